This design comes from an exercise in tuning for small area on the open sky130 flow, not from production work. At most, simulation tests tie the RTL to the original design; equivalence was not proved. The runs stand in the order in which they began. Some may have run side by side, so a run need not build on the results above it, and the first need not be the original design. Some runs may be left out. An edit can pass the tests and still lose a function that they never use. The RTL of runs 1 to 4, 9 and 11 was laid out without a check of its function. Power and IR drop assume default switching activity.

<file path="flow/run.sh">
#!/bin/bash
# synth_recipe.tcl (not shown) runs the flow's synth.tcl, then flattens the netlist and writes it again
# the make line also repeats each setting of config.mk as NAME=value (left out here)
make -C /OpenROAD-flow-scripts/flow DESIGN_CONFIG=/design/flow/config.mk WORK_HOME=/design/flow/orfs CLKGATE_MAP_FILE= SYNTH_SCRIPT=/design/flow/synth_recipe.tcl finish
</file>
<file path="flow/config.mk">
export PLATFORM = sky130hd
export DESIGN_NAME = comm
export DESIGN_NICKNAME = comm
export VERILOG_FILES = /design/flow/design.v
export SDC_FILE = /design/flow/constraint.sdc
export NUM_CORES = 4
export LEC_CHECK = 0
export CAP_MARGIN = 20
export CORE_MARGIN = 2
export CORE_UTILIZATION = 40
export SLEW_MARGIN = 20
</file>
<file path="flow/constraint.sdc">
create_clock -name core_clock -period 10.0 [get_ports {clk}]
set_input_delay 2.0000 -clock core_clock [delete_from_list [all_inputs] [get_ports {clk}]]
set_output_delay 2.0000 -clock core_clock [all_outputs]
set_load 0.01 [all_outputs]
</file>
<file path="flow/design.v">
module FIFO #(parameter DATA_W = 8, ADDR_W = 5, BUFF_L = 32, OUT_ADDR_W = 3) (
    input  wire              clk           ,  
    input  wire              rst_n         ,  
    input  wire [DATA_W-1:0] fifo_in       ,
    input  wire              fifo_in_valid ,
    input  wire              rd_en         ,
    output reg               fifo_out      ,
    output reg               fifo_out_valid
);
    reg [DATA_W - 1 : 0] mem_array  [0: 2**ADDR_W - 1];
    reg [ADDR_W - 1 : 0] rd_ptr, wr_ptr;
    reg [ADDR_W - 1 : 0] rd_ptr_nxt, wr_ptr_nxt;
    reg                  full_ff, empty_ff;
    reg                  full_ff_nxt, empty_ff_nxt;
    reg [    DATA_W - 1 : 0] out_buff    ;
    reg [OUT_ADDR_W - 1 : 0] out_cnt, out_cnt_nxt;
    reg [             1 : 0] out_state_ff, out_state_ff_nxt;
    reg                      fetch       ;
    always @(posedge clk or negedge rst_n) begin : proc_reg_update
        if (~rst_n)    begin
            rd_ptr       <= {(ADDR_W){1'b 0}};
            wr_ptr       <= {(ADDR_W){1'b 0}};
            full_ff      <= 1'b 0;
            empty_ff     <= 1'b 1;
            out_cnt      <= {(OUT_ADDR_W){1'b 0}};
            out_state_ff <= 2'b 00;
        end else begin
            rd_ptr       <= rd_ptr_nxt;
            wr_ptr       <= wr_ptr_nxt;
            empty_ff     <= empty_ff_nxt;
            full_ff      <= full_ff_nxt;
            out_cnt      <= out_cnt_nxt;
            out_state_ff <= out_state_ff_nxt;
        end
    end
    always @(*) begin
        fetch <= (rd_en && out_state_ff == 2'b 00) || out_state_ff == 2'b 10;
    end
    always @(*) begin
        if (fetch == 1'b 1 && fifo_in_valid == 1'b 0) begin
            wr_ptr_nxt   <= wr_ptr;
            if (~empty_ff) begin
                rd_ptr_nxt   <= (rd_ptr < BUFF_L - 1)? rd_ptr + 4'h 1: {(ADDR_W){1'b 0}};
                if ((rd_ptr + 1 == wr_ptr) || ((rd_ptr == BUFF_L- 1) && (wr_ptr == 0)))
                    empty_ff_nxt <= 1'b 1;
                else
                    empty_ff_nxt <= 1'b 0;
                full_ff_nxt  <= 1'b 0;
            end else begin
                rd_ptr_nxt   <= rd_ptr;
                empty_ff_nxt <= empty_ff;
                full_ff_nxt  <= full_ff;
            end
        end else if (fetch == 1'b 0 && fifo_in_valid == 1'b 1) begin
            rd_ptr_nxt   <= rd_ptr;
            if (~full_ff) begin
                wr_ptr_nxt   <= (wr_ptr < BUFF_L - 1)? wr_ptr + 4'h 1: {(ADDR_W){1'b 0}};
                if ((wr_ptr + 1 == rd_ptr) || ((wr_ptr == BUFF_L- 1) && (rd_ptr == 0)))
                    full_ff_nxt  <= 1'b 1;
                else
                    full_ff_nxt  <= 1'b 0;
                empty_ff_nxt <= 1'b 0;
            end else begin
                wr_ptr_nxt   <= wr_ptr;
                empty_ff_nxt <= empty_ff;
                full_ff_nxt  <= full_ff;
            end
        end else if (fetch == 1'b 1 && fifo_in_valid == 1'b 1 && ~empty_ff) begin
            rd_ptr_nxt   <= (rd_ptr < BUFF_L - 1)? rd_ptr + 4'h 1: {(ADDR_W){1'b 0}};
            wr_ptr_nxt   <= (wr_ptr < BUFF_L - 1)? wr_ptr + 4'h 1: {(ADDR_W){1'b 0}};
            full_ff_nxt  <= full_ff;
            empty_ff_nxt <= empty_ff;
        end else begin
            rd_ptr_nxt   <= rd_ptr;
            wr_ptr_nxt   <= wr_ptr;
            full_ff_nxt  <= full_ff;
            empty_ff_nxt <= empty_ff;
        end
    end
    always @(posedge clk) begin : proc_mem
        if (fetch && ~fifo_in_valid) begin
             mem_array[wr_ptr] <= mem_array[wr_ptr];
            if (out_state_ff[0] == 1'b 0 && ~empty_ff) begin
                out_buff          <= mem_array[rd_ptr];
            end else
                out_buff          <= {(DATA_W){1'b 0}};
        end else if (~fetch && fifo_in_valid) begin
            out_buff <= out_buff;
            if (~full_ff)
                mem_array[wr_ptr] <= fifo_in;
            else
                mem_array[wr_ptr] <= mem_array[wr_ptr];
        end else if (fetch && fifo_in_valid) begin
            if (out_state_ff[0] == 1'b 0) begin
                if (empty_ff) begin
                    out_buff          <= fifo_in;
                    mem_array[wr_ptr] <= mem_array[wr_ptr];
                end else begin
                    out_buff          <= mem_array[rd_ptr];
                    mem_array[wr_ptr] <= fifo_in;
                end
            end else if (~full_ff) begin
                out_buff          <= out_buff;
                mem_array[wr_ptr] <= fifo_in;
            end else begin
                out_buff          <= out_buff;
                mem_array[wr_ptr] <= mem_array[wr_ptr];
            end
        end else begin
            out_buff          <= out_buff;
            mem_array[wr_ptr] <= mem_array[wr_ptr];
        end
    end
    always @(*) begin
        case (out_state_ff)
            2'b 00 : begin
                out_cnt_nxt <= {(OUT_ADDR_W){1'b 0}};
                if ((rd_en && ~empty_ff) || (rd_en && fifo_in_valid))
                    out_state_ff_nxt <= 2'b 01;
                else
                    out_state_ff_nxt <= 2'b 00;
            end
            2'b 01 : begin
                out_cnt_nxt <= out_cnt + 3'h 1;
                if (out_cnt == {{(OUT_ADDR_W - 1){1'b 1}}, 1'b 0}) begin
                    out_state_ff_nxt <= 2'b 10;
                end else begin
                    out_state_ff_nxt <= 2'b 01;
                end
            end
            2'b 10 : begin
                out_cnt_nxt <= {(OUT_ADDR_W){1'b 0}};
                if (empty_ff == 1'b 1)
                    out_state_ff_nxt <= 2'b 00;
                else
                    out_state_ff_nxt <= 2'b 01;
            end
            default : begin 
                out_cnt_nxt <= {(OUT_ADDR_W){1'b 0}};
                out_state_ff_nxt <= 2'b 00;
            end
        endcase
    end
    always @(negedge clk or negedge rst_n) begin
        if (~rst_n) begin
            fifo_out_valid <= 1'b 0;
            fifo_out       <= 1'b 0;
        end else begin
            fifo_out_valid <= (out_state_ff != 2'b00);
            fifo_out       <= (out_state_ff == 2'b 00)? 1'b 0 : out_buff[out_cnt];
        end
    end
endmodule
module CRC (
    input  wire clk           ,  
    input  wire rst_n         ,  
    input  wire data_in       ,
    input  wire data_in_valid ,
    output reg  data_out      ,
    output reg  data_out_valid
);
    reg  [ 3 : 0] out_ptr, out_ptr_nxt;
    reg  [ 1 : 0] state_ff, state_ff_nxt;
    reg  [15 : 0] ff      ;
    wire [15 : 0] next_ff ;
    assign {next_ff[14:11], next_ff[9:4], next_ff[2:0]} = {ff[15:12], ff[10:5], ff[3:1]};
    assign next_ff[3]  = ff[4] ^ next_ff[15];
    assign next_ff[10] = ff[11] ^ next_ff[15];
    assign next_ff[15] = ff[0] ^ data_in;
    always @(posedge clk or negedge rst_n) begin : proc_ff
        if(~rst_n) begin
            ff <= {16{1'b 1}};
        end else if (data_in_valid == 1'b 0 && state_ff == 2'b 00) begin
            ff <= {16{1'b 1}};
        end else if (data_in_valid == 1'b 1) begin
            ff <= next_ff;
        end else 
            ff <= ff;
    end
    always @(posedge clk or negedge rst_n) begin : proc_state_update
        if(~rst_n) begin
            out_ptr  <= {4{1'b 0}};
            state_ff <= 2'b 00;
        end else begin
            out_ptr  <= out_ptr_nxt;
            state_ff <= state_ff_nxt;
        end
    end
    always @(*)    begin
        case (state_ff)
            2'b 00 : begin
                out_ptr_nxt  <= {4{1'b 0}};
                if (data_in_valid == 1'b 1)
                    state_ff_nxt <= 2'b 01;
                else
                    state_ff_nxt <= 2'b 00;
            end
            2'b 01 : begin
                out_ptr_nxt  <= {4{1'b 0}};
                if (data_in_valid == 1'b 0)
                    state_ff_nxt <= 2'b 10;
                else
                    state_ff_nxt <= 2'b 01;
            end
            2'b 10 : begin
                if (out_ptr == {4{1'b 1}}) begin
                    state_ff_nxt <= 2'b 00;
                    out_ptr_nxt  <= {4{1'b 0}};
                end else begin
                    state_ff_nxt <= 2'b 10;
                    out_ptr_nxt  <= out_ptr + 4'h 1;
                end
            end
            default : begin
                state_ff_nxt <= 2'b 00;
                out_ptr_nxt  <= {4{1'b 0}};
            end
        endcase
    end
    always @(negedge clk or negedge rst_n) begin : proc_out
        if (~rst_n) begin
            data_out       <= 1'b 0;
            data_out_valid <= 1'b 0;
        end else begin
            data_out       <= (state_ff == 2'b 10)? ~ff[out_ptr] : 1'b 0;
            data_out_valid <= state_ff == 2'b 10;
        end
    end
endmodule
module WHITENING (
    input  wire       clk           ,  
    input  wire       rst_n         ,  
    input  wire       fifo_in       ,
    input  wire       fifo_in_valid ,
    input  wire       CRC_in        ,
    input  wire       CRC_in_valid  ,
    output reg  [7 : 0] data_out      ,
    output reg        data_out_valid
);
    reg [1 : 0] in_state_ff, in_state_ff_nxt;
    reg [2 : 0] in_bit_cnt, in_bit_cnt_nxt;
    reg [8 : 0] pin_ff     ;
    reg [7 : 0] pin_reg, pin_reg_nxt;
    reg [7 : 0] in_buff    ;
    wire [8 : 0] pin_ff_nxt;
    wire         data_in   ;
    assign pin_ff_nxt = {(pin_ff[0] ^ pin_ff[5]), pin_ff[8 : 1]};
    assign data_in = (fifo_in_valid)? fifo_in :
        (CRC_in_valid)? CRC_in : 1'b 0;
    always @(posedge clk or negedge rst_n) begin : proc_whitening
        if (~rst_n) begin
            pin_ff <= {9{1'b 1}};
        end else if (fifo_in_valid || CRC_in_valid) begin
            pin_ff <= pin_ff_nxt;
        end else if (in_state_ff == 2'b 00) begin
            pin_ff <= {9{1'b 1}};
        end else
            pin_ff <= pin_ff;
    end
    always @(posedge clk or negedge rst_n) begin : proc_update_states
        if(~rst_n) begin
            in_state_ff <= 2'b 00;
            in_bit_cnt  <= {3{1'b 0}};
            pin_reg     <= {3{1'b 0}};
        end else begin
            in_state_ff <= in_state_ff_nxt;
            in_bit_cnt  <= in_bit_cnt_nxt;
            pin_reg     <= pin_reg_nxt;
        end
    end
    always @(*) begin : proc_input_state_control
        case (in_state_ff)
            2'b 00 : begin
                if (fifo_in_valid == 1'b 1) begin
                    in_state_ff_nxt <= 2'b 01;
                    in_bit_cnt_nxt  <= 3'b001;
                end else begin
                    in_state_ff_nxt <= 2'b 00;
                    in_bit_cnt_nxt  <= {3{1'b 0}};
                end
            end
            2'b 01 : begin
                if (fifo_in_valid == 1'b 0) begin
                    in_bit_cnt_nxt  <= {3{1'b 0}};
                    in_state_ff_nxt <= 2'b 10;
                end else begin
                    in_state_ff_nxt <= 2'b 01;
                    in_bit_cnt_nxt  <= in_bit_cnt + 3'h 1;
                end
            end
            2'b 10 : begin
                if (CRC_in_valid == 1'b 1) begin
                    in_state_ff_nxt <= 2'b 11;
                    in_bit_cnt_nxt  <= 3'b 001;
                end else begin
                    in_state_ff_nxt <= 2'b 10;
                    in_bit_cnt_nxt  <= {3{1'b 0}};
                end
            end
            2'b 11 : begin
                in_bit_cnt_nxt  <= in_bit_cnt + 3'h 1;
                if (CRC_in_valid == 1'b 0)
                    in_state_ff_nxt <= 2'b 00;
                else
                    in_state_ff_nxt <= 2'b 11;
            end
            default : begin
                in_state_ff_nxt <= 2'b 00;
                in_bit_cnt_nxt  <= {3{1'b 0}};
            end
        endcase
    end
    always @(*) begin : proc_pincode_control
        if ((CRC_in_valid || fifo_in_valid) && in_bit_cnt == {3{1'b 0}})
            pin_reg_nxt <= pin_ff[7 : 0];
        else
            pin_reg_nxt <= pin_reg;
    end
    always @(posedge clk or negedge rst_n) begin : proc_input_update
        if(~rst_n) begin
            in_buff <= {8{1'b 0}};
        end else if (fifo_in_valid || CRC_in_valid) begin
            in_buff <= {data_in, in_buff[7 : 1]};
        end else if (in_state_ff == 2'b 00) begin
            in_buff <= {8{1'b 0}};
        end else 
            in_buff <= in_buff;
    end
    always @(negedge clk or negedge rst_n) begin : proc_output_update
        if(~rst_n) begin
            data_out       <= {8{1'b 0}};
            data_out_valid <= 1'b 0;
        end else begin
            data_out       <= pin_reg ^ in_buff;
            data_out_valid <= ((in_state_ff == 2'b 01 || in_state_ff == 2'b 11) && (in_bit_cnt == {3{1'b 0}}))? 1'b 1 : 1'b 0;
        end
    end
endmodule
module FRAMING (
    input  wire       clk           ,  
    input  wire       rst_n         ,  
    input  wire       frame_en      ,
    input  wire [7:0] data_in       ,
    input  wire       data_in_valid ,
    output reg        data_out      ,
    output reg        data_out_valid,
    output reg        frame_ready
);
    parameter [63:0] Preamble = 64'h AA_AA_AA_AA_AA_AA_AA_AA;
    parameter [15:0] SFD = 16'h F3_98;
    parameter DATA_W = 8, ADDR_W = 4, BUFF_L = 10, OUT_ADDR_W = 3;
    reg [1:0] state_ff, state_ff_nxt;
    reg [5:0] bit_ptr, bit_ptr_nxt;
    wire      fifo_rd_en, fifo_out, fifo_out_valid;
    reg [DATA_W - 1 : 0] mem_array  [0: 2**ADDR_W - 1];
    reg [ADDR_W - 1 : 0] rd_ptr, wr_ptr;
    reg [ADDR_W - 1 : 0] rd_ptr_nxt, wr_ptr_nxt;
    reg                  full_ff, empty_ff;
    reg                  full_ff_nxt, empty_ff_nxt;
    reg [    DATA_W - 1 : 0] out_buff    ;
    reg [OUT_ADDR_W - 1 : 0] out_cnt, out_cnt_nxt;
    reg [             1 : 0] out_state_ff, out_state_ff_nxt;
    wire                     fetch       ;
    always @(posedge clk or negedge rst_n) begin : proc_reg_update
        if (~rst_n)    begin
            rd_ptr       <= {(ADDR_W){1'b 0}};
            wr_ptr       <= {(ADDR_W){1'b 0}};
            full_ff      <= 1'b 0;
            empty_ff     <= 1'b 1;
            out_cnt      <= {(OUT_ADDR_W){1'b 0}};
            out_state_ff <= 2'b 00;
            state_ff     <= 2'b 00;
            bit_ptr      <= {6{1'b 0}};
        end else begin
            rd_ptr       <= rd_ptr_nxt;
            wr_ptr       <= wr_ptr_nxt;
            empty_ff     <= empty_ff_nxt;
            full_ff      <= full_ff_nxt;
            out_cnt      <= out_cnt_nxt;
            out_state_ff <= out_state_ff_nxt;
            state_ff     <= state_ff_nxt;
            bit_ptr      <= bit_ptr_nxt;
        end
    end
    assign fetch      = (fifo_rd_en && out_state_ff == 2'b 00) || out_state_ff == 2'b 10;
    assign fifo_rd_en = (state_ff == 2'b 10) && (bit_ptr == 6'h 0F);
    always @(*) begin
        if (fetch == 1'b 1 && data_in_valid == 1'b 0) begin
            wr_ptr_nxt   <= wr_ptr;
            if (~empty_ff) begin
                rd_ptr_nxt   <= (rd_ptr < BUFF_L - 1)? rd_ptr + 4'h 1: {(ADDR_W){1'b 0}};
                if ((rd_ptr + 1 == wr_ptr) || ((rd_ptr == BUFF_L- 1) && (wr_ptr == 0)))
                    empty_ff_nxt <= 1'b 1;
                else
                    empty_ff_nxt <= 1'b 0;
                full_ff_nxt  <= 1'b 0;
            end else begin
                rd_ptr_nxt   <= rd_ptr;
                empty_ff_nxt <= empty_ff;
                full_ff_nxt  <= full_ff;
            end
        end else if (fetch == 1'b 0 && data_in_valid == 1'b 1) begin
            rd_ptr_nxt   <= rd_ptr;
            if (~full_ff) begin
                wr_ptr_nxt   <= (wr_ptr < BUFF_L - 1)? wr_ptr + 4'h 1: {(ADDR_W){1'b 0}};
                if ((wr_ptr + 1 == rd_ptr) || ((wr_ptr == BUFF_L- 1) && (rd_ptr == 0)))
                    full_ff_nxt  <= 1'b 1;
                else
                    full_ff_nxt  <= 1'b 0;
                empty_ff_nxt <= 1'b 0;
            end else begin
                wr_ptr_nxt   <= wr_ptr;
                empty_ff_nxt <= empty_ff;
                full_ff_nxt  <= full_ff;
            end
        end else if (fetch == 1'b 1 && data_in_valid == 1'b 1 && ~empty_ff) begin
            rd_ptr_nxt   <= (rd_ptr < BUFF_L - 1)? rd_ptr + 4'h 1: {(ADDR_W){1'b 0}};
            wr_ptr_nxt   <= (wr_ptr < BUFF_L - 1)? wr_ptr + 4'h 1: {(ADDR_W){1'b 0}};
            full_ff_nxt  <= full_ff;
            empty_ff_nxt <= empty_ff;
        end else begin
            rd_ptr_nxt   <= rd_ptr;
            wr_ptr_nxt   <= wr_ptr;
            full_ff_nxt  <= full_ff;
            empty_ff_nxt <= empty_ff;
        end
    end
    always @(posedge clk) begin : proc_mem
        if (fetch && ~data_in_valid) begin
            mem_array[wr_ptr] <= mem_array[wr_ptr];
            if (out_state_ff[0] == 1'b 0 && ~empty_ff)
                out_buff          <= mem_array[rd_ptr];
            else
                out_buff          <= out_buff;
        end else if (~fetch && data_in_valid) begin
            out_buff          <= out_buff;
            if (~full_ff)
                mem_array[wr_ptr] <= data_in;
            else 
                mem_array[wr_ptr] <= mem_array[wr_ptr];
        end else if (fetch && data_in_valid) begin
            if (out_state_ff[0] == 1'b 0) begin
                if (empty_ff) begin
                    out_buff          <= data_in;
                    mem_array[wr_ptr] <= mem_array[wr_ptr];
                end else begin
                    out_buff          <= mem_array[rd_ptr];
                    mem_array[wr_ptr] <= data_in;
                end
            end else if (~full_ff) begin
                out_buff          <= out_buff;
                mem_array[wr_ptr] <= data_in;
            end
        end else begin
            out_buff          <= out_buff;
            mem_array[wr_ptr] <= mem_array[wr_ptr];
        end
    end
    always @(*) begin
        case (out_state_ff)
            2'b 00 : begin
                out_cnt_nxt <= {(OUT_ADDR_W){1'b 0}};
                if ((fifo_rd_en && ~empty_ff) || (fifo_rd_en && data_in_valid))
                    out_state_ff_nxt <= 2'b 01;
                else
                    out_state_ff_nxt <= 2'b 00;
            end
            2'b 01 : begin
                out_cnt_nxt <= out_cnt + 3'h 1;
                if (out_cnt == {{(OUT_ADDR_W - 1){1'b 1}}, 1'b 0})
                    out_state_ff_nxt <= 2'b 10;
                else
                    out_state_ff_nxt <= 2'b 01;
            end
            2'b 10 : begin
                out_cnt_nxt <= {(OUT_ADDR_W){1'b 0}};
                if (empty_ff == 1'b 1)
                    out_state_ff_nxt <= 2'b 00;
                else
                    out_state_ff_nxt <= 2'b 01;
            end
            default : begin
                out_cnt_nxt <= {(OUT_ADDR_W){1'b 0}};
                out_state_ff_nxt <= 2'b 00;
            end
        endcase
    end
    always @(*) begin : proc_state_control
        case (state_ff)
            2'b 00 : begin
                bit_ptr_nxt  <= {6{1'b 0}};
                if(frame_en == 1'b 1) begin
                    state_ff_nxt <= 2'b 01;
                end else begin
                    state_ff_nxt <= 2'b 00;
                end
            end
            2'b 01 : begin
                if(bit_ptr == 6'h 3F) begin
                    state_ff_nxt <= 2'b 10;
                    bit_ptr_nxt  <= {6{1'b 0}};
                end else begin
                    state_ff_nxt <= 2'b 01;
                    bit_ptr_nxt  <= bit_ptr + 6'h 1;
                end
            end
            2'b 10 : begin
                if(bit_ptr == 6'h 0F) begin
                    state_ff_nxt <= 2'b 11;
                    bit_ptr_nxt  <= {6{1'b 0}};
                end else begin
                    state_ff_nxt <= 2'b 10;
                    bit_ptr_nxt  <= bit_ptr + 6'h 1;
                end
            end
            2'b 11 : begin
                bit_ptr_nxt  <= {6{1'b 0}};
                if(data_out_valid == 1'b 1) begin
                    state_ff_nxt <= 2'b 11;
                end else begin
                    state_ff_nxt <= 2'b 00;
                end
            end
            default : begin
                state_ff_nxt <= 2'b 00;
                bit_ptr_nxt  <= {6{1'b 0}};
            end
        endcase
    end
    always @(negedge clk or negedge rst_n) begin : proc_output_control
        if (~rst_n) begin
            data_out_valid <= 1'b 0;
            data_out       <= 1'b 0;
        end else begin
            case (state_ff)
                2'b 00 : begin
                    data_out_valid <= 1'b 0;
                    data_out       <= 1'b 0;
                end
                2'b 01 : begin
                    data_out_valid <= 1'b 1;
                    data_out       <= Preamble[bit_ptr];
                end
                2'b 10 : begin
                    data_out_valid <= 1'b 1;
                    data_out       <= SFD[bit_ptr];
                end
                2'b 11 : begin
                    data_out_valid <= (out_state_ff != 2'b00);
                    data_out       <= (out_state_ff == 2'b 00)? 1'b 0 : out_buff[out_cnt];
                end
                default : begin
                    data_out_valid <= data_out_valid;
                    data_out       <= data_out;
                end
            endcase
        end
    end
    always @(*) begin : proc_output_connect
        frame_ready <= state_ff == 2'b 00;
    end
endmodule
module framing_encoding (
	input  wire       clk                       ,  
	input  wire       reset_n                   ,  
	input  wire [7:0] phr_psdu_in               ,
	input  wire       phr_psdu_in_valid         ,
	output wire       framing_encoding_out      ,
	output wire       framing_encoding_out_valid
);
	wire       fifo_rd_en, fifo_out, fifo_out_valid, crc_out, crc_out_valid, whitening_out_valid;
	wire [7:0] whitening_out;
	FIFO #(
		.ADDR_W(4 ),
		.BUFF_L(16)
	) fifo (
		.clk           (clk              ),
		.rst_n         (reset_n          ),
		.fifo_in       (phr_psdu_in      ),
		.fifo_in_valid (phr_psdu_in_valid),
		.rd_en         (fifo_rd_en       ),
		.fifo_out      (fifo_out         ),
		.fifo_out_valid(fifo_out_valid   )
	);
	CRC crc (
		.clk           (clk           ),
		.rst_n         (reset_n       ),
		.data_in       (fifo_out      ),
		.data_in_valid (fifo_out_valid),
		.data_out      (crc_out       ),
		.data_out_valid(crc_out_valid )
	);
	WHITENING whitening (
		.clk           (clk                ),
		.rst_n         (reset_n            ),
		.fifo_in       (fifo_out           ),
		.fifo_in_valid (fifo_out_valid     ),
		.CRC_in        (crc_out            ),
		.CRC_in_valid  (crc_out_valid      ),
		.data_out      (whitening_out      ),
		.data_out_valid(whitening_out_valid)
	);
	FRAMING framing (
		.clk           (clk                       ),
		.rst_n         (reset_n                   ),
		.frame_en      (phr_psdu_in_valid         ),
		.data_in       (whitening_out             ),
		.data_in_valid (whitening_out_valid       ),
		.data_out      (framing_encoding_out      ),
		.data_out_valid(framing_encoding_out_valid),
		.frame_ready   (fifo_rd_en                )
	);
endmodule
module DEMODULATION(
  input      wire      clk,
  input      wire      rst,
  input      wire      data_in,
  input      wire      fsc_end,
  output     reg       data_out,
  output     reg       data_out_valid
  );
    reg            state, state_nxt;
    reg [79:0]     buffer, buffer_nxt;
    wire           match;
    parameter SHR = 80'hF3_98_AA_AA_AA_AA_AA_AA_AA_AA;
    assign match = (buffer == SHR);
    always @(posedge clk or negedge rst) begin
        if (~rst) begin
            buffer  <= {80{1'b1}};
        end else begin
            buffer  <= buffer_nxt;
        end
    end
    always @(negedge clk or negedge rst) begin
        if (~rst) begin
            state  <= 0;
        end else begin
            state  <= state_nxt;
        end
    end
    always @(*) begin : proc_buffer_control
        if (state == 2'b 00 || fsc_end) begin
            buffer_nxt <= {data_in, buffer[79 : 1]};
        end else begin
            buffer_nxt <= {80{1'b1}};
        end
    end
    always @(*) begin : proc_state_control
        case (state)
            0 : state_nxt <= (match)? 1'b 1 : state;
            1 : state_nxt <= (fsc_end)? 1'b 0 : state;
        endcase
    end
    always @(*) begin : proc_out_control
        data_out <= (state)? data_in : 1'b 0;
        data_out_valid <= state;
    end
endmodule
module DEWHITENING (
    input  wire           clk           ,  
    input  wire           rst_n         ,  
    input  wire           data_in       ,
    input  wire           data_in_valid ,
    output reg  [7 : 0]   data_out      ,
    output reg  [1 : 0]   data_out_valid,
    output reg            fsc_end
);
    reg [2 : 0] in_bit_cnt, in_bit_cnt_nxt;
    reg [8 : 0] pin_ff     ;
    reg [7 : 0] pin_reg, pin_reg_nxt;
    reg [7 : 0] in_buff    ;
    reg [7 : 0] cnt, cnt_nxt;
    reg [1 : 0] phr_cnt, phr_cnt_nxt;
    reg [1 : 0] state, state_nxt;
    wire [8 : 0] pin_ff_nxt;
    wire [7 : 0] whitening_out;
    assign pin_ff_nxt = {(pin_ff[0] ^ pin_ff[5]), pin_ff[8 : 1]};
    assign whitening_out = pin_reg ^ in_buff;
    always @(posedge clk or negedge rst_n) begin : proc_update_states
        if(~rst_n) begin
            in_bit_cnt  <= {3{1'b 0}};
            pin_reg     <= {8{1'b 0}};
            cnt         <= {8{1'b 0}};
            phr_cnt     <= 2'b 00;
            state       <= 2'b 00;
        end else begin
            in_bit_cnt  <= in_bit_cnt_nxt;
            pin_reg     <= pin_reg_nxt;
            cnt         <= cnt_nxt;
            phr_cnt     <= phr_cnt_nxt;
            state       <= state_nxt;
        end
    end
    always @(posedge clk or negedge rst_n) begin : proc_update_pin
        if (~rst_n)
            pin_ff <= {9{1'b 1}};
        else if (~data_in_valid || fsc_end)
            pin_ff <= {9{1'b 1}};
        else
            pin_ff <= pin_ff_nxt;
    end
    always @(*) begin : proc_input_state_control
        if (data_in_valid == 1'b 1) begin
            in_bit_cnt_nxt  <= in_bit_cnt + 3'h 1;
        end else begin
            in_bit_cnt_nxt  <= {3{1'b 0}};
        end
    end
    always @(*) begin : proc_pincode_control
        if (data_in_valid && in_bit_cnt == {3{1'b 0}})
            pin_reg_nxt <= pin_ff[7 : 0];
        else
            pin_reg_nxt <= pin_reg;
    end
    always @(posedge clk or negedge rst_n) begin : proc_input_update
        if(~rst_n) begin
            in_buff <= {8{1'b 0}};
        end else if (data_in_valid && ~fsc_end) begin
            in_buff <= {data_in, in_buff[7 : 1]};
        end else
            in_buff <= in_buff;
    end
    always @(*) begin : proc_state
        if (in_bit_cnt == 3'h 0)
            case (state)
                2'b 00 : state_nxt <= (data_in_valid && ~fsc_end) ? 2'b 01 : state;
                2'b 01 : state_nxt <= phr_cnt == 2'h 1 ? 2'b 10 : state;
                2'b 10 : state_nxt <= cnt == 8'h 01 ? 2'b 11 : state;
                2'b 11 : state_nxt <= cnt == 8'h 01 ? 2'b 00 : state;
            endcase
        else 
            state_nxt <= state;
    end
    always @(*) begin : proc_cnt
        if (in_bit_cnt == 3'h 0 && data_in_valid && state != 2'h 0) begin
            if (state == 2'h 1) begin
                cnt_nxt <= (cnt == 8'h 00) ? whitening_out : cnt - 8'h 01;
                phr_cnt_nxt <= (phr_cnt == 2'h 0) ? 2'h 3 : phr_cnt - 2'h 1;
            end else begin
                cnt_nxt <= (cnt == 8'h 01 && state != 2'h 3) ? 8'h 2 : cnt - 8'h 01;
                phr_cnt_nxt <= 2'h 0;
            end
        end else begin
            cnt_nxt <= cnt;
            phr_cnt_nxt <= phr_cnt;
        end
    end
    always @(negedge clk or negedge rst_n) begin : proc_output
        if (~rst_n) begin
            data_out       <= 8'h 00;
            data_out_valid <= 2'h 0;
            fsc_end        <= 1'b 0;
        end else if (in_bit_cnt == 3'h 0 && data_in_valid && ~fsc_end) begin
            data_out       <= whitening_out;
            data_out_valid <= state;
            fsc_end <=  (state == 2'h 3 && cnt == 8'h 01) ? 1'b 1 : 1'b 0;
        end else begin
            data_out       <= 8'h 00;
            data_out_valid <= 2'h 0;
            fsc_end        <= 1'b 0;
        end
   end
endmodule
module framing_decoding (
	input  wire       clk                       ,  
	input  wire       reset_n                   ,  
	input  wire       data_in,
	output wire [7:0] data_out,
	output wire [1:0]      data_out_valid
);
    wire fsc_end;
    wire dem_out, dem_out_valid;
    DEMODULATION u0Demodulation(
        .clk    (clk),
        .rst    (reset_n),
        .data_in    (data_in),
        .fsc_end    (fsc_end),
        .data_out   (dem_out),
        .data_out_valid    (dem_out_valid)
    );
    DEWHITENING u0Dewhitening(
        .clk        (clk),
        .rst_n      (reset_n),
        .data_in    (dem_out),
        .data_in_valid (dem_out_valid),
        .data_out   (data_out),
        .data_out_valid (data_out_valid),
        .fsc_end    (fsc_end)
    );
endmodule
module comm (
     input  wire          clk,
     input  wire          reset_n,
     input  wire [7:0]    phr_psdu_in,
     input  wire          phr_psdu_in_valid,
     output wire          tx_out,
     output wire          tx_out_valid,
     input  wire          rx_in,
     output wire [7:0]    out,
     output wire [1:0]    out_valid
);
framing_encoding u0framing_encoding(
    .framing_encoding_out        (tx_out),
    .framing_encoding_out_valid  (tx_out_valid),
    .phr_psdu_in                 (phr_psdu_in),
    .phr_psdu_in_valid           (phr_psdu_in_valid),
    .clk                         (clk),
    .reset_n                     (reset_n)
);
framing_decoding u0framing_decoding(
    .data_out        (out),
    .data_out_valid  (out_valid),
    .data_in         (rx_in),
    .clk             (clk),
    .reset_n         (reset_n)
);
endmodule
</file>
==> results.txt, run 1 <==
- CTS resizes: 0
- I/O Pins: 24
- Post-Synthesis Cells: 1,600
- # diodes: 0
- Post-synthesis cell type count: 70
- Leak pwr: 9.31 nW
- Placed cell area: 23,800 sq um
- Worst Path Buf+Inv: 1
- Slew Viols, Final: 0
- Worst endpoint required time: 8.00 ns
- DIE WIDTH: 243 um
- Top fanout value on the critical path: 3
- Post-CTS Setup Bufs: 0
- Syn_area_per_cell: 14.2 sq um
- Worst-Margin Slew: 1.09 ns
- RSZ-0062 raised after global routing: false
- Ys async rst share: 46.6%
- CP max stage delay: 0.54 ns
- Fin nets: 1,674
- Die Y-Extent: 243 um
- Routed Wire Length: 47,600 um
- Initial antenna violation count: 0
- Register bit total from synthesis: 509
- First-pass GRT wire length: 76,000 um
- Placer Congestion: 0.809
- Fillers: 5,010
- Area grow syn2layout: 12.1%
- DIE AREA: 58,900 sq um
- Share of the synthesized area in the top cell type: 35.8%
- Vias per cell: 5.40
- Final Hold Vio Count: 0
- CP delay by family, top: buffers and inverters
- Hold Startpoint: u0framing_encoding.crc.ff[8]$_DFFE_PN1P_
- Post-route core utilization: 45.3%
- # port buffers: 23
- Result of the run: timing/DRC/antenna clean
- Setup-failing EPs final: 0
- Worst path cell trace: clkdlybuf4s50_1
- Pwr/cell area: 259 nW/um^2
- Clock Tree Buf Depth: 3
- Drt pass-1 iters: 6
- DR WL/cell: 19.7 um
- CTS sink cnt: 509
- 1st-iter DRT viols: 947
- Most common library cells after synthesis: 272 x edfxtp_1, 148 x nor2_1, 116 x dfstp_2
- Total grt overflow: 0
- EDFF count, synth: 272
- WP data arrival: 6.53 ns
- Vias in the first global route: 13,422
- CP endpoint kind: primary output
- CTS buffer count: 53
- CP Class: flop to primary output
- Drc violations: 0
- Final TNS setup: 0 ns
- Max-cap violations: 0
- Via count: 13,046
- Starting Density: 40.4%
- Design Area, Final: 25,600 sq um
- Hold Path Class: flop to flop
- Reg clk slew, reported paths: 0.06 ns
- Rel. slew slack: 26.8%
- Peak supply drop: 0.144 mV
- Core Rows: 87
- H-Tree Depth: 2
- Cts hold-fix bufs: 0
- Synth Net Count: 1,661
- GRT Util Overall: 16.3%
- Most common flop cell mapped by yosys: edfxtp_1
- Sequential area share after synthesis: 62.5%
- Hold WS: 0.463 ns
- Antenna viol nets, final: 0
- Clock latency on the worst-skew pair: 0.60 ns
- Root Buffer: clkbuf_16
- Layout cell share with drive strength beyond 1: 21.0%
- Final Skew: 0.0356 ns
- Critical-path top delay cell: clkdlybuf4s50_1
- Hpwl dp: 30,500 um
- Core ar.: 56,400 sq um
- Startpoint class of the critical path: flop
- Number of synthesis warnings: 6
- Synth top area cells: edfxtp_1 36%, dfstp_2 13%, dfrtp_1 10%
- Most numerous cell in the Yosys netlist: edfxtp_1
- Critical Path Start: u0framing_encoding.framing.data_out_valid$_DFF_NN0_
- Area leader, netlist: edfxtp_1
- Area of the mapped netlist: 22,800 sq um
- Top flop regs: u0framing_encoding.fifo.mem_array: 128 flops, u0framing_encoding.framing.mem_array: 128 flops, u0framing_decoding.u0Demodulation.buffer: 80 flops
- R2r startpoint: u0framing_encoding.whitening.data_out_valid$_DFF_NN0_
- Largest net degree at the start of global routing: 102
- CTS tree: done
[per-stage QoR]
stage	setup WS [ns]	total power [W]	instances
detailed placement	2.05	0.00468	2313
floorplan	2.36	0.00416	1600
CTS	1.43	0.00668	2413
global placement	2.05	0.00463	2313
finish	1.47	0.00661	2414
global route	1.43	0.00695	2414
[cells in the final DEF (no fill, tap or decap), types with 27 or more instances in the layout]
| master | Yosys | layout |
|---|---|---|
| a211oi_1 | 46 | 45 |
| a21oi_1 | 41 | 41 |
| clkbuf_16 | 0 | 53 |
| dfrtn_1 | 27 | 27 |
| dfrtp_1 | 94 | 90 |
| dfstp_2 | 116 | 116 |
| edfxtp_1 | 272 | 272 |
| ha_1 | 49 | 49 |
| inv_1 | 55 | 55 |
| mux2_2 | 37 | 37 |
| mux2i_1 | 30 | 30 |
| mux4_2 | 74 | 74 |
| nand2_1 | 75 | 75 |
| nand2b_1 | 106 | 105 |
| nor2_1 | 148 | 146 |
| nor2b_1 | 27 | 27 |
| o21ai_0 | 33 | 33 |
| xnor2_1 | 31 | 31 |
[area by class of cell]
type	instances	area (sq um)	share of cell area, %
Inverter	57	214	0.837
Tap cell	756	946	3.70
Timing Repair Buffer	39	355	1.39
Multi-Input combinational cell	953	8030	31.4
Clock inverter	34	365	1.43
Clock buffer	66	1400	5.46
Sequential cell	509	14200	55.8
[routing by layer]
metal  routed length (um)  vias to the layer above  part of all wire, %  GRT usage [%]
met3                 1980                       92                  4.1           2.51
met2                23200                      308                   49           27.1
met4                 1680                        0                  3.5           6.53
met5                    0                        -                    0              0
li1                     -                     6001                    -              -
met1                20700                     6645                   44           21.5
[power by group]
group | switching [W] | internal [W]
sequential | 0.000277 | 0.00274
combinational | 0.000944 | 0.000675
clock | 0.000825 | 0.00115
total | 0.00205 | 0.00457
[path summary, 6_finish.rpt]
kind,endpoint,cells after the start,slack [ns]
setup / recovery,tx_out_valid,1,1.47
hold / removal,u0framing_encoding.crc.ff[7]$_DFFE_PN1P_,2,0.46
setup reg to reg,u0framing_encoding.framing.mem_array[1][0]$_DFFE_PP_,6,2.18
hold reg to reg,u0framing_encoding.crc.ff[7]$_DFFE_PN1P_,2,0.46
max in group asynchronous,u0framing_encoding.crc.data_out$_DFF_NN0_,1,3.06
min in group asynchronous,u0framing_encoding.framing.out_cnt[2]$_DFF_PN0_,1,1.43
[cells by family (layout without fill, tap and decap cells)]
group | Yosys count | count (layout) | share of synthesized area [%]
muxes | 165 | 165 | 13.2
xor gates and xnor gates | 45 | 45 | 1.73
adders and majority gates | 49 | 49 | 2.69
and+or+nand+nor | 465 | 465 | 10.6
AOI/OAI and AO/OA | 229 | 229 | 6.82
DFF | 509 | 509 | 62.5
buffers and inverters | 138 | 196 | 2.54
==> inputs of run 2 (changes only) <==
==> flow/design.v (replaced) <==
module comm (
     input  wire          clk,
     input  wire          reset_n,
     input  wire [7:0]    phr_psdu_in,
     input  wire          phr_psdu_in_valid,
     output wire          tx_out,
     output wire          tx_out_valid,
     input  wire          rx_in,
     output wire [7:0]    out,
     output wire [1:0]    out_valid
);
    reg        active;
    reg [7:0]  t;
    reg [4:0]  nreg;    
    reg [1:0]  g;       
    reg [8:0]  pn;
    reg [15:0] crc;
    reg [20:0] ring [0:7];
    wire       dphase = active && (t[7:3] >= 5'd10) && (t[7:3] < nreg);
    wire       sphase = active && (t[7:3] >= 5'd10);
    wire [2:0] bi = t[2:0];
    reg        dbit;
    always @(*) begin
        case (g)
            2'd0:    dbit = ring[bi][(17 + bi) % 21];
            2'd1:    dbit = ring[bi][3 + bi];
            default: dbit = ring[bi][10 + bi];
        endcase
    end
    localparam [15:0] SFD = 16'hF398;
    wire       hbit = (t[7:6] == 2'b00) ? t[0] : SFD[t[3:0]];
    wire       sbit = (dphase ? dbit : ~crc[0]) ^ pn[0];
    assign tx_out_valid = active;
    assign tx_out       = active && (sphase ? sbit : hbit);
    integer k;
    always @(posedge clk) begin
        for (k = 0; k < 8; k = k + 1)
            ring[k] <= {ring[k][19:0], phr_psdu_in_valid ? phr_psdu_in[k] : ring[k][20]};
    end
    always @(posedge clk or negedge reset_n) begin
        if (~reset_n) begin
            active <= 1'b0;
            t      <= 8'd0;
            nreg   <= 5'd10;
            g      <= 2'd0;
        end else begin
            if (!active) begin
                active <= phr_psdu_in_valid;
                t      <= 8'd0;
                nreg   <= phr_psdu_in_valid ? 5'd11 : 5'd10;
                g      <= 2'd0;
            end else begin
                t <= t + 8'd1;
                if (phr_psdu_in_valid)
                    nreg <= nreg + 5'd1;
                if (sphase && t[2:0] == 3'd7)
                    g <= (g == 2'd2) ? 2'd0 : g + 2'd1;
                if (t[7:3] == nreg + 5'd1 && t[2:0] == 3'd7)
                    active <= 1'b0;
            end
        end
    end
    wire crc_fb = dphase ? (crc[0] ^ dbit) : 1'b0;
    always @(posedge clk) begin
        if (sphase) begin
            pn  <= {pn[0] ^ pn[5], pn[8:1]};
            crc <= {crc_fb, crc[15:12], crc[11] ^ crc_fb, crc[10:5], crc[4] ^ crc_fb, crc[3:1]};
        end else begin
            pn  <= 9'h1FF;
            crc <= 16'hFFFF;
        end
    end
    reg  [6:0] kmp;
    reg        dsr;         
    reg        fer;         
    reg  [2:0] ibc;
    reg  [1:0] st;
    reg  [7:0] cnt;
    reg  [1:0] pc;
    reg  [8:0] pf;
    reg  [7:0] ib;          
    function [6:0] kmp_next(input [6:0] s, input b);
        begin
            if (s < 7'd64)
                kmp_next = (b == s[0]) ? s + 7'd1 : (s[0] ? 7'd1 : 7'd0);
            else case (s)
                7'd64: kmp_next = b ? 7'd0  : 7'd65;
                7'd65: kmp_next = b ? 7'd64 : 7'd66;
                7'd66: kmp_next = b ? 7'd2  : 7'd67;
                7'd67: kmp_next = b ? 7'd68 : 7'd1;
                7'd68: kmp_next = b ? 7'd69 : 7'd3;
                7'd69: kmp_next = b ? 7'd0  : 7'd70;
                7'd70: kmp_next = b ? 7'd2  : 7'd71;
                7'd71: kmp_next = b ? 7'd72 : 7'd1;
                7'd72: kmp_next = b ? 7'd73 : 7'd3;
                7'd73: kmp_next = b ? 7'd74 : 7'd1;
                7'd74: kmp_next = b ? 7'd0  : 7'd75;
                7'd75: kmp_next = b ? 7'd2  : 7'd76;
                7'd76: kmp_next = b ? 7'd77 : 7'd1;
                7'd77: kmp_next = b ? 7'd78 : 7'd3;
                7'd78: kmp_next = b ? 7'd79 : 7'd1;
                7'd79: kmp_next = b ? 7'd80 : 7'd1;
                default: kmp_next = b ? 7'd0 : 7'd1;
            endcase
        end
    endfunction
    wire match = (kmp == 7'd80);
    wire ds    = dsr ? ~fer : match;
    wire fire  = (ibc == 3'd0) && dsr && !fer;
    wire fe    = fire && (st == 2'd3) && (cnt == 8'd1);
    assign out       = fire ? ib : 8'd0;
    assign out_valid = fire ? st : 2'd0;
    always @(posedge clk or negedge reset_n) begin
        if (~reset_n) begin
            kmp <= 7'd0;
            dsr <= 1'b0;
            fer <= 1'b0;
            ibc <= 3'd0;
            st  <= 2'd0;
            cnt <= 8'd0;
            pc  <= 2'd0;
        end else begin
            kmp <= (!ds || fe) ? kmp_next(kmp, rx_in) : 7'd0;
            dsr <= ds;
            fer <= fe;
            ibc <= ds ? ibc + 3'd1 : 3'd0;
            if (ibc == 3'd0) begin
                case (st)
                    2'd0: st <= (ds && !fe) ? 2'd1 : 2'd0;
                    2'd1: st <= (pc == 2'd1) ? 2'd2 : 2'd1;
                    2'd2: st <= (cnt == 8'd1) ? 2'd3 : 2'd2;
                    2'd3: st <= (cnt == 8'd1) ? 2'd0 : 2'd3;
                endcase
                if (ds && st != 2'd0) begin
                    if (st == 2'd1) begin
                        cnt <= (cnt == 8'd0) ? ib : cnt - 8'd1;
                        pc  <= (pc == 2'd0) ? 2'd3 : pc - 2'd1;
                    end else begin
                        cnt <= (cnt == 8'd1 && st != 2'd3) ? 8'd2 : cnt - 8'd1;
                        pc  <= 2'd0;
                    end
                end
            end
        end
    end
    always @(posedge clk) begin
        pf <= (!ds || fe) ? 9'h1FF : {pf[0] ^ pf[5], pf[8:1]};
        if (ds && !fe)
            ib <= {rx_in ^ pf[0], ib[7:1]};
    end
endmodule
==> results.txt, run 2 <==
- Result of the run: timing/DRC/antenna clean (unchanged)
- 1st-iter DRT viols: 555 (was 947)
- Layout cell share with drive strength beyond 1: 8.90% (was 21.0%)
- Largest register FFs: 168
- Synth Net Count: 851 (was 1,661)
- DR WL/cell: 17.0 um (was 19.7 um)
- Starting Density: 40.9% (was 40.4%)
- Hold Path Class: flop to flop (unchanged)
- Sequential area share after synthesis: 58.9% (was 62.5%)
- Worst Hold End: ring[1][16]$_DFF_P_ (was u0framing_encoding.crc.ff[7]$_DFFE_PN1P_)
- Post-Synthesis Cells: 817 (was 1,600)
- Die Y-Extent: 154 um (was 243 um)
- H-Tree Depth: 1 (was 2)
- Hold Startpoint: ring[1][15]$_DFF_P_ (was u0framing_encoding.crc.ff[8]$_DFFE_PN1P_)
- Fin crit share: 68.9%
- Final Critical Period: 6.89 ns
- Placed cell area: 9370 sq um (was 23,800 sq um)
- Setup-failing EPs final: 0 (unchanged)
- Total grt overflow: 0 (unchanged)
- Fillers: 1,984 (was 5,010)
- First-pass GRT wire length: 31,900 um (was 76,000 um)
- Reg2reg setup slack: 6.01 ns (was 2.18 ns)
- Reg clk slew, reported paths: 0.06 ns (about the same)
- Most common library cells after synthesis: 202 x dfxtp_1, 44 x a21oi_1, 43 x nand2_1 (was 272 x edfxtp_1, 148 x nor2_1, 116 x dfstp_2)
- Largest net degree at the start of global routing: 41 (was 102)
- Most numerous cell in the Yosys netlist: dfxtp_1 (was edfxtp_1)
- Final Hold Vio Count: 0 (unchanged)
- Reg2Reg Depth: 12 (was 6)
- Via count: 6,094 (was 13,046)
- Hpwl dp: 12,500 um (was 30,500 um)
- Simple-gate area share of the yosys netlist: 12.8% (was 10.6%)
- Area grow syn2layout: 14.2% (was 12.1%)
- RSZ-0062 raised after global routing: false (unchanged)
- Post-CTS Setup Bufs: 0 (unchanged)
- Register bit total from synthesis: 250 (was 509)
- Final Skew: 0.0306 ns (was 0.0356 ns)
- Hold WS: 0.324 ns (was 0.463 ns)
- CP Class: flop to primary output (unchanged)
- Drc violations: 0 (unchanged)
- Leak pwr: 3.97 nW (was 9.31 nW)
- Peak supply drop: 0.184 mV (was 0.144 mV)
- Placer Congestion: 0.864 (was 0.809)
- Syn_area_per_cell: 11.0 sq um (was 14.2 sq um)
- Adder-cell area share of the yosys netlist: 3.06% (was 2.69%)
- Largest family of logic cells by synthesized area: compound AO/OA/AOI/OAI gates (was multiplexers)
- Final WS setup: 3.11 ns (was 1.47 ns)
- Worst endpoint required time: 8.00 ns (about the same)
- Post-synthesis cell type count: 75 (was 70)
- Most common flop cell mapped by yosys: dfxtp_1 (was edfxtp_1)
- Storage cell area: 5290 sq um (was 14,200 sq um)
- Antenna viol nets, final: 0 (unchanged)
- Area of the multi-input gates: 3370 sq um (was 8030 sq um)
- Pre-CTS setup slack: 3.71 ns (was 2.05 ns)
- # port buffers: 23 (unchanged)
- R2r startpoint: t[0]$_DFF_PN0_ (was u0framing_encoding.whitening.data_out_valid$_DFF_NN0_)
- Routed Wire Length: 19,100 um (was 47,600 um)
- Cts hold-fix bufs: 0 (unchanged)
- Design Area, Final: 10,300 sq um (was 25,600 sq um)
- Vias per cell: 5.43 (was 5.40)
- # diodes: 0 (unchanged)
- Clock Tree Buf Depth: 3 (unchanged)
- Final TNS setup: 0 ns (unchanged)
- Slew Viols, Final: 0 (unchanged)
- Worst-Margin Slew: 0.981 ns (was 1.09 ns)
- CTS buffer count: 26 (was 53)
- Worst R2R End: crc[10]$_SDFF_PN1_ (was u0framing_encoding.framing.mem_array[1][0]$_DFFE_PP_)
- WP data arrival: 4.89 ns (was 6.53 ns)
- Area of the mapped netlist: 8980 sq um (was 22,800 sq um)
- CTS sink cnt: 250 (was 509)
- Area leader, netlist: dfxtp_1 (was edfxtp_1)
- Ys async rst share: 16.0% (was 46.6%)
- Top flop regs: ring: 168 flops, crc: 16 flops (was u0framing_encoding.fifo.mem_array: 128 flops, u0framing_encoding.framing.mem_array: 128 flops, u0framing_decoding.u0Demodulation.buffer: 80 flops)
- Commonest non-fill, non-tap cells in the layout: 202 x dfxtp_1, 44 x a21oi_1, 43 x nand2_1 (was 272 x edfxtp_1, 146 x nor2_1, 116 x dfstp_2)
- Pwr/cell area: 314 nW/um^2 (was 259 nW/um^2)
- Core Rows: 54 (was 87)
- EDFF count, synth: 8 (was 272)
- Number of synthesis warnings: 2 (was 6)
- Vias in the first global route: 6,086 (was 13,422)
- Root Buffer: clkbuf_16 (unchanged)
- Initial antenna violation count: 0 (unchanged)
- Rel. slew slack: 34.4% (was 26.8%)
- Clock latency on the worst-skew pair: 0.54 ns (was 0.60 ns)
- Synth Area in XOR/XNOR: 1.95% (was 1.73%)
- Drt pass-1 iters: 7 (was 6)
- CTS resizes: 0 (unchanged)
- Startpoint class of the critical path: flop (unchanged)
- DIE AREA: 23,700 sq um (was 58,900 sq um)
- CTS tree: done (unchanged)
- Share of the synthesized area in the top cell type: 45.0% (was 35.8%)
- Max-cap violations: 0 (unchanged)
- I/O Pins: 24 (unchanged)
- Fin nets: 859 (was 1,674)
- Core ar.: 22,000 sq um (was 56,400 sq um)
- WHS Path Cells: 0 (was 2)
- Most common cell after layout, fill and taps aside: dfxtp_1 (was edfxtp_1)
- Biggest register: ring
- Multiplexer share of the synthesized area: 2.47% (was 13.2%)
- Top fanout value on the critical path: 26 (was 3)
- Synth Area in Compound Gates: 17.3% (was 6.82%)
- FMAX: 0.145 GHz
- CP endpoint kind: primary output (unchanged)
- Synth top area cells: dfxtp_1 45%, dfrtp_1 11%, ha_1 3.1% (was edfxtp_1 36%, dfstp_2 13%, dfrtp_1 10%)
- GRT Util Overall: 16.4% (was 16.3%)
- DIE WIDTH: 154 um (was 243 um)
==> run 2: changes by cell type after synthesis, moves of 38 or more <==
cell | previous run | this run
a211oi_1 | 46 | 8
edfxtp_1 | 272 | 8
mux4_2 | 74 | 1
dfxtp_1 | 0 | 202
dfstp_2 | 116 | 2
nand2b_1 | 106 | 31
nor2_1 | 148 | 34
dfrtp_1 | 94 | 38
==> run 2: area by class of cell <==
type / count / area share (%)
Sequential cell: 250 / 51.6
Multi-Input combinational cell: 494 / 32.8
Clock buffer: 37 / 7.04
Tap cell: 280 / 3.42
Timing Repair Buffer: 30 / 2.71
Clock inverter: 9 / 1.59
Inverter: 23 / 0.842
==> run 2: logic make-up (layout without fill, tap and decap cells) <==
logic type | count (synthesis) | in the layout
XOR/XNOR | 20 | 20
adder cells (fa/ha/maj) | 22 | 22
flip-flops | 250 | 250
AND/OR/NAND/NOR | 216 | 216
AO/OA/AOI/OAI | 217 | 217
multiplexers | 19 | 19
buffers and inverters | 73 | 99
==> run 2: critical path, stage by stage, from the launching register on <==
cell             delay, ns
dfrtp_1               0.72
inv_1                 0.21
ha_1                  0.47
buf_4                 0.33
a2111oi_4             0.21
buf_4                 0.30
or2b_1                0.25
o31a_1                0.12
a2111oi_0             0.46
o31a_2                0.25
a31oi_2               0.11
xnor2_1               0.15
a21oi_1               0.18
clkdlybuf4s50_1       0.56
==> run 2: power by group <==
part	internal [W]	leakage (nW)	switching, W
Sequential	0.00112	2.26	0.000148
Combinational	0.000401	1.27	0.000559
Clock	0.000606	0.432	0.000385
Total	0.00213	3.97	0.00109
==> run 2: how the worst max path moves through the flow <==
stage                  end            from  cells after the start  slack, ns
finish              tx_out  t[0]$_DFF_PN0_                     13       3.11
global route        tx_out  t[0]$_DFF_PN0_                     13       2.80
CTS                 tx_out  t[0]$_DFF_PN0_                     13       3.09
detailed placement  tx_out  t[0]$_DFF_PN0_                     13       3.71
global placement    tx_out  t[0]$_DFF_PN0_                     13       3.70
floorplan           tx_out  t[0]$_DFF_PN0_                     14       4.84
==> run 2: routing by layer <==
metal  track usage, %  share of wire [%]  vias up
li1                 -                  -     2978
met1             22.3                 46     2920
met2             27.0                 47      157
met3             2.99                5.0       39
met4             4.85                2.4        0
met5                0                  0        -
==> run 2: through the flow <==
step | std cells | utilization [%] | power (W)
after global routing | 1123 | 46.7 | 0.00342
after floorplan | 817 | - | 0.00202
after CTS | 1123 | 46.7 | 0.00325
final | 1123 | 46.7 | 0.00322
after detailed placement | 1077 | 42.7 | 0.00224
after global placement | 1077 | 42.7 | 0.00223
==> inputs of run 3 (changes only) <==
--- a/flow/config.mk
+++ b/flow/config.mk
@@ -8,4 +8,6 @@
 export CAP_MARGIN = 20
 export CORE_MARGIN = 2
 export CORE_UTILIZATION = 40
+export CTS_BUF_LIST = sky130_fd_sc_hd__clkbuf_8
+export CTS_CLUSTER_SIZE = 30
 export SLEW_MARGIN = 20
==> results.txt, run 3 <==
- Result of the run: timing/DRC/antenna clean (unchanged)
- WP data arrival: 4.90 ns (was 4.89 ns)
- Peak supply drop: 0.167 mV (was 0.184 mV)
- Most common cell after layout, fill and taps aside: dfxtp_1 (unchanged)
- Fin crit share: 69.0% (was 68.9%)
- Via count: 6,157 (was 6,094)
- Synth Net Count: 851 (unchanged)
- Vias per cell: 5.35 (was 5.43)
- 1st-iter DRT viols: 444 (was 555)
- CP endpoint kind: primary output (unchanged)
- Grt met1 use: 22.1% (was 22.3%)
- Pre-CTS setup slack: 3.71 ns (unchanged)
- Starting Density: 40.9% (unchanged)
- CTS buffer count: 41 (was 26)
- I/O Pins: 24 (unchanged)
- Routed Wire Length: 19,000 um (was 19,100 um)
- CP max stage delay: 0.72 ns (about the same)
- Startpoint class of the critical path: flop (unchanged)
- Syn_area_per_cell: 11.0 sq um (unchanged)
- First-pass GRT wire length: 32,000 um (was 31,900 um)
- Worst path cell trace: inv_1 > ha_1 > buf_4 > a2111oi_4 > buf_4 > or2b_1 > o31a_1 > a2111oi_0 > o31a_2 > a31oi_2 > xnor2_1 > a21oi_1 > clkdlybuf4s50_1 (unchanged)
- Clock Tree Buf Depth: 3 (unchanged)
- Drt pass-1 iters: 5 (was 7)
- Area leader, netlist: dfxtp_1 (unchanged)
- CP most frequent cell: buf_4 (unchanged)
- Post-CTS Setup Bufs: 0 (unchanged)
- Final WS setup: 3.10 ns (was 3.11 ns)
- Critical-path top delay cell: dfrtp_1 (unchanged)
- Post-synthesis cell type count: 75 (unchanged)
- Layout cell share with drive strength beyond 1: 11.6% (was 8.90%)
- Setup-failing EPs final: 0 (unchanged)
- Pwr/cell area: 306 nW/um^2 (was 314 nW/um^2)
- Root Buffer: clkbuf_8 (was clkbuf_16)
- Cts hold-fix bufs: 0 (unchanged)
- DIE WIDTH: 154 um (unchanged)
- Area of the mapped netlist: 8980 sq um (unchanged)
- Largest net degree at the start of global routing: 41 (unchanged)
- Total grt overflow: 0 (unchanged)
- Core Rows: 54 (unchanged)
- Final Hold Vio Count: 0 (unchanged)
- Most numerous cell in the Yosys netlist: dfxtp_1 (unchanged)
- Worst-Margin Slew: 1.00 ns (was 0.981 ns)
- Most common flop cell mapped by yosys: dfxtp_1 (unchanged)
- Max-cap violations: 0 (unchanged)
- FMAX: 0.145 GHz (about the same)
- # diodes: 0 (unchanged)
- Core ar.: 22,000 sq um (unchanged)
- Reg2reg setup slack: 5.98 ns (was 6.01 ns)
- CTS sink cnt: 250 (unchanged)
- Register bit total from synthesis: 250 (unchanged)
- Synth top area cells: dfxtp_1 45%, dfrtp_1 11%, ha_1 3.1% (unchanged)
- Rel. slew slack: 33.1% (was 34.4%)
- Clock latency on the worst-skew pair: 0.55 ns (was 0.54 ns)
- Met2 Resource Use GR: 26.7% (was 27.0%)
- Most Crowded Layer GR: met2 (unchanged)
- Ys async rst share: 16.0% (unchanged)
- Placer Congestion: 0.864 (unchanged)
- Post-Synthesis Cells: 817 (unchanged)
- Hpwl dp: 12,500 um (unchanged)
- Commonest non-fill, non-tap cells in the layout: 202 x dfxtp_1, 49 x clkbuf_8, 44 x a21oi_1 (was 202 x dfxtp_1, 44 x a21oi_1, 43 x nand2_1)
- Slew Viols, Final: 0 (unchanged)
- DIE AREA: 23,700 sq um (unchanged)
- Top flop regs: ring: 168 flops, crc: 16 flops (unchanged)
- Biggest register: ring (unchanged)
- Worst Path Buf+Inv: 4 (unchanged)
- Final TNS setup: 0 ns (unchanged)
- Final Skew: 0.0323 ns (was 0.0306 ns)
- Die Y-Extent: 154 um (unchanged)
- Drc violations: 0 (unchanged)
- CP delay by family, top: buffers and inverters (unchanged)
- GRT Util Overall: 16.6% (was 16.4%)
- Most common library cells after synthesis: 202 x dfxtp_1, 44 x a21oi_1, 43 x nand2_1 (unchanged)
- Final Critical Period: 6.90 ns (was 6.89 ns)
- H-Tree Depth: 2 (was 1)
- DR WL/cell: 16.5 um (was 17.0 um)
- Reg clk slew, reported paths: 0.06 ns (about the same)
- EDFF count, synth: 8 (unchanged)
- Sequential area share after synthesis: 58.9% (unchanged)
- Share of the synthesized area in the top cell type: 45.0% (unchanged)
- Met3 Usage GRT: 3.75% (was 2.99%)
- Worst endpoint required time: 8.00 ns (about the same)
- Largest register FFs: 168 (unchanged)
- Antenna viol nets, final: 0 (unchanged)
- CP Class: flop to primary output (unchanged)
- CTS resizes: 0 (unchanged)
- Number of synthesis warnings: 2 (unchanged)
- Leak pwr: 4.02 nW (was 3.97 nW)
- Vias in the first global route: 6,211 (was 6,086)
- Hold Path Class: flop to flop (unchanged)
- # port buffers: 23 (unchanged)
- Initial antenna violation count: 0 (unchanged)
- RSZ-0062 raised after global routing: false (unchanged)
- CTS tree: done (unchanged)
- Top fanout value on the critical path: 26 (unchanged)
- Fin nets: 874 (was 859)
- Area grow syn2layout: 13.8% (was 14.2%)
-- run 3: cell counts after synthesis --
Identical to the previous run, type by type.
-- run 3: path summary, 6_finish.rpt --
path | startpoint | endpoint | cells past startpoint
max reg2reg | t[0]$_DFF_PN0_ | crc[10]$_SDFF_PN1_ | 12
min | ring[2][15]$_DFF_P_ | ring[2][16]$_DFF_P_ | 0
min in group asynchronous | reset_n | cnt[1]$_DFFE_PN0P_ | 2
min reg2reg | ring[2][15]$_DFF_P_ | ring[2][16]$_DFF_P_ | 0
max in group asynchronous | reset_n | t[2]$_DFF_PN0_ | 2
max | t[0]$_DFF_PN0_ | tx_out | 13
-- run 3: metal layers --
layer,share of wire (%),vias up
li1,-,3032
met1,47,2949
met2,46,144
met3,5.3,32
met4,1.8,0
met5,0,-
-- run 3: layout make-up --
type | count | area [sq um]
Sequential cell | 250 | 5290
Multi-Input combinational cell | 494 | 3370
Timing Repair Buffer | 30 | 278
Fill cell | 1982 | 11700
Clock buffer | 49 | 674
Inverter | 23 | 86.3
Clock inverter | 24 | 178
Tap cell | 280 | 350
-- run 3: cells by family after synthesis --
kind of cell	synth area share, %
and+or+nand+nor	12.8
DFF	58.9
buffers and inverters	3.61
xor gates and xnor gates	1.95
AOI/OAI and AO/OA	17.3
adders and majority gates	3.06
muxes	2.47
-- run 3: stage by stage --
| stage | std cells | power, W | util (%) | hold WS [ns] | cell area [sq um] |
|---|---|---|---|---|---|
| detailed placement | 1077 | 0.00224 | 42.7 | 0.312 | 9370 |
| CTS | 1150 | 0.00316 | 46.6 | 0.324 | 10200 |
| finish | 1150 | 0.00313 | 46.6 | 0.325 | 10200 |
| global placement | 1077 | 0.00223 | 42.7 | 0.311 | 9370 |
| floorplan | 817 | 0.00202 | - | 0.310 | 8980 |
| global route | 1150 | 0.00335 | 46.6 | 0.319 | 10200 |
-- run 3: where the power goes --
| part | internal, W | switching [W] | leakage [nW] |
|---|---|---|---|
| logic | 0.000401 | 0.000556 | 1.27 |
| clock network | 0.000504 | 0.000400 | 0.484 |
| registers | 0.00112 | 0.000147 | 2.26 |
| total | 0.00203 | 0.00110 | 4.02 |
==> inputs of run 4 (changes only) <==
--- a/flow/design.v
+++ b/flow/design.v
@@ -19,14 +19,14 @@
     wire       dphase = active && (t[7:3] >= 5'd10) && (t[7:3] < nreg);
     wire       sphase = active && (t[7:3] >= 5'd10);
     wire [2:0] bi = t[2:0];
-    reg        dbit;
-    always @(*) begin
-        case (g)
-            2'd0:    dbit = ring[bi][(17 + bi) % 21];
-            2'd1:    dbit = ring[bi][3 + bi];
-            default: dbit = ring[bi][10 + bi];
-        endcase
-    end
+    wire [7:0] r0, r1, r2;
+    genvar gi;
+    generate for (gi = 0; gi < 8; gi = gi + 1) begin : rd
+        assign r0[gi] = ring[gi][(17 + gi) % 21];
+        assign r1[gi] = ring[gi][3 + gi];
+        assign r2[gi] = ring[gi][10 + gi];
+    end endgenerate
+    wire dbit = g[1] ? r2[bi] : g[0] ? r1[bi] : r0[bi];
     localparam [15:0] SFD = 16'hF398;
     wire       hbit = (t[7:6] == 2'b00) ? t[0] : SFD[t[3:0]];
     wire       sbit = (dphase ? dbit : ~crc[0]) ^ pn[0];
@@ -38,37 +38,31 @@
             ring[k] <= {ring[k][19:0], phr_psdu_in_valid ? phr_psdu_in[k] : ring[k][20]};
     end
     always @(posedge clk or negedge reset_n) begin
-        if (~reset_n) begin
+        if (~reset_n)
             active <= 1'b0;
-            t      <= 8'd0;
-            nreg   <= 5'd10;
-            g      <= 2'd0;
+        else if (!active)
+            active <= phr_psdu_in_valid;
+        else if (t[7:3] == nreg + 5'd1 && t[2:0] == 3'd7)
+            active <= 1'b0;
+    end
+    always @(posedge clk) begin
+        if (!active) begin
+            t    <= 8'd0;
+            nreg <= phr_psdu_in_valid ? 5'd11 : 5'd10;
         end else begin
-            if (!active) begin
-                active <= phr_psdu_in_valid;
-                t      <= 8'd0;
-                nreg   <= phr_psdu_in_valid ? 5'd11 : 5'd10;
-                g      <= 2'd0;
-            end else begin
-                t <= t + 8'd1;
-                if (phr_psdu_in_valid)
-                    nreg <= nreg + 5'd1;
-                if (sphase && t[2:0] == 3'd7)
-                    g <= (g == 2'd2) ? 2'd0 : g + 2'd1;
-                if (t[7:3] == nreg + 5'd1 && t[2:0] == 3'd7)
-                    active <= 1'b0;
-            end
+            t <= t + 8'd1;
+            if (phr_psdu_in_valid)
+                nreg <= nreg + 5'd1;
         end
+        if (!sphase)
+            g <= 2'd0;
+        else if (t[2:0] == 3'd7)
+            g <= (g == 2'd2) ? 2'd0 : g + 2'd1;
     end
     wire crc_fb = dphase ? (crc[0] ^ dbit) : 1'b0;
     always @(posedge clk) begin
-        if (sphase) begin
-            pn  <= {pn[0] ^ pn[5], pn[8:1]};
-            crc <= {crc_fb, crc[15:12], crc[11] ^ crc_fb, crc[10:5], crc[4] ^ crc_fb, crc[3:1]};
-        end else begin
-            pn  <= 9'h1FF;
-            crc <= 16'hFFFF;
-        end
+        pn  <= {sphase ? pn[0] ^ pn[5] : 1'b1, pn[8:1]};
+        crc <= {dphase ? crc_fb : !sphase, crc[15:12], crc[11] ^ crc_fb, crc[10:5], crc[4] ^ crc_fb, crc[3:1]};
     end
     reg  [6:0] kmp;
     reg        dsr;         
@@ -114,16 +108,12 @@
         if (~reset_n) begin
             kmp <= 7'd0;
             dsr <= 1'b0;
-            fer <= 1'b0;
-            ibc <= 3'd0;
             st  <= 2'd0;
             cnt <= 8'd0;
             pc  <= 2'd0;
         end else begin
             kmp <= (!ds || fe) ? kmp_next(kmp, rx_in) : 7'd0;
             dsr <= ds;
-            fer <= fe;
-            ibc <= ds ? ibc + 3'd1 : 3'd0;
             if (ibc == 3'd0) begin
                 case (st)
                     2'd0: st <= (ds && !fe) ? 2'd1 : 2'd0;
@@ -144,8 +134,9 @@
         end
     end
     always @(posedge clk) begin
-        pf <= (!ds || fe) ? 9'h1FF : {pf[0] ^ pf[5], pf[8:1]};
-        if (ds && !fe)
-            ib <= {rx_in ^ pf[0], ib[7:1]};
+        fer <= fe;
+        ibc <= ds ? ibc + 3'd1 : 3'd0;
+        pf  <= ds ? {pf[0] ^ pf[5], pf[8:1]} : 9'h1FF;
+        ib  <= {rx_in ^ pf[0], ib[7:1]};
     end
 endmodule
==> flow/flow/run.sh (new file) <==
#!/bin/bash
# Standard layout, with a leaner clock tree (no dummy loads, larger sink
# clusters) and the smallest buffer on the ports.
set -euo pipefail
export CTS_ARGS="-sink_clustering_enable -repair_clock_nets -dont_use_dummy_load -buf_list sky130_fd_sc_hd__clkbuf_16 -sink_clustering_size 20 -sink_clustering_max_diameter 150"
export BUFFER_PORTS_ARGS="-buffer_cell sky130_fd_sc_hd__buf_1"
bash standard.sh > standard.log 2>&1
==> flow/standard.sh (new file) <==
#!/bin/bash
# synth_recipe.tcl (not shown) runs the flow's synth.tcl, then flattens the netlist and writes it again
# the make line also repeats each setting of config.mk as NAME=value (left out here)
make -C /OpenROAD-flow-scripts/flow DESIGN_CONFIG=/design/flow/config.mk WORK_HOME=/design/flow/orfs CLKGATE_MAP_FILE= SYNTH_SCRIPT=/design/flow/synth_recipe.tcl "${@:-finish}"
--- a/flow/config.mk
+++ b/flow/config.mk
@@ -8,6 +8,4 @@
 export CAP_MARGIN = 20
 export CORE_MARGIN = 2
 export CORE_UTILIZATION = 40
-export CTS_BUF_LIST = sky130_fd_sc_hd__clkbuf_8
-export CTS_CLUSTER_SIZE = 30
 export SLEW_MARGIN = 20
removed: flow/run.sh
==> results.txt, run 4 <==
- Result of the run: timing/DRC/antenna clean (unchanged)
- Number of synthesis warnings: 2 (unchanged)
- WP data arrival: 3.02 ns (was 4.90 ns)
- Antenna viol nets, final: 0 (unchanged)
- Final WS setup: 4.98 ns (was 3.10 ns)
- H-Tree Depth: 1 (was 2)
- CTS tree: done (unchanged)
- Pwr/cell area: 274 nW/um^2 (was 306 nW/um^2)
- Rel. slew slack: 48.9% (was 33.1%)
- Most common library cells after synthesis: 224 x dfxtp_1, 30 x nor2_1, 24 x o21ai_0 (was 202 x dfxtp_1, 44 x a21oi_1, 43 x nand2_1)
- Vias per cell: 4.78 (was 5.35)
- Area grow syn2layout: 9.64% (was 13.8%)
- Commonest non-fill, non-tap cells in the layout: 224 x dfxtp_1, 30 x nor2_1, 24 x o21ai_0 (was 202 x dfxtp_1, 49 x clkbuf_8, 44 x a21oi_1)
- Share of the synthesized area in the top cell type: 61.6% (was 45.0%)
- EDFF count, synth: 5 (was 8)
- Clock Tree Buf Depth: 3 (unchanged)
- Vias in the first global route: 3,839 (was 6,211)
- Hold Path Class: flop to flop (unchanged)
- CP delay by family, top: multiplexers (was buffers and inverters)
- Drc violations: 0 (unchanged)
- Post-synthesis cell type count: 48 (was 75)
- Initial antenna violation count: 0 (unchanged)
- Worst-Margin Slew: 0.767 ns (was 1.00 ns)
- GRT Util Overall: 12.0% (was 16.6%)
- Fin nets: 624 (was 874)
- First-pass GRT wire length: 19,400 um (was 32,000 um)
- Most common flop cell mapped by yosys: dfxtp_1 (unchanged)
- Total grt overflow: 0 (unchanged)
- Area of the mapped netlist: 7280 sq um (was 8980 sq um)
- CTS resizes: 0 (unchanged)
- Core Rows: 49 (was 54)
- Fin crit share: 50.2% (was 69.0%)
- Synth top area cells: dfxtp_1 62%, dfrtp_1 7.2%, ha_1 3.3% (was dfxtp_1 45%, dfrtp_1 11%, ha_1 3.1%)
- Worst endpoint required time: 8.00 ns (about the same)
- Routed Wire Length: 11,500 um (was 19,000 um)
- Sequential area share after synthesis: 70.8% (was 58.9%)
- CP endpoint kind: primary output (unchanged)
- Starting Density: 40.7% (was 40.9%)
- Placer Congestion: 0.846 (was 0.864)
- Placed cell area: 7590 sq um (was 9370 sq um)
- Top flop regs: ring: 168 flops, crc: 16 flops (unchanged)
- # diodes: 0 (unchanged)
- CTS buffer count: 16 (was 41)
- DIE AREA: 19,300 sq um (was 23,700 sq um)
- Drt pass-1 iters: 4 (was 5)
- Final Critical Period: 5.02 ns (was 6.90 ns)
- Biggest register: ring (unchanged)
- CTS sink cnt: 250 (unchanged)
- Final TNS setup: 0 ns (unchanged)
- Peak supply drop: 0.146 mV (was 0.167 mV)
- Cts hold-fix bufs: 0 (unchanged)
- Leak pwr: 3.27 nW (was 4.02 nW)
- Max-cap violations: 0 (unchanged)
- Layout Cells excl Fill: 820 (was 1,150)
- Root Buffer: clkbuf_16 (was clkbuf_8)
- 1st-iter DRT viols: 260 (was 444)
- Hpwl dp: 7520 um (was 12,500 um)
- CP max stage delay: 0.61 ns (was 0.72 ns)
- Worst path cell trace: mux2_2 > mux4_2 > mux4_2 > xnor2_1 > a211oi_1 > buf_1 (was inv_1 > ha_1 > buf_4 > a2111oi_4 > buf_4 > or2b_1 > o31a_1 > a2111oi_0 > o31a_2 > a31oi_2 > xnor2_1 > a21oi_1 > clkdlybuf4s50_1)
- Setup-failing EPs final: 0 (unchanged)
- Final Hold Vio Count: 0 (unchanged)
- Syn_area_per_cell: 12.8 sq um (was 11.0 sq um)
- Via count: 3,921 (was 6,157)
- DR WL/cell: 14.0 um (was 16.5 um)
- Most common cell after layout, fill and taps aside: dfxtp_1 (unchanged)
- Register bit total from synthesis: 250 (unchanged)
- Reg clk slew, reported paths: 0.08 ns (was 0.06 ns)
- Worst Path Buf+Inv: 1 (was 4)
- # port buffers: 23 (unchanged)
- Fillers: 1,648 (was 1,982)
- Final Skew: 0.0251 ns (was 0.0323 ns)
- Top fanout value on the critical path: 11 (was 26)
- Critical-path top delay cell: dfxtp_1 (was dfrtp_1)
- Placed Cells: 804 (was 1,077)
- Synth Net Count: 601 (was 851)
- Largest net degree at the start of global routing: 22 (was 41)
- Post-CTS Setup Bufs: 0 (unchanged)
- Layout cell share with drive strength beyond 1: 7.11% (was 11.6%)
- CP Class: flop to primary output (unchanged)
- CP most frequent cell: mux4_2 (was buf_4)
- Ys async rst share: 8.40% (was 16.0%)
- Core ar.: 17,900 sq um (was 22,000 sq um)
- Area leader, netlist: dfxtp_1 (unchanged)
- I/O Pins: 24 (unchanged)
- Slew Viols, Final: 0 (unchanged)
- FMAX: 0.199 GHz (was 0.145 GHz)
- DIE WIDTH: 139 um (was 154 um)
- Post-Synthesis Cells: 570 (was 817)
- Design Area, Final: 7990 sq um (was 10,200 sq um)
- RSZ-0062 raised after global routing: false (unchanged)
- Clock latency on the worst-skew pair: 0.46 ns (was 0.55 ns)
- Most numerous cell in the Yosys netlist: dfxtp_1 (unchanged)
- Die Y-Extent: 139 um (was 154 um)
- Largest register FFs: 168 (unchanged)
- Startpoint class of the critical path: flop (unchanged)
- Pre-CTS setup slack: 5.40 ns (was 3.71 ns)
run 4: cell count changes after synthesis, sizes merged, moves of 20 or more:
cell,before,now
dfxtp,202,224
a22oi,26,3
nand2,43,19
a21oi,44,16
buf,21,1
run 4: final timing paths:
path | to | cells after the start | slack (ns) | startpoint
worst max-delay path | tx_out | 6 | 4.98 | g[0]$_SDFFE_PP0N_
worst min-delay path | ring[6][15]$_DFF_P_ | 0 | 0.30 | ring[6][14]$_DFF_P_
worst max register to register | cnt[6]$_DFFE_PN0P_ | 7 | 7.16 | kmp[0]$_DFFE_PN0P_
worst min register to register | ring[6][15]$_DFF_P_ | 0 | 0.30 | ring[6][14]$_DFF_P_
max in group asynchronous | cnt[2]$_DFFE_PN0P_ | 2 | 8.28 | reset_n
min in group asynchronous | dsr$_DFF_PN0_ | 2 | 1.48 | reset_n
run 4: per-stage QoR:
step | hold WS [ns] | util [%] | power [W]
6_report | 0.296 | 44.6 | 0.00219
5_1_grt | 0.311 | 44.6 | 0.00232
4_1_cts | 0.299 | 44.6 | 0.00221
3_5_place_dp | 0.312 | 42.4 | 0.00163
3_3_place_gp | 0.310 | 42.4 | 0.00161
2_1_floorplan | 0.310 | - | 0.00153
run 4: final cells by class:
| type | count | area [sq um] | share of cell area, % |
|---|---|---|---|
| tap | 229 | 287 | 3.59 |
| inverter | 21 | 78.8 | 0.987 |
| multi-input combinational | 280 | 1970 | 24.6 |
| timing repair buffer | 24 | 93.8 | 1.17 |
| sequential | 250 | 5160 | 64.6 |
| clock buffer | 16 | 400 | 5.01 |
run 4: where the power goes:
part	switching, W	total (W)	internal, W
combinational	0.000191	0.000361	0.000170
clock	0.000290	0.000575	0.000285
sequential	0.000105	0.00125	0.00114
total	0.000586	0.00219	0.00160
run 4: cell families (layout without fill, tap and decap cells):
group / after synthesis / count (layout) / share of synthesized area [%]
flops: 250 / 250 / 70.8
xor+xnor: 24 / 24 / 2.89
fa+ha+maj: 19 / 19 / 3.26
buf+inv: 40 / 61 / 2.16
compound gates: 74 / 74 / 6.30
mux: 26 / 26 / 4.72
simple gates: 137 / 137 / 9.83
run 4: layer usage:
metal  routed length (um)  track usage [%]
met1                 5780             17.9
met2                 5040             18.4
met3                  444             1.93
met4                  195             3.14
met5                    0                0
==> inputs of run 5 (changes only) <==
--- a/flow/design.v
+++ b/flow/design.v
@@ -66,42 +66,32 @@
     end
     reg  [6:0] kmp;
     reg        dsr;         
-    reg        fer;         
-    reg  [2:0] ibc;
+    reg  [2:0] ibc;         
     reg  [1:0] st;
     reg  [7:0] cnt;
-    reg  [1:0] pc;
+    reg  [1:0] pc;          
     reg  [8:0] pf;
     reg  [7:0] ib;          
-    function [6:0] kmp_next(input [6:0] s, input b);
-        begin
-            if (s < 7'd64)
-                kmp_next = (b == s[0]) ? s + 7'd1 : (s[0] ? 7'd1 : 7'd0);
-            else case (s)
-                7'd64: kmp_next = b ? 7'd0  : 7'd65;
-                7'd65: kmp_next = b ? 7'd64 : 7'd66;
-                7'd66: kmp_next = b ? 7'd2  : 7'd67;
-                7'd67: kmp_next = b ? 7'd68 : 7'd1;
-                7'd68: kmp_next = b ? 7'd69 : 7'd3;
-                7'd69: kmp_next = b ? 7'd0  : 7'd70;
-                7'd70: kmp_next = b ? 7'd2  : 7'd71;
-                7'd71: kmp_next = b ? 7'd72 : 7'd1;
-                7'd72: kmp_next = b ? 7'd73 : 7'd3;
-                7'd73: kmp_next = b ? 7'd74 : 7'd1;
-                7'd74: kmp_next = b ? 7'd0  : 7'd75;
-                7'd75: kmp_next = b ? 7'd2  : 7'd76;
-                7'd76: kmp_next = b ? 7'd77 : 7'd1;
-                7'd77: kmp_next = b ? 7'd78 : 7'd3;
-                7'd78: kmp_next = b ? 7'd79 : 7'd1;
-                7'd79: kmp_next = b ? 7'd80 : 7'd1;
-                default: kmp_next = b ? 7'd0 : 7'd1;
-            endcase
-        end
-    endfunction
+    localparam [15:0] SFD_BITS = 16'hF398;
+    reg [6:0] kmp_fb;
+    always @(*) begin
+        if (!kmp[6])
+            kmp_fb = {6'd0, kmp[0]};
+        else case (kmp[3:0])
+            4'd1:                    kmp_fb = 7'd64;
+            4'd2, 4'd6, 4'd11:       kmp_fb = 7'd2;
+            4'd4, 4'd8, 4'd13:       kmp_fb = 7'd3;
+            4'd0, 4'd5, 4'd10:       kmp_fb = 7'd0;
+            default:                 kmp_fb = 7'd1;
+        endcase
+    end
+    wire       kmp_exp = kmp[6] ? SFD_BITS[kmp[3:0]] : kmp[0];
+    wire [6:0] kmp_nx  = (rx_in == kmp_exp) ? kmp + 7'd1 : kmp_fb;
     wire match = (kmp == 7'd80);
-    wire ds    = dsr ? ~fer : match;
-    wire fire  = (ibc == 3'd0) && dsr && !fer;
-    wire fe    = fire && (st == 2'd3) && (cnt == 8'd1);
+    wire busy  = dsr && (st != 2'd0);           
+    wire ds    = dsr ? busy : match;
+    wire fire  = (ibc == 3'd0) && busy;
+    wire fe    = fire && (st == 2'd3) && pc[0];
     assign out       = fire ? ib : 8'd0;
     assign out_valid = fire ? st : 2'd0;
     always @(posedge clk or negedge reset_n) begin
@@ -112,29 +102,30 @@
             cnt <= 8'd0;
             pc  <= 2'd0;
         end else begin
-            kmp <= (!ds || fe) ? kmp_next(kmp, rx_in) : 7'd0;
+            kmp <= (!ds || fe) ? kmp_nx : 7'd0;
             dsr <= ds;
-            if (ibc == 3'd0) begin
+            if (!dsr && match)
+                st <= 2'd1;
+            if (fire) begin
                 case (st)
-                    2'd0: st <= (ds && !fe) ? 2'd1 : 2'd0;
-                    2'd1: st <= (pc == 2'd1) ? 2'd2 : 2'd1;
-                    2'd2: st <= (cnt == 8'd1) ? 2'd3 : 2'd2;
-                    2'd3: st <= (cnt == 8'd1) ? 2'd0 : 2'd3;
+                    2'd1: begin
+                        st  <= (pc == 2'd1) ? 2'd2 : 2'd1;
+                        cnt <= (cnt == 8'd0) ? ib : cnt - 8'd1;
+                        pc  <= pc - 2'd1;
+                    end
+                    2'd2: begin
+                        st  <= (cnt == 8'd1) ? 2'd3 : 2'd2;
+                        cnt <= cnt - 8'd1;
+                    end
+                    default: begin
+                        st  <= pc[0] ? 2'd0 : 2'd3;
+                        pc  <= {1'b0, ~pc[0]};
+                    end
                 endcase
-                if (ds && st != 2'd0) begin
-                    if (st == 2'd1) begin
-                        cnt <= (cnt == 8'd0) ? ib : cnt - 8'd1;
-                        pc  <= (pc == 2'd0) ? 2'd3 : pc - 2'd1;
-                    end else begin
-                        cnt <= (cnt == 8'd1 && st != 2'd3) ? 8'd2 : cnt - 8'd1;
-                        pc  <= 2'd0;
-                    end
-                end
             end
         end
     end
     always @(posedge clk) begin
-        fer <= fe;
         ibc <= ds ? ibc + 3'd1 : 3'd0;
         pf  <= ds ? {pf[0] ^ pf[5], pf[8:1]} : 9'h1FF;
         ib  <= {rx_in ^ pf[0], ib[7:1]};
==> results.txt, run 5 <==
- Post-Synthesis Cells: 513 (was 570)
- Register bit total from synthesis: 249 (was 250)
- Placer Congestion: 0.752 (was 0.846)
- Critical-path top delay cell: dfxtp_1 (unchanged)
- Core ar.: 17,200 sq um (was 17,900 sq um)
- Worst endpoint required time: 8.00 ns (about the same)
- Pwr/cell area: 253 nW/um^2 (was 274 nW/um^2)
- WP data arrival: 3.06 ns (was 3.02 ns)
- Largest register FFs: 168 (unchanged)
- Layout cell share with drive strength beyond 1: 9.01% (was 7.11%)
- CTS buffer count: 16 (unchanged)
- Final Hold Vio Count: 0 (unchanged)
- Setup-failing EPs final: 0 (unchanged)
- H-Tree Depth: 1 (unchanged)
- Leak pwr: 3.17 nW (was 3.27 nW)
- Sequential area share after synthesis: 73.7% (was 70.8%)
- Top flop regs: ring: 168 flops, crc: 16 flops (unchanged)
- Top layer in use: met4 (unchanged)
- DIE WIDTH: 136 um (was 139 um)
- Antenna viol nets, final: 0 (unchanged)
- Met2 WL: 4370 um (was 5040 um)
- Fillers: 1,580 (was 1,648)
- Slew Viols, Final: 0 (unchanged)
- Total grt overflow: 0 (unchanged)
- CP max stage delay: 0.60 ns (was 0.61 ns)
- Rel. slew slack: 49.9% (was 48.9%)
- Synth top area cells: dfxtp_1 64%, dfrtp_1 7.5%, ha_1 3.8% (was dfxtp_1 62%, dfrtp_1 7.2%, ha_1 3.3%)
- Pre-CTS setup slack: 5.36 ns (was 5.40 ns)
- M1 WL: 5140 um (was 5780 um)
- Most numerous cell in the Yosys netlist: dfxtp_1 (unchanged)
- Synth Area in XOR/XNOR: 3.52% (was 2.89%)
- # diodes: 0 (unchanged)
- Post-synthesis cell type count: 41 (was 48)
- FMAX: 0.198 GHz (was 0.199 GHz)
- 1st-iter DRT viols: 96 (was 260)
- RSZ-0062 raised after global routing: false (unchanged)
- Commonest non-fill, non-tap cells in the layout: 223 x dfxtp_1, 27 x nor2_1, 23 x buf_1 (was 224 x dfxtp_1, 30 x nor2_1, 24 x o21ai_0)
- CTS resizes: 0 (unchanged)
- Area of the mapped netlist: 6980 sq um (was 7280 sq um)
- Drc violations: 0 (unchanged)
- Startpoint class of the critical path: flop (unchanged)
- Fin nets: 579 (was 624)
- Number of synthesis warnings: 2 (unchanged)
- CP delay by family, top: multiplexers (unchanged)
- Initial antenna violation count: 0 (unchanged)
- Most common cell after layout, fill and taps aside: dfxtp_1 (unchanged)
- Max-cap violations: 0 (unchanged)
- EDFF count, synth: 5 (unchanged)
- Fin crit share: 50.6% (was 50.2%)
- Final TNS setup: 0 ns (unchanged)
- Clock latency on the worst-skew pair: 0.48 ns (was 0.46 ns)
- Ys async rst share: 8.43% (was 8.40%)
- CTS sink cnt: 249 (was 250)
- Most common flop cell mapped by yosys: dfxtp_1 (unchanged)
- I/O Pins: 24 (unchanged)
- Via count: 3,403 (was 3,921)
- Final Skew: 0.0439 ns (was 0.0251 ns)
- Largest net degree at the start of global routing: 22 (unchanged)
- CTS tree: done (unchanged)
- Simple-gate area share of the yosys netlist: 9.11% (was 9.82%)
- Starting Density: 40.6% (was 40.7%)
- Design Power: 0.00195 W (was 0.00219 W)
- Multiplexer share of the synthesized area: 4.64% (was 4.72%)
- Die Y-Extent: 136 um (was 139 um)
- Worst-Margin Slew: 0.752 ns (was 0.767 ns)
- GRT Util Overall: 11.3% (was 12.0%)
- CP endpoint kind: primary output (unchanged)
- Reg2reg setup slack: 7.37 ns (was 7.16 ns)
- Largest family of logic cells by synthesized area: simple AND/OR/NAND/NOR gates (unchanged)
- Area leader, netlist: dfxtp_1 (unchanged)
- Syn_area_per_cell: 13.6 sq um (was 12.8 sq um)
- Result of the run: timing/DRC/antenna clean (unchanged)
- Area of the multi-input gates: 1730 sq um (was 1970 sq um)
- Area grow syn2layout: 10.7% (was 9.64%)
- Adder-cell area share of the yosys netlist: 3.77% (was 3.26%)
- Final Critical Period: 5.06 ns (was 5.02 ns)
- First-pass GRT wire length: 16,700 um (was 19,400 um)
- Peak supply drop: 0.161 mV (was 0.146 mV)
- Top fanout value on the critical path: 11 (unchanged)
- Cts hold-fix bufs: 0 (unchanged)
- Post-CTS Setup Bufs: 0 (unchanged)
- CP Class: flop to primary output (unchanged)
- Drt pass-1 iters: 4 (unchanged)
- # port buffers: 23 (unchanged)
- Core Rows: 48 (was 49)
- Synth Area in Compound Gates: 3.62% (was 6.30%)
- Hold WS: 0.297 ns (was 0.296 ns)
- Synth Net Count: 546 (was 601)
- Routed Wire Length: 10,100 um (was 11,500 um)
- CP most frequent cell: mux4_2 (unchanged)
- Hold Path Class: flop to flop (unchanged)
- Biggest register: ring (unchanged)
- Hpwl dp: 6560 um (was 7520 um)
- Most common library cells after synthesis: 223 x dfxtp_1, 27 x nor2_1, 21 x dfrtp_1, 21 x ha_1, 19 x inv_1 (was 224 x dfxtp_1, 30 x nor2_1, 24 x o21ai_0)
- DIE AREA: 18,500 sq um (was 19,300 sq um)
- Met3 WL post-DR: 304 um (was 444 um)
- Reg clk slew, reported paths: 0.08 ns (about the same)
- Worst Path Buf+Inv: 1 (unchanged)
- Vias per cell: 4.43 (was 4.78)
- DR WL/cell: 13.1 um (was 14.0 um)
- Storage cell area: 5140 sq um (was 5160 sq um)
- Share of the synthesized area in the top cell type: 64.0% (was 61.6%)
- Clock Tree Buf Depth: 3 (unchanged)
- Vias in the first global route: 3,375 (was 3,839)
- Final WS setup: 4.94 ns (was 4.98 ns)
- Worst path cell trace: mux2_2 > mux4_2 > mux4_2 > xnor2_1 > a211oi_1 > buf_1 (unchanged)
- Root Buffer: clkbuf_16 (unchanged)
run 5: path summary, 6_finish.rpt:
path / startpoint / end / cells after the start
worst max register to register: g[0]$_SDFFE_PP0N_ / crc[15]$_DFF_P_ / 6
worst min register to register: ring[7][18]$_DFF_P_ / ring[7][19]$_DFF_P_ / 0
min in group asynchronous: reset_n / kmp[0]$_DFFE_PN0P_ / 2
worst max-delay path: g[0]$_SDFFE_PP0N_ / tx_out / 6
worst min-delay path: ring[7][18]$_DFF_P_ / ring[7][19]$_DFF_P_ / 0
max in group asynchronous: reset_n / cnt[4]$_DFFE_PN0P_ / 2
run 5: layout make-up:
cell class	count	share of cell area [%]
Clock buffer	16	5.19
Timing Repair Buffer	25	1.31
Multi-Input combinational cell	235	22.4
Inverter	19	0.924
Tap cell	225	3.65
Sequential cell	249	66.6
run 5: power by group:
part	internal [W]	switching [W]	total, W	leakage (nW)
registers	0.00112	0.0000726	0.00119	2.20
logic	0.000104	0.0000847	0.000188	0.773
clock network	0.000285	0.000293	0.000578	0.197
run 5: metal layers:
metal  vias to the layer above  global-route usage (%)
li1                       1748                       -
met1                      1602                    16.0
met2                        36                    17.5
met3                        17                    2.39
met4                         0                    3.70
met5                         -                       0
run 5: through the flow:
step                instance area, sq um  util [%]  instances
finish                              7720      44.9        769
global route                        7720      44.9        769
CTS                                 7710      44.9        769
detailed placement                  7310      42.6        753
global placement                    7310      42.6        753
floorplan                           6980         -        513
run 5: cells by family after synthesis:
| kind of cell | after synthesis |
|---|---|
| compound gates | 43 |
| xor+xnor | 28 |
| fa+ha+maj | 21 |
| buf+inv | 29 |
| flops | 249 |
| mux | 24 |
| simple gates | 119 |
==> inputs of run 6 (changes only) <==
==> flow/flow/run.sh (replaced) <==
#!/bin/bash
# Standard layout, with a leaner clock tree (no dummy loads, larger sink
# clusters) and the smallest buffer on the ports.
set -euo pipefail
export CTS_ARGS="-sink_clustering_enable -repair_clock_nets -dont_use_dummy_load -buf_list sky130_fd_sc_hd__clkbuf_16 -sink_clustering_buffer sky130_fd_sc_hd__clkbuf_8 -sink_clustering_size 16 -sink_clustering_max_diameter 80"
export BUFFER_PORTS_ARGS="-buffer_cell sky130_fd_sc_hd__buf_1"
bash standard.sh > standard.log 2>&1
==> results.txt, run 6 <==
- DIE AREA: 18,500 sq um (unchanged)
- Pwr/cell area: 243 nW/um^2 (was 253 nW/um^2)
- Drc violations: 0 (unchanged)
- Root Buffer: clkbuf_16 (unchanged)
- I/O Pins: 24 (unchanged)
- Register bit total from synthesis: 249 (unchanged)
- Most common cell after layout, fill and taps aside: dfxtp_1 (unchanged)
- Routed Wire Length: 9950 um (was 10,100 um)
- Syn_area_per_cell: 13.6 sq um (unchanged)
- CTS buffer count: 19 (was 16)
- 1st-iter DRT viols: 99 (was 96)
- Biggest register: ring (unchanged)
- Clock Tree Buf Depth: 3 (unchanged)
- Result of the run: timing/DRC/antenna clean (unchanged)
- Ys async rst share: 8.43% (unchanged)
- Fin crit share: 50.4% (was 50.6%)
- FMAX: 0.198 GHz (about the same)
- CTS tree: done (unchanged)
- Initial antenna violation count: 0 (unchanged)
- Reg clk slew, reported paths: 0.10 ns (was 0.08 ns)
- Final Skew: 0.0409 ns (was 0.0439 ns)
- EDFF count, synth: 5 (unchanged)
- Sequential area share after synthesis: 73.7% (unchanged)
- Final Hold Vio Count: 0 (unchanged)
- Layout cell share with drive strength beyond 1: 9.51% (was 9.01%)
- Share of the synthesized area in the top cell type: 64.0% (unchanged)
- Hold WS: 0.304 ns (was 0.297 ns)
- Most numerous cell in the Yosys netlist: dfxtp_1 (unchanged)
- Via count: 3,445 (was 3,403)
- Max-cap violations: 0 (unchanged)
- Rel. slew slack: 49.5% (was 49.9%)
- DIE WIDTH: 136 um (unchanged)
- H-Tree Depth: 1 (unchanged)
- Antenna viol nets, final: 0 (unchanged)
- CP endpoint kind: primary output (unchanged)
- Drt pass-1 iters: 4 (unchanged)
- Top fanout value on the critical path: 11 (unchanged)
- Reg2reg setup slack: 7.37 ns (about the same)
- Storage cell area: 5140 sq um (unchanged)
- Synth top area cells: dfxtp_1 64%, dfrtp_1 7.5%, ha_1 3.8% (unchanged)
- Final Critical Period: 5.04 ns (was 5.06 ns)
- Placer Congestion: 0.752 (unchanged)
- Most common library cells after synthesis: 223 x dfxtp_1, 27 x nor2_1, 21 x dfrtp_1, 21 x ha_1, 19 x inv_1 (unchanged)
- Vias in the first global route: 3,446 (was 3,375)
- Largest net degree at the start of global routing: 22 (unchanged)
- DR WL/cell: 12.9 um (was 13.1 um)
- # port buffers: 23 (unchanged)
- Starting Density: 40.6% (unchanged)
- CP Class: flop to primary output (unchanged)
- Cts hold-fix bufs: 0 (unchanged)
- Post-synthesis cell type count: 41 (unchanged)
- Peak supply drop: 0.127 mV (was 0.161 mV)
- Leak pwr: 3.12 nW (was 3.17 nW)
- Fin nets: 582 (was 579)
- Post-CTS Setup Bufs: 0 (unchanged)
- Post-Synthesis Cells: 513 (unchanged)
- Fillers: 1,587 (was 1,580)
- Clock latency on the worst-skew pair: 0.46 ns (was 0.48 ns)
- Number of synthesis warnings: 2 (unchanged)
- # diodes: 0 (unchanged)
- Die Y-Extent: 136 um (unchanged)
- Final TNS setup: 0 ns (unchanged)
- Hold Path Class: flop to flop (unchanged)
- Critical-path top delay cell: dfxtp_1 (unchanged)
- Slew Viols, Final: 0 (unchanged)
- Top flop regs: ring: 168 flops, crc: 16 flops (unchanged)
- RSZ-0062 raised after global routing: false (unchanged)
- Total grt overflow: 0 (unchanged)
- Setup-failing EPs final: 0 (unchanged)
- CP most frequent cell: mux4_2 (unchanged)
- Worst path cell trace: mux2_2 > mux4_2 > mux4_2 > xnor2_1 > a211oi_1 > buf_1 (unchanged)
- Worst endpoint required time: 8.00 ns (about the same)
- CTS resizes: 0 (unchanged)
- GRT Util Overall: 11.4% (was 11.3%)
- Area grow syn2layout: 9.15% (was 10.7%)
- CP max stage delay: 0.61 ns (was 0.60 ns)
- Area of the mapped netlist: 6980 sq um (unchanged)
- Hpwl dp: 6560 um (unchanged)
- Largest register FFs: 168 (unchanged)
- Worst-Margin Slew: 0.757 ns (was 0.752 ns)
- Synth Net Count: 546 (unchanged)
- Vias per cell: 4.46 (was 4.43)
- Commonest non-fill, non-tap cells in the layout: 223 x dfxtp_1, 27 x nor2_1, 23 x buf_1 (unchanged)
- First-pass GRT wire length: 16,800 um (was 16,700 um)
- CTS sink cnt: 249 (unchanged)
- Most common flop cell mapped by yosys: dfxtp_1 (unchanged)
- WP data arrival: 3.04 ns (was 3.06 ns)
- Area of the multi-input gates: 1730 sq um (unchanged)
- Area leader, netlist: dfxtp_1 (unchanged)
- Core Rows: 48 (unchanged)
- Core ar.: 17,200 sq um (unchanged)
- Startpoint class of the critical path: flop (unchanged)
run 6: changes by cell type in the layout (fill, tap and decap cells not counted):
cell / delta
clkbuf_8: +16
clkbuf_16: -13
run 6: through the flow:
stage	area [sq um]	util (%)	power, W	cells	worst slack [ns]
final	7610	44.3	0.00185	772	4.96
after floorplan	6980	-	0.00134	513	5.77
after global placement	7310	42.6	0.00140	753	5.39
after global routing	7610	44.3	0.00196	772	4.79
after detailed placement	7310	42.6	0.00140	753	5.36
after CTS	7610	44.3	0.00189	772	4.85
run 6: cell type report:
type                       instances  share of cell area [%]
sequential                       249                    67.5
multi-input combinational        235                    22.7
clock buffer                      19                    3.88
tap                              225                    3.70
timing repair buffer              25                    1.33
inverter                          19                   0.937
run 6: path summary, 6_finish.rpt:
check,start,to,depth (start not counted)
setup / recovery,g[0]$_SDFFE_PP0N_,tx_out,6
hold reg to reg,crc[13]$_DFF_P_,crc[12]$_DFF_P_,0
setup reg to reg,g[0]$_SDFFE_PP0N_,crc[15]$_DFF_P_,6
max in group asynchronous,reset_n,kmp[4]$_DFF_PN0_,2
hold / removal,crc[13]$_DFF_P_,crc[12]$_DFF_P_,0
min in group asynchronous,reset_n,pc[1]$_DFFE_PN0P_,2
run 6: cells by family after synthesis:
kind of cell / count (synthesis) / synth area share, %
DFF: 249 / 73.7
and+or+nand+nor: 119 / 9.11
AOI/OAI and AO/OA: 43 / 3.62
buffers and inverters: 29 / 1.67
xor gates and xnor gates: 28 / 3.52
muxes: 24 / 4.64
adders and majority gates: 21 / 3.77
run 6: report_power, final:
| part | internal, W | total, W | switching [W] | leakage (nW) |
|---|---|---|---|---|
| sequential | 0.00112 | 0.00119 | 0.0000721 | 2.20 |
| combinational | 0.000104 | 0.000188 | 0.0000845 | 0.773 |
| clock | 0.000199 | 0.000477 | 0.000279 | 0.152 |
| total | 0.00142 | 0.00185 | 0.000435 | 3.12 |
run 6: metal layers:
metal / track usage [%] / part of all wire [%]
met1: 15.9 / 50
met2: 17.6 / 44
met3: 2.31 / 3.7
met4: 4.17 / 2.1
met5: 0 / 0
run 6: critical path, delay by kind of cell (launching register included):
family | cells | cell delay (ns)
AOI/OAI and AO/OA | 1 | 0.27
xor gates and xnor gates | 1 | 0.15
buffers and inverters | 1 | 0.18
DFF | 1 | 0.61
muxes | 3 | 1.38
==> inputs of run 7 (changes only) <==
--- a/flow/config.mk
+++ b/flow/config.mk
@@ -7,5 +7,5 @@
 export LEC_CHECK = 0
 export CAP_MARGIN = 20
 export CORE_MARGIN = 2
-export CORE_UTILIZATION = 40
+export CORE_UTILIZATION = 65
 export SLEW_MARGIN = 20
==> results.txt, run 7 <==
- Result of the run: timing/DRC/antenna clean (unchanged)
- CTS tree: done (unchanged)
- Layout Cells excl Fill: 683 (was 772)
- Syn_area_per_cell: 13.6 sq um (unchanged)
- Pwr/cell area: 246 nW/um^2 (was 243 nW/um^2)
- Vias in the first global route: 3,419 (was 3,446)
- Most common flop cell mapped by yosys: dfxtp_1 (unchanged)
- EDFF count, synth: 5 (unchanged)
- Core Rows: 37 (was 48)
- Drc violations: 0 (unchanged)
- Routed Wire Length: 9730 um (was 9950 um)
- 1st-iter DRT viols: 191 (was 99)
- Final TNS setup: 0 ns (unchanged)
- Layout cell share with drive strength beyond 1: 9.51% (unchanged)
- Reg clk slew, reported paths: 0.09 ns (was 0.10 ns)
- Cts hold-fix bufs: 0 (unchanged)
- Placed cell area: 7200 sq um (was 7310 sq um)
- Register bit total from synthesis: 249 (unchanged)
- H-Tree Depth: 1 (unchanged)
- Clock Tree Buf Depth: 3 (unchanged)
- Ys async rst share: 8.43% (unchanged)
- GRT Util Overall: 18.0% (was 11.4%)
- Biggest register: ring (unchanged)
- Starting Density: 67.3% (was 40.6%)
- Sequential area share after synthesis: 73.7% (unchanged)
- CP Class: flop to primary output (unchanged)
- Design Area, Final: 7500 sq um (was 7610 sq um)
- Clock latency on the worst-skew pair: 0.45 ns (was 0.46 ns)
- Setup-failing EPs final: 0 (unchanged)
- DR WL/cell: 14.2 um (was 12.9 um)
- Commonest non-fill, non-tap cells in the layout: 223 x dfxtp_1, 27 x nor2_1, 23 x buf_1 (unchanged)
- Post-synthesis cell type count: 41 (unchanged)
- Fillers: 734 (was 1,587)
- Slew Viols, Final: 0 (unchanged)
- Final Critical Period: 4.99 ns (was 5.04 ns)
- Die Y-Extent: 108 um (was 136 um)
- Root Buffer: clkbuf_16 (unchanged)
- Vias per cell: 5.03 (was 4.46)
- Total grt overflow: 0 (unchanged)
- Post-CTS Setup Bufs: 0 (unchanged)
- Antenna viol nets, final: 0 (unchanged)
- Top fanout value on the critical path: 11 (unchanged)
- CTS resizes: 0 (unchanged)
- Worst endpoint required time: 8.00 ns (about the same)
- Area grow syn2layout: 7.55% (was 9.15%)
- Number of synthesis warnings: 2 (unchanged)
- Startpoint class of the critical path: flop (unchanged)
- Placed Cells: 664 (was 753)
- Fin nets: 582 (unchanged)
- Worst-Margin Slew: 0.719 ns (was 0.757 ns)
- Most common cell after layout, fill and taps aside: dfxtp_1 (unchanged)
- First-pass GRT wire length: 16,400 um (was 16,800 um)
- Peak supply drop: 0.177 mV (was 0.127 mV)
- Largest net degree at the start of global routing: 22 (unchanged)
- Max-cap violations: 0 (unchanged)
- Drt pass-1 iters: 4 (unchanged)
- WP data arrival: 2.99 ns (was 3.04 ns)
- Fin crit share: 49.9% (was 50.4%)
- Share of the synthesized area in the top cell type: 64.0% (unchanged)
- Post-Synthesis Cells: 513 (unchanged)
- Largest register FFs: 168 (unchanged)
- CTS buffer count: 19 (unchanged)
- Area leader, netlist: dfxtp_1 (unchanged)
- FMAX: 0.200 GHz (was 0.198 GHz)
- Hpwl dp: 6460 um (was 6560 um)
- Initial antenna violation count: 0 (unchanged)
- Placer Congestion: 0.811 (was 0.752)
- # port buffers: 23 (unchanged)
- Most common library cells after synthesis: 223 x dfxtp_1, 27 x nor2_1, 21 x dfrtp_1, 21 x ha_1, 19 x inv_1 (unchanged)
- Rel. slew slack: 52.1% (was 49.5%)
- RSZ-0062 raised after global routing: false (unchanged)
- DIE WIDTH: 108 um (was 136 um)
- Synth top area cells: dfxtp_1 64%, dfrtp_1 7.5%, ha_1 3.8% (unchanged)
- Via count: 3,435 (was 3,445)
- Leak pwr: 3.12 nW (unchanged)
- # diodes: 0 (unchanged)
- Top flop regs: ring: 168 flops, crc: 16 flops (unchanged)
- Final Hold Vio Count: 0 (unchanged)
- Design Power: 0.00185 W (about the same)
- Final Skew: 0.0273 ns (was 0.0409 ns)
- Core ar.: 10,400 sq um (was 17,200 sq um)
- Synth Net Count: 546 (unchanged)
- CTS sink cnt: 249 (unchanged)
- CP endpoint kind: primary output (unchanged)
- DIE AREA: 11,600 sq um (was 18,500 sq um)
- Most numerous cell in the Yosys netlist: dfxtp_1 (unchanged)
- Area of the mapped netlist: 6980 sq um (unchanged)
- Hold Path Class: flop to flop (unchanged)
- I/O Pins: 24 (unchanged)
## run 7: cell counts in the layout (fill, tap and decap cells not counted)
No cell type changed its count.
## run 7: cells by family after synthesis
group                      share of synthesized area [%]
DFF                                                 73.7
and+or+nand+nor                                     9.11
AOI/OAI and AO/OA                                   3.62
buffers and inverters                               1.67
xor gates and xnor gates                            3.52
muxes                                               4.64
adders and majority gates                           3.77
## run 7: area by class of cell
class | instances | area, sq um | share of cell area (%)
sequential | 249 | 5140 | 68.5
multi-input combinational | 235 | 1730 | 23.0
clock buffer | 19 | 295 | 3.94
tap | 136 | 170 | 2.27
timing repair buffer | 25 | 101 | 1.35
inverter | 19 | 71.3 | 0.950
## run 7: worst max-delay path, stage by stage (launching register included)
cell,delay [ns]
dfxtp_1,0.60
mux2_2,0.38
mux4_2,0.46
mux4_2,0.54
xnor2_1,0.15
a211oi_1,0.23
buf_1,0.19
## run 7: per-stage QoR
stage | setup WS [ns] | hold slack [ns] | util (%)
3_3_place_gp | 5.46 | 0.310 | 69.5
3_5_place_dp | 5.47 | 0.312 | 69.5
6_report | 5.01 | 0.296 | 72.4
5_1_grt | 4.87 | 0.293 | 72.4
2_1_floorplan | 5.77 | 0.310 | -
4_1_cts | 4.97 | 0.298 | 72.3
## run 7: path summary, 6_finish.rpt
kind,from,to,slack [ns],cells past startpoint
setup / recovery,g[0]$_SDFFE_PP0N_,tx_out,5.01,6
hold / removal,ring[6][15]$_DFF_P_,ring[6][16]$_DFF_P_,0.30,0
setup reg to reg,g[0]$_SDFFE_PP0N_,crc[15]$_DFF_P_,7.37,6
hold reg to reg,ring[6][15]$_DFF_P_,ring[6][16]$_DFF_P_,0.30,0
max in group asynchronous,reset_n,cnt[5]$_DFFE_PN0P_,8.27,2
min in group asynchronous,reset_n,kmp[4]$_DFF_PN0_,1.50,2
## run 7: per-layer routing
layer  routed length, um  vias up  part of all wire, %  GRT usage (%)
li1                    -     1746                    -              -
met2                4400       58                   45           28.5
met1                4740     1618                   49           25.7
met5                   0        -                    0              0
met4                 156        0                  1.6           4.58
met3                 427       13                  4.4           3.39
## run 7: where the power goes
part           total, W  switching, W  leakage (nW)  internal [W]
combinational  0.000188     0.0000842         0.773      0.000103
clock          0.000471      0.000273         0.152      0.000198
sequential      0.00119     0.0000741          2.20       0.00112
total           0.00185      0.000431          3.12       0.00142
==> inputs of run 8 (changes only) <==
==> flow/flow/run.sh (replaced) <==
#!/bin/bash
# Standard layout (standard.sh, standard synthesis unchanged) with:
# - a leaner clock tree: no dummy loads, clkbuf_8 sink clusters of up to 16
#   flip-flops, clkbuf_8 root;
# - the smallest buffer (buf_1) on every input and output port.
# The make output goes to standard.log; ORFS keeps each step's log in orfs/logs.
set -euo pipefail
export CTS_ARGS="-sink_clustering_enable -repair_clock_nets -dont_use_dummy_load -buf_list sky130_fd_sc_hd__clkbuf_16 -root_buf sky130_fd_sc_hd__clkbuf_8 -sink_clustering_buffer sky130_fd_sc_hd__clkbuf_8 -sink_clustering_size 16 -sink_clustering_max_diameter 80"
export BUFFER_PORTS_ARGS="-buffer_cell sky130_fd_sc_hd__buf_1"
bash standard.sh > standard.log 2>&1
==> results.txt, run 8 <==
- Share of the synthesized area in the top cell type: 64.0% (unchanged)
- Biggest register: ring (unchanged)
- Placer Congestion: 0.811 (unchanged)
- Register bit total from synthesis: 249 (unchanged)
- CTS sink cnt: 249 (unchanged)
- Drt pass-1 iters: 4 (unchanged)
- Peak supply drop: 0.176 mV (was 0.177 mV)
- Most common cell after layout, fill and taps aside: dfxtp_1 (unchanged)
- Via count: 3,439 (was 3,435)
- Synth top area cells: dfxtp_1 64%, dfrtp_1 7.5%, ha_1 3.8% (unchanged)
- H-Tree Depth: 1 (unchanged)
- Most common library cells after synthesis: 223 x dfxtp_1, 27 x nor2_1, 21 x dfrtp_1, 21 x ha_1, 19 x inv_1 (unchanged)
- Area of the mapped netlist: 6980 sq um (unchanged)
- Setup-failing EPs final: 0 (unchanged)
- Vias per cell: 5.04 (was 5.03)
- Routed Wire Length: 9720 um (was 9730 um)
- WP data arrival: 3.02 ns (was 2.99 ns)
- Worst endpoint required time: 8.00 ns (about the same)
- Max-cap violations: 0 (unchanged)
- Worst path cell trace: mux2_2 > mux4_2 > mux4_2 > xnor2_1 > a211oi_1 > buf_1 (unchanged)
- Hpwl dp: 6460 um (unchanged)
- CTS resizes: 0 (unchanged)
- CTS buffer count: 19 (unchanged)
- DR WL/cell: 14.2 um (about the same)
- First-pass GRT wire length: 16,300 um (was 16,400 um)
- GRT Util Overall: 17.8% (was 18.0%)
- Leak pwr: 3.11 nW (was 3.12 nW)
- Number of synthesis warnings: 2 (unchanged)
- Commonest non-fill, non-tap cells in the layout: 223 x dfxtp_1, 27 x nor2_1, 23 x buf_1 (unchanged)
- Area grow syn2layout: 7.07% (was 7.55%)
- Most common flop cell mapped by yosys: dfxtp_1 (unchanged)
- Drc violations: 0 (unchanged)
- Clock latency on the worst-skew pair: 0.49 ns (was 0.45 ns)
- Slew Viols, Final: 0 (unchanged)
- Area leader, netlist: dfxtp_1 (unchanged)
- Fillers: 738 (was 734)
- Hold Path Class: flop to flop (unchanged)
- Sequential area share after synthesis: 73.7% (unchanged)
- Startpoint class of the critical path: flop (unchanged)
- # port buffers: 23 (unchanged)
- Most numerous cell in the Yosys netlist: dfxtp_1 (unchanged)
- Post-Synthesis Cells: 513 (unchanged)
- DIE WIDTH: 108 um (unchanged)
- # diodes: 0 (unchanged)
- Top fanout value on the critical path: 11 (unchanged)
- Clock Tree Buf Depth: 3 (unchanged)
- Largest net degree at the start of global routing: 22 (unchanged)
- I/O Pins: 24 (unchanged)
- Pwr/cell area: 244 nW/um^2 (was 246 nW/um^2)
- Hold WS: 0.296 ns (about the same)
- Layout cell share with drive strength beyond 1: 9.51% (unchanged)
- Final Hold Vio Count: 0 (unchanged)
- CP Class: flop to primary output (unchanged)
- Result of the run: timing/DRC/antenna clean (unchanged)
- Post-synthesis cell type count: 41 (unchanged)
- EDFF count, synth: 5 (unchanged)
- Syn_area_per_cell: 13.6 sq um (unchanged)
- CTS tree: done (unchanged)
- Synth Net Count: 546 (unchanged)
- Post-CTS Setup Bufs: 0 (unchanged)
- Core ar.: 10,400 sq um (unchanged)
- CP endpoint kind: primary output (unchanged)
- Vias in the first global route: 3,412 (was 3,419)
- Final Critical Period: 5.02 ns (was 4.99 ns)
- Cts hold-fix bufs: 0 (unchanged)
- Fin crit share: 50.2% (was 49.9%)
- Final Skew: 0.0269 ns (was 0.0273 ns)
- Initial antenna violation count: 0 (unchanged)
- Root Buffer: clkbuf_8 (was clkbuf_16)
- Final TNS setup: 0 ns (unchanged)
- RSZ-0062 raised after global routing: false (unchanged)
- Starting Density: 67.3% (unchanged)
- Antenna viol nets, final: 0 (unchanged)
- FMAX: 0.199 GHz (was 0.200 GHz)
- Reg clk slew, reported paths: 0.10 ns (was 0.09 ns)
- Total grt overflow: 0 (unchanged)
- Top flop regs: ring: 168 flops, crc: 16 flops (unchanged)
- Core Rows: 37 (unchanged)
- Largest register FFs: 168 (unchanged)
- Fin nets: 582 (unchanged)
- CP max stage delay: 0.60 ns (about the same)
- DIE AREA: 11,600 sq um (unchanged)
- Ys async rst share: 8.43% (unchanged)
- Die Y-Extent: 108 um (unchanged)
- Worst-Margin Slew: 0.734 ns (was 0.719 ns)
- 1st-iter DRT viols: 171 (was 191)
- CP most frequent cell: mux4_2 (unchanged)
- Rel. slew slack: 51.0% (was 52.1%)
- Critical-path top delay cell: dfxtp_1 (unchanged)
==> run 8: cell count changes in the layout (fill, tap and decap cells not counted) <==
cell       delta
clkbuf_8      +3
clkbuf_16     -3
==> run 8: worst max-delay path, delay by kind of cell, from the launching register on <==
kind	cells	cell delay (ns)
muxes	3	1.38
DFF	1	0.60
AOI/OAI and AO/OA	1	0.23
buffers and inverters	1	0.19
xor gates and xnor gates	1	0.15
==> run 8: area by class of cell <==
class	count	area, sq um	share of cell area [%]
Sequential cell	249	5140	68.8
Inverter	19	71.3	0.955
Tap cell	136	170	2.28
Multi-Input combinational cell	235	1730	23.1
Timing Repair Buffer	25	101	1.36
Clock buffer	19	262	3.50
==> run 8: report_power, final <==
part | leakage (nW) | internal (W) | total, W | switching [W]
logic | 0.773 | 0.000103 | 0.000188 | 0.0000843
registers | 2.20 | 0.00112 | 0.00119 | 0.0000748
clock network | 0.137 | 0.000171 | 0.000440 | 0.000269
total | 3.11 | 0.00139 | 0.00182 | 0.000428
==> run 8: kinds of logic (layout without fill, tap and decap cells) <==
group / after synthesis / count (layout) / synth area share [%]
compound gates: 43 / 43 / 3.62
xor+xnor: 28 / 28 / 3.52
fa+ha+maj: 21 / 21 / 3.77
buf+inv: 29 / 63 / 1.67
flops: 249 / 249 / 73.7
mux: 24 / 24 / 4.64
simple gates: 119 / 119 / 9.11
==> run 8: final timing paths <==
path / depth (start not counted) / slack [ns] / startpoint / endpoint
min in group asynchronous: 2 / 1.47 / reset_n / kmp[4]$_DFF_PN0_
worst max-delay path: 6 / 4.98 / g[0]$_SDFFE_PP0N_ / tx_out
max in group asynchronous: 2 / 8.30 / reset_n / dsr$_DFF_PN0_
worst min register to register: 0 / 0.30 / ring[6][15]$_DFF_P_ / ring[6][16]$_DFF_P_
worst min-delay path: 0 / 0.30 / ring[6][15]$_DFF_P_ / ring[6][16]$_DFF_P_
worst max register to register: 6 / 7.37 / g[0]$_SDFFE_PP0N_ / crc[15]$_DFF_P_
==> run 8: per-stage QoR <==
step                      utilization (%)  area (sq um)  total power, W  instances  worst slack, ns
final                                72.0          7470         0.00182        683             4.98
after global placement               69.5          7200         0.00139        664             5.46
after CTS                            72.0          7460         0.00184        683             4.94
after floorplan                         -          6980         0.00134        513             5.77
after global routing                 72.0          7470         0.00191        683             4.84
after detailed placement             69.5          7200         0.00140        664             5.47
==> run 8: per-layer routing <==
metal	vias up	share of wire (%)	track usage, %
met4	0	1.9	4.49
met1	1621	49	25.6
met3	18	3.5	2.85
met5	-	0	0
met2	51	45	28.4
li1	1749	-	-
==> inputs of run 9 (changes only) <==
--- a/flow/design.v
+++ b/flow/design.v
@@ -67,9 +67,8 @@
     reg  [6:0] kmp;
     reg        dsr;         
     reg  [2:0] ibc;         
-    reg  [1:0] st;
+    reg  [2:0] st;
     reg  [7:0] cnt;
-    reg  [1:0] pc;          
     reg  [8:0] pf;
     reg  [7:0] ib;          
     localparam [15:0] SFD_BITS = 16'hF398;
@@ -88,41 +87,29 @@
     wire       kmp_exp = kmp[6] ? SFD_BITS[kmp[3:0]] : kmp[0];
     wire [6:0] kmp_nx  = (rx_in == kmp_exp) ? kmp + 7'd1 : kmp_fb;
     wire match = (kmp == 7'd80);
-    wire busy  = dsr && (st != 2'd0);           
+    wire busy  = dsr && (st != 3'd0);           
     wire ds    = dsr ? busy : match;
     wire fire  = (ibc == 3'd0) && busy;
-    wire fe    = fire && (st == 2'd3) && pc[0];
+    wire fe    = fire && (st == 3'd7);
+    wire hdr   = (st != 3'd0) && (st <= 3'd4);
+    wire pay   = (st == 3'd5);
     assign out       = fire ? ib : 8'd0;
-    assign out_valid = fire ? st : 2'd0;
+    assign out_valid = fire ? {st[2] && !hdr, !pay} : 2'd0;
     always @(posedge clk or negedge reset_n) begin
         if (~reset_n) begin
             kmp <= 7'd0;
             dsr <= 1'b0;
-            st  <= 2'd0;
+            st  <= 3'd0;
             cnt <= 8'd0;
-            pc  <= 2'd0;
         end else begin
             kmp <= (!ds || fe) ? kmp_nx : 7'd0;
             dsr <= ds;
-            if (!dsr && match)
-                st <= 2'd1;
-            if (fire) begin
-                case (st)
-                    2'd1: begin
-                        st  <= (pc == 2'd1) ? 2'd2 : 2'd1;
-                        cnt <= (cnt == 8'd0) ? ib : cnt - 8'd1;
-                        pc  <= pc - 2'd1;
-                    end
-                    2'd2: begin
-                        st  <= (cnt == 8'd1) ? 2'd3 : 2'd2;
-                        cnt <= cnt - 8'd1;
-                    end
-                    default: begin
-                        st  <= pc[0] ? 2'd0 : 2'd3;
-                        pc  <= {1'b0, ~pc[0]};
-                    end
-                endcase
-            end
+            if ((!dsr && match) || (fire && !(pay && cnt != 8'd1)))
+                st <= st + 3'd1;
+            if (fire && hdr)
+                cnt <= (cnt == 8'd0) ? ib : cnt - 8'd1;
+            else if (fire && pay)
+                cnt <= cnt - 8'd1;
         end
     end
     always @(posedge clk) begin
==> results.txt, run 9 <==
- Most numerous cell in the Yosys netlist: dfxtp_1 (unchanged)
- H-Tree Depth: 1 (unchanged)
- Fin crit share: 50.4% (was 50.2%)
- Synth top area cells: dfxtp_1 64%, dfrtp_1 7.2%, ha_1 4.1% (was dfxtp_1 64%, dfrtp_1 7.5%, ha_1 3.8%)
- Final WS setup: 4.96 ns (was 4.98 ns)
- FMAX: 0.199 GHz (about the same)
- Hold Path Class: flop to flop (unchanged)
- Peak supply drop: 0.178 mV (was 0.176 mV)
- CP delay by family, top: multiplexers (unchanged)
- Worst Hold End: ring[7][1]$_DFF_P_ (was ring[6][16]$_DFF_P_)
- Area of the mapped netlist: 6970 sq um (was 6980 sq um)
- Core Rows: 37 (unchanged)
- Reg2reg setup slack: 6.92 ns (was 7.37 ns)
- # port buffers: 23 (unchanged)
- Area grow syn2layout: 6.94% (was 7.07%)
- Layout cell share with drive strength beyond 1: 9.47% (was 9.51%)
- CP most frequent cell: mux4_2 (unchanged)
- Antenna viol nets, final: 0 (unchanged)
- R2r startpoint: st[0]$_DFFE_PN0P_ (was g[0]$_SDFFE_PP0N_)
- Most common library cells after synthesis: 223 x dfxtp_1, 24 x a21oi_1, 23 x ha_1 (was 223 x dfxtp_1, 27 x nor2_1, 21 x dfrtp_1, 21 x ha_1, 19 x inv_1)
- CTS sink cnt: 248 (was 249)
- CTS tree: done (unchanged)
- Clock Tree Buf Depth: 3 (unchanged)
- Startpoint class of the critical path: flop (unchanged)
- Largest net degree at the start of global routing: 21 (was 22)
- Placer Congestion: 0.788 (was 0.811)
- Vias in the first global route: 3,424 (was 3,412)
- Final Skew: 0.0354 ns (was 0.0269 ns)
- Root Buffer: clkbuf_8 (unchanged)
- Final Critical Period: 5.04 ns (was 5.02 ns)
- Worst endpoint required time: 8.00 ns (about the same)
- Share of the synthesized area in the top cell type: 64.0% (about the same)
- Largest register FFs: 168 (unchanged)
- Met2 WL: 4630 um (was 4390 um)
- CTS resizes: 0 (unchanged)
- Syn_area_per_cell: 13.5 sq um (was 13.6 sq um)
- Final Hold Vio Count: 0 (unchanged)
- Most common flop cell mapped by yosys: dfxtp_1 (unchanged)
- 1st-iter DRT viols: 127 (was 171)
- Routed Wire Length: 9960 um (was 9720 um)
- Worst path cell trace: mux2_2 > mux4_2 > mux4_2 > xnor2_1 > a211oi_1 > buf_1 (unchanged)
- Reg clk slew, reported paths: 0.09 ns (was 0.10 ns)
- Vias per cell: 5.06 (was 5.04)
- I/O Pins: 24 (unchanged)
- CP max stage delay: 0.58 ns (was 0.60 ns)
- DR WL/cell: 14.5 um (was 14.2 um)
- GRT Util Overall: 18.2% (was 17.8%)
- First-pass GRT wire length: 16,500 um (was 16,300 um)
- DIE WIDTH: 108 um (about the same)
- Area leader, netlist: dfxtp_1 (unchanged)
- Cts hold-fix bufs: 0 (unchanged)
- M1 WL: 4720 um (was 4810 um)
- Slew Viols, Final: 0 (unchanged)
- Drc violations: 0 (unchanged)
- CTS buffer count: 19 (unchanged)
- Hold Startpoint: ring[7][0]$_DFF_P_ (was ring[6][15]$_DFF_P_)
- Ys async rst share: 8.06% (was 8.43%)
- Top fanout value on the critical path: 11 (unchanged)
- Top layer in use: met4 (unchanged)
- Core ar.: 10,400 sq um (unchanged)
- Synth Net Count: 552 (was 546)
- Post-route core utilization: 71.9% (was 72.0%)
- Result of the run: timing/DRC/antenna clean (unchanged)
- Final TNS setup: 0 ns (unchanged)
- Post-CTS Setup Bufs: 0 (unchanged)
- Post-synthesis cell type count: 42 (was 41)
- Post-Synthesis Cells: 517 (was 513)
- Critical-path top delay cell: dfxtp_1 (unchanged)
- Starting Density: 67.3% (about the same)
- Total grt overflow: 0 (unchanged)
- Leak pwr: 3.10 nW (was 3.11 nW)
- Top flop regs: ring: 168 flops, crc: 16 flops (unchanged)
- Clock latency on the worst-skew pair: 0.50 ns (was 0.49 ns)
- EDFF count, synth: 5 (unchanged)
- # diodes: 0 (unchanged)
- Number of synthesis warnings: 2 (unchanged)
- CP Class: flop to primary output (unchanged)
- Setup-failing EPs final: 0 (unchanged)
- Die Y-Extent: 108 um (about the same)
- CP endpoint kind: primary output (unchanged)
- Sequential area share after synthesis: 73.3% (was 73.7%)
- WHS Path Cells: 0 (unchanged)
- Reg2Reg Depth: 8 (was 6)
- WP data arrival: 3.04 ns (was 3.02 ns)
- Via count: 3,464 (was 3,439)
- Pre-CTS setup slack: 5.48 ns (was 5.47 ns)
- Hpwl dp: 6660 um (was 6460 um)
- Commonest non-fill, non-tap cells in the layout: 223 x dfxtp_1, 24 x a21oi_1, 23 x ha_1 (was 223 x dfxtp_1, 27 x nor2_1, 23 x buf_1)
- Rel. slew slack: 38.5% (was 51.0%)
- Initial antenna violation count: 0 (unchanged)
- Worst Path Buf+Inv: 1 (unchanged)
- Fin nets: 586 (was 582)
- Register bit total from synthesis: 248 (was 249)
- Worst R2R End: cnt[5]$_DFFE_PN0P_ (was crc[15]$_DFF_P_)
- Met3 WL post-DR: 356 um (was 339 um)
- Pwr/cell area: 243 nW/um^2 (was 244 nW/um^2)
- Worst-Margin Slew: 0.915 ns (was 0.734 ns)
- Drt pass-1 iters: 4 (unchanged)
- RSZ-0062 raised after global routing: false (unchanged)
- Max-cap violations: 0 (unchanged)
- Most common cell after layout, fill and taps aside: dfxtp_1 (unchanged)
- Biggest register: ring (unchanged)
- DIE AREA: 11,600 sq um (about the same)
## run 9: changes by cell type in the layout (fill, tap and decap cells not counted), sizes merged, moves of 2 or more
cell	change
or4	-2
nor3	-4
nand2	+6
nand3	-3
and2	+2
a21oi	+10
ha	+2
nor2	-6
or3	+2
a31oi	-2
## run 9: area by class of cell
class | count | area, sq um
fillers | 694 | 2910
repair buffers | 24 | 95.1
multi-input cells | 238 | 1740
well taps | 136 | 170
flip-flops and latches | 248 | 5110
inverters | 20 | 75.1
clock buffers | 19 | 262
## run 9: worst max-delay path by stage
stage | to | depth (start not counted) | startpoint
finish | tx_out | 6 | g[0]$_SDFFE_PP0N_
floorplan | tx_out | 6 | g[0]$_SDFFE_PP0N_
CTS | tx_out | 6 | g[0]$_SDFFE_PP0N_
detailed placement | tx_out | 6 | g[0]$_SDFFE_PP0N_
global route | tx_out | 6 | g[0]$_SDFFE_PP0N_
global placement | tx_out | 6 | g[0]$_SDFFE_PP0N_
## run 9: through the flow
step	std cells	hold WS (ns)	area, sq um	total power (W)
after global placement	666	0.310	7200	0.00139
after global routing	685	0.327	7460	0.00190
after detailed placement	666	0.312	7200	0.00139
after CTS	685	0.318	7460	0.00183
after floorplan	517	0.310	6970	0.00134
final	685	0.312	7460	0.00182
## run 9: cells by family (layout without fill, tap and decap cells)
group           Yosys count  after routing  synth area share (%)
flops                   248            248                  73.3
fa+ha+maj                23             23                  4.13
buf+inv                  31             63                  1.78
simple gates            113            113                  8.59
xor+xnor                 28             28                  3.52
compound gates           51             51                  4.14
mux                      23             23                  4.50
## run 9: power by group
group | internal, W | switching (W) | leakage [nW]
logic | 0.000102 | 0.0000835 | 0.777
clock network | 0.000171 | 0.000273 | 0.137
registers | 0.00111 | 0.0000743 | 2.19
total | 0.00139 | 0.000430 | 3.10
## run 9: metal layers
| layer | vias to the layer above | GRT usage [%] |
|---|---|---|
| li1 | 1760 | - |
| met1 | 1622 | 24.2 |
| met2 | 60 | 30.5 |
| met3 | 22 | 3.63 |
| met4 | 0 | 5.31 |
| met5 | - | 0 |
==> inputs of run 10 (changes only) <==
--- a/flow/design.v
+++ b/flow/design.v
@@ -10,14 +10,15 @@
      output wire [1:0]    out_valid
 );
     reg        active;
-    reg [7:0]  t;
-    reg [4:0]  nreg;    
-    reg [1:0]  g;       
+    reg [6:0]  t;       
+    reg        sph;     
+    reg [4:0]  nb;      
+    wire [1:0] g = t[4:3];
     reg [8:0]  pn;
     reg [15:0] crc;
     reg [20:0] ring [0:7];
-    wire       dphase = active && (t[7:3] >= 5'd10) && (t[7:3] < nreg);
-    wire       sphase = active && (t[7:3] >= 5'd10);
+    wire       sphase = sph;
+    wire       dphase = sph && (nb > 5'd2);
     wire [2:0] bi = t[2:0];
     wire [7:0] r0, r1, r2;
     genvar gi;
@@ -28,7 +29,7 @@
     end endgenerate
     wire dbit = g[1] ? r2[bi] : g[0] ? r1[bi] : r0[bi];
     localparam [15:0] SFD = 16'hF398;
-    wire       hbit = (t[7:6] == 2'b00) ? t[0] : SFD[t[3:0]];
+    wire       hbit = t[6] ? SFD[t[3:0]] : t[0];
     wire       sbit = (dphase ? dbit : ~crc[0]) ^ pn[0];
     assign tx_out_valid = active;
     assign tx_out       = active && (sphase ? sbit : hbit);
@@ -42,22 +43,29 @@
             active <= 1'b0;
         else if (!active)
             active <= phr_psdu_in_valid;
-        else if (t[7:3] == nreg + 5'd1 && t[2:0] == 3'd7)
+        else if (sph && nb == 5'd1 && t[2:0] == 3'd7)
             active <= 1'b0;
     end
     always @(posedge clk) begin
         if (!active) begin
-            t    <= 8'd0;
-            nreg <= phr_psdu_in_valid ? 5'd11 : 5'd10;
+            t   <= 7'd0;
+            sph <= 1'b0;
+            nb  <= phr_psdu_in_valid ? 5'd3 : 5'd2;
         end else begin
-            t <= t + 8'd1;
+            if (!sph)
+                t <= (t == 7'd79) ? 7'd0 : t + 7'd1;
+            else begin
+                t[2:0] <= t[2:0] + 3'd1;
+                if (t[2:0] == 3'd7)
+                    t[4:3] <= (t[4:3] == 2'd2) ? 2'd0 : t[4:3] + 2'd1;
+            end
+            if (t == 7'd79)
+                sph <= 1'b1;
             if (phr_psdu_in_valid)
-                nreg <= nreg + 5'd1;
+                nb <= nb + 5'd1;
+            else if (sph && t[2:0] == 3'd7)
+                nb <= nb - 5'd1;
         end
-        if (!sphase)
-            g <= 2'd0;
-        else if (t[2:0] == 3'd7)
-            g <= (g == 2'd2) ? 2'd0 : g + 2'd1;
     end
     wire crc_fb = dphase ? (crc[0] ^ dbit) : 1'b0;
     always @(posedge clk) begin
@@ -100,21 +108,20 @@
             kmp <= 7'd0;
             dsr <= 1'b0;
             st  <= 3'd0;
-            cnt <= 8'd0;
         end else begin
             kmp <= (!ds || fe) ? kmp_nx : 7'd0;
             dsr <= ds;
             if ((!dsr && match) || (fire && !(pay && cnt != 8'd1)))
                 st <= st + 3'd1;
-            if (fire && hdr)
-                cnt <= (cnt == 8'd0) ? ib : cnt - 8'd1;
-            else if (fire && pay)
-                cnt <= cnt - 8'd1;
         end
     end
     always @(posedge clk) begin
+        if (fire && (hdr || pay))
+            cnt <= (st == 3'd1 || (hdr && cnt == 8'd0)) ? ib : cnt - 8'd1;
+    end
+    always @(posedge clk) begin
         ibc <= ds ? ibc + 3'd1 : 3'd0;
-        pf  <= ds ? {pf[0] ^ pf[5], pf[8:1]} : 9'h1FF;
+        pf  <= {ds ? pf[0] ^ pf[5] : 1'b1, pf[8:1]};
         ib  <= {rx_in ^ pf[0], ib[7:1]};
     end
 endmodule
==> results.txt, run 10 <==
- Total grt overflow: 0 (unchanged)
- Vias in the first global route: 3,344 (was 3,424)
- GRT Util Overall: 18.1% (was 18.2%)
- Final Hold Vio Count: 0 (unchanged)
- Worst path cell trace: mux2_2 > mux4_2 > o22ai_1 > nor3_1 > xor2_1 > o221a_2 > buf_1 (was mux2_2 > mux4_2 > mux4_2 > xnor2_1 > a211oi_1 > buf_1)
- Synth top area cells: dfxtp_1 65%, edfxtp_1 5.7%, dfrtp_1 4.4% (was dfxtp_1 64%, dfrtp_1 7.2%, ha_1 4.1%)
- Largest register FFs: 168 (unchanged)
- Die Y-Extent: 107 um (was 108 um)
- Placer Congestion: 0.871 (was 0.788)
- Worst Path Buf+Inv: 1 (unchanged)
- Storage cell area: 5110 sq um (unchanged)
- Post-CTS Setup Bufs: 0 (unchanged)
- Syn_area_per_cell: 13.9 sq um (was 13.5 sq um)
- Cts hold-fix bufs: 0 (unchanged)
- Most common cell after layout, fill and taps aside: dfxtp_1 (unchanged)
- I/O Pins: 24 (unchanged)
- Rel. slew slack: 29.2% (was 38.5%)
- Root Buffer: clkbuf_8 (unchanged)
- CP Class: flop to primary output (unchanged)
- Setup-failing EPs final: 0 (unchanged)
- WP data arrival: 2.91 ns (was 3.04 ns)
- Vias per cell: 5.06 (about the same)
- Critical-path top delay cell: dfxtp_1 (unchanged)
- Post-Synthesis Cells: 491 (was 517)
- Result of the run: timing/DRC/antenna clean (unchanged)
- Clock Tree Buf Depth: 3 (unchanged)
- CTS resizes: 0 (unchanged)
- Area grow syn2layout: 6.96% (was 6.94%)
- Final TNS setup: 0 ns (unchanged)
- Worst-Margin Slew: 1.06 ns (was 0.915 ns)
- Peak supply drop: 0.208 mV (was 0.178 mV)
- Layout cell share with drive strength beyond 1: 8.38% (was 9.47%)
- CTS buffer count: 19 (unchanged)
- Reg clk slew, reported paths: 0.09 ns (about the same)
- FMAX: 0.204 GHz (was 0.199 GHz)
- Core Rows: 37 (unchanged)
- CTS tree: done (unchanged)
- Routed Wire Length: 9730 um (was 9960 um)
- Area of the mapped netlist: 6850 sq um (was 6970 sq um)
- Most common library cells after synthesis: 221 x dfxtp_1, 29 x nor2_1, 21 x ha_1 (was 223 x dfxtp_1, 24 x a21oi_1, 23 x ha_1)
- Top fanout value on the critical path: 15 (was 11)
- Worst endpoint required time: 8.00 ns (about the same)
- Area of the multi-input gates: 1610 sq um (was 1740 sq um)
- Slew Viols, Final: 0 (unchanged)
- DIE AREA: 11,400 sq um (was 11,600 sq um)
- Antenna viol nets, final: 0 (unchanged)
- Biggest register: ring (unchanged)
- RSZ-0062 raised after global routing: false (unchanged)
- Number of synthesis warnings: 2 (unchanged)
- Top layer in use: met4 (unchanged)
- Final Skew: 0.0367 ns (was 0.0354 ns)
- Placed cell area: 7060 sq um (was 7200 sq um)
- Ys async rst share: 4.88% (was 8.06%)
- M1 WL: 4870 um (was 4720 um)
- CP delay by family, top: multiplexers (unchanged)
- Design Area, Final: 7320 sq um (was 7460 sq um)
- Top flop regs: ring: 168 flops, crc: 16 flops (unchanged)
- Register bit total from synthesis: 246 (was 248)
- Share of the synthesized area in the top cell type: 64.6% (was 64.0%)
- First-pass GRT wire length: 16,300 um (was 16,500 um)
- H-Tree Depth: 1 (unchanged)
- 1st-iter DRT viols: 179 (was 127)
- DR WL/cell: 14.7 um (was 14.5 um)
- Final Critical Period: 4.91 ns (was 5.04 ns)
- Drc violations: 0 (unchanged)
- CP max stage delay: 0.67 ns (was 0.58 ns)
- Hold Path Class: flop to flop (unchanged)
- Fin nets: 560 (was 586)
- Max-cap violations: 0 (unchanged)
- Fillers: 740 (was 694)
- Pwr/cell area: 255 nW/um^2 (was 243 nW/um^2)
- Starting Density: 66.6% (was 67.3%)
- Most common flop cell mapped by yosys: dfxtp_1 (unchanged)
- DIE WIDTH: 107 um (was 108 um)
- Sequential area share after synthesis: 74.7% (was 73.3%)
- Via count: 3,346 (was 3,464)
- Initial antenna violation count: 0 (unchanged)
- Hpwl dp: 6510 um (was 6660 um)
- Area leader, netlist: dfxtp_1 (unchanged)
- Commonest non-fill, non-tap cells in the layout: 221 x dfxtp_1, 29 x nor2_1, 23 x buf_1 (was 223 x dfxtp_1, 24 x a21oi_1, 23 x ha_1)
- EDFF count, synth: 13 (was 5)
- Drt pass-1 iters: 4 (unchanged)
- Largest net degree at the start of global routing: 18 (was 21)
- CP endpoint kind: primary output (unchanged)
- Met2 WL: 4350 um (was 4630 um)
- Clock latency on the worst-skew pair: 0.49 ns (was 0.50 ns)
- Met3 WL post-DR: 362 um (was 356 um)
- Post-synthesis cell type count: 47 (was 42)
- Leak pwr: 3.02 nW (was 3.10 nW)
- Synth Net Count: 524 (was 552)
- # diodes: 0 (unchanged)
- Core ar.: 10,300 sq um (was 10,400 sq um)
- Most numerous cell in the Yosys netlist: dfxtp_1 (unchanged)
- Fin crit share: 49.1% (was 50.4%)
- Startpoint class of the critical path: flop (unchanged)
- CTS sink cnt: 246 (was 248)
- # port buffers: 23 (unchanged)
[run 10: power breakdown]
part / internal, W / total, W / switching (W)
clock network: 0.000171 / 0.000437 / 0.000266
logic: 0.000117 / 0.000212 / 0.0000941
registers: 0.00113 / 0.00122 / 0.0000900
total: 0.00141 / 0.00186 / 0.000451
[run 10: path summary, 6_finish.rpt]
check                                   startpoint            endpoint  slack (ns)  cells past startpoint
worst max-delay path             t[3]$_SDFFE_PN0P_              tx_out        5.09                      7
worst min-delay path            ring[2][8]$_DFF_P_  ring[2][9]$_DFF_P_        0.28                      0
worst max register to register   st[0]$_DFFE_PN0P_    kmp[4]$_DFF_PN0_        7.42                      8
worst min register to register  ring[2][8]$_DFF_P_  ring[2][9]$_DFF_P_        0.28                      0
max in group asynchronous                  reset_n    active$_DFF_PN0_        8.03                      1
min in group asynchronous                  reset_n    kmp[2]$_DFF_PN0_        1.53                      1
[run 10: metrics by stage]
step	hold WS, ns	util, %	std cells	total power (W)	setup WS [ns]
4_1_cts	0.282	71.2	660	0.00188	5.05
2_1_floorplan	0.310	-	491	0.00139	6.12
3_5_place_dp	0.312	68.7	641	0.00145	5.60
6_report	0.282	71.2	661	0.00186	5.09
3_3_place_gp	0.310	68.7	641	0.00144	5.63
5_1_grt	0.281	71.2	661	0.00196	4.92
[run 10: kinds of logic after synthesis]
group,after synthesis,synth area share (%)
buffers and inverters,29,1.83
AOI/OAI and AO/OA,42,3.67
DFF,246,74.7
and+or+nand+nor,102,7.77
adders and majority gates,21,3.84
xor gates and xnor gates,25,3.20
muxes,26,4.97
[run 10: per-layer routing]
layer	GRT usage (%)	vias up
li1	-	1687
met1	26.0	1594
met2	29.1	53
met3	3.34	12
met4	4.17	0
met5	0	-
[run 10: final cells by class]
| cell class | count | area share (%) |
|---|---|---|
| clock buffers | 19 | 3.57 |
| well taps | 136 | 2.32 |
| flip-flops and latches | 246 | 69.9 |
| multi-input cells | 216 | 21.9 |
| repair buffers | 25 | 1.35 |
| inverters | 19 | 0.974 |
[run 10: worst reg2reg max path, stage by stage (launching register included)]
cell and delay, ns:
dfrtp_1 0.39, inv_1 0.08, ha_1 0.22, ha_1 0.19
nand2b_1 0.19, nor3_1 0.64, a21oi_1 0.31, or2_2 0.40
nor2_1 0.11
==> inputs of run 11 (changes only) <==
--- a/flow/design.v
+++ b/flow/design.v
@@ -73,7 +73,6 @@
         crc <= {dphase ? crc_fb : !sphase, crc[15:12], crc[11] ^ crc_fb, crc[10:5], crc[4] ^ crc_fb, crc[3:1]};
     end
     reg  [6:0] kmp;
-    reg        dsr;         
     reg  [2:0] ibc;         
     reg  [2:0] st;
     reg  [7:0] cnt;
@@ -95,8 +94,8 @@
     wire       kmp_exp = kmp[6] ? SFD_BITS[kmp[3:0]] : kmp[0];
     wire [6:0] kmp_nx  = (rx_in == kmp_exp) ? kmp + 7'd1 : kmp_fb;
     wire match = (kmp == 7'd80);
-    wire busy  = dsr && (st != 3'd0);           
-    wire ds    = dsr ? busy : match;
+    wire busy  = (st != 3'd0);
+    wire ds    = busy || match;
     wire fire  = (ibc == 3'd0) && busy;
     wire fe    = fire && (st == 3'd7);
     wire hdr   = (st != 3'd0) && (st <= 3'd4);
@@ -106,12 +105,10 @@
     always @(posedge clk or negedge reset_n) begin
         if (~reset_n) begin
             kmp <= 7'd0;
-            dsr <= 1'b0;
             st  <= 3'd0;
         end else begin
             kmp <= (!ds || fe) ? kmp_nx : 7'd0;
-            dsr <= ds;
-            if ((!dsr && match) || (fire && !(pay && cnt != 8'd1)))
+            if (match || (fire && !(pay && cnt != 8'd1)))
                 st <= st + 3'd1;
         end
     end
==> flow/flow/run.sh (replaced) <==
#!/bin/bash
# Standard layout (standard.sh, standard synthesis unchanged) with:
# - a leaner clock tree: no dummy loads, clkbuf_8 sink clusters of up to 16
#   flip-flops, clkbuf_4 root and tree levels;
# - the smallest buffer (buf_1) on every input and output port.
# The make output goes to standard.log; ORFS keeps each step's log in orfs/logs.
set -euo pipefail
export CTS_ARGS="-sink_clustering_enable -repair_clock_nets -dont_use_dummy_load -buf_list sky130_fd_sc_hd__clkbuf_4 -root_buf sky130_fd_sc_hd__clkbuf_4 -sink_clustering_buffer sky130_fd_sc_hd__clkbuf_8 -sink_clustering_size 16 -sink_clustering_max_diameter 80"
export BUFFER_PORTS_ARGS="-buffer_cell sky130_fd_sc_hd__buf_1"
bash standard.sh > standard.log 2>&1
==> results.txt, run 11 <==
- Initial antenna violation count: 0 (unchanged)
- CTS sink cnt: 245 (was 246)
- Final Skew: 0.0393 ns (was 0.0367 ns)
- Simple-gate area share of the yosys netlist: 7.74% (was 7.77%)
- CTS tree: done (unchanged)
- First-pass GRT wire length: 15,500 um (was 16,300 um)
- Pre-CTS setup slack: 5.61 ns (was 5.60 ns)
- Most numerous cell in the Yosys netlist: dfxtp_1 (unchanged)
- Reg clk slew, reported paths: 0.09 ns (about the same)
- Core ar.: 10,200 sq um (was 10,300 sq um)
- DR WL/cell: 14.2 um (was 14.7 um)
- Result of the run: timing/DRC/antenna clean (unchanged)
- # diodes: 0 (unchanged)
- Drt pass-1 iters: 4 (unchanged)
- H-Tree Depth: 1 (unchanged)
- Worst endpoint required time: 8.00 ns (about the same)
- Top fanout value on the critical path: 15 (unchanged)
- Root Buffer: clkbuf_4 (was clkbuf_8)
- Syn_area_per_cell: 14.0 sq um (was 13.9 sq um)
- Rel. slew slack: 52.3% (was 29.2%)
- Hold Path Class: flop to flop (unchanged)
- Die Y-Extent: 106 um (was 107 um)
- Most common flop cell mapped by yosys: dfxtp_1 (unchanged)
- Vias in the first global route: 3,250 (was 3,344)
- 1st-iter DRT viols: 146 (was 179)
- Startpoint class of the critical path: flop (unchanged)
- RSZ-0062 raised after global routing: false (unchanged)
- Adder-cell area share of the yosys netlist: 3.86% (was 3.84%)
- Area of the mapped netlist: 6810 sq um (was 6850 sq um)
- Leak pwr: 2.98 nW (was 3.02 nW)
- Peak supply drop: 0.210 mV (was 0.208 mV)
- DIE AREA: 11,300 sq um (was 11,400 sq um)
- FMAX: 0.201 GHz (was 0.204 GHz)
- Synth Area in Compound Gates: 3.53% (was 3.67%)
- Number of synthesis warnings: 2 (unchanged)
- Register bit total from synthesis: 245 (was 246)
- Setup-failing EPs final: 0 (unchanged)
- Vias per cell: 4.92 (was 5.06)
- Pwr/cell area: 296 nW/um^2 (was 255 nW/um^2)
- Final WS setup: 5.03 ns (was 5.09 ns)
- Clock Tree Buf Depth: 3 (unchanged)
- Synth Net Count: 521 (was 524)
- Layout cell share with drive strength beyond 1: 8.45% (was 8.38%)
- Largest family of logic cells by synthesized area: simple AND/OR/NAND/NOR gates (unchanged)
- Starting Density: 66.6% (about the same)
- Largest net degree at the start of global routing: 18 (unchanged)
- Post-synthesis cell type count: 44 (was 47)
- Total grt overflow: 0 (unchanged)
- Max-cap violations: 0 (unchanged)
- Cts hold-fix bufs: 0 (unchanged)
- CTS resizes: 0 (unchanged)
- WP data arrival: 2.97 ns (was 2.91 ns)
- Placed Cells: 637 (was 641)
- Drc violations: 0 (unchanged)
- Routed Wire Length: 9310 um (was 9730 um)
- Core Rows: 37 (unchanged)
- EDFF count, synth: 13 (unchanged)
- Worst-Margin Slew: 0.714 ns (was 1.06 ns)
- Area grow syn2layout: 6.62% (was 6.96%)
- Most common library cells after synthesis: 221 x dfxtp_1, 32 x nor2_1, 21 x ha_1 (was 221 x dfxtp_1, 29 x nor2_1, 21 x ha_1)
- Antenna viol nets, final: 0 (unchanged)
- DIE WIDTH: 106 um (was 107 um)
- Post-Synthesis Cells: 488 (was 491)
- Ys async rst share: 4.49% (was 4.88%)
- GRT Util Overall: 17.3% (was 18.1%)
- Final TNS setup: 0 ns (unchanged)
- Design Power: 0.00215 W (was 0.00186 W)
- Slew Viols, Final: 0 (unchanged)
- CP endpoint kind: primary output (unchanged)
- CP Class: flop to primary output (unchanged)
- Placer Congestion: 0.816 (was 0.871)
- Largest register FFs: 168 (unchanged)
- Layout Cells excl Fill: 657 (was 661)
- Via count: 3,232 (was 3,346)
- Multiplexer share of the synthesized area: 4.98% (was 4.97%)
- Top flop regs: ring: 168 flops, crc: 16 flops (unchanged)
- Fin nets: 556 (was 560)
- Fin crit share: 49.7% (was 49.1%)
- Area leader, netlist: dfxtp_1 (unchanged)
- Reg2reg setup slack: 7.55 ns (was 7.42 ns)
- Final Hold Vio Count: 0 (unchanged)
- Final Critical Period: 4.97 ns (was 4.91 ns)
- Synth Area in XOR/XNOR: 3.34% (was 3.20%)
- Synth top area cells: dfxtp_1 65%, edfxtp_1 5.7%, dfrtp_1 4.0% (was dfxtp_1 65%, edfxtp_1 5.7%, dfrtp_1 4.4%)
- Commonest non-fill, non-tap cells in the layout: 221 x dfxtp_1, 32 x nor2_1, 22 x buf_1 (was 221 x dfxtp_1, 29 x nor2_1, 23 x buf_1)
- Post-CTS Setup Bufs: 0 (unchanged)
- Most common cell after layout, fill and taps aside: dfxtp_1 (unchanged)
- CTS buffer count: 19 (unchanged)
- Biggest register: ring (unchanged)
- Hpwl dp: 6090 um (was 6510 um)
- Sequential area share after synthesis: 74.8% (was 74.7%)
- # port buffers: 23 (unchanged)
- Clock latency on the worst-skew pair: 0.57 ns (was 0.49 ns)
- Share of the synthesized area in the top cell type: 65.0% (was 64.6%)
- I/O Pins: 24 (unchanged)
==> run 11: changes by cell type in the layout (fill, tap and decap cells not counted), moves of 2 or more <==
cell and change:
and2_1 -3, clkbuf_4 +3, clkbuf_8 -3, nor2_1 +3
nor4_1 -2
==> run 11: logic make-up (layout without fill, tap and decap cells) <==
kind of cell             Yosys count  after routing
flip-flops                       245            245
buffers and inverters             28             61
adder cells (fa/ha/maj)           21             21
AND/OR/NAND/NOR                  101            101
XOR/XNOR                          26             26
multiplexers                      26             26
AO/OA/AOI/OAI                     41             41
==> run 11: path summary, 6_finish.rpt <==
kind | to | startpoint | cells after the start
max | tx_out | t[3]$_SDFFE_PN0P_ | 7
min | ring[3][5]$_DFF_P_ | ring[3][4]$_DFF_P_ | 0
max reg2reg | crc[15]$_DFF_P_ | t[3]$_SDFFE_PN0P_ | 6
min reg2reg | ring[3][5]$_DFF_P_ | ring[3][4]$_DFF_P_ | 0
max in group asynchronous | st[0]$_DFFE_PN0P_ | reset_n | 1
min in group asynchronous | kmp[1]$_DFF_PN0_ | reset_n | 1
==> run 11: metrics by stage <==
stage,cell area (sq um),util (%),hold WS (ns)
after global placement,7010,68.5,0.310
final,7260,71.0,0.280
after global routing,7260,71.0,0.291
after detailed placement,7010,68.5,0.312
after CTS,7250,70.9,0.283
after floorplan,6810,-,0.310
==> run 11: critical path: stages, from the launching register on <==
cell     delay (ns)
dfxtp_1        0.72
mux2_2         0.40
mux4_2         0.46
o22ai_1        0.18
nor3_1         0.13
xor2_1         0.16
o221a_2        0.25
buf_1          0.12
==> run 11: layer usage <==
metal | wire length (um) | share of wire (%) | GRT usage, %
met5 | 0 | 0 | 0
met3 | 302 | 3.2 | 3.07
met2 | 4200 | 45 | 27.6
met4 | 165 | 1.8 | 5.17
met1 | 4640 | 50 | 24.4
==> run 11: where the power goes <==
part,switching (W),total (W),internal [W]
Combinational,0.000206,0.000402,0.000196
Clock,0.000262,0.000419,0.000156
Sequential,0.000128,0.00133,0.00120
Total,0.000597,0.00215,0.00155
==> run 11: layout make-up <==
class	count	area (sq um)
Clock buffer	19	243
Fill cell	722	2970
Inverter	18	67.6
Multi-Input combinational cell	215	1600
Sequential cell	245	5090
Tap cell	136	170
Timing Repair Buffer	24	92.6
==> inputs of run 12 (changes only) <==
--- a/flow/design.v
+++ b/flow/design.v
@@ -18,7 +18,8 @@
     reg [15:0] crc;
     reg [20:0] ring [0:7];
     wire       sphase = sph;
-    wire       dphase = sph && (nb > 5'd2);
+    wire       crc_ph = (nb[4:2] == 3'b111) && (nb[1] != nb[0]);    
+    wire       dphase = sph && !crc_ph;
     wire [2:0] bi = t[2:0];
     wire [7:0] r0, r1, r2;
     genvar gi;
@@ -43,14 +44,14 @@
             active <= 1'b0;
         else if (!active)
             active <= phr_psdu_in_valid;
-        else if (sph && nb == 5'd1 && t[2:0] == 3'd7)
+        else if (sph && nb == 5'd29 && t[2:0] == 3'd7)
             active <= 1'b0;
     end
     always @(posedge clk) begin
         if (!active) begin
             t   <= 7'd0;
             sph <= 1'b0;
-            nb  <= phr_psdu_in_valid ? 5'd3 : 5'd2;
+            nb  <= 5'd31;
         end else begin
             if (!sph)
                 t <= (t == 7'd79) ? 7'd0 : t + 7'd1;
@@ -62,7 +63,7 @@
             if (t == 7'd79)
                 sph <= 1'b1;
             if (phr_psdu_in_valid)
-                nb <= nb + 5'd1;
+                nb <= t[4:0];            
             else if (sph && t[2:0] == 3'd7)
                 nb <= nb - 5'd1;
         end
@@ -113,7 +114,7 @@
         end
     end
     always @(posedge clk) begin
-        if (fire && (hdr || pay))
+        if (fire)
             cnt <= (st == 3'd1 || (hdr && cnt == 8'd0)) ? ib : cnt - 8'd1;
     end
     always @(posedge clk) begin
==> results.txt, run 12 <==
- Rel. slew slack: 49.3% (was 52.3%)
- Biggest register: ring (unchanged)
- FMAX: 0.191 GHz (was 0.201 GHz)
- CP endpoint kind: primary output (unchanged)
- Setup-failing EPs final: 0 (unchanged)
- Total grt overflow: 0 (unchanged)
- Reg2Reg Depth: 5 (was 6)
- # diodes: 0 (unchanged)
- Drt pass-1 iters: 5 (was 4)
- Core ar.: 10,200 sq um (unchanged)
- CTS resizes: 0 (unchanged)
- Fin crit share: 52.5% (was 49.7%)
- Via count: 3,293 (was 3,232)
- DIE WIDTH: 106 um (about the same)
- Most Crowded Layer GR: met2 (unchanged)
- Synth top area cells: dfxtp_1 67%, dfrtp_1 4.1%, edfxtp_1 3.5% (was dfxtp_1 65%, edfxtp_1 5.7%, dfrtp_1 4.0%)
- Met3 Usage GRT: 2.82% (was 3.07%)
- Register bit total from synthesis: 245 (unchanged)
- Clock power share: 19.2% (was 19.5%)
- CTS sink cnt: 245 (unchanged)
- Grt met1 use: 24.9% (was 24.4%)
- Critical Path Start: t[3]$_SDFFE_PN0P_ (unchanged)
- Reg2reg setup slack: 7.23 ns (was 7.55 ns)
- Top fanout value on the critical path: 19 (was 15)
- Most common library cells after synthesis: 226 x dfxtp_1, 30 x nor2_1, 22 x inv_1 (was 221 x dfxtp_1, 32 x nor2_1, 21 x ha_1)
- RSZ-0062 raised after global routing: false (unchanged)
- Final Skew: 0.0442 ns (was 0.0393 ns)
- Largest register FFs: 168 (unchanged)
- Leak pwr: 3.02 nW (was 2.98 nW)
- Reg clk slew, reported paths: 0.09 ns (about the same)
- Largest net degree at the start of global routing: 20 (was 18)
- Top flop regs: ring: 168 flops, crc: 16 flops (unchanged)
- Worst endpoint required time: 8.00 ns (about the same)
- Fin nets: 556 (unchanged)
- Vias per cell: 5.00 (was 4.92)
- CP most frequent cell: mux4_2
- # port buffers: 23 (unchanged)
- Sequential area share after synthesis: 74.5% (was 74.8%)
- First-pass GRT wire length: 15,700 um (was 15,500 um)
- 1st-iter DRT viols: 174 (was 146)
- Synth Net Count: 521 (unchanged)
- Most numerous cell in the Yosys netlist: dfxtp_1 (unchanged)
- Hpwl dp: 6220 um (was 6090 um)
- Vias in the first global route: 3,278 (was 3,250)
- Final Hold Vio Count: 0 (unchanged)
- Share of the synthesized area in the top cell type: 66.8% (was 65.0%)
- Hold Path Class: flop to flop (unchanged)
- Clock Tree Buf Depth: 3 (unchanged)
- Peak supply drop: 0.183 mV (was 0.210 mV)
- Pre-CTS setup slack: 5.36 ns (was 5.61 ns)
- Core Rows: 37 (unchanged)
- Initial antenna violation count: 0 (unchanged)
- Antenna viol nets, final: 0 (unchanged)
- Worst-Margin Slew: 0.751 ns (was 0.714 ns)
- Post-synthesis cell type count: 46 (was 44)
- Switching Share: 28.2% (was 27.8%)
- Startpoint class of the critical path: flop (unchanged)
- Met2 Resource Use GR: 28.0% (was 27.6%)
- EDFF count, synth: 8 (was 13)
- Slew Viols, Final: 0 (unchanged)
- Max-cap violations: 0 (unchanged)
- CTS buffer count: 19 (unchanged)
- Pint: 0.00157 W (was 0.00155 W)
- Routed Wire Length: 9410 um (was 9310 um)
- Area leader, netlist: dfxtp_1 (unchanged)
- Worst R2R End: crc[3]$_DFF_P_ (was crc[15]$_DFF_P_)
- Most common cell after layout, fill and taps aside: dfxtp_1 (unchanged)
- R2r startpoint: t[3]$_SDFFE_PN0P_ (unchanged)
- Clock latency on the worst-skew pair: 0.58 ns (was 0.57 ns)
- NetSw: 0.000619 W (was 0.000597 W)
- Starting Density: 66.2% (was 66.6%)
- Area grow syn2layout: 6.95% (was 6.62%)
- Commonest non-fill, non-tap cells in the layout: 226 x dfxtp_1, 30 x nor2_1, 23 x buf_1 (was 221 x dfxtp_1, 32 x nor2_1, 22 x buf_1)
- Drc violations: 0 (unchanged)
- Post-CTS Setup Bufs: 0 (unchanged)
- Placer Congestion: 0.825 (was 0.816)
- H-Tree Depth: 1 (unchanged)
- Cts hold-fix bufs: 0 (unchanged)
- Combinational share of power: 19.7% (was 18.7%)
- Most common flop cell mapped by yosys: dfxtp_1 (unchanged)
- Hold WS: 0.274 ns (was 0.280 ns)
- Sequential Power Share: 61.1% (was 61.8%)
- DIE AREA: 11,200 sq um (was 11,300 sq um)
- Die Y-Extent: 106 um (about the same)
- Final TNS setup: 0 ns (unchanged)
- CTS tree: done (unchanged)
- Final WS setup: 4.75 ns (was 5.03 ns)
- Result of the run: timing/DRC/antenna clean (unchanged)
- Pwr/cell area: 303 nW/um^2 (was 296 nW/um^2)
- Final Critical Period: 5.25 ns (was 4.97 ns)
- DR WL/cell: 14.3 um (was 14.2 um)
- CP max stage delay: 0.77 ns (was 0.72 ns)
- GRT Util Overall: 17.5% (was 17.3%)
- Ys async rst share: 4.49% (unchanged)
- Worst Setup EP: tx_out (unchanged)
- CP Class: flop to primary output (unchanged)
- Layout cell share with drive strength beyond 1: 7.84% (was 8.45%)
- WP data arrival: 3.25 ns (was 2.97 ns)
- Number of synthesis warnings: 2 (unchanged)
- Syn_area_per_cell: 13.8 sq um (was 14.0 sq um)
- Worst path cell trace: mux2_2 > mux4_2 > mux4_2 > xnor2_1 > a21oi_1 > buf_1 (was mux2_2 > mux4_2 > o22ai_1 > nor3_1 > xor2_1 > o221a_2 > buf_1)
- Critical-path top delay cell: dfxtp_1 (unchanged)
- Root Buffer: clkbuf_4 (unchanged)
- Post-Synthesis Cells: 490 (was 488)
- I/O Pins: 24 (unchanged)
- Area of the mapped netlist: 6770 sq um (was 6810 sq um)
- Post-route core utilization: 70.8% (was 71.0%)
[run 12: metrics by stage]
step           total power, W  cells  cell area [sq um]
6_report              0.00219    659               7240
4_1_cts               0.00221    657               7220
5_1_grt               0.00233    659               7240
3_5_place_dp          0.00179    638               6980
2_1_floorplan         0.00167    490               6770
3_3_place_gp          0.00177    638               6980
[run 12: layer usage]
metal  vias up  part of all wire, %  wire length (um)
li1       1684                    -                 -
met1      1550                   50              4680
met2        42                   46              4300
met3        17                  3.0               278
met4         0                  1.7               157
met5         -                    0                 0
[run 12: worst min-delay path by stage]
stage / startpoint / to / slack (ns) / depth (start not counted)
after global routing: ring[4][3]$_DFF_P_ / ring[4][4]$_DFF_P_ / 0.27 / 0
after detailed placement: pf[1]$_DFF_P_ / pf[0]$_DFF_P_ / 0.31 / 0
after floorplan: crc[1]$_DFF_P_ / crc[0]$_DFF_P_ / 0.31 / 0
after CTS: ring[5][7]$_DFF_P_ / ring[5][8]$_DFF_P_ / 0.28 / 0
after global placement: ring[0][8]$_DFF_P_ / ring[0][9]$_DFF_P_ / 0.31 / 0
final: ring[5][7]$_DFF_P_ / ring[5][8]$_DFF_P_ / 0.27 / 0
[run 12: critical path, delay by kind of cell (launching register included)]
kind	cells	cell delay, ns
AOI/OAI and AO/OA	1	0.15
xor gates and xnor gates	1	0.15
buffers and inverters	1	0.17
DFF	1	0.77
muxes	3	1.41
[run 12: cell type report]
cell class / count / area, sq um
Multi-Input combinational cell: 212 / 1600
Timing Repair Buffer: 25 / 106
Inverter: 22 / 82.6
Tap cell: 136 / 170
Sequential cell: 245 / 5040
Fill cell: 720 / 2990
Clock buffer: 19 / 243
[run 12: power by group through the flow]
stage                     Sequential, W  Combinational (W)  Clock [W]
after global routing            0.00137           0.000491   0.000468
after CTS                       0.00134           0.000436   0.000436
after global placement          0.00135           0.000416          0
final                           0.00134           0.000431   0.000421
after detailed placement        0.00136           0.000430          0
after floorplan                 0.00130           0.000370          0
[run 12: cells by family after synthesis]
logic type / share of synthesized area (%)
adders and majority gates: 3.51
and+or+nand+nor: 7.15
muxes: 5.60
DFF: 74.5
AOI/OAI and AO/OA: 4.23
xor gates and xnor gates: 3.11
buffers and inverters: 1.94
==> inputs of run 13 (changes only) <==
--- a/flow/design.v
+++ b/flow/design.v
@@ -114,7 +114,7 @@
         end
     end
     always @(posedge clk) begin
-        if (fire)
+        if (fire && (hdr || pay))
             cnt <= (st == 3'd1 || (hdr && cnt == 8'd0)) ? ib : cnt - 8'd1;
     end
     always @(posedge clk) begin
==> results.txt, run 13 <==
- CP Class: flop to primary output (unchanged)
- Vias per cell: 5.05 (was 5.00)
- Placer Congestion: 0.752 (was 0.825)
- Routed Wire Length: 9540 um (was 9410 um)
- Hpwl dp: 6200 um (was 6220 um)
- Placed Cells: 643 (was 638)
- Post-CTS Setup Bufs: 0 (unchanged)
- FMAX: 0.200 GHz (was 0.191 GHz)
- Multiplexer share of the synthesized area: 4.81% (was 5.60%)
- Rel. slew slack: 27.1% (was 49.3%)
- Synth Net Count: 527 (was 521)
- CTS resizes: 0 (unchanged)
- H-Tree Depth: 1 (unchanged)
- Sequential Power Share: 61.1% (about the same)
- Commonest non-fill, non-tap cells in the layout: 226 x dfxtp_1, 31 x nor2_1, 23 x buf_1 (was 226 x dfxtp_1, 30 x nor2_1, 23 x buf_1)
- Post-Synthesis Cells: 496 (was 490)
- Switching Share: 28.4% (was 28.2%)
- Worst-Margin Slew: 1.09 ns (was 0.751 ns)
- Most common library cells after synthesis: 226 x dfxtp_1, 31 x nor2_1, 20 x nand2_1 (was 226 x dfxtp_1, 30 x nor2_1, 22 x inv_1)
- I/O Pins: 24 (unchanged)
- WP data arrival: 3.01 ns (was 3.25 ns)
- Area of the mapped netlist: 6790 sq um (was 6770 sq um)
- Sequential area share after synthesis: 74.2% (was 74.5%)
- Ys async rst share: 4.49% (unchanged)
- 1st-iter DRT viols: 134 (was 174)
- Reg2Reg Depth: 6 (was 5)
- Combinational share of power: 19.3% (was 19.7%)
- Starting Density: 66.4% (was 66.2%)
- DR WL/cell: 14.4 um (was 14.3 um)
- Die Y-Extent: 106 um (about the same)
- Slew Viols, Final: 0 (unchanged)
- Area grow syn2layout: 6.43% (was 6.95%)
- Largest register FFs: 168 (unchanged)
- Most common cell after layout, fill and taps aside: dfxtp_1 (unchanged)
- DIE WIDTH: 106 um (about the same)
- Area leader, netlist: dfxtp_1 (unchanged)
- RSZ-0062 raised after global routing: false (unchanged)
- Core Rows: 37 (unchanged)
- Post-synthesis cell type count: 47 (was 46)
- # diodes: 0 (unchanged)
- Final Hold Vio Count: 0 (unchanged)
- Syn_area_per_cell: 13.7 sq um (was 13.8 sq um)
- DIE AREA: 11,300 sq um (was 11,200 sq um)
- Pint: 0.00155 W (was 0.00157 W)
- GRT Util Overall: 17.6% (was 17.5%)
- Worst path cell trace: mux2_2 > mux4_2 > o22ai_2 > nor2_2 > xnor2_1 > a21oi_1 > buf_1 (was mux2_2 > mux4_2 > mux4_2 > xnor2_1 > a21oi_1 > buf_1)
- Core ar.: 10,200 sq um (unchanged)
- Drc violations: 0 (unchanged)
- Startpoint class of the critical path: flop (unchanged)
- Setup-failing EPs final: 0 (unchanged)
- Critical-path top delay cell: dfxtp_1 (unchanged)
- Cts hold-fix bufs: 0 (unchanged)
- # port buffers: 23 (unchanged)
- Clock latency on the worst-skew pair: 0.58 ns (about the same)
- Number of synthesis warnings: 2 (unchanged)
- Final TNS setup: 0 ns (unchanged)
- Drt pass-1 iters: 4 (was 5)
- Via count: 3,344 (was 3,293)
- Antenna viol nets, final: 0 (unchanged)
- EDFF count, synth: 8 (unchanged)
- Fin nets: 559 (was 556)
- Final Critical Period: 5.01 ns (was 5.25 ns)
- Result of the run: timing/DRC/antenna clean (unchanged)
- Largest net degree at the start of global routing: 18 (was 20)
- Worst R2R End: cnt[0]$_DFFE_PP_ (was crc[3]$_DFF_P_)
- Layout Cells excl Fill: 662 (was 659)
- Initial antenna violation count: 0 (unchanged)
- Vias in the first global route: 3,237 (was 3,278)
- Reg clk slew, reported paths: 0.09 ns (about the same)
- Adder-cell area share of the yosys netlist: 3.50% (was 3.51%)
- Most numerous cell in the Yosys netlist: dfxtp_1 (unchanged)
- Final Skew: 0.0450 ns (was 0.0442 ns)
- CTS buffer count: 19 (unchanged)
- CTS sink cnt: 245 (unchanged)
- CTS tree: done (unchanged)
- Max-cap violations: 0 (unchanged)
- Hold Path Class: flop to flop (unchanged)
- Register bit total from synthesis: 245 (unchanged)
- Simple-gate area share of the yosys netlist: 7.63% (was 7.15%)
- CP endpoint kind: primary output (unchanged)
- Largest family of logic cells by synthesized area: simple AND/OR/NAND/NOR gates (unchanged)
- Layout cell share with drive strength beyond 1: 8.56% (was 7.84%)
- R2r startpoint: st[0]$_DFFE_PN0P_ (was t[3]$_SDFFE_PN0P_)
- Clock power share: 19.5% (was 19.2%)
- Top fanout value on the critical path: 15 (was 19)
- Root Buffer: clkbuf_4 (unchanged)
- Clock Tree Buf Depth: 3 (unchanged)
- Reg2reg setup slack: 7.46 ns (was 7.23 ns)
- Worst endpoint required time: 8.00 ns (about the same)
- Leak pwr: 2.99 nW (was 3.02 nW)
- Total grt overflow: 0 (unchanged)
- Most common flop cell mapped by yosys: dfxtp_1 (unchanged)
- First-pass GRT wire length: 15,700 um (unchanged)
- Fin crit share: 50.1% (was 52.5%)
- Critical Path Start: t[3]$_SDFFE_PN0P_ (unchanged)
- CP max stage delay: 0.71 ns (was 0.77 ns)
- Post-route core utilization: 70.7% (was 70.8%)
- Share of the synthesized area in the top cell type: 66.6% (was 66.8%)
- Top flop regs: ring: 168 flops, crc: 16 flops (unchanged)
- Worst Setup EP: tx_out (unchanged)
- Synth top area cells: dfxtp_1 67%, dfrtp_1 4.1%, edfxtp_1 3.5% (unchanged)
- Biggest register: ring (unchanged)
- Pwr/cell area: 300 nW/um^2 (was 303 nW/um^2)
- Synth Area in Compound Gates: 4.55% (was 4.23%)
- Synth Area in XOR/XNOR: 3.35% (was 3.11%)
- Peak supply drop: 0.214 mV (was 0.183 mV)
- NetSw: 0.000616 W (was 0.000619 W)
run 13: cell types whose count changed in the layout (fill, tap and decap cells not counted), moves of 4 or more:
cell and change:
inv_1 -5, nor3_1 +5, a21oi_1 +4, nand3_1 +6
run 13: power by group through the flow:
stage	clock network [W]	registers [W]	logic [W]
finish	0.000423	0.00132	0.000419
global route	0.000469	0.00135	0.000471
CTS	0.000439	0.00133	0.000422
floorplan	0	0.00128	0.000372
global placement	0	0.00134	0.000402
detailed placement	0	0.00135	0.000418
run 13: logic make-up (layout without fill, tap and decap cells):
| logic type | Yosys count | after routing |
|---|---|---|
| AND/OR/NAND/NOR | 105 | 105 |
| multiplexers | 25 | 25 |
| flip-flops | 245 | 245 |
| adder cells (fa/ha/maj) | 19 | 19 |
| buffers and inverters | 30 | 60 |
| AO/OA/AOI/OAI | 46 | 46 |
| XOR/XNOR | 26 | 26 |
run 13: worst max-delay path, delay by kind of cell, from the launching register on:
family,cells,cell delay [ns]
multiplexers,2,0.85
buffers and inverters,1,0.19
AND/OR/NAND/NOR,1,0.10
flip-flops,1,0.71
AO/OA/AOI/OAI,2,0.43
XOR/XNOR,1,0.13
run 13: worst min path at each step:
stage	from	to	cells past startpoint
after CTS	ring[1][10]$_DFF_P_	ring[1][11]$_DFF_P_	0
final	ring[1][10]$_DFF_P_	ring[1][11]$_DFF_P_	0
after detailed placement	ring[6][15]$_DFF_P_	ring[6][16]$_DFF_P_	0
after global placement	ring[2][17]$_DFF_P_	ring[2][18]$_DFF_P_	0
after global routing	ring[1][10]$_DFF_P_	ring[1][11]$_DFF_P_	0
after floorplan	crc[1]$_DFF_P_	crc[0]$_DFF_P_	0
run 13: cell type report:
| cell class | instances | area (sq um) |
|---|---|---|
| Clock buffer | 19 | 243 |
| Fill cell | 730 | 3000 |
| Inverter | 17 | 63.8 |
| Multi-Input combinational cell | 221 | 1620 |
| Sequential cell | 245 | 5040 |
| Tap cell | 136 | 170 |
| Timing Repair Buffer | 24 | 93.8 |
run 13: routing by layer:
layer / share of wire, % / track usage, %
met4: 2.1 / 5.26
met1: 51 / 26.0
met2: 44 / 26.6
met3: 3.3 / 3.56
met5: 0 / 0
run 13: metrics by stage:
stage,hold WS (ns),total power (W),instance area [sq um],setup slack [ns]
after global routing,0.277,0.00229,7230,4.77
after floorplan,0.310,0.00165,6790,6.12
after global placement,0.310,0.00174,6980,5.67
after detailed placement,0.312,0.00176,6990,5.60
after CTS,0.270,0.00219,7230,4.94
final,0.271,0.00217,7230,4.99
==> inputs of run 14 (changes only) <==
==> flow/flow/run.sh (replaced) <==
#!/bin/bash
# Layout flow: standard.sh, with
# - a leaner clock tree: no dummy loads, clkbuf_8 sink clusters of up to 16
#   flip-flops, clkbuf_4 root and tree levels;
# - the smallest buffer (buf_1) on every input and output port.
# Each step's output goes to a log file in this folder (ORFS also keeps each
# step's log in orfs/logs).
set -euo pipefail
work="$PWD"
res="$work/orfs/results/$FLOW_PLATFORM/comm/base"
export CTS_ARGS="-sink_clustering_enable -repair_clock_nets -dont_use_dummy_load -buf_list sky130_fd_sc_hd__clkbuf_4 -root_buf sky130_fd_sc_hd__clkbuf_4 -sink_clustering_buffer sky130_fd_sc_hd__clkbuf_8 -sink_clustering_size 16 -sink_clustering_max_diameter 80"
export BUFFER_PORTS_ARGS="-buffer_cell sky130_fd_sc_hd__buf_1"
export AREA_ABC_SCRIPT="$work/flow/abc_area.script"
export FLOW_SYNTH_TCL="$work/synth_recipe.tcl"

flops() { grep -E '^ *sky130_fd_sc_hd__[a-z0-9_]*(df|dl)[a-z0-9_]* ' "$1" | awk '{sub(/_[0-9]+$/, "", $1); print $1, $2}' | sort; }

# 1. Standard synthesis, kept for reference.
bash standard.sh synth > synth_standard.log 2>&1
cp "$res/1_2_yosys.v" "$work/standard_1_2_yosys.v"

# 2. Area-oriented synthesis: the same make command with synth_area.tcl.
sed -e "s#SYNTH_SCRIPT=[^ ]*#SYNTH_SCRIPT=$work/flow/synth_area.tcl#" standard.sh > area_synth.sh
rm -f "$res"/1_2_yosys.v "$res"/1_2_yosys.sdc "$res"/1_synth.odb "$res"/1_synth.sdc
if bash area_synth.sh synth > synth_area.log 2>&1 \
   && [[ -s "$res/1_2_yosys.v" ]] \
   && [[ "$(flops "$work/standard_1_2_yosys.v")" == "$(flops "$res/1_2_yosys.v")" ]]; then
  echo "area synthesis used" > synth_choice.log
else
  echo "area synthesis failed or changed the flip-flops: standard synthesis used" > synth_choice.log
  rm -f "$res"/1_2_yosys.v "$res"/1_2_yosys.sdc "$res"/1_synth.odb "$res"/1_synth.sdc
  bash standard.sh synth > synth_standard2.log 2>&1
fi

# 3. The rest of the standard layout.
bash standard.sh > standard.log 2>&1
==> flow/flow/abc_area.script (new file) <==
strash
dch -f
amap
topo
==> flow/flow/synth_area.tcl (new file) <==
# The standard synthesis (synth_recipe.tcl, unchanged), except that the
# technology mapping of the combinational logic uses an area-oriented ABC
# script. Flip-flops are mapped before ABC runs, so their names and cell types
# are those of the standard synthesis.
proc abc {args} {
  set i [lsearch -exact $args -script]
  if {$i >= 0} {
    lset args [expr {$i + 1}] $::env(AREA_ABC_SCRIPT)
  }
  yosys abc {*}$args
}
source $::env(FLOW_SYNTH_TCL)
==> results.txt, run 14 <==
- Result of the run: timing/DRC/antenna clean (unchanged)
- Cts hold-fix bufs: 0 (unchanged)
- Reg clk slew, reported paths: 0.10 ns (was 0.09 ns)
- CP delay by family, top: compound AO/OA/AOI/OAI gates (was multiplexers)
- Final TNS setup: 0 ns (unchanged)
- Clock power share: 20.6% (was 19.5%)
- Antenna viol nets, final: 0 (unchanged)
- GRT Util Overall: 19.0% (was 17.6%)
- Commonest non-fill, non-tap cells in the layout: 226 x dfxtp_1, 46 x clkinv_1, 46 x nor2_1 (was 226 x dfxtp_1, 31 x nor2_1, 23 x buf_1)
- Most common cell after layout, fill and taps aside: dfxtp_1 (unchanged)
- Setup-failing EPs final: 0 (unchanged)
- Number of synthesis warnings: 2 (unchanged)
- Worst endpoint required time: 8.00 ns (about the same)
- CP max stage delay: 0.68 ns (was 0.71 ns)
- Top flop regs: ring: 168 flops, crc: 16 flops (unchanged)
- Drc violations: 0 (unchanged)
- Hpwl dp: 6790 um (was 6200 um)
- Peak supply drop: 0.197 mV (was 0.214 mV)
- Final WS setup: 4.79 ns (was 4.99 ns)
- CTS tree: done (unchanged)
- NetSw: 0.000570 W (was 0.000616 W)
- CTS buffer count: 19 (unchanged)
- Vias per cell: 5.22 (was 5.05)
- RSZ-0062 raised after global routing: false (unchanged)
- Pint: 0.00148 W (was 0.00155 W)
- Most numerous cell in the Yosys netlist: dfxtp_1 (unchanged)
- Core ar.: 9820 sq um (was 10,200 sq um)
- Sequential Power Share: 63.0% (was 61.1%)
- DIE AREA: 11,000 sq um (was 11,300 sq um)
- Via count: 3,588 (was 3,344)
- DR WL/cell: 14.7 um (was 14.4 um)
- EDFF count, synth: 8 (unchanged)
- Sequential area share after synthesis: 76.5% (was 74.2%)
- Final Hold Vio Count: 0 (unchanged)
- 1st-iter DRT viols: 205 (was 134)
- Initial antenna violation count: 0 (unchanged)
- CP Class: flop to primary output (unchanged)
- Top fanout value on the critical path: 16 (was 15)
- Register bit total from synthesis: 245 (unchanged)
- Worst-Margin Slew: 0.727 ns (was 1.09 ns)
- # diodes: 0 (unchanged)
- Starting Density: 67.1% (was 66.4%)
- CP endpoint kind: primary output (unchanged)
- Ys async rst share: 4.49% (unchanged)
- CTS resizes: 0 (unchanged)
- Area leader, netlist: dfxtp_1 (unchanged)
- Routed Wire Length: 10,100 um (was 9540 um)
- Fillers: 710 (was 730)
- Switching Share: 27.9% (was 28.4%)
- Post-CTS Setup Bufs: 0 (unchanged)
- Die Y-Extent: 105 um (was 106 um)
- Post-route core utilization: 72.1% (was 70.7%)
- Synth Net Count: 544 (was 527)
- Pwr/cell area: 289 nW/um^2 (was 300 nW/um^2)
- Biggest register: ring (unchanged)
- Placer Congestion: 0.884 (was 0.752)
- # port buffers: 23 (unchanged)
- Largest net degree at the start of global routing: 19 (was 18)
- WP data arrival: 3.21 ns (was 3.01 ns)
- Core Rows: 36 (was 37)
- Syn_area_per_cell: 12.8 sq um (was 13.7 sq um)
- Hold WS: 0.273 ns (was 0.271 ns)
- Worst Path Buf+Inv: 2 (was 1)
- Clock Tree Buf Depth: 3 (unchanged)
- Most common flop cell mapped by yosys: dfxtp_1 (unchanged)
- Share of the synthesized area in the top cell type: 68.7% (was 66.6%)
- DIE WIDTH: 105 um (was 106 um)
- H-Tree Depth: 1 (unchanged)
- Post-Synthesis Cells: 513 (was 496)
- Area grow syn2layout: 7.52% (was 6.43%)
- Vias in the first global route: 3,546 (was 3,237)
- Layout cell share with drive strength beyond 1: 3.42% (was 8.56%)
- Fin crit share: 52.1% (was 50.1%)
- Final Critical Period: 5.21 ns (was 5.01 ns)
- Slew Viols, Final: 0 (unchanged)
- Area of the mapped netlist: 6590 sq um (was 6790 sq um)
- Post-synthesis cell type count: 36 (was 47)
- Startpoint class of the critical path: flop (unchanged)
- Final Skew: 0.0428 ns (was 0.0450 ns)
- Worst path cell trace: clkinv_1 > a22oi_1 > o21ai_0 > a22oi_1 > o32ai_1 > o22a_1 > nor2_1 > a21oi_1 > nor2_1 > a21oi_1 > a221oi_1 > buf_1 (was mux2_2 > mux4_2 > o22ai_2 > nor2_2 > xnor2_1 > a21oi_1 > buf_1)
- Largest register FFs: 168 (unchanged)
- Drt pass-1 iters: 4 (unchanged)
- Pre-CTS setup slack: 5.44 ns (was 5.60 ns)
- Root Buffer: clkbuf_4 (unchanged)
- Leak pwr: 2.83 nW (was 2.99 nW)
- Clock latency on the worst-skew pair: 0.59 ns (was 0.58 ns)
- Combinational share of power: 16.4% (was 19.3%)
- FMAX: 0.192 GHz (was 0.200 GHz)
- CTS sink cnt: 245 (unchanged)
- Max-cap violations: 0 (unchanged)
- Hold Path Class: flop to flop (unchanged)
- Fin nets: 588 (was 559)
- Critical-path top delay cell: dfxtp_1 (unchanged)
- I/O Pins: 24 (unchanged)
- Rel. slew slack: 51.5% (was 27.1%)
- Synth top area cells: dfxtp_1 69%, dfrtp_1 4.2%, edfxtp_1 3.6% (was dfxtp_1 67%, dfrtp_1 4.1%, edfxtp_1 3.5%)
- Total grt overflow: 0 (unchanged)
- Most common library cells after synthesis: 226 x dfxtp_1, 46 x clkinv_1, 46 x nor2_1 (was 226 x dfxtp_1, 31 x nor2_1, 20 x nand2_1)
- First-pass GRT wire length: 16,800 um (was 15,700 um)
run 14: area by class of cell:
cell class | instances | area, sq um | share of cell area, %
Inverter | 46 | 173 | 2.44
Sequential cell | 245 | 5040 | 71.2
Clock buffer | 19 | 243 | 3.43
Timing Repair Buffer | 23 | 86.3 | 1.22
Multi-Input combinational cell | 222 | 1370 | 19.4
Tap cell | 133 | 166 | 2.35
run 14: power groups by stage:
stage          clock (W)  combinational (W)  sequential [W]
6_report        0.000421           0.000335         0.00129
4_1_cts         0.000434           0.000337         0.00129
3_5_place_dp           0           0.000336         0.00131
2_1_floorplan          0           0.000263         0.00127
3_3_place_gp           0           0.000325         0.00130
5_1_grt         0.000469           0.000387         0.00131
run 14: cells by family after synthesis:
group	share of synthesized area [%]
flip-flops	76.5
AND/OR/NAND/NOR	7.20
AO/OA/AOI/OAI	9.92
buffers and inverters	2.62
adder cells (fa/ha/maj)	3.61
XOR/XNOR	0.133
run 14: worst paths after layout:
check                                    from                  to  slack [ns]  cells after the start
hold / removal             ring[4][5]$_DFF_P_  ring[4][6]$_DFF_P_        0.27                      0
max in group asynchronous             reset_n    kmp[3]$_DFF_PN0_        8.15                      1
setup reg to reg           kmp[0]$_DFFE_PN0P_  kmp[0]$_DFFE_PN0P_        7.25                     10
hold reg to reg            ring[4][5]$_DFF_P_  ring[4][6]$_DFF_P_        0.27                      0
setup / recovery            t[3]$_SDFFE_PN0P_              tx_out        4.79                     12
min in group asynchronous             reset_n   st[2]$_DFFE_PN0P_        1.39                      1
run 14: through the flow:
stage               total power, W  cells  cell area, sq um
global route               0.00217    688              7080
finish                     0.00205    688              7080
CTS                        0.00206    688              7080
global placement           0.00163    669              6840
floorplan                  0.00154    513              6590
detailed placement         0.00165    669              6840
run 14: routing by layer:
layer  GRT usage (%)  wire length (um)
met1            25.1              4630
met2            32.2              4890
met3            3.43               394
met4            5.24               175
met5               0                 0
==> inputs of run 15 (changes only) <==
--- a/flow/flow/run.sh
+++ b/flow/flow/run.sh
@@ -19,8 +19,9 @@
 bash standard.sh synth > synth_standard.log 2>&1
 cp "$res/1_2_yosys.v" "$work/standard_1_2_yosys.v"
 
-# 2. Area-oriented synthesis: the same make command with synth_area.tcl.
-sed -e "s#SYNTH_SCRIPT=[^ ]*#SYNTH_SCRIPT=$work/flow/synth_area.tcl#" standard.sh > area_synth.sh
+# 2. Area-oriented synthesis: the same make command with synth_area.tcl and
+#    no adder map.
+sed -e "s#SYNTH_SCRIPT=[^ ]*#SYNTH_SCRIPT=$work/flow/synth_area.tcl ADDER_MAP_FILE=#" standard.sh > area_synth.sh
 rm -f "$res"/1_2_yosys.v "$res"/1_2_yosys.sdc "$res"/1_synth.odb "$res"/1_synth.sdc
 if bash area_synth.sh synth > synth_area.log 2>&1 \
    && [[ -s "$res/1_2_yosys.v" ]] \
==> results.txt, run 15 <==
- Result of the run: timing/DRC/antenna clean (unchanged)
- # diodes: 0 (unchanged)
- Sequential Power Share: 63.6% (was 63.0%)
- Critical-path top delay cell: dfxtp_1 (unchanged)
- Worst endpoint required time: 8.00 ns (about the same)
- Final Hold Vio Count: 0 (unchanged)
- I/O Pins: 24 (unchanged)
- Largest register FFs: 168 (unchanged)
- Vias in the first global route: 3,244 (was 3,546)
- CTS resizes: 0 (unchanged)
- FMAX: 0.191 GHz (was 0.192 GHz)
- Switching Share: 26.8% (was 27.9%)
- Most common flop cell mapped by yosys: dfxtp_1 (unchanged)
- Initial antenna violation count: 0 (unchanged)
- Synth Net Count: 498 (was 544)
- CP endpoint kind: primary output (unchanged)
- Via count: 3,363 (was 3,588)
- RSZ-0062 raised after global routing: false (unchanged)
- Placer Congestion: 0.858 (was 0.884)
- Largest net degree at the start of global routing: 17 (was 19)
- CTS buffer count: 19 (unchanged)
- Most common library cells after synthesis: 226 x dfxtp_1, 65 x nor2_1, 40 x clkinv_1 (was 226 x dfxtp_1, 46 x clkinv_1, 46 x nor2_1)
- Core ar.: 9280 sq um (was 9820 sq um)
- # port buffers: 23 (unchanged)
- Drc violations: 0 (unchanged)
- Post-CTS Setup Bufs: 0 (unchanged)
- Number of synthesis warnings: 2 (unchanged)
- H-Tree Depth: 1 (unchanged)
- EDFF count, synth: 8 (unchanged)
- WP data arrival: 3.23 ns (was 3.21 ns)
- Area of the multi-input gates: 1090 sq um (was 1370 sq um)
- CTS sink cnt: 245 (unchanged)
- DR WL/cell: 14.1 um (was 14.7 um)
- Top flop regs: ring: 168 flops, crc: 16 flops (unchanged)
- First-pass GRT wire length: 15,300 um (was 16,800 um)
- Design Power: 0.00195 W (was 0.00205 W)
- Routed Wire Length: 9280 um (was 10,100 um)
- Worst path cell trace: nor2_1 > a222oi_1 > o32ai_1 > nor2_1 > o21ai_0 > o32a_1 > nor2_1 > a21oi_1 > nor2_1 > a21oi_1 > a211oi_1 > buf_1 (was clkinv_1 > a22oi_1 > o21ai_0 > a22oi_1 > o32ai_1 > o22a_1 > nor2_1 > a21oi_1 > nor2_1 > a21oi_1 > a221oi_1 > buf_1)
- Storage cell area: 5040 sq um (unchanged)
- CP most frequent cell: nor2_1
- Core Rows: 35 (was 36)
- Post-Synthesis Cells: 486 (was 513)
- CP delay by family, top: compound AO/OA/AOI/OAI gates (unchanged)
- Root Buffer: clkbuf_4 (unchanged)
- Most numerous cell in the Yosys netlist: dfxtp_1 (unchanged)
- Leak pwr: 2.67 nW (was 2.83 nW)
- Total grt overflow: 0 (unchanged)
- Worst-Margin Slew: 0.970 ns (was 0.727 ns)
- Share of the synthesized area in the top cell type: 72.1% (was 68.7%)
- Post-route core utilization: 72.9% (was 72.1%)
- Final Skew: 0.0444 ns (was 0.0428 ns)
- Cts hold-fix bufs: 0 (unchanged)
- Register bit total from synthesis: 245 (unchanged)
- Commonest non-fill, non-tap cells in the layout: 226 x dfxtp_1, 65 x nor2_1, 40 x clkinv_1 (was 226 x dfxtp_1, 46 x clkinv_1, 46 x nor2_1)
- Hold Path Class: flop to flop (unchanged)
- Fin nets: 542 (was 588)
- Die Y-Extent: 102 um (was 105 um)
- GRT Util Overall: 18.9% (was 19.0%)
- Vias per cell: 5.12 (was 5.22)
- Area of the mapped netlist: 6280 sq um (was 6590 sq um)
- Rel. slew slack: 34.6% (was 51.5%)
- Starting Density: 67.6% (was 67.1%)
- Antenna viol nets, final: 0 (unchanged)
- Hold WS: 0.279 ns (was 0.273 ns)
- DIE WIDTH: 102 um (was 105 um)
- CP Class: flop to primary output (unchanged)
- Max-cap violations: 0 (unchanged)
- Fin crit share: 52.3% (was 52.1%)
- Area leader, netlist: dfxtp_1 (unchanged)
- Clock Tree Buf Depth: 3 (unchanged)
- Setup-failing EPs final: 0 (unchanged)
- Peak supply drop: 0.212 mV (was 0.197 mV)
- Placed cell area: 6520 sq um (was 6840 sq um)
- Biggest register: ring (unchanged)
- Final Critical Period: 5.23 ns (was 5.21 ns)
- Drt pass-1 iters: 4 (unchanged)
- Clock power share: 21.6% (was 20.6%)
- CP max stage delay: 0.65 ns (was 0.68 ns)
- Post-synthesis cell type count: 31 (was 36)
- Area grow syn2layout: 7.82% (was 7.52%)
- Slew Viols, Final: 0 (unchanged)
- Design Area, Final: 6770 sq um (was 7080 sq um)
- NetSw: 0.000521 W (was 0.000570 W)
- Final TNS setup: 0 ns (unchanged)
- CTS tree: done (unchanged)
- Most common cell after layout, fill and taps aside: dfxtp_1 (unchanged)
- Pwr/cell area: 287 nW/um^2 (was 289 nW/um^2)
- Hpwl dp: 6330 um (was 6790 um)
- Startpoint class of the critical path: flop (unchanged)
- Top fanout value on the critical path: 16 (unchanged)
- DIE AREA: 10,500 sq um (was 11,000 sq um)
- Ys async rst share: 4.49% (unchanged)
- Synth top area cells: dfxtp_1 72%, dfrtp_1 4.4%, nor2_1 3.9% (was dfxtp_1 69%, dfrtp_1 4.2%, edfxtp_1 3.6%)
- Fillers: 631 (was 710)
- Clock latency on the worst-skew pair: 0.57 ns (was 0.59 ns)
- Sequential area share after synthesis: 80.3% (was 76.5%)
- Worst Path Buf+Inv: 1 (was 2)
- Syn_area_per_cell: 12.9 sq um (was 12.8 sq um)
- Combinational share of power: 14.8% (was 16.4%)
- Layout cell share with drive strength beyond 1: 3.60% (was 3.42%)
- Pint: 0.00142 W (was 0.00148 W)
- Reg clk slew, reported paths: 0.09 ns (was 0.10 ns)
- 1st-iter DRT viols: 223 (was 205)
==> run 15: changes by cell type in the layout (fill, tap and decap cells not counted), moves of 5 or more <==
cell / before / now
nand3_1: 9 / 4
nor2_1: 46 / 65
clkinv_1: 46 / 40
ha_1: 19 / 0
a22oi_1: 7 / 1
a211oi_1: 7 / 2
a222oi_1: 0 / 8
==> run 15: path summary, 6_finish.rpt <==
path | depth (start not counted) | start | slack [ns] | endpoint
min reg2reg | 0 | ring[3][1]$_DFF_P_ | 0.28 | ring[3][2]$_DFF_P_
max | 12 | t[4]$_SDFFE_PN0P_ | 4.77 | tx_out
max reg2reg | 6 | cnt[0]$_DFFE_PP_ | 7.41 | cnt[7]$_DFFE_PP_
min in group asynchronous | 1 | reset_n | 1.39 | active$_DFF_PN0_
min | 0 | ring[3][1]$_DFF_P_ | 0.28 | ring[3][2]$_DFF_P_
max in group asynchronous | 1 | reset_n | 8.20 | kmp[0]$_DFFE_PN0P_
==> run 15: worst reg2reg max path: stages, from the launching register on <==
cell,delay (ns)
edfxtp_1,0.46
or3_1,0.43
nor2_1,0.23
nand3_1,0.10
o21ai_0,0.39
clkinv_1,0.48
o22a_1,0.27
==> run 15: through the flow <==
step	cells	worst slack (ns)
2_1_floorplan	486	5.86
3_3_place_gp	638	5.60
4_1_cts	657	4.75
3_5_place_dp	638	5.42
5_1_grt	657	4.46
6_report	657	4.77
==> run 15: logic make-up (layout without fill, tap and decap cells) <==
| family | count (synthesis) | in the layout | share of synthesized area, % |
|---|---|---|---|
| and+or+nand+nor | 111 | 111 | 7.42 |
| buffers and inverters | 40 | 82 | 2.39 |
| DFF | 245 | 245 | 80.3 |
| AOI/OAI and AO/OA | 89 | 89 | 9.75 |
| xor gates and xnor gates | 1 | 1 | 0.140 |
==> run 15: cell type report <==
cell class | instances | share of cell area [%]
tap | 129 | 2.39
clock buffer | 19 | 3.59
sequential | 245 | 74.5
inverter | 40 | 2.22
timing repair buffer | 23 | 1.28
multi-input combinational | 201 | 16.1
==> run 15: power groups by stage <==
| stage | sequential, W | combinational [W] | clock (W) |
|---|---|---|---|
| finish | 0.00124 | 0.000287 | 0.000420 |
| global placement | 0.00125 | 0.000278 | 0 |
| CTS | 0.00124 | 0.000289 | 0.000433 |
| global route | 0.00126 | 0.000331 | 0.000466 |
| detailed placement | 0.00126 | 0.000287 | 0 |
| floorplan | 0.00123 | 0.000225 | 0 |
==> run 15: routing by layer <==
layer / GRT usage, % / vias up / wire length [um]
li1: - / 1733 / -
met1: 25.1 / 1552 / 4380
met2: 31.2 / 59 / 4360
met3: 3.21 / 19 / 321
met4: 7.38 / 0 / 217
met5: 0 / - / 0
==> inputs of run 16 (changes only) <==
--- a/flow/design.v
+++ b/flow/design.v
@@ -114,7 +114,7 @@
         end
     end
     always @(posedge clk) begin
-        if (fire && (hdr || pay))
+        if (fire)
             cnt <= (st == 3'd1 || (hdr && cnt == 8'd0)) ? ib : cnt - 8'd1;
     end
     always @(posedge clk) begin
--- a/flow/flow/run.sh
+++ b/flow/flow/run.sh
@@ -1,6 +1,6 @@
 #!/bin/bash
 # Layout flow: standard.sh, with
-# - a leaner clock tree: no dummy loads, clkbuf_8 sink clusters of up to 16
+# - a leaner clock tree: no dummy loads, clkbuf_8 sink clusters of up to 18
 #   flip-flops, clkbuf_4 root and tree levels;
 # - the smallest buffer (buf_1) on every input and output port.
 # Each step's output goes to a log file in this folder (ORFS also keeps each
@@ -8,7 +8,7 @@
 set -euo pipefail
 work="$PWD"
 res="$work/orfs/results/$FLOW_PLATFORM/comm/base"
-export CTS_ARGS="-sink_clustering_enable -repair_clock_nets -dont_use_dummy_load -buf_list sky130_fd_sc_hd__clkbuf_4 -root_buf sky130_fd_sc_hd__clkbuf_4 -sink_clustering_buffer sky130_fd_sc_hd__clkbuf_8 -sink_clustering_size 16 -sink_clustering_max_diameter 80"
+export CTS_ARGS="-sink_clustering_enable -repair_clock_nets -dont_use_dummy_load -buf_list sky130_fd_sc_hd__clkbuf_4 -root_buf sky130_fd_sc_hd__clkbuf_4 -sink_clustering_buffer sky130_fd_sc_hd__clkbuf_8 -sink_clustering_size 18 -sink_clustering_max_diameter 80"
 export BUFFER_PORTS_ARGS="-buffer_cell sky130_fd_sc_hd__buf_1"
 export AREA_ABC_SCRIPT="$work/flow/abc_area.script"
 export FLOW_SYNTH_TCL="$work/synth_recipe.tcl"
==> results.txt, run 16 <==
- Result of the run: timing/DRC/antenna clean (unchanged)
- Final Critical Period: 5.16 ns (was 5.23 ns)
- Stages on worst setup path: 11 (was 12)
- Leak pwr: 2.66 nW (was 2.67 nW)
- Worst Path Buf+Inv: 1 (unchanged)
- DIE AREA: 10,400 sq um (was 10,500 sq um)
- Share of the synthesized area in the top cell type: 72.2% (was 72.1%)
- Fin nets: 539 (was 542)
- Vias per cell: 5.11 (was 5.12)
- Final Hold Vio Count: 0 (unchanged)
- Placer Congestion: 0.805 (was 0.858)
- Die Y-Extent: 102 um (about the same)
- Peak supply drop: 0.161 mV (was 0.212 mV)
- Area leader, netlist: dfxtp_1 (unchanged)
- Total grt overflow: 0 (unchanged)
- Top flop regs: ring: 168 flops, crc: 16 flops (unchanged)
- Biggest register: ring (unchanged)
- Clock Tree Buf Depth: 3 (unchanged)
- Sequential Power Share: 66.5% (was 63.6%)
- Pwr/cell area: 273 nW/um^2 (was 287 nW/um^2)
- Clock power share: 21.8% (was 21.6%)
- CP endpoint kind: primary output (unchanged)
- Area of the mapped netlist: 6260 sq um (was 6280 sq um)
- Drc violations: 0 (unchanged)
- Most common flop cell mapped by yosys: dfxtp_1 (unchanged)
- Top fanout value on the critical path: 16 (unchanged)
- Pre-CTS setup slack: 5.40 ns (was 5.42 ns)
- Core ar.: 9280 sq um (unchanged)
- CP delay by family, top: compound AO/OA/AOI/OAI gates (unchanged)
- Final Skew: 0.0312 ns (was 0.0444 ns)
- Worst R2R End: crc[10]$_DFF_P_ (was cnt[7]$_DFFE_PP_)
- Max-cap violations: 0 (unchanged)
- Ys async rst share: 4.49% (unchanged)
- Number of synthesis warnings: 2 (unchanged)
- Fin crit share: 51.6% (was 52.3%)
- Layout Cells excl Fill: 654 (was 657)
- Post-route core utilization: 72.6% (was 72.9%)
- Hpwl dp: 6300 um (was 6330 um)
- Starting Density: 67.5% (was 67.6%)
- Final TNS setup: 0 ns (unchanged)
- Sequential area share after synthesis: 80.5% (was 80.3%)
- Post-synthesis cell type count: 30 (was 31)
- Reg clk slew, reported paths: 0.10 ns (was 0.09 ns)
- First-pass GRT wire length: 15,300 um (about the same)
- Synth Net Count: 495 (was 498)
- Most common cell after layout, fill and taps aside: dfxtp_1 (unchanged)
- Root Buffer: clkbuf_4 (unchanged)
- Largest net degree at the start of global routing: 19 (was 17)
- # diodes: 0 (unchanged)
- Reg2reg setup slack: 7.52 ns (was 7.41 ns)
- Most common library cells after synthesis: 226 x dfxtp_1, 61 x nor2_1, 42 x clkinv_1 (was 226 x dfxtp_1, 65 x nor2_1, 40 x clkinv_1)
- DR WL/cell: 14.4 um (was 14.1 um)
- DIE WIDTH: 102 um (about the same)
- Drt pass-1 iters: 4 (unchanged)
- Rel. slew slack: 60.2% (was 34.6%)
- Worst-Margin Slew: 0.590 ns (was 0.970 ns)
- Area grow syn2layout: 7.63% (was 7.82%)
- CTS tree: done (unchanged)
- NetSw: 0.000466 W (was 0.000521 W)
- Setup-failing EPs final: 0 (unchanged)
- Syn_area_per_cell: 13.0 sq um (was 12.9 sq um)
- CTS buffer count: 17 (was 19)
- I/O Pins: 24 (unchanged)
- RSZ-0062 raised after global routing: false (unchanged)
- Worst endpoint required time: 8.00 ns (about the same)
- Commonest non-fill, non-tap cells in the layout: 226 x dfxtp_1, 61 x nor2_1, 42 x clkinv_1 (was 226 x dfxtp_1, 65 x nor2_1, 40 x clkinv_1)
- GRT Util Overall: 18.9% (about the same)
- Core Rows: 35 (unchanged)
- Initial antenna violation count: 0 (unchanged)
- Combinational share of power: 11.7% (was 14.8%)
- Switching Share: 25.4% (was 26.8%)
- Hold Path Class: flop to flop (unchanged)
- CP most frequent cell: nor2_1 (unchanged)
- 1st-iter DRT viols: 146 (was 223)
- Post-Synthesis Cells: 483 (was 486)
- Post-CTS Setup Bufs: 0 (unchanged)
- # port buffers: 23 (unchanged)
- Layout cell share with drive strength beyond 1: 3.62% (was 3.60%)
- Critical Path Start: t[4]$_SDFFE_PN0P_ (unchanged)
- CTS resizes: 0 (unchanged)
- Worst path cell trace: nor2_1 > a222oi_1 > o32ai_1 > nor2_1 > o21ai_0 > o32a_1 > nor2_1 > a21oi_1 > a21oi_1 > a211oi_1 > buf_1 (was nor2_1 > a222oi_1 > o32ai_1 > nor2_1 > o21ai_0 > o32a_1 > nor2_1 > a21oi_1 > nor2_1 > a21oi_1 > a211oi_1 > buf_1)
- Pint: 0.00137 W (was 0.00142 W)
- Cts hold-fix bufs: 0 (unchanged)
- H-Tree Depth: 1 (unchanged)
- R2r startpoint: t[4]$_SDFFE_PN0P_ (was cnt[0]$_DFFE_PP_)
- Startpoint class of the critical path: flop (unchanged)
- Critical-path top delay cell: nor2_1 (was dfxtp_1)
- Antenna viol nets, final: 0 (unchanged)
- FMAX: 0.194 GHz (was 0.191 GHz)
- Placed Cells: 637 (was 638)
- WP data arrival: 3.16 ns (was 3.23 ns)
- Worst Setup EP: tx_out (unchanged)
- Final WS setup: 4.84 ns (was 4.77 ns)
- CP Class: flop to primary output (unchanged)
- Via count: 3,342 (was 3,363)
- Synth top area cells: dfxtp_1 72%, dfrtp_1 4.4%, edfxtp_1 3.8% (was dfxtp_1 72%, dfrtp_1 4.4%, nor2_1 3.9%)
- Vias in the first global route: 3,236 (was 3,244)
- Routed Wire Length: 9420 um (was 9280 um)
- Register bit total from synthesis: 245 (unchanged)
- Most numerous cell in the Yosys netlist: dfxtp_1 (unchanged)
- Reg2Reg Depth: 8 (was 6)
- CTS sink cnt: 245 (unchanged)
- Largest register FFs: 168 (unchanged)
- CP max stage delay: 0.54 ns (was 0.65 ns)
- Slew Viols, Final: 0 (unchanged)
- EDFF count, synth: 8 (unchanged)
- Clock latency on the worst-skew pair: 0.56 ns (was 0.57 ns)
run 16: changes by cell type after synthesis, sizes merged, moves of 2 or more:
| cell | delta |
|---|---|
| a32oi | -2 |
| clkinv | +2 |
| nand2 | -2 |
| nor2 | -4 |
| nor3 | +2 |
| nor4 | -3 |
| or3 | -2 |
run 16: cells by family after synthesis:
kind of cell,share of synthesized area [%]
xor gates and xnor gates,0.140
AOI/OAI and AO/OA,10.0
and+or+nand+nor,6.85
buffers and inverters,2.52
DFF,80.5
run 16: worst min-delay path by stage:
| stage | slack, ns | end | cells past startpoint | from |
|---|---|---|---|---|
| after global placement | 0.31 | ring[2][18]$_DFF_P_ | 0 | ring[2][17]$_DFF_P_ |
| after detailed placement | 0.31 | ring[7][12]$_DFF_P_ | 0 | ring[7][11]$_DFF_P_ |
| final | 0.29 | ring[3][17]$_DFF_P_ | 0 | ring[3][16]$_DFF_P_ |
| after floorplan | 0.31 | crc[0]$_DFF_P_ | 0 | crc[1]$_DFF_P_ |
| after global routing | 0.29 | ring[3][17]$_DFF_P_ | 0 | ring[3][16]$_DFF_P_ |
| after CTS | 0.30 | ring[3][17]$_DFF_P_ | 0 | ring[3][16]$_DFF_P_ |
run 16: power groups by stage:
| stage | sequential (W) | clock [W] | combinational, W |
|---|---|---|---|
| 4_1_cts | 0.00123 | 0.000413 | 0.000216 |
| 3_5_place_dp | 0.00125 | 0 | 0.000215 |
| 5_1_grt | 0.00124 | 0.000448 | 0.000246 |
| 6_report | 0.00122 | 0.000400 | 0.000215 |
| 3_3_place_gp | 0.00124 | 0 | 0.000208 |
| 2_1_floorplan | 0.00122 | 0 | 0.000163 |
run 16: metal layers:
metal / global-route usage [%] / routed length, um / vias up
met5: 0 / 0 / -
met2: 30.6 / 4380 / 46
met4: 5.33 / 143 / 0
met1: 26.6 / 4550 / 1557
li1: - / - / 1726
met3: 3.15 / 350 / 13
run 16: layout make-up:
class	count	area [sq um]
multi-input combinational	196	1070
timing repair buffer	25	101
clock buffer	17	215
sequential	245	5040
inverter	42	158
tap	129	161
fill	613	2540
run 16: stage by stage:
stage | area (sq um) | hold WS, ns | total power (W)
after floorplan | 6260 | 0.310 | 0.00138
after global placement | 6530 | 0.310 | 0.00144
after detailed placement | 6530 | 0.312 | 0.00146
after CTS | 6740 | 0.299 | 0.00186
after global routing | 6740 | 0.295 | 0.00193
final | 6740 | 0.293 | 0.00184
==> inputs of run 17 (changes only) <==
--- a/flow/flow/run.sh
+++ b/flow/flow/run.sh
@@ -8,7 +8,7 @@
 set -euo pipefail
 work="$PWD"
 res="$work/orfs/results/$FLOW_PLATFORM/comm/base"
-export CTS_ARGS="-sink_clustering_enable -repair_clock_nets -dont_use_dummy_load -buf_list sky130_fd_sc_hd__clkbuf_4 -root_buf sky130_fd_sc_hd__clkbuf_4 -sink_clustering_buffer sky130_fd_sc_hd__clkbuf_8 -sink_clustering_size 18 -sink_clustering_max_diameter 80"
+export CTS_ARGS="-sink_clustering_enable -repair_clock_nets -dont_use_dummy_load -buf_list sky130_fd_sc_hd__clkbuf_4 -root_buf sky130_fd_sc_hd__clkbuf_4 -sink_clustering_buffer sky130_fd_sc_hd__clkbuf_8 -sink_clustering_size 20 -sink_clustering_max_diameter 80"
 export BUFFER_PORTS_ARGS="-buffer_cell sky130_fd_sc_hd__buf_1"
 export AREA_ABC_SCRIPT="$work/flow/abc_area.script"
 export FLOW_SYNTH_TCL="$work/synth_recipe.tcl"
--- a/flow/config.mk
+++ b/flow/config.mk
@@ -7,5 +7,5 @@
 export LEC_CHECK = 0
 export CAP_MARGIN = 20
 export CORE_MARGIN = 2
-export CORE_UTILIZATION = 65
+export CORE_UTILIZATION = 80
 export SLEW_MARGIN = 20
==> results.txt, run 17 <==
- Result of the run: timing/DRC/antenna clean (unchanged)
- Top fanout value on the critical path: 16 (unchanged)
- Area grow syn2layout: 6.75% (was 7.63%)
- Post-Synthesis Cells: 483 (unchanged)
- First-pass GRT wire length: 20,300 um (was 15,300 um)
- Most numerous cell in the Yosys netlist: dfxtp_1 (unchanged)
- Synth Net Count: 495 (unchanged)
- DIE WIDTH: 92.5 um (was 102 um)
- Routed Wire Length: 13,000 um (was 9420 um)
- Switching Share: 27.6% (was 25.4%)
- Largest net degree at the start of global routing: 21 (was 19)
- Final Hold Vio Count: 0 (unchanged)
- Final TNS setup: 0 ns (unchanged)
- Sequential area share after synthesis: 80.5% (unchanged)
- Final WS setup: 4.21 ns (was 4.84 ns)
- Synth Area in Compound Gates: 10.0% (unchanged)
- Clock Tree Buf Depth: 3 (unchanged)
- H-Tree Depth: 1 (unchanged)
- Most common cell after layout, fill and taps aside: dfxtp_1 (unchanged)
- Number of synthesis warnings: 2 (unchanged)
- DIE AREA: 8550 sq um (was 10,400 sq um)
- Biggest register: ring (unchanged)
- RSZ-0062 raised after global routing: false (unchanged)
- Pre-CTS setup slack: 5.10 ns (was 5.40 ns)
- Slew Viols, Final: 0 (unchanged)
- Synth Area in XOR/XNOR: 0.140% (unchanged)
- # diodes: 0 (unchanged)
- Worst-Margin Slew: 0.761 ns (was 0.590 ns)
- Fin nets: 537 (was 539)
- Die Y-Extent: 92.5 um (was 102 um)
- Hold Path Class: flop to flop (unchanged)
- Simple-gate area share of the yosys netlist: 6.85% (unchanged)
- Antenna viol nets, final: 0 (unchanged)
- Fillers: 291 (was 613)
- Reg clk slew, reported paths: 0.11 ns (was 0.10 ns)
- Combinational share of power: 13.1% (was 11.7%)
- Adder-cell area share of the yosys netlist: 0% (unchanged)
- Post-synthesis cell type count: 30 (unchanged)
- Core Rows: 32 (was 35)
- Most common library cells after synthesis: 226 x dfxtp_1, 61 x nor2_1, 42 x clkinv_1 (unchanged)
- CTS sink cnt: 245 (unchanged)
- CTS buffer count: 16 (was 17)
- WHS Path Cells: 0 (unchanged)
- Rel. slew slack: 49.1% (was 60.2%)
- Largest family of logic cells by synthesized area: compound AO/OA/AOI/OAI gates (unchanged)
- Top flop regs: ring: 168 flops, crc: 16 flops (unchanged)
- Final Critical Period: 5.79 ns (was 5.16 ns)
- Clock power share: 21.3% (was 21.8%)
- Final Skew: 0.0728 ns (was 0.0312 ns)
- Starting Density: 81.9% (was 67.5%)
- Ys async rst share: 4.49% (unchanged)
- Pint: 0.00136 W (was 0.00137 W)
- Worst Hold End: ring[3][11]$_DFF_P_ (was ring[3][17]$_DFF_P_)
- Total grt overflow: 0 (unchanged)
- Startpoint class of the critical path: flop (unchanged)
- Core ar.: 7650 sq um (was 9280 sq um)
- Area leader, netlist: dfxtp_1 (unchanged)
- Sequential Power Share: 65.6% (was 66.5%)
- Pwr/cell area: 282 nW/um^2 (was 273 nW/um^2)
- 1st-iter DRT viols: 339 (was 146)
- Drt pass-1 iters: 6 (was 4)
- CTS resizes: 0 (unchanged)
- CP endpoint kind: primary output (unchanged)
- Max-cap violations: 0 (unchanged)
- Initial antenna violation count: 0 (unchanged)
- WP data arrival: 3.79 ns (was 3.16 ns)
- CTS tree: done (unchanged)
- Most common flop cell mapped by yosys: dfxtp_1 (unchanged)
- Vias in the first global route: 3,881 (was 3,236)
- Peak supply drop: 0.258 mV (was 0.161 mV)
- I/O Pins: 24 (unchanged)
- Multiplexer share of the synthesized area: 0% (unchanged)
- Hpwl dp: 7880 um (was 6300 um)
- Hold Startpoint: ring[3][10]$_DFF_P_ (was ring[3][16]$_DFF_P_)
- Reg2Reg Depth: 10 (was 8)
- DR WL/cell: 20.9 um (was 14.4 um)
- Drc violations: 0 (unchanged)
- Setup-failing EPs final: 0 (unchanged)
- FMAX: 0.173 GHz (was 0.194 GHz)
- Layout cell share with drive strength beyond 1: 3.25% (was 3.62%)
- EDFF count, synth: 8 (unchanged)
- Area of the mapped netlist: 6260 sq um (unchanged)
- Design Area, Final: 6690 sq um (was 6740 sq um)
- Placer Congestion: 0.856 (was 0.805)
- Post-CTS Setup Bufs: 0 (unchanged)
- Largest register FFs: 168 (unchanged)
- Register bit total from synthesis: 245 (unchanged)
- Share of the synthesized area in the top cell type: 72.2% (unchanged)
- Fin crit share: 57.9% (was 51.6%)
- Worst endpoint required time: 8.00 ns (about the same)
- Leak pwr: 2.65 nW (was 2.66 nW)
- Commonest non-fill, non-tap cells in the layout: 226 x dfxtp_1, 61 x nor2_1, 42 x clkinv_1 (unchanged)
- Reg2reg setup slack: 6.88 ns (was 7.52 ns)
- CP Class: flop to primary output (unchanged)
- Synth top area cells: dfxtp_1 72%, dfrtp_1 4.4%, edfxtp_1 3.8% (unchanged)
- Root Buffer: clkbuf_4 (unchanged)
- Vias per cell: 5.97 (was 5.11)
- Cts hold-fix bufs: 0 (unchanged)
- GRT Util Overall: 31.5% (was 18.9%)
- Clock latency on the worst-skew pair: 0.60 ns (was 0.56 ns)
- Placed cell area: 6480 sq um (was 6530 sq um)
- # port buffers: 23 (unchanged)
- Syn_area_per_cell: 13.0 sq um (unchanged)
- Via count: 3,732 (was 3,342)
- R2r startpoint: t[4]$_SDFFE_PN0P_ (unchanged)
- NetSw: 0.000520 W (was 0.000466 W)
- Worst R2R End: crc[3]$_DFF_P_ (was crc[10]$_DFF_P_)
## run 17: final cells by class
cell class                 instances  area [sq um]  area share (%)
clock buffer                      16           201            3.01
inverter                          42           158            2.36
multi-input combinational        196          1070            15.9
sequential                       245          5040            75.4
tap                              102           128            1.91
timing repair buffer              24          93.8            1.40
## run 17: worst max path at each step
stage                        end         startpoint  cells after the start  slack, ns
final                     tx_out  t[4]$_SDFFE_PN0P_                     11       4.21
after global routing      tx_out  t[4]$_SDFFE_PN0P_                     11       4.01
after CTS                 tx_out  t[3]$_SDFFE_PN0P_                     12       4.27
after detailed placement  tx_out  t[4]$_SDFFE_PN0P_                     11       5.10
after global placement    tx_out  t[4]$_SDFFE_PN0P_                     11       5.63
after floorplan           tx_out  t[4]$_SDFFE_PN0P_                      9       5.86
## run 17: power by group through the flow
stage	logic, W	clock network (W)	registers (W)
finish	0.000247	0.000401	0.00124
global route	0.000267	0.000434	0.00125
CTS	0.000241	0.000401	0.00123
detailed placement	0.000231	0	0.00125
global placement	0.000205	0	0.00123
floorplan	0.000163	0	0.00122
## run 17: kinds of logic (layout without fill, tap and decap cells)
family / count (synthesis) / in the layout
simple gates: 103 / 103
xor+xnor: 1 / 1
flops: 245 / 245
buf+inv: 42 / 82
compound gates: 92 / 92
## run 17: critical path: stages (launching register included)
cell,delay [ns]
dfxtp_1,0.55
nor2_1,0.70
a222oi_1,0.31
o32ai_1,0.43
nor2_1,0.09
o21ai_0,0.10
o32a_1,0.25
nor2_1,0.06
a21oi_1,0.22
a21oi_1,0.11
a211oi_1,0.25
buf_1,0.18
## run 17: stage by stage
stage | total power (W) | utilization [%] | hold WS, ns | cells
final | 0.00188 | 87.4 | 0.257 | 625
after detailed placement | 0.00148 | 84.8 | 0.312 | 609
after CTS | 0.00188 | 87.4 | 0.264 | 625
after floorplan | 0.00138 | - | 0.310 | 483
after global placement | 0.00144 | 84.8 | 0.310 | 609
after global routing | 0.00195 | 87.4 | 0.258 | 625
## run 17: routing by layer
metal | share of wire, % | up-vias | GRT usage, % | routed length (um)
met5 | 0 | - | 0 | 0
met4 | 3.8 | 0 | 12.3 | 495
met3 | 5.9 | 50 | 5.70 | 771
met2 | 50 | 193 | 55.5 | 6560
met1 | 40 | 1775 | 38.5 | 5210
li1 | - | 1714 | - | -
==> inputs of run 18 (changes only) <==
--- a/flow/config.mk
+++ b/flow/config.mk
@@ -7,5 +7,5 @@
 export LEC_CHECK = 0
 export CAP_MARGIN = 20
 export CORE_MARGIN = 2
-export CORE_UTILIZATION = 80
+export CORE_UTILIZATION = 65
 export SLEW_MARGIN = 20
==> results.txt, run 18 <==
- CTS resizes: 0 (unchanged)
- Clock latency on the worst-skew pair: 0.57 ns (was 0.60 ns)
- Startpoint class of the critical path: flop (unchanged)
- Cts hold-fix bufs: 0 (unchanged)
- FMAX: 0.192 GHz (was 0.173 GHz)
- Die Y-Extent: 102 um (was 92.5 um)
- Biggest register: ring (unchanged)
- Worst-Margin Slew: 0.605 ns (was 0.761 ns)
- Placed Cells: 637 (was 609)
- Hold Startpoint: ring[3][1]$_DFF_P_ (was ring[3][10]$_DFF_P_)
- Leak pwr: 2.65 nW (about the same)
- WHS Path Cells: 0 (unchanged)
- Largest register FFs: 168 (unchanged)
- WP data arrival: 3.21 ns (was 3.79 ns)
- Vias in the first global route: 3,223 (was 3,881)
- Pwr/cell area: 272 nW/um^2 (was 282 nW/um^2)
- Register bit total from synthesis: 245 (unchanged)
- Total grt overflow: 0 (unchanged)
- Clock Tree Buf Depth: 3 (unchanged)
- Syn_area_per_cell: 13.0 sq um (unchanged)
- Design Area, Final: 6730 sq um (was 6690 sq um)
- Reg2reg setup slack: 7.42 ns (was 6.88 ns)
- Reg clk slew, reported paths: 0.11 ns (about the same)
- Synth top area cells: dfxtp_1 72%, dfrtp_1 4.4%, edfxtp_1 3.8% (unchanged)
- EDFF count, synth: 8 (unchanged)
- Core ar.: 9280 sq um (was 7650 sq um)
- Final Critical Period: 5.21 ns (was 5.79 ns)
- Top fanout value on the critical path: 16 (unchanged)
- Rel. slew slack: 59.5% (was 49.1%)
- CTS buffer count: 16 (unchanged)
- Drc violations: 0 (unchanged)
- Initial antenna violation count: 0 (unchanged)
- Fin nets: 538 (was 537)
- Slew Viols, Final: 0 (unchanged)
- Synth Net Count: 495 (unchanged)
- Most numerous cell in the Yosys netlist: dfxtp_1 (unchanged)
- Result of the run: timing/DRC/antenna clean (unchanged)
- CTS sink cnt: 245 (unchanged)
- Worst R2R End: crc[10]$_DFF_P_ (was crc[3]$_DFF_P_)
- Via count: 3,327 (was 3,732)
- Max-cap violations: 0 (unchanged)
- Setup-failing EPs final: 0 (unchanged)
- # diodes: 0 (unchanged)
- RSZ-0062 raised after global routing: false (unchanged)
- Commonest non-fill, non-tap cells in the layout: 226 x dfxtp_1, 61 x nor2_1, 42 x clkinv_1 (unchanged)
- Post-Synthesis Cells: 483 (unchanged)
- Routed Wire Length: 9320 um (was 13,000 um)
- # port buffers: 23 (unchanged)
- Layout Cells excl Fill: 653 (was 625)
- Number of synthesis warnings: 2 (unchanged)
- Most common flop cell mapped by yosys: dfxtp_1 (unchanged)
- Starting Density: 67.5% (was 81.9%)
- Reg2Reg Depth: 8 (was 10)
- Ys async rst share: 4.49% (unchanged)
- Most common library cells after synthesis: 226 x dfxtp_1, 61 x nor2_1, 42 x clkinv_1 (unchanged)
- Final Skew: 0.0566 ns (was 0.0728 ns)
- Top flop regs: ring: 168 flops, crc: 16 flops (unchanged)
- Root Buffer: clkbuf_4 (unchanged)
- I/O Pins: 24 (unchanged)
- Peak supply drop: 0.193 mV (was 0.258 mV)
- Placed cell area: 6530 sq um (was 6480 sq um)
- Area leader, netlist: dfxtp_1 (unchanged)
- GRT Util Overall: 18.7% (was 31.5%)
- Placer Congestion: 0.805 (was 0.856)
- Largest net degree at the start of global routing: 21 (unchanged)
- Share of the synthesized area in the top cell type: 72.2% (unchanged)
- DIE WIDTH: 102 um (was 92.5 um)
- DR WL/cell: 14.3 um (was 20.9 um)
- Fin crit share: 52.1% (was 57.9%)
- Post-synthesis cell type count: 30 (unchanged)
- Hpwl dp: 6300 um (was 7880 um)
- Drt pass-1 iters: 5 (was 6)
- Antenna viol nets, final: 0 (unchanged)
- Core Rows: 35 (was 32)
- Worst endpoint required time: 8.00 ns (about the same)
- DIE AREA: 10,400 sq um (was 8550 sq um)
- First-pass GRT wire length: 15,100 um (was 20,300 um)
- CP Class: flop to primary output (unchanged)
- Layout cell share with drive strength beyond 1: 3.44% (was 3.25%)
- R2r startpoint: t[4]$_SDFFE_PN0P_ (unchanged)
- Hold Path Class: flop to flop (unchanged)
- CP endpoint kind: primary output (unchanged)
- Worst Hold End: ring[3][2]$_DFF_P_ (was ring[3][11]$_DFF_P_)
- CTS tree: done (unchanged)
- Post-CTS Setup Bufs: 0 (unchanged)
- Sequential area share after synthesis: 80.5% (unchanged)
- H-Tree Depth: 1 (unchanged)
- Vias per cell: 5.09 (was 5.97)
- 1st-iter DRT viols: 179 (was 339)
- Final Hold Vio Count: 0 (unchanged)
- Most common cell after layout, fill and taps aside: dfxtp_1 (unchanged)
- Area grow syn2layout: 7.41% (was 6.75%)
- Area of the mapped netlist: 6260 sq um (unchanged)
- Final TNS setup: 0 ns (unchanged)
==> run 18: worst max-delay path, cell delays in order, from the launching register on <==
cell	delay, ns
dfxtp_1	0.67
nor2_1	0.26
a222oi_1	0.47
o22ai_1	0.15
o32a_1	0.39
nor2_1	0.10
a21oi_1	0.06
nor2_1	0.11
a21oi_1	0.05
a211oi_1	0.24
buf_1	0.18
==> run 18: routing by layer <==
metal | GRT usage (%) | part of all wire (%)
met1 | 25.9 | 48
met5 | 0 | 0
met3 | 3.15 | 3.1
met2 | 30.7 | 47
met4 | 5.54 | 1.5
==> run 18: cells by family after synthesis <==
family                 Yosys count  share of synthesized area [%]
XOR/XNOR                         1                          0.140
flip-flops                     245                           80.5
AO/OA/AOI/OAI                   92                           10.0
buffers and inverters           42                           2.52
AND/OR/NAND/NOR                103                           6.85
==> run 18: cell type report <==
cell class              instances  area [sq um]
inverters                      42           158
well taps                     129           161
repair buffers                 25           101
fillers                       634          2560
flip-flops and latches        245          5040
multi-input cells             196          1070
clock buffers                  16           201
==> run 18: how the worst max path moves through the flow <==
| stage | startpoint | endpoint | slack, ns | cells after the start |
|---|---|---|---|---|
| 4_1_cts | t[4]$_SDFFE_PN0P_ | tx_out | 4.80 | 10 |
| 2_1_floorplan | t[4]$_SDFFE_PN0P_ | tx_out | 5.86 | 9 |
| 3_3_place_gp | t[4]$_SDFFE_PN0P_ | tx_out | 5.54 | 11 |
| 3_5_place_dp | t[4]$_SDFFE_PN0P_ | tx_out | 5.40 | 11 |
| 6_report | t[4]$_SDFFE_PN0P_ | tx_out | 4.79 | 10 |
| 5_1_grt | t[4]$_SDFFE_PN0P_ | tx_out | 4.52 | 12 |
==> run 18: report_power, final <==
group	switching [W]	total [W]	internal (W)
Clock	0.000258	0.000389	0.000131
Combinational	0.000134	0.000215	0.0000813
Sequential	0.0000720	0.00122	0.00115
Total	0.000463	0.00183	0.00136
==> run 18: stage by stage <==
| step | hold WS (ns) | setup slack, ns | total power [W] | utilization (%) |
|---|---|---|---|---|
| floorplan | 0.310 | 5.86 | 0.00138 | - |
| global route | 0.266 | 4.52 | 0.00192 | 72.5 |
| detailed placement | 0.312 | 5.40 | 0.00146 | 70.3 |
| finish | 0.260 | 4.79 | 0.00183 | 72.5 |
| global placement | 0.310 | 5.54 | 0.00144 | 70.3 |
| CTS | 0.268 | 4.80 | 0.00184 | 72.5 |
==> inputs of run 19 (changes only) <==
--- a/flow/design.v
+++ b/flow/design.v
@@ -76,7 +76,9 @@
     reg  [6:0] kmp;
     reg  [2:0] ibc;         
     reg  [2:0] st;
-    reg  [7:0] cnt;
+    reg  [7:0] cnt;         
+    reg        cld;         
+    reg        cbr;         
     reg  [8:0] pf;
     reg  [7:0] ib;          
     localparam [15:0] SFD_BITS = 16'hF398;
@@ -109,13 +111,17 @@
             st  <= 3'd0;
         end else begin
             kmp <= (!ds || fe) ? kmp_nx : 7'd0;
-            if (match || (fire && !(pay && cnt != 8'd1)))
+            if (match || (fire && !(pay && cnt != 8'd0)))
                 st <= st + 3'd1;
         end
     end
+    wire       cnt_ld = match ? 1'b1 :
+                        fire  ? ((st == 3'd1 || st == 3'd2 || st == 3'd3) && cnt == 8'd0) : cld;
+    wire       cnt_br = (match || fire) ? 1'b1 : cbr;
     always @(posedge clk) begin
-        if (fire)
-            cnt <= (st == 3'd1 || (hdr && cnt == 8'd0)) ? ib : cnt - 8'd1;
+        cld <= cnt_ld;
+        cbr <= cnt_br && !cnt[0];
+        cnt <= {cnt_ld ? rx_in ^ pf[0] : cnt[0] ^ cnt_br, cnt[7:1]};
     end
     always @(posedge clk) begin
         ibc <= ds ? ibc + 3'd1 : 3'd0;
--- a/flow/flow/run.sh
+++ b/flow/flow/run.sh
@@ -8,7 +8,7 @@
 set -euo pipefail
 work="$PWD"
 res="$work/orfs/results/$FLOW_PLATFORM/comm/base"
-export CTS_ARGS="-sink_clustering_enable -repair_clock_nets -dont_use_dummy_load -buf_list sky130_fd_sc_hd__clkbuf_4 -root_buf sky130_fd_sc_hd__clkbuf_4 -sink_clustering_buffer sky130_fd_sc_hd__clkbuf_8 -sink_clustering_size 20 -sink_clustering_max_diameter 80"
+export CTS_ARGS="-sink_clustering_enable -repair_clock_nets -dont_use_dummy_load -buf_list sky130_fd_sc_hd__clkbuf_4 -root_buf sky130_fd_sc_hd__clkbuf_4 -sink_clustering_buffer sky130_fd_sc_hd__clkbuf_8 -sink_clustering_size 18 -sink_clustering_max_diameter 80"
 export BUFFER_PORTS_ARGS="-buffer_cell sky130_fd_sc_hd__buf_1"
 export AREA_ABC_SCRIPT="$work/flow/abc_area.script"
 export FLOW_SYNTH_TCL="$work/synth_recipe.tcl"
==> results.txt, run 19 <==
- Result of the run: timing/DRC/antenna clean (unchanged)
- Largest family of logic cells by synthesized area: compound AO/OA/AOI/OAI gates (unchanged)
- Syn_area_per_cell: 13.4 sq um (was 13.0 sq um)
- Hold Startpoint: ring[0][12]$_DFF_P_ (was ring[3][1]$_DFF_P_)
- Via count: 3,143 (was 3,327)
- Largest net degree at the start of global routing: 19 (was 21)
- Placed Cells: 591 (was 637)
- Max-cap violations: 0 (unchanged)
- Reg2reg setup slack: 7.12 ns (was 7.42 ns)
- I/O Pins: 24 (unchanged)
- Most common cell after layout, fill and taps aside: dfxtp_1 (unchanged)
- Core Rows: 35 (unchanged)
- Sequential area share after synthesis: 81.8% (was 80.5%)
- FMAX: 0.194 GHz (was 0.192 GHz)
- Startpoint class of the critical path: flop (unchanged)
- RSZ-0062 raised after global routing: false (unchanged)
- R2r startpoint: kmp[0]$_DFFE_PN0P_ (was t[4]$_SDFFE_PN0P_)
- Synth top area cells: dfxtp_1 77%, dfrtp_1 4.5%, nor2_1 3.0% (was dfxtp_1 72%, dfrtp_1 4.4%, edfxtp_1 3.8%)
- Largest register FFs: 168 (unchanged)
- CTS tree: done (unchanged)
- Hpwl dp: 5790 um (was 6300 um)
- Area grow syn2layout: 7.20% (was 7.41%)
- Worst endpoint required time: 8.00 ns (about the same)
- Biggest register: ring (unchanged)
- Area of the multi-input gates: 976 sq um (was 1070 sq um)
- Routed Wire Length: 8740 um (was 9320 um)
- CP endpoint kind: primary output (unchanged)
- Antenna viol nets, final: 0 (unchanged)
- H-Tree Depth: 1 (unchanged)
- Slew Viols, Final: 0 (unchanged)
- # port buffers: 23 (unchanged)
- First-pass GRT wire length: 14,600 um (was 15,100 um)
- Number of synthesis warnings: 2 (unchanged)
- Met2 WL: 3980 um (was 4370 um)
- Final Hold Vio Count: 0 (unchanged)
- Most common flop cell mapped by yosys: dfxtp_1 (unchanged)
- CTS sink cnt: 247 (was 245)
- WHS Path Cells: 0 (unchanged)
- EDFF count, synth: 0 (was 8)
- DR WL/cell: 14.4 um (was 14.3 um)
- Vias per cell: 5.17 (was 5.09)
- DIE AREA: 10,200 sq um (was 10,400 sq um)
- Leak pwr: 2.61 nW (was 2.65 nW)
- Top flop regs: ring: 168 flops, crc: 16 flops (unchanged)
- Setup-failing EPs final: 0 (unchanged)
- Core ar.: 9200 sq um (was 9280 sq um)
- Clock latency on the worst-skew pair: 0.59 ns (was 0.57 ns)
- DIE WIDTH: 101 um (was 102 um)
- Design Area, Final: 6560 sq um (was 6730 sq um)
- Final Skew: 0.0517 ns (was 0.0566 ns)
- CTS buffer count: 17 (was 16)
- Storage cell area: 5000 sq um (was 5040 sq um)
- Synth Area in XOR/XNOR: 0% (was 0.140%)
- Vias in the first global route: 3,069 (was 3,223)
- Synth Net Count: 469 (was 495)
- CP Class: flop to primary output (unchanged)
- Commonest non-fill, non-tap cells in the layout: 236 x dfxtp_1, 49 x nor2_1, 37 x clkinv_1 (was 226 x dfxtp_1, 61 x nor2_1, 42 x clkinv_1)
- Pwr/cell area: 272 nW/um^2 (about the same)
- Placed cell area: 6340 sq um (was 6530 sq um)
- Post-CTS Setup Bufs: 0 (unchanged)
- Final Critical Period: 5.16 ns (was 5.21 ns)
- Share of the synthesized area in the top cell type: 77.3% (was 72.2%)
- Root Buffer: clkbuf_4 (unchanged)
- Fin crit share: 51.6% (was 52.1%)
- Fillers: 661 (was 634)
- Top fanout value on the critical path: 16 (unchanged)
- Clock Tree Buf Depth: 3 (unchanged)
- Fin nets: 511 (was 538)
- Placer Congestion: 0.867 (was 0.805)
- Met3 WL post-DR: 324 um (was 293 um)
- Starting Density: 66.5% (was 67.5%)
- Cts hold-fix bufs: 0 (unchanged)
- Drt pass-1 iters: 6 (was 5)
- Reg2Reg Depth: 10 (was 8)
- # diodes: 0 (unchanged)
- Peak supply drop: 0.164 mV (was 0.193 mV)
- Post-Synthesis Cells: 457 (was 483)
- M1 WL: 4250 um (was 4520 um)
- Drc violations: 0 (unchanged)
- Adder-cell area share of the yosys netlist: 0% (unchanged)
- Area leader, netlist: dfxtp_1 (unchanged)
- Layout Cells excl Fill: 608 (was 653)
- Total grt overflow: 0 (unchanged)
- GRT Util Overall: 18.4% (was 18.7%)
- Worst Hold End: ring[0][13]$_DFF_P_ (was ring[3][2]$_DFF_P_)
- Simple-gate area share of the yosys netlist: 6.61% (was 6.85%)
- Post-route core utilization: 71.3% (was 72.5%)
- 1st-iter DRT viols: 137 (was 179)
- Top layer in use: met4 (unchanged)
- Layout cell share with drive strength beyond 1: 3.42% (was 3.44%)
- Reg clk slew, reported paths: 0.10 ns (was 0.11 ns)
- WP data arrival: 3.16 ns (was 3.21 ns)
- CTS resizes: 0 (unchanged)
- Synth Area in Compound Gates: 9.35% (was 10.0%)
- Worst R2R End: kmp[6]$_DFF_PN0_ (was crc[10]$_DFF_P_)
- Most common library cells after synthesis: 236 x dfxtp_1, 49 x nor2_1, 37 x clkinv_1 (was 226 x dfxtp_1, 61 x nor2_1, 42 x clkinv_1)
- Most numerous cell in the Yosys netlist: dfxtp_1 (unchanged)
- Area of the mapped netlist: 6110 sq um (was 6260 sq um)
- Die Y-Extent: 101 um (was 102 um)
- Ys async rst share: 4.45% (was 4.49%)
- Rel. slew slack: 45.0% (was 59.5%)
- Register bit total from synthesis: 247 (was 245)
- Hold Path Class: flop to flop (unchanged)
- Worst-Margin Slew: 0.816 ns (was 0.605 ns)
- Post-synthesis cell type count: 31 (was 30)
- Final TNS setup: 0 ns (unchanged)
- Design Power: 0.00179 W (was 0.00183 W)
- Initial antenna violation count: 0 (unchanged)
- Multiplexer share of the synthesized area: 0% (unchanged)
==> run 19: cell count changes in the layout (fill, tap and decap cells not counted), moves of 5 or more <==
cell / previous run / this run
nor2_1: 61 / 49
dfxtp_1: 226 / 236
o21ai_0: 14 / 9
edfxtp_1: 8 / 0
nor2b_1: 2 / 9
clkinv_1: 42 / 37
==> run 19: routing by layer <==
layer / track usage, % / vias up
met1: 25.4 / 1432
met4: 5.51 / 0
met3: 3.61 / 17
met5: 0 / -
li1: - / 1635
met2: 29.7 / 59
==> run 19: cells by family after synthesis <==
logic type / after synthesis
buf+inv: 37
simple gates: 93
compound gates: 80
flops: 247
==> run 19: worst max path at each step <==
stage / startpoint / endpoint / slack [ns] / depth (start not counted)
2_1_floorplan: t[4]$_SDFFE_PN0P_ / tx_out / 5.90 / 7
3_3_place_gp: t[4]$_SDFFE_PN0P_ / tx_out / 5.62 / 10
3_5_place_dp: t[4]$_SDFFE_PN0P_ / tx_out / 5.50 / 10
4_1_cts: t[4]$_SDFFE_PN0P_ / tx_out / 4.88 / 10
5_1_grt: t[4]$_SDFFE_PN0P_ / tx_out / 4.51 / 10
6_report: t[4]$_SDFFE_PN0P_ / tx_out / 4.84 / 10
==> run 19: layout make-up <==
class                   count  area share (%)
inverters                  37            2.12
flip-flops and latches    247            76.3
multi-input cells         173            14.9
well taps                 111            2.12
clock buffers              17            3.28
repair buffers             23            1.32
==> run 19: power by group <==
| group | internal [W] | switching [W] | leakage, nW | total (W) |
|---|---|---|---|---|
| Sequential | 0.00115 | 0.0000677 | 2.13 | 0.00122 |
| Clock | 0.000140 | 0.000260 | 0.114 | 0.000400 |
| Combinational | 0.0000656 | 0.000100 | 0.368 | 0.000166 |
==> run 19: through the flow <==
stage | hold WS, ns | setup WS [ns]
2_1_floorplan | 0.310 | 5.90
3_3_place_gp | 0.310 | 5.62
3_5_place_dp | 0.312 | 5.50
4_1_cts | 0.279 | 4.88
5_1_grt | 0.290 | 4.51
6_report | 0.292 | 4.84
==> run 19: worst max-delay path, cell delays in order, from the launching register on <==
cell and delay [ns]:
dfxtp_1 0.66, nor2_1 0.28, a222oi_1 0.41, o32ai_1 0.13, nor2_1 0.09, o21ai_0 0.08
o32a_1 0.22, o22ai_1 0.18, a21oi_1 0.10, a211oi_1 0.28, buf_1 0.18

-- separate check: timing with driven ports --
The flow's constraints put no driver on any port. The routed layouts listed below were extracted and timed again, unchanged, in two steps. Step 1 assumes that a clkbuf_16 drives the clock port and a buf_2 every other input. Step 2 adds t to the input delays and takes it off the output delays; t is the mean of the earliest and latest rising clock arrival at the registers after step 1. Input paths then give back, and output paths get back, about the clock's delay inside the block. a / b / c = no drivers / after step 1 / after step 2; a / b = the first two.
run	t (ns)	setup WS [ns]	worst register clock-pin slew, ns
run 2	0.572	3.108 / 3.063 / 3.635	0.06 / 0.06
run 3	0.576	3.101 / 3.063 / 3.639	0.07 / 0.07
run 4	0.493	4.984 / 4.944 / 5.437	0.09 / 0.09
run 5	0.499	4.940 / 4.899 / 5.398	0.08 / 0.08
run 6	0.486	4.960 / 4.920 / 5.406	0.10 / 0.10
run 7	0.478	5.011 / 4.973 / 5.451	0.10 / 0.10
run 8	0.509	4.977 / 4.944 / 5.453	0.10 / 0.10
run 9	0.514	4.964 / 4.932 / 5.446	0.10 / 0.10
run 10	0.502	5.094 / 5.061 / 5.563	0.10 / 0.10
run 11	0.581	5.031 / 4.999 / 5.580	0.10 / 0.10
run 12	0.595	4.753 / 4.721 / 5.316	0.10 / 0.10
run 13	0.589	4.989 / 4.957 / 5.546	0.10 / 0.10
run 14	0.607	4.795 / 4.763 / 5.370	0.10 / 0.10
run 15	0.583	4.772 / 4.742 / 5.325	0.10 / 0.10
run 16	0.578	4.842 / 4.811 / 5.389	0.10 / 0.10
run 17	0.592	4.206 / 4.180 / 4.772	0.12 / 0.12
run 18	0.572	4.790 / 4.762 / 5.334	0.12 / 0.12
run 19	0.596	4.839 / 4.808 / 5.404	0.10 / 0.10
After both steps every run listed still meets setup and hold.
